This is an optimization exercise on Yosys and OpenROAD, whose aim is small area, a short achievable clock period and few clock cycles, not a production implementation. RTL that was checked went through simulation tests only; none was proved equivalent to the original. Order is by start time. A run may have started before the one above it ended, and the first run may already hold edits. The series may have gaps, and a smaller design here may also do less where the tests do not look. The RTL of runs 2 to 6 and 8 was laid out without a check of its function.

<file path="flow/design.v">
module INV_IP #(parameter IP_WIDTH = 6) (
    IN_1, IN_2,
    OUT_INV
);
input  [IP_WIDTH-1:0] IN_1, IN_2;
output [IP_WIDTH-1:0] OUT_INV;
parameter LOOP_IDX = 8;
genvar i;
reg [IP_WIDTH-1:0] old_r [0:LOOP_IDX-1];
reg [IP_WIDTH-1:0] r [0:LOOP_IDX-1];
reg [IP_WIDTH-1:0] q [0:LOOP_IDX-1];
reg signed [IP_WIDTH-1:0] old_t [0:LOOP_IDX-1];
reg [3:0] index [1:LOOP_IDX-1];
reg signed [IP_WIDTH-1:0] t [0:LOOP_IDX-1];
generate
for(i=0;i<LOOP_IDX;i=i+1) begin: loop_old_r
    always@(*) begin
        if(i==0) begin
            old_r[0] = (IN_1 > IN_2)? IN_1:IN_2;
        end
        else begin
            old_r[i] = r[i-1];        
        end
    end
end
endgenerate
generate
for(i=0;i<LOOP_IDX;i=i+1) begin: loop_r
    always@(*) begin
        if(i==0) begin
            r[0] = (IN_1 > IN_2)? IN_2:IN_1;
        end
        else begin
            if(r[i-1]!=0)
                r[i] = old_r[i-1] - q[i-1] * r[i-1];
            else
                r[i] = 0;
        end
    end
end
endgenerate
generate
for(i=0;i<LOOP_IDX;i=i+1) begin: loop_q
    always@(*) begin
        if(r[i]!=0)
            q[i] = old_r[i] / r[i];
        else
            q[i] = 0;
    end
end
endgenerate
generate
for(i=0;i<LOOP_IDX;i=i+1) begin: loop_old_t
    always@(*) begin
        if(i==0) begin
            old_t[0] = 0;    
        end
        else begin
            if(r[i-1]!=0) begin
                old_t[i] = t[i-1];
            end
            else
                old_t[i] = 0;
        end
    end
end
endgenerate
generate
for(i=1;i<LOOP_IDX;i=i+1) begin: loop_index
    always@(*) begin
            if(r[i-1]!=0) begin
                index[i] = i;
            end
            else
                index[i] = index[i-1];
    end
end
endgenerate
generate
for(i=0;i<LOOP_IDX;i=i+1) begin: loop_t
    always@(*) begin
        if(i==0) begin
            t[0] = 1;    
        end
        else begin
            if(r[i-1]!=0)
                t[i] = old_t[i-1] - q[i-1] * t[i-1];
            else
                t[i] = 0;
        end
    end
end
endgenerate
assign OUT_INV = (old_t[index[LOOP_IDX-1]][IP_WIDTH-1]==1)? old_t[index[LOOP_IDX-1]]+old_r[0]:old_t[index[LOOP_IDX-1]];
endmodule
module EC_TOP(
    clk, rst_n, in_valid,
    in_Px, in_Py, in_Qx, in_Qy, in_prime, in_a,
    out_valid, out_Rx, out_Ry
);
input clk, rst_n, in_valid;
input [6-1:0] in_Px, in_Py, in_Qx, in_Qy, in_prime, in_a;
output reg out_valid;
output reg [6-1:0] out_Rx, out_Ry;
localparam S_IDLE = 0;
localparam S_IN_DATA = 1;
localparam S_P_ADD = 2;
localparam S_P_DOU = 3;
localparam S_XR_YR = 4;
localparam S_OUT = 5;
parameter IP_WIDTH = 6;
reg [2:0] current_state, next_state;
reg [3:0] cnt_s_p;
reg [2:0] cnt_xr_yr;
reg [5:0] px_reg;
reg [5:0] py_reg;
reg [5:0] qx_reg;
reg [5:0] qy_reg;
reg [5:0] a_reg;
reg [5:0] prime_reg;
wire [5:0] p_sub_xp;
wire [5:0] p_sub_yp;
wire [5:0] p_sub_xq;
wire [5:0] p_sub_xr;
wire [6:0] xq_xp1;
wire [6:0] yq_yp1;
wire [7:0] xr_w;
wire [6:0] xp2_3_a;
reg [5:0] xr_reg ;
reg [5:0] s_reg;
reg [11:0] mod_in;
wire [5:0] mod_out;
reg [IP_WIDTH-1:0]  IN_2;
wire [IP_WIDTH-1:0] OUT_INV;
reg [5:0] yp2_ip;
wire [6:0] xp_xr1;
wire [11:0]mul_out;
reg [5:0] mul_in1, mul_in2;
wire [6:0] s_xp_xr1_yp1;
always@(posedge clk or negedge rst_n) begin
    if(!rst_n)
        current_state <= S_IDLE;
    else
        current_state <= next_state;
end
always@(*) begin
    case (current_state)
        S_IDLE:    next_state = in_valid? S_IN_DATA:S_IDLE;
        S_IN_DATA: next_state = (px_reg==qx_reg && py_reg==qy_reg)? S_P_DOU:S_P_ADD;
        S_P_ADD:   next_state = (cnt_s_p==4)? S_XR_YR:S_P_ADD;
        S_P_DOU:   next_state = (cnt_s_p==8)? S_XR_YR:S_P_DOU;
        S_XR_YR:   next_state = (cnt_xr_yr==6)? S_OUT:S_XR_YR;
        S_OUT:     next_state = S_IDLE;
        default: next_state = S_IDLE;
    endcase
end
always @(posedge clk or negedge rst_n) begin
    if (!rst_n) 
        cnt_s_p <= 0;    
    else begin
        if(current_state==S_P_ADD && cnt_s_p<=3)
            cnt_s_p <= cnt_s_p + 1;
        else if(current_state==S_P_DOU && cnt_s_p<=7)
            cnt_s_p <= cnt_s_p + 1;
        else
            cnt_s_p <= 0;
    end  
end
always @(posedge clk or negedge rst_n) begin
    if (!rst_n) 
        cnt_xr_yr <= 0;    
    else begin
        if(current_state==S_XR_YR && cnt_xr_yr<=5)
            cnt_xr_yr <= cnt_xr_yr + 1;
        else
            cnt_xr_yr <= 0;
    end  
end
always@(posedge clk or negedge rst_n) begin
    if(!rst_n) 
        px_reg <= 0;
    else begin
        if(in_valid)
            px_reg <= in_Px;
    end
end
always@(posedge clk or negedge rst_n) begin
    if(!rst_n) 
        py_reg <= 0;
    else begin
        if(in_valid)
            py_reg <= in_Py;
    end
end
always@(posedge clk or negedge rst_n) begin
    if(!rst_n) 
        qx_reg <= 0;
    else begin
        if(in_valid)
            qx_reg <= in_Qx;
    end
end
always@(posedge clk or negedge rst_n) begin
    if(!rst_n) 
        qy_reg <= 0;
    else begin
        if(in_valid)
            qy_reg <= in_Qy;
    end
end
always@(posedge clk or negedge rst_n) begin
    if(!rst_n) 
        a_reg <= 0;
    else begin
        if(in_valid)
            a_reg <= in_a;
    end
end
always@(posedge clk or negedge rst_n) begin
    if(!rst_n) 
        prime_reg <= 2;
    else begin
        if(in_valid)
            prime_reg <= in_prime;
    end
end
assign p_sub_xp = prime_reg - px_reg;
assign p_sub_yp = prime_reg - py_reg;
assign p_sub_xq = prime_reg - qx_reg;
assign p_sub_xr = prime_reg - mod_out;
assign xq_xp1 = qx_reg + p_sub_xp;    
assign yq_yp1 = qy_reg + p_sub_yp;    
assign xr_w = mod_out + p_sub_xp + p_sub_xq;  
assign xp_xr1 = px_reg + p_sub_xr;
assign s_xp_xr1_yp1 = mod_out + p_sub_yp;
assign xp2_3_a = mod_out + a_reg;
always@(posedge clk or negedge rst_n) begin
    if(!rst_n)
        s_reg <= 0;
    else begin
        if(current_state==S_P_ADD && cnt_s_p==4 || current_state==S_P_DOU && cnt_s_p==8)
            s_reg <= mod_out;
    end
end
always @(posedge clk or negedge rst_n) begin
    if (!rst_n) begin
       xr_reg <= 0;
    end
    else begin
        if(cnt_xr_yr==2) 
            xr_reg <= mod_out;
    end
end
always @(posedge clk or negedge rst_n) begin
    if(!rst_n)
        mod_in <= 0;
    else begin
        if(current_state==S_P_ADD) begin
            case(cnt_s_p)
                'd0: mod_in <= xq_xp1;
                'd1: mod_in <= yq_yp1;
                'd3: mod_in <= mul_out;
            endcase
        end
        else if(current_state==S_P_DOU) begin
            case(cnt_s_p)
                'd0: mod_in <= {py_reg, 1'b0};
                'd2: mod_in <= mul_out;
                'd4: mod_in <= mul_out;
                'd5: mod_in <= xp2_3_a;
                'd7: mod_in <= mul_out;
            endcase
        end
        else if(current_state==S_XR_YR) begin
             case(cnt_xr_yr)
                'd0: mod_in <= mul_out;
                'd1: mod_in <= xr_w;
                'd2: mod_in <= xp_xr1;
                'd4: mod_in <= mul_out;
                'd5: mod_in <= s_xp_xr1_yp1;
            endcase
        end
    end
end
assign mod_out = mod_in % prime_reg;
always@(posedge clk or negedge rst_n) begin
    if(!rst_n)
        IN_2 <= 0;
    else begin
        if((current_state==S_P_ADD || current_state==S_P_DOU) && cnt_s_p==1) begin
            IN_2 <= mod_out;
        end
    end
end
INV_IP #(.IP_WIDTH(IP_WIDTH)) I_INV_IP ( .IN_1(prime_reg), .IN_2(IN_2), . OUT_INV(OUT_INV));
always@(posedge clk or negedge rst_n) begin
    if(!rst_n) 
        yp2_ip <= 0;
    else begin
        if(current_state==S_P_DOU && cnt_s_p==2)
            yp2_ip <= OUT_INV;
    end
end
always @(posedge clk or negedge rst_n) begin
    if(!rst_n)
        mul_in1 <= 0;
    else begin
         if(current_state==S_P_ADD) begin
            case(cnt_s_p)
                'd2: mul_in1 <= mod_out;
                'd4: mul_in1 <= mod_out;
            endcase
        end
        else if(current_state==S_P_DOU) begin
            case(cnt_s_p)
                'd1: mul_in1 <= px_reg;
                'd3: mul_in1 <= 3;
                'd6: mul_in1 <= mod_out;
                'd8: mul_in1 <= mod_out;
            endcase
        end
        else if(current_state==S_XR_YR) begin
            case(cnt_xr_yr)
                'd3: mul_in1 <= s_reg;
            endcase
        end
    end
end
always @(posedge clk or negedge rst_n) begin
    if(!rst_n)
        mul_in2 <= 0;
    else begin
         if(current_state==S_P_ADD) begin
            case(cnt_s_p)
                'd2: mul_in2 <= OUT_INV;
                'd4: mul_in2 <= mod_out;
            endcase
        end
        else if(current_state==S_P_DOU) begin
            case(cnt_s_p)
                'd1: mul_in2 <= px_reg;
                'd3: mul_in2 <= mod_out;
                'd6: mul_in2 <= yp2_ip;
                'd8: mul_in2 <= mod_out;
            endcase
        end
        else if(current_state==S_XR_YR) begin
            case(cnt_xr_yr)
                'd3: mul_in2 <= mod_out;
            endcase
        end
    end
end
assign mul_out = mul_in1 * mul_in2;
always @(posedge clk or negedge rst_n) begin
    if(!rst_n)
        out_valid <= 0;
    else begin
        if(cnt_xr_yr==6)
            out_valid <= 1;
        else
            out_valid <= 0;
    end
end
always @(posedge clk or negedge rst_n) begin
    if(!rst_n)
        out_Rx <= 0;
    else begin
        if(cnt_xr_yr==6)
            out_Rx <= xr_reg;
        else
            out_Rx <= 0;
    end
end
always @(posedge clk or negedge rst_n) begin
    if(!rst_n)
        out_Ry <= 0;
    else begin
        if(cnt_xr_yr==6)
            out_Ry <= mod_out;
        else
            out_Ry <= 0;
    end
end
endmodule
</file>
<file path="flow/run.sh">
#!/bin/bash
# synth_recipe.tcl (not shown) runs the flow's synth.tcl, then flattens the netlist and writes it again
# the make line also repeats each setting of config.mk as NAME=value (left out here)
make -C /OpenROAD-flow-scripts/flow DESIGN_CONFIG=/design/flow/config.mk WORK_HOME=/design/flow/orfs CLKGATE_MAP_FILE= SYNTH_SCRIPT=/design/flow/synth_recipe.tcl finish
</file>
<file path="flow/config.mk">
export PLATFORM = sky130hd
export DESIGN_NAME = EC_TOP
export DESIGN_NICKNAME = EC_TOP
export VERILOG_FILES = /design/flow/design.v
export SDC_FILE = /design/flow/constraint.sdc
export NUM_CORES = 4
export LEC_CHECK = 0
export CAP_MARGIN = 20
export CORE_MARGIN = 2
export CORE_UTILIZATION = 40
export SLEW_MARGIN = 20
</file>
<file path="flow/constraint.sdc">
create_clock -name core_clock -period 77.0 [get_ports {clk}]
set_input_delay 15.4000 -clock core_clock [delete_from_list [all_inputs] [get_ports {clk}]]
set_output_delay 15.4000 -clock core_clock [all_outputs]
set_load 0.01 [all_outputs]
</file>
==> summary.md, run 1 <==
| Metric | Value |
|---|---|
| Total CTS buffers | 9 |
| Post-synth top area share | 20.9% |
| Final setup fails | 0 |
| Top cells by area in the synthesized netlist | ha_1 (21%), dfrtp_1 (11%), fa_1 (8.7%) |
| Post-CTS resize count | 0 |
| R2R setup slack | 6.68 ns |
| Most used cell, CP | ha_1 |
| Most used flip-flop cell after synthesis | dfrtp_1 |
| Port Buf Inserts | 51 |
| Critical path startpoint | prime_reg[0] |
| Vias in the first global route | 21400 |
| Crit Path Class | reg2reg |
| CTS tree | built |
| H-tree levels | 3 |
| Total Wirelength | 74.2 mm |
| Design area | 26700 um^2 |
| Count leader, synth | ha_1 |
| Setup_tns | 0 ns |
| Measured slew at the worst slew-check pin | 1.05 ns |
| Crit path DAT | 70.52 ns |
| DRC Markers | 0 |
| Max-Cap Viols | 0 |
| Required @ worst endpoint | 77.20 ns |
| WL met3 | 3.40 mm |
| # hold bufs at CTS | 0 |
| Synth Register Bits | 107 |
| GRT overflow | 0 |
| Ys async rst share | 100% |
| Post-DR wirelength/cell | 18.6 um |
| Via/cell ratio | 5.60 |
| Syn_area_per_cell | 7.93 um^2 |
| Fmax | 0.0142 GHz |
| Crit path capture type | flip-flop |
| ANT nets after route | 0 |
| Final Hold Fails | 0 |
| Max clock buf depth | 2 |
| Tcrit/Tclk final | 91.3% |
| Synthesized cell area | 25000 um^2 |
| Post-synth top area cell | ha_1 |
| Met2 WL | 34.8 mm |
| Max Used Layer | met4 |
| Largest stage delay, worst path | 0.68 ns |
| DP HPWL | 60.5 mm |
| Vias | 22400 |
| Synth warnings | 8 |
| Root Driver | clkbuf_16 |
| Die X | 254 um |
| I/O pin cnt | 52 |
| Starting Density | 40.5% |
| EDFF count, synth | 0 |
| Commonest cells in the netlist | ha_1 (417), nor2_1 (296), inv_1 (293) |
| GRT Total Usage | 23.0% |
| First-pass GRT wire length | 118 mm |
| # clock sinks | 107 |
| Worst Path Max Fanout | 35 |
| Drt initial violations | 1776 |
| Rel. slew slack | 29.7% |
| RSZ-0062 raised after global routing | no |
| Tmin final | 70.32 ns |
| Crit Reg-Reg Startpoint | prime_reg[0] |
| Final net count | 3717 |
| Outcome | finished clean |
| Layout cells sized above 1 | 6.49% |
| Initial DRT Pass Iterations | 6 |
| R2R cell count | 311 |
| Core Rows | 91 |
| Met1 WL | 34.1 mm |
| Setup Skew | 0.0208 ns |
| Initial antenna violation count | 1 |
| Post-Synthesis Cells | 3150 |
| Area Growth Syn to Fin | 6.93% |
| Die height | 254 um |
| Crit Reg-Reg Endpoint | mul_in2[5] |
| Count of different cell masters after synthesis | 100 |
| Post-CTS Setup Inserts | 0 |
| Largest net degree at the start of global routing | 59 |
| DP Area | 26400 um^2 |
| Final slew viol count | 0 |
| Startpoint Class | flip-flop |
| Seq/Total Area, Yosys | 10.7% |
| Critical path destination | mul_in2[5] |
| CP max-delay cell | dfrtp_1 |
| Syn nets | 3714 |
| Floorplan core area | 61700 um^2 |
| Hold Path Class | reg2reg |
| Worst-Skew Late Latency | 0.37 ns |
| CTS clk-pin slew, worst paths | 0.09 ns |
| Placer's final routability congestion estimate | 0.949 |
| Max FFs per register | 12 |
| ANT cells | 0 |
| Biggest register | mod_in |
| Core Util, Final | 43.3% |
| Die area | 64500 um^2 |
## metrics by stage
step	cells	worst slack [ns]	hold WS (ns)
4_1_cts	3995	6.89	0.487
2_1_floorplan	3150	13.72	0.443
3_5_place_dp	3979	7.04	0.466
5_1_grt	3995	0.140	0.513
6_report	3995	6.68	0.486
3_3_place_gp	3979	9.08	0.457
## cell type report
cell class,count,area [um^2]
Clock buffer,9,225
Clock inverter,7,80.1
Fill cell,6333,35000
Tap cell,837,1050
Timing Repair Buffer,87,773
Inverter,298,1120
Sequential cell,107,2680
Multi-Input combinational cell,2650,20800
## critical path, delay by kind of cell, from the launching register on
kind	cells	cell delay [ns]
AOI/OAI and AO/OA	123	24.77
xor gates and xnor gates	14	2.91
adders and majority gates	62	21.29
buffers and inverters	23	2.52
DFF	1	0.68
muxes	19	5.69
and+or+nand+nor	70	12.14
## per-layer routing
layer / track usage [%] / up-vias
met5: 0 / -
met4: 5.92 / 0
met3: 1.96 / 106
met2: 39.0 / 621
met1: 31.2 / 10600
li1: - / 11100
## worst min path at each step
stage / slack (ns) / end / start / cells past startpoint
6_report: 0.49 / s_reg[0] / s_reg[0] / 2
5_1_grt: 0.51 / s_reg[2] / s_reg[2] / 2
4_1_cts: 0.49 / s_reg[5] / s_reg[5] / 2
3_5_place_dp: 0.47 / s_reg[5] / s_reg[5] / 2
3_3_place_gp: 0.46 / s_reg[0] / s_reg[0] / 2
2_1_floorplan: 0.44 / xr_reg[0] / xr_reg[0] / 2
## cells in the final DEF, fill, tap and decap left out, types with 17 or more instances in the layout
cell,count
xor2_1,90
o21a_1,91
nand3_1,46
and2_1,39
clkdlybuf4s50_1,49
or3_1,22
nand2b_1,55
fa_1,108
o31ai_1,31
a21oi_1,173
nor2b_1,42
nand2_1,252
buf_4,37
mux2_2,65
o21ai_0,188
a21o_1,84
nor3_1,108
or2_2,29
dfrtp_1,106
mux2i_1,49
o21bai_1,18
nor2_1,296
inv_1,293
ha_1,417
xnor2_1,152
o211ai_1,17
nor4_1,24
## kinds of logic after synthesis
group / Yosys count / share of synthesized area (%)
AO/OA/AOI/OAI: 754 / 19.5
flip-flops: 107 / 10.7
AND/OR/NAND/NOR: 991 / 19.1
XOR/XNOR: 258 / 9.74
multiplexers: 122 / 5.31
adder cells (fa/ha/maj): 525 / 29.5
buffers and inverters: 393 / 6.08
Testbench counts, summed over its fixed seeds: cycles 38,496.
Power of run 1 is not shown: default switching activity piles up to over one toggle a cycle in this logic, so the estimate is an artifact.
==> run 2: changes to the inputs <==
==> flow/design.v (replaced) <==
module INV_IP (IN_P, IN_K, OUT_INV);
input  [5:0] IN_P;
input  [4:0] IN_K;
output reg [5:0] OUT_INV;
reg [4:0] idx;
always @(*) begin
    case (IN_P)
        6'd3: idx = 5'd0;
        6'd5: idx = 5'd1;
        6'd7: idx = 5'd2;
        6'd11: idx = 5'd3;
        6'd13: idx = 5'd4;
        6'd17: idx = 5'd5;
        6'd19: idx = 5'd6;
        6'd23: idx = 5'd7;
        6'd29: idx = 5'd8;
        6'd31: idx = 5'd9;
        6'd37: idx = 5'd10;
        6'd41: idx = 5'd11;
        6'd43: idx = 5'd12;
        6'd47: idx = 5'd13;
        6'd53: idx = 5'd14;
        6'd59: idx = 5'd15;
        6'd61: idx = 5'd16;
        default: idx = 5'd0;
    endcase
end
always @(*) begin
    case ({idx, IN_K})
        10'd0: OUT_INV = 6'd1;
        10'd32: OUT_INV = 6'd1;
        10'd33: OUT_INV = 6'd2;
        10'd64: OUT_INV = 6'd1;
        10'd65: OUT_INV = 6'd5;
        10'd66: OUT_INV = 6'd3;
        10'd96: OUT_INV = 6'd1;
        10'd97: OUT_INV = 6'd4;
        10'd98: OUT_INV = 6'd9;
        10'd99: OUT_INV = 6'd8;
        10'd100: OUT_INV = 6'd5;
        10'd128: OUT_INV = 6'd1;
        10'd129: OUT_INV = 6'd9;
        10'd130: OUT_INV = 6'd8;
        10'd131: OUT_INV = 6'd2;
        10'd132: OUT_INV = 6'd3;
        10'd133: OUT_INV = 6'd6;
        10'd160: OUT_INV = 6'd1;
        10'd161: OUT_INV = 6'd6;
        10'd162: OUT_INV = 6'd7;
        10'd163: OUT_INV = 6'd5;
        10'd164: OUT_INV = 6'd2;
        10'd165: OUT_INV = 6'd14;
        10'd166: OUT_INV = 6'd4;
        10'd167: OUT_INV = 6'd8;
        10'd192: OUT_INV = 6'd1;
        10'd193: OUT_INV = 6'd13;
        10'd194: OUT_INV = 6'd4;
        10'd195: OUT_INV = 6'd11;
        10'd196: OUT_INV = 6'd17;
        10'd197: OUT_INV = 6'd7;
        10'd198: OUT_INV = 6'd3;
        10'd199: OUT_INV = 6'd14;
        10'd200: OUT_INV = 6'd9;
        10'd224: OUT_INV = 6'd1;
        10'd225: OUT_INV = 6'd8;
        10'd226: OUT_INV = 6'd14;
        10'd227: OUT_INV = 6'd10;
        10'd228: OUT_INV = 6'd18;
        10'd229: OUT_INV = 6'd21;
        10'd230: OUT_INV = 6'd16;
        10'd231: OUT_INV = 6'd20;
        10'd232: OUT_INV = 6'd19;
        10'd233: OUT_INV = 6'd17;
        10'd234: OUT_INV = 6'd11;
        10'd256: OUT_INV = 6'd1;
        10'd257: OUT_INV = 6'd10;
        10'd258: OUT_INV = 6'd6;
        10'd259: OUT_INV = 6'd25;
        10'd260: OUT_INV = 6'd13;
        10'd261: OUT_INV = 6'd8;
        10'd262: OUT_INV = 6'd9;
        10'd263: OUT_INV = 6'd2;
        10'd264: OUT_INV = 6'd12;
        10'd265: OUT_INV = 6'd26;
        10'd266: OUT_INV = 6'd18;
        10'd267: OUT_INV = 6'd24;
        10'd268: OUT_INV = 6'd7;
        10'd269: OUT_INV = 6'd14;
        10'd288: OUT_INV = 6'd1;
        10'd289: OUT_INV = 6'd21;
        10'd290: OUT_INV = 6'd25;
        10'd291: OUT_INV = 6'd9;
        10'd292: OUT_INV = 6'd7;
        10'd293: OUT_INV = 6'd17;
        10'd294: OUT_INV = 6'd12;
        10'd295: OUT_INV = 6'd29;
        10'd296: OUT_INV = 6'd11;
        10'd297: OUT_INV = 6'd18;
        10'd298: OUT_INV = 6'd3;
        10'd299: OUT_INV = 6'd27;
        10'd300: OUT_INV = 6'd5;
        10'd301: OUT_INV = 6'd23;
        10'd302: OUT_INV = 6'd15;
        10'd320: OUT_INV = 6'd1;
        10'd321: OUT_INV = 6'd25;
        10'd322: OUT_INV = 6'd15;
        10'd323: OUT_INV = 6'd16;
        10'd324: OUT_INV = 6'd33;
        10'd325: OUT_INV = 6'd27;
        10'd326: OUT_INV = 6'd20;
        10'd327: OUT_INV = 6'd5;
        10'd328: OUT_INV = 6'd24;
        10'd329: OUT_INV = 6'd2;
        10'd330: OUT_INV = 6'd30;
        10'd331: OUT_INV = 6'd29;
        10'd332: OUT_INV = 6'd3;
        10'd333: OUT_INV = 6'd11;
        10'd334: OUT_INV = 6'd23;
        10'd335: OUT_INV = 6'd6;
        10'd336: OUT_INV = 6'd9;
        10'd337: OUT_INV = 6'd18;
        10'd352: OUT_INV = 6'd1;
        10'd353: OUT_INV = 6'd14;
        10'd354: OUT_INV = 6'd33;
        10'd355: OUT_INV = 6'd6;
        10'd356: OUT_INV = 6'd32;
        10'd357: OUT_INV = 6'd15;
        10'd358: OUT_INV = 6'd19;
        10'd359: OUT_INV = 6'd11;
        10'd360: OUT_INV = 6'd29;
        10'd361: OUT_INV = 6'd13;
        10'd362: OUT_INV = 6'd2;
        10'd363: OUT_INV = 6'd25;
        10'd364: OUT_INV = 6'd23;
        10'd365: OUT_INV = 6'd38;
        10'd366: OUT_INV = 6'd17;
        10'd367: OUT_INV = 6'd4;
        10'd368: OUT_INV = 6'd5;
        10'd369: OUT_INV = 6'd34;
        10'd370: OUT_INV = 6'd10;
        10'd371: OUT_INV = 6'd20;
        10'd384: OUT_INV = 6'd1;
        10'd385: OUT_INV = 6'd29;
        10'd386: OUT_INV = 6'd26;
        10'd387: OUT_INV = 6'd37;
        10'd388: OUT_INV = 6'd24;
        10'd389: OUT_INV = 6'd4;
        10'd390: OUT_INV = 6'd10;
        10'd391: OUT_INV = 6'd23;
        10'd392: OUT_INV = 6'd38;
        10'd393: OUT_INV = 6'd34;
        10'd394: OUT_INV = 6'd41;
        10'd395: OUT_INV = 6'd15;
        10'd396: OUT_INV = 6'd31;
        10'd397: OUT_INV = 6'd8;
        10'd398: OUT_INV = 6'd3;
        10'd399: OUT_INV = 6'd25;
        10'd400: OUT_INV = 6'd30;
        10'd401: OUT_INV = 6'd16;
        10'd402: OUT_INV = 6'd7;
        10'd403: OUT_INV = 6'd32;
        10'd404: OUT_INV = 6'd21;
        10'd416: OUT_INV = 6'd1;
        10'd417: OUT_INV = 6'd16;
        10'd418: OUT_INV = 6'd19;
        10'd419: OUT_INV = 6'd27;
        10'd420: OUT_INV = 6'd21;
        10'd421: OUT_INV = 6'd30;
        10'd422: OUT_INV = 6'd29;
        10'd423: OUT_INV = 6'd22;
        10'd424: OUT_INV = 6'd36;
        10'd425: OUT_INV = 6'd5;
        10'd426: OUT_INV = 6'd9;
        10'd427: OUT_INV = 6'd45;
        10'd428: OUT_INV = 6'd32;
        10'd429: OUT_INV = 6'd7;
        10'd430: OUT_INV = 6'd13;
        10'd431: OUT_INV = 6'd44;
        10'd432: OUT_INV = 6'd10;
        10'd433: OUT_INV = 6'd43;
        10'd434: OUT_INV = 6'd14;
        10'd435: OUT_INV = 6'd41;
        10'd436: OUT_INV = 6'd39;
        10'd437: OUT_INV = 6'd35;
        10'd438: OUT_INV = 6'd23;
        10'd448: OUT_INV = 6'd1;
        10'd449: OUT_INV = 6'd18;
        10'd450: OUT_INV = 6'd32;
        10'd451: OUT_INV = 6'd38;
        10'd452: OUT_INV = 6'd6;
        10'd453: OUT_INV = 6'd29;
        10'd454: OUT_INV = 6'd49;
        10'd455: OUT_INV = 6'd46;
        10'd456: OUT_INV = 6'd25;
        10'd457: OUT_INV = 6'd14;
        10'd458: OUT_INV = 6'd48;
        10'd459: OUT_INV = 6'd30;
        10'd460: OUT_INV = 6'd17;
        10'd461: OUT_INV = 6'd2;
        10'd462: OUT_INV = 6'd11;
        10'd463: OUT_INV = 6'd12;
        10'd464: OUT_INV = 6'd45;
        10'd465: OUT_INV = 6'd50;
        10'd466: OUT_INV = 6'd43;
        10'd467: OUT_INV = 6'd34;
        10'd468: OUT_INV = 6'd22;
        10'd469: OUT_INV = 6'd37;
        10'd470: OUT_INV = 6'd33;
        10'd471: OUT_INV = 6'd44;
        10'd472: OUT_INV = 6'd13;
        10'd473: OUT_INV = 6'd26;
        10'd480: OUT_INV = 6'd1;
        10'd481: OUT_INV = 6'd20;
        10'd482: OUT_INV = 6'd12;
        10'd483: OUT_INV = 6'd17;
        10'd484: OUT_INV = 6'd46;
        10'd485: OUT_INV = 6'd43;
        10'd486: OUT_INV = 6'd50;
        10'd487: OUT_INV = 6'd4;
        10'd488: OUT_INV = 6'd7;
        10'd489: OUT_INV = 6'd28;
        10'd490: OUT_INV = 6'd45;
        10'd491: OUT_INV = 6'd18;
        10'd492: OUT_INV = 6'd26;
        10'd493: OUT_INV = 6'd35;
        10'd494: OUT_INV = 6'd57;
        10'd495: OUT_INV = 6'd40;
        10'd496: OUT_INV = 6'd34;
        10'd497: OUT_INV = 6'd27;
        10'd498: OUT_INV = 6'd8;
        10'd499: OUT_INV = 6'd56;
        10'd500: OUT_INV = 6'd36;
        10'd501: OUT_INV = 6'd11;
        10'd502: OUT_INV = 6'd21;
        10'd503: OUT_INV = 6'd54;
        10'd504: OUT_INV = 6'd53;
        10'd505: OUT_INV = 6'd22;
        10'd506: OUT_INV = 6'd49;
        10'd507: OUT_INV = 6'd44;
        10'd508: OUT_INV = 6'd29;
        10'd512: OUT_INV = 6'd1;
        10'd513: OUT_INV = 6'd41;
        10'd514: OUT_INV = 6'd49;
        10'd515: OUT_INV = 6'd35;
        10'd516: OUT_INV = 6'd34;
        10'd517: OUT_INV = 6'd50;
        10'd518: OUT_INV = 6'd47;
        10'd519: OUT_INV = 6'd57;
        10'd520: OUT_INV = 6'd18;
        10'd521: OUT_INV = 6'd45;
        10'd522: OUT_INV = 6'd32;
        10'd523: OUT_INV = 6'd8;
        10'd524: OUT_INV = 6'd22;
        10'd525: OUT_INV = 6'd52;
        10'd526: OUT_INV = 6'd40;
        10'd527: OUT_INV = 6'd2;
        10'd528: OUT_INV = 6'd37;
        10'd529: OUT_INV = 6'd7;
        10'd530: OUT_INV = 6'd33;
        10'd531: OUT_INV = 6'd36;
        10'd532: OUT_INV = 6'd3;
        10'd533: OUT_INV = 6'd44;
        10'd534: OUT_INV = 6'd19;
        10'd535: OUT_INV = 6'd13;
        10'd536: OUT_INV = 6'd5;
        10'd537: OUT_INV = 6'd6;
        10'd538: OUT_INV = 6'd38;
        10'd539: OUT_INV = 6'd10;
        10'd540: OUT_INV = 6'd15;
        10'd541: OUT_INV = 6'd30;
        default: OUT_INV = 6'd0;
    endcase
end
endmodule
module EC_TOP(
    clk, rst_n, in_valid,
    in_Px, in_Py, in_Qx, in_Qy, in_prime, in_a,
    out_valid, out_Rx, out_Ry
);
input clk, rst_n, in_valid;
input [6-1:0] in_Px, in_Py, in_Qx, in_Qy, in_prime, in_a;
output reg out_valid;
output reg [6-1:0] out_Rx, out_Ry;
reg v1, v2, v3, v4;
always @(posedge clk or negedge rst_n) begin
    if (!rst_n) begin
        v1 <= 1'b0; v2 <= 1'b0; v3 <= 1'b0; v4 <= 1'b0;
    end else begin
        v1 <= in_valid; v2 <= v1; v3 <= v2; v4 <= v3;
    end
end
reg [5:0] px, py, qx, qy, pr, aa;
always @(posedge clk) begin
    if (in_valid) begin
        px <= in_Px; py <= in_Py; qx <= in_Qx; qy <= in_Qy; pr <= in_prime; aa <= in_a;
    end
end
reg  [5:0] mm_a, mm_b;
reg  [6:0] mm_c;
reg  [11:0] mm_x;
reg  [7:0] mm_d;
integer k;
always @(*) begin
    mm_x = mm_a * mm_b + mm_c;
    for (k = 5; k >= 0; k = k - 1) begin
        mm_d = {1'b0, mm_x[k +: 7]} - {2'b00, pr};
        if (!mm_d[7]) mm_x[k +: 7] = mm_d[6:0];
    end
end
wire [5:0] mm_out = mm_x[5:0];
wire dbl = (px == qx) && (py == qy);
wire [7:0] px3  = {2'b00, px} + {1'b0, px, 1'b0};
wire [7:0] px3a = px3 - {1'b0, pr, 1'b0};
wire [7:0] px3b = px3 - {2'b00, pr};
wire [5:0] tx   = !px3a[7] ? px3a[5:0] : (!px3b[7] ? px3b[5:0] : px3[5:0]);    
wire [6:0] py2  = {py, 1'b0};
wire [7:0] py2s = {1'b0, py2} - {2'b00, pr};
wire [6:0] dsub = {1'b0, qx} - {1'b0, px};
wire [5:0] den  = dbl ? (py2s[7] ? py2[5:0] : py2s[5:0])
                      : (dsub[6] ? dsub[5:0] + pr : dsub[5:0]);
wire [5:0] dodd = den[0] ? den : pr - den;       
wire [5:0] rinv;
INV_IP I_INV_IP (.IN_P(pr), .IN_K(dodd[5:1]), .OUT_INV(rinv));
wire [5:0] inv  = den[0] ? rinv : pr - rinv;
reg [5:0] r_num, r_inv, r_s, r_rx, r_t;
wire [6:0] tsub = {1'b0, px} - {1'b0, mm_out};
wire [5:0] tval = tsub[6] ? tsub[5:0] + pr : tsub[5:0];
always @(*) begin
    mm_a = r_s; mm_b = r_s; mm_c = 7'd0;
    if (v1) begin
        mm_a = px;
        mm_b = dbl ? tx : 6'd0;
        mm_c = dbl ? {1'b0, aa} : ({1'b0, qy} + {1'b0, pr} - {1'b0, py});
    end else if (v2) begin
        mm_a = r_num; mm_b = r_inv; mm_c = 7'd0;
    end else if (v3) begin
        mm_a = r_s; mm_b = r_s; mm_c = {pr, 1'b0} - {1'b0, px} - {1'b0, qx};
    end else begin
        mm_a = r_s; mm_b = r_t; mm_c = {1'b0, pr} - {1'b0, py};
    end
end
always @(posedge clk) begin
    if (v1) begin r_num <= mm_out; r_inv <= inv; end
    if (v2) r_s <= mm_out;
    if (v3) begin r_rx <= mm_out; r_t <= tval; end
end
always @(posedge clk or negedge rst_n) begin
    if (!rst_n) begin
        out_valid <= 1'b0; out_Rx <= 6'd0; out_Ry <= 6'd0;
    end else begin
        out_valid <= v4;
        out_Rx <= v4 ? r_rx : 6'd0;
        out_Ry <= v4 ? mm_out : 6'd0;
    end
end
endmodule
--- a/flow/config.mk
+++ b/flow/config.mk
@@ -5,6 +5,7 @@
 export SDC_FILE = /design/flow/constraint.sdc
 export NUM_CORES = 4
 export LEC_CHECK = 0
+export ABC_CLOCK_PERIOD_IN_PS = 12000
 export CAP_MARGIN = 20
 export CORE_MARGIN = 2
 export CORE_UTILIZATION = 40
==> summary.md, run 2 <==
| Metric | Value |
|---|---|
| Outcome | stopped before the end |
| Failing step | synthesis |
| Stop err | ERROR: TCL interpreter returned an error: Source files actually used in the design: |
| Synth warnings | 2 (-6) |
==> run 3: changes to the inputs <==
--- a/flow/config.mk
+++ b/flow/config.mk
@@ -5,7 +5,6 @@
 export SDC_FILE = /design/flow/constraint.sdc
 export NUM_CORES = 4
 export LEC_CHECK = 0
-export ABC_CLOCK_PERIOD_IN_PS = 12000
 export CAP_MARGIN = 20
 export CORE_MARGIN = 2
 export CORE_UTILIZATION = 40
==> summary.md, run 3 <==
| Metric | Value |
|---|---|
| Stop err | ERROR: TCL interpreter returned an error: Source files actually used in the design: |
| Outcome | stopped before the end |
| Synth warnings | 2 (unchanged) |
| Failing step | synthesis |
==> run 4: changes to the inputs <==
==> flow/design.v (replaced) <==
module INV_IP (IN_P, IN_K, OUT_INV);
input  [5:0] IN_P;
input  [4:0] IN_K;
output [5:0] OUT_INV;
reg [4:0] idx;
always @(*) begin
    case (IN_P)
        6'd3: idx = 5'd0;
        6'd5: idx = 5'd1;
        6'd7: idx = 5'd2;
        6'd11: idx = 5'd3;
        6'd13: idx = 5'd4;
        6'd17: idx = 5'd5;
        6'd19: idx = 5'd6;
        6'd23: idx = 5'd7;
        6'd29: idx = 5'd8;
        6'd31: idx = 5'd9;
        6'd37: idx = 5'd10;
        6'd41: idx = 5'd11;
        6'd43: idx = 5'd12;
        6'd47: idx = 5'd13;
        6'd53: idx = 5'd14;
        6'd59: idx = 5'd15;
        6'd61: idx = 5'd16;
        default: idx = 5'd0;
    endcase
end
localparam [1023:0] T0 = 1024'h00000000000000000000000000000000000000000000000000000000000000000000000000000000000000000000000000000000000000000000000011d702cf1562652901655161007a6e5d0014dc8b00015be5000178b700007dbf00001059000007210000017b0000000d0000001300000015000000070000000100000001;
localparam [1023:0] T1 = 1024'h0000000000000000000000000000000000000000000000000000000000000000000000000000000000000000000000000000000000000000000000003e52917802a33970021e6a9a007720ac00055bc4000634ea0002f62400006f10000036860000051c000000e8000000360000003800000000000000040000000200000000;
localparam [1023:0] T2 = 1024'h00000000000000000000000000000000000000000000000000000000000000000000000000000000000000000000000000000000000000000000000037ab32401bd0079601b18ab80054ebf0001519aa0009b32a0000ccc4000070d200003114000000a4000000a60000006e0000002000000012000000020000000000000000;
localparam [1023:0] T3 = 1024'h00000000000000000000000000000000000000000000000000000000000000000000000000000000000000000000000000000000000000000000000038a04ac2182ed6340385cba0000fcc680001bc5600040ba200012d26000049cc00002b7a0000040e0000018a000000a0000000060000000c000000000000000000000000;
localparam [1023:0] T4 = 1024'h000000000000000000000000000000000000000000000000000000000000000000000000000000000000000000000000000000000000000000000000204031a417ca5a4a02121d62004000fe001390960008594000024d6a00002aa600000e08000003f000000010000000000000000000000000000000000000000000000000;
localparam [1023:0] T5 = 1024'h000000000000000000000000000000000000000000000000000000000000000000000000000000000000000000000000000000000000000000000000042d66fe0d99e47000ef04cc003a990000080708000220140000001000000000000000000000000000000000000000000000000000000000000000000000000000000000;
wire [9:0] sel = {idx, IN_K};
assign OUT_INV[0] = T0[sel];
assign OUT_INV[1] = T1[sel];
assign OUT_INV[2] = T2[sel];
assign OUT_INV[3] = T3[sel];
assign OUT_INV[4] = T4[sel];
assign OUT_INV[5] = T5[sel];
endmodule
module EC_TOP(
    clk, rst_n, in_valid,
    in_Px, in_Py, in_Qx, in_Qy, in_prime, in_a,
    out_valid, out_Rx, out_Ry
);
input clk, rst_n, in_valid;
input [6-1:0] in_Px, in_Py, in_Qx, in_Qy, in_prime, in_a;
output reg out_valid;
output reg [6-1:0] out_Rx, out_Ry;
reg v1, v2, v3, v4;
always @(posedge clk or negedge rst_n) begin
    if (!rst_n) begin
        v1 <= 1'b0; v2 <= 1'b0; v3 <= 1'b0; v4 <= 1'b0;
    end else begin
        v1 <= in_valid; v2 <= v1; v3 <= v2; v4 <= v3;
    end
end
reg [5:0] px, py, qx, qy, pr, aa;
always @(posedge clk) begin
    if (in_valid) begin
        px <= in_Px; py <= in_Py; qx <= in_Qx; qy <= in_Qy; pr <= in_prime; aa <= in_a;
    end
end
reg  [5:0] mm_a, mm_b;
reg  [6:0] mm_c;
reg  [11:0] mm_x;
reg  [7:0] mm_d;
integer k;
always @(*) begin
    mm_x = mm_a * mm_b + mm_c;
    for (k = 5; k >= 0; k = k - 1) begin
        mm_d = {1'b0, mm_x[k +: 7]} - {2'b00, pr};
        if (!mm_d[7]) mm_x[k +: 7] = mm_d[6:0];
    end
end
wire [5:0] mm_out = mm_x[5:0];
wire dbl = (px == qx) && (py == qy);
wire [7:0] px3  = {2'b00, px} + {1'b0, px, 1'b0};
wire [7:0] px3a = px3 - {1'b0, pr, 1'b0};
wire [7:0] px3b = px3 - {2'b00, pr};
wire [5:0] tx   = !px3a[7] ? px3a[5:0] : (!px3b[7] ? px3b[5:0] : px3[5:0]);    
wire [6:0] py2  = {py, 1'b0};
wire [7:0] py2s = {1'b0, py2} - {2'b00, pr};
wire [6:0] dsub = {1'b0, qx} - {1'b0, px};
wire [5:0] den  = dbl ? (py2s[7] ? py2[5:0] : py2s[5:0])
                      : (dsub[6] ? dsub[5:0] + pr : dsub[5:0]);
wire [5:0] dodd = den[0] ? den : pr - den;       
wire [5:0] rinv;
INV_IP I_INV_IP (.IN_P(pr), .IN_K(dodd[5:1]), .OUT_INV(rinv));
wire [5:0] inv  = den[0] ? rinv : pr - rinv;
reg [5:0] r_num, r_inv, r_s, r_rx, r_t;
wire [6:0] tsub = {1'b0, px} - {1'b0, mm_out};
wire [5:0] tval = tsub[6] ? tsub[5:0] + pr : tsub[5:0];
always @(*) begin
    mm_a = r_s; mm_b = r_s; mm_c = 7'd0;
    if (v1) begin
        mm_a = px;
        mm_b = dbl ? tx : 6'd0;
        mm_c = dbl ? {1'b0, aa} : ({1'b0, qy} + {1'b0, pr} - {1'b0, py});
    end else if (v2) begin
        mm_a = r_num; mm_b = r_inv; mm_c = 7'd0;
    end else if (v3) begin
        mm_a = r_s; mm_b = r_s; mm_c = {pr, 1'b0} - {1'b0, px} - {1'b0, qx};
    end else begin
        mm_a = r_s; mm_b = r_t; mm_c = {1'b0, pr} - {1'b0, py};
    end
end
always @(posedge clk) begin
    if (v1) begin r_num <= mm_out; r_inv <= inv; end
    if (v2) r_s <= mm_out;
    if (v3) begin r_rx <= mm_out; r_t <= tval; end
end
always @(posedge clk or negedge rst_n) begin
    if (!rst_n) begin
        out_valid <= 1'b0; out_Rx <= 6'd0; out_Ry <= 6'd0;
    end else begin
        out_valid <= v4;
        out_Rx <= v4 ? r_rx : 6'd0;
        out_Ry <= v4 ? mm_out : 6'd0;
    end
end
endmodule
--- a/flow/config.mk
+++ b/flow/config.mk
@@ -5,6 +5,7 @@
 export SDC_FILE = /design/flow/constraint.sdc
 export NUM_CORES = 4
 export LEC_CHECK = 0
+export ABC_CLOCK_PERIOD_IN_PS = 12000
 export CAP_MARGIN = 20
 export CORE_MARGIN = 2
 export CORE_UTILIZATION = 40
==> summary.md, run 4 <==
| Metric | Value |
|---|---|
| Outcome | finished clean |
| Max clock buf depth | 2 |
| Worst Path Max Fanout | 11 |
| Fmax | 0.0421 GHz |
| Final net count | 1840 |
| Die X | 185 um |
| RSZ-0062 raised after global routing | no |
| Count leader, synth | nor2_1 |
| Most common cell after layout, fill and taps aside | nor2_1 |
| Post-synth top area cell | edfxtp_1 |
| CTS clk-pin slew, worst paths | 0.07 ns |
| Root Driver | clkbuf_16 |
| Commonest cells in the netlist | nor2_1 (156), ha_1 (155), a21oi_1 (137) |
| Seq/Total Area, Yosys | 19.2% |
| Most used cell, CP | ha_1 |
| Most used flip-flop cell after synthesis | edfxtp_1 |
| Crit Path Class | reg2reg |
| Post-CTS Setup Inserts | 0 |
| Drt initial violations | 1331 |
| Post-DR wirelength/cell | 20.1 um |
| Crit path capture type | flip-flop |
| CP top delay family | compound AO/OA/AOI/OAI gates |
| DRC Markers | 0 |
| Final Hold Fails | 0 |
| Rel. slew slack | 33.0% |
| Measured slew at the worst slew-check pin | 0.978 ns |
| Post-Synthesis Cells | 1586 |
| Floorplan core area | 32400 um^2 |
| # hold bufs at CTS | 0 |
| Area occupied by multi-input gates | 9760 um^2 |
| Core Rows | 66 |
| Total Wirelength | 41.1 mm |
| Required @ worst endpoint | 77.09 ns |
| CP max-delay cell | edfxtp_1 |
| Die area | 34100 um^2 |
| Worst-Skew Late Latency | 0.35 ns |
| ANT cells | 0 |
| Tcrit/Tclk final | 30.8% |
| I/O pin cnt | 52 |
| Synthesized cell area | 13100 um^2 |
| Crit path buf inv count | 10 |
| Largest net degree at the start of global routing | 51 |
| Syn nets | 1828 |
| Count of different cell masters after synthesis | 98 |
| Max-Cap Viols | 0 |
| GRT overflow | 0 |
| Ys async rst share | 19.3% |
| Post-synth top area share | 15.2% |
| GRT Total Usage | 24.4% |
| Final slew viol count | 0 |
| Vias in the first global route | 11800 |
| Initial DRT Pass Iterations | 5 |
| Most frequent cells in the layout | nor2_1 (156), ha_1 (155), a21oi_1 (136) |
| EDFF count, synth | 66 |
| Die height | 185 um |
| Crit path DAT | 23.83 ns |
| Starting Density | 40.3% |
| Tmin final | 23.74 ns |
| Initial antenna violation count | 0 |
| Final setup fails | 0 |
| Area Growth Syn to Fin | 9.93% |
| Reg area | 2510 um^2 |
| Vias | 12300 |
| Synth Register Bits | 88 |
| Core Util, Final | 44.3% |
| Fillers | 3283 |
| Post-CTS resize count | 0 |
| Top cells by area in the synthesized netlist | edfxtp_1 (15%), ha_1 (15%), fa_1 (7.4%) |
| Largest stage delay, worst path | 0.57 ns |
| # clock sinks | 88 |
| Setup_tns | 0 ns |
| Via/cell ratio | 6.04 |
| Placer's final routability congestion estimate | 0.966 |
| Port Buf Inserts | 51 |
| Synth warnings | 2 (unchanged) |
| ANT nets after route | 0 |
| Hold Path Class | reg2reg |
| Layout cells sized above 1 | 6.86% |
| CTS tree | built |
| H-tree levels | 3 |
| First-pass GRT wire length | 64.7 mm |
| Startpoint Class | flip-flop |
| DP HPWL | 30.4 mm |
| Setup Skew | 0.00869 ns |
| Total CTS buffers | 9 |
| Syn_area_per_cell | 8.23 um^2 |
[run 4: logic make-up (layout without fill, tap and decap cells)]
logic type	after synthesis	after routing	synth area share (%)
compound gates	517	517	27.0
fa+ha+maj	205	205	22.4
mux	52	52	4.40
xor+xnor	79	79	5.30
buf+inv	211	228	6.25
simple gates	434	434	15.4
flops	88	88	19.2
[run 4: worst register-to-register path, delay by kind of cell, from the launching register on]
| family | cells | cell delay (ns) |
|---|---|---|
| buf+inv | 10 | 0.60 |
| fa+ha+maj | 18 | 6.25 |
| mux | 6 | 2.43 |
| flops | 1 | 0.57 |
| xor+xnor | 3 | 0.88 |
| simple gates | 14 | 2.64 |
| compound gates | 46 | 10.08 |
[run 4: metal layers]
layer  share of wire (%)  global-route usage [%]  vias up
met3                 8.3                    4.23       93
li1                    -                       -     5804
met1                  45                    33.9     5845
met5                   0                       0        -
met4                 2.4                    7.68        0
met2                  45                    38.4      602
[run 4: worst paths after layout]
kind | slack [ns] | end | start | depth (start not counted)
max | 53.26 | r_t[5] | px[1] | 97
min | 0.46 | out_Rx[5] | r_rx[5] | 1
max reg2reg | 53.26 | r_t[5] | px[1] | 97
min reg2reg | 0.46 | out_Rx[5] | r_rx[5] | 1
max in group asynchronous | 61.05 | out_Ry[4] | rst_n | 1
min in group asynchronous | 15.48 | out_Rx[2] | rst_n | 1
[run 4: cell type report]
type,instances,share of cell area [%]
clock buffers,12,1.97
clock inverters,4,0.262
inverters,134,3.51
multi-input cells,1287,68.0
flip-flops and latches,88,17.5
well taps,442,3.85
repair buffers,78,4.94
[run 4: stage by stage]
| stage | cells | instance area [um^2] | hold WS (ns) | setup WS (ns) |
|---|---|---|---|---|
| floorplan | 1586 | 13100 | 0.378 | 55.85 |
| global placement | 2029 | 14000 | 0.442 | 54.08 |
| detailed placement | 2029 | 14000 | 0.447 | 53.51 |
| CTS | 2045 | 14300 | 0.463 | 53.40 |
| global route | 2045 | 14300 | 0.468 | 51.43 |
| finish | 2045 | 14300 | 0.457 | 53.26 |
Power of run 4 is left out for the same reason.
==> run 5: changes to the inputs <==
--- a/flow/config.mk
+++ b/flow/config.mk
@@ -5,7 +5,6 @@
 export SDC_FILE = /design/flow/constraint.sdc
 export NUM_CORES = 4
 export LEC_CHECK = 0
-export ABC_CLOCK_PERIOD_IN_PS = 12000
 export CAP_MARGIN = 20
 export CORE_MARGIN = 2
 export CORE_UTILIZATION = 40
==> summary.md, run 5 <==
| Metric | Value |
|---|---|
| Die area | 34100 um^2 (unchanged) |
| Synth warnings | 2 (unchanged) |
| Vias in the first global route | 11800 (unchanged) |
| Startpoint Class | flip-flop |
| Crit Path Class | reg2reg |
| Tmin final | 23.74 ns (unchanged) |
| Setup Skew | 0.00869 ns (unchanged) |
| Final slew viol count | 0 (unchanged) |
| DRC Markers | 0 (unchanged) |
| R2R cell count | 97 (unchanged) |
| Total CTS buffers | 9 (unchanged) |
| Crit Reg-Reg Startpoint | px[1] |
| Root Driver | clkbuf_16 |
| Worst Path Max Fanout | 11 (unchanged) |
| Vias | 12300 (unchanged) |
| Largest stage delay, worst path | 0.57 ns (about the same) |
| Final net count | 1840 (unchanged) |
| Max clock buf depth | 2 (unchanged) |
| DP HPWL | 30.4 mm (unchanged) |
| Largest net degree at the start of global routing | 51 (unchanged) |
| Syn nets | 1828 (unchanged) |
| Crit Reg-Reg Endpoint | r_t[5] |
| Floorplan core area | 32400 um^2 (unchanged) |
| Design area | 14300 um^2 (unchanged) |
| Port Buf Inserts | 51 (unchanged) |
| Count leader, synth | nor2_1 |
| Setup_tns | 0 ns (unchanged) |
| Die X | 185 um (unchanged) |
| Fmax | 0.0421 GHz (unchanged) |
| Hold_sp | r_rx[5] |
| Max-Cap Viols | 0 (unchanged) |
| Post-CTS resize count | 0 (unchanged) |
| Measured slew at the worst slew-check pin | 0.978 ns (unchanged) |
| Die height | 185 um (unchanged) |
| Post-CTS Setup Inserts | 0 (unchanged) |
| DP Area | 14000 um^2 (unchanged) |
| Crit path DAT | 23.83 ns (about the same) |
| Hold Path End | out_Rx[5] |
| Layout cells sized above 1 | 6.86% (unchanged) |
| Top cells by area in the synthesized netlist | edfxtp_1 (15%), ha_1 (15%), fa_1 (7.4%) |
| Seq/Total Area, Yosys | 19.2% (unchanged) |
| Syn_area_per_cell | 8.23 um^2 (unchanged) |
| EDFF count, synth | 66 (unchanged) |
| CTS tree | built |
| Placed cells | 2029 (unchanged) |
| Initial antenna violation count | 0 (unchanged) |
| Starting Density | 40.3% (unchanged) |
| # hold bufs at CTS | 0 (unchanged) |
| Hold Worst Slack | 0.457 ns (unchanged) |
| Count of different cell masters after synthesis | 98 (unchanged) |
| R2R setup slack | 53.26 ns (about the same) |
| First-pass GRT wire length | 64.7 mm (unchanged) |
| CTS clk-pin slew, worst paths | 0.07 ns (about the same) |
| Finished Layout Cells | 2045 (unchanged) |
| Outcome | finished clean |
| Tcrit/Tclk final | 30.8% (unchanged) |
| Most used cell, CP | ha_1 |
| H-tree levels | 3 (unchanged) |
| Core Rows | 66 (unchanged) |
| Most frequent cells in the layout | nor2_1 (156), ha_1 (155), a21oi_1 (136) |
| ANT nets after route | 0 (unchanged) |
| Rel. slew slack | 33.0% (unchanged) |
| ANT cells | 0 (unchanged) |
| Ys async rst share | 19.3% (unchanged) |
| Initial DRT Pass Iterations | 5 (unchanged) |
| Post-synth top area share | 15.2% (unchanged) |
| Total Wirelength | 41.1 mm (unchanged) |
| Worst-Skew Late Latency | 0.35 ns (about the same) |
| Post-Synthesis Cells | 1586 (unchanged) |
| Crit path capture type | flip-flop |
| # clock sinks | 88 (unchanged) |
| Commonest cells in the netlist | nor2_1 (156), ha_1 (155), a21oi_1 (137) |
| Final setup fails | 0 (unchanged) |
| GRT overflow | 0 (unchanged) |
| Most used flip-flop cell after synthesis | edfxtp_1 |
| Placer's final routability congestion estimate | 0.966 (unchanged) |
| Drt initial violations | 1331 (unchanged) |
| Final Hold Fails | 0 (unchanged) |
| Post-DR wirelength/cell | 20.1 um (unchanged) |
| I/O pin cnt | 52 (unchanged) |
| Most common cell after layout, fill and taps aside | nor2_1 |
| GRT Total Usage | 24.4% (unchanged) |
| Via/cell ratio | 6.04 (unchanged) |
| CP max-delay cell | edfxtp_1 |
| Area Growth Syn to Fin | 9.93% (unchanged) |
| Synth Register Bits | 88 (unchanged) |
| Hold Crit Depth | 1 (unchanged) |
| Hold Path Class | reg2reg |
| Synthesized cell area | 13100 um^2 (unchanged) |
| RSZ-0062 raised after global routing | no |
| Required @ worst endpoint | 77.09 ns (about the same) |
| Post-synth top area cell | edfxtp_1 |
[run 5: cell counts after synthesis]
Identical to the previous run, type by type.
[run 5: cells by family after synthesis]
group	share of synthesized area (%)
AOI/OAI and AO/OA	27.0
DFF	19.2
muxes	4.40
and+or+nand+nor	15.4
buffers and inverters	6.25
xor gates and xnor gates	5.30
adders and majority gates	22.4
[run 5: layer usage]
layer | track usage (%) | routed length [um] | share of wire (%)
met1 | 33.9 | 18300 | 45
met2 | 38.4 | 18400 | 45
met3 | 4.23 | 3430 | 8.3
met4 | 7.68 | 990 | 2.4
met5 | 0 | 0 | 0
[run 5: worst max-delay path: cells and delay by family (launching register included)]
family,cells,cell delay [ns]
muxes,6,2.43
buffers and inverters,10,0.60
xor gates and xnor gates,3,0.88
adders and majority gates,18,6.25
DFF,1,0.57
AOI/OAI and AO/OA,46,10.08
and+or+nand+nor,14,2.64
[run 5: how the worst max path moves through the flow]
stage / from / to / slack [ns] / cells past startpoint
floorplan: pr[1] / r_t[5] / 55.85 / 97
global placement: px[1] / r_t[5] / 54.08 / 97
detailed placement: px[1] / r_t[5] / 53.51 / 97
CTS: px[1] / r_t[5] / 53.40 / 97
global route: px[1] / r_t[5] / 51.43 / 97
finish: px[1] / r_t[5] / 53.26 / 97
[run 5: final cells by class]
cell class | count | area, um^2
Fill cell | 3283 | 18000
Multi-Input combinational cell | 1287 | 9760
Sequential cell | 88 | 2510
Timing Repair Buffer | 78 | 708
Tap cell | 442 | 553
Inverter | 134 | 503
Clock buffer | 12 | 283
Clock inverter | 4 | 37.5
[run 5: through the flow]
stage                     setup slack [ns]  util [%]
final                                53.26      44.3
after global routing                 51.43      44.3
after CTS                            53.40      44.3
after detailed placement             53.51      43.3
after global placement               54.08      43.3
after floorplan                      55.85         -
Power of run 5 is left out for the same reason.
==> run 6: changes to the inputs <==
--- a/flow/design.v
+++ b/flow/design.v
@@ -48,76 +48,114 @@
 input [6-1:0] in_Px, in_Py, in_Qx, in_Qy, in_prime, in_a;
 output reg out_valid;
 output reg [6-1:0] out_Rx, out_Ry;
-reg v1, v2, v3, v4;
+reg v1, vd, v2, v3, v4;
+wire dbl;
 always @(posedge clk or negedge rst_n) begin
     if (!rst_n) begin
-        v1 <= 1'b0; v2 <= 1'b0; v3 <= 1'b0; v4 <= 1'b0;
+        v1 <= 1'b0; vd <= 1'b0; v2 <= 1'b0; v3 <= 1'b0; v4 <= 1'b0;
     end else begin
-        v1 <= in_valid; v2 <= v1; v3 <= v2; v4 <= v3;
+        v1 <= in_valid;
+        vd <= v1 & dbl;
+        v2 <= (v1 & ~dbl) | vd;
+        v3 <= v2;
+        v4 <= v3;
     end
 end
 reg [5:0] px, py, qx, qy, pr, aa;
 always @(posedge clk) begin
     if (in_valid) begin
-        px <= in_Px; py <= in_Py; qx <= in_Qx; qy <= in_Qy; pr <= in_prime; aa <= in_a;
+        px <= in_Px; py <= in_Py; qx <= in_Qx; pr <= in_prime; aa <= in_a;
     end
+    qy <= in_Qy;
 end
+assign dbl = (px == qx) && (py == qy);
 reg  [5:0] mm_a, mm_b;
-reg  [6:0] mm_c;
+reg  [7:0] mm_c;
 reg  [11:0] mm_x;
-reg  [7:0] mm_d;
+reg  [8:0] mm_d1, mm_d2, mm_d3;
+wire [7:0] p3 = {2'b00, pr} + {1'b0, pr, 1'b0};
 integer k;
 always @(*) begin
     mm_x = mm_a * mm_b + mm_c;
-    for (k = 5; k >= 0; k = k - 1) begin
-        mm_d = {1'b0, mm_x[k +: 7]} - {2'b00, pr};
-        if (!mm_d[7]) mm_x[k +: 7] = mm_d[6:0];
+    for (k = 4; k >= 0; k = k - 2) begin
+        mm_d1 = {1'b0, mm_x[k +: 8]} - {3'b000, pr};
+        mm_d2 = {1'b0, mm_x[k +: 8]} - {2'b00, pr, 1'b0};
+        mm_d3 = {1'b0, mm_x[k +: 8]} - {1'b0, p3};
+        if (!mm_d3[8])      mm_x[k +: 8] = mm_d3[7:0];
+        else if (!mm_d2[8]) mm_x[k +: 8] = mm_d2[7:0];
+        else if (!mm_d1[8]) mm_x[k +: 8] = mm_d1[7:0];
     end
 end
 wire [5:0] mm_out = mm_x[5:0];
-wire dbl = (px == qx) && (py == qy);
-wire [7:0] px3  = {2'b00, px} + {1'b0, px, 1'b0};
-wire [7:0] px3a = px3 - {1'b0, pr, 1'b0};
-wire [7:0] px3b = px3 - {2'b00, pr};
-wire [5:0] tx   = !px3a[7] ? px3a[5:0] : (!px3b[7] ? px3b[5:0] : px3[5:0]);    
-wire [6:0] py2  = {py, 1'b0};
-wire [7:0] py2s = {1'b0, py2} - {2'b00, pr};
-wire [6:0] dsub = {1'b0, qx} - {1'b0, px};
-wire [5:0] den  = dbl ? (py2s[7] ? py2[5:0] : py2s[5:0])
-                      : (dsub[6] ? dsub[5:0] + pr : dsub[5:0]);
-wire [5:0] dodd = den[0] ? den : pr - den;       
+wire [6:0] ex   = dbl ? {py, 1'b0} : {1'b0, qx};
+wire [6:0] ey   = dbl ? {1'b0, pr} : {1'b0, px};
+wire [7:0] e;
+wire [5:0] eneg_v, dflip;
+RIPPLE #(8) u_e  (.a({1'b0, ex}), .b(~{1'b0, ey}), .ci(1'b1), .s(e));
+RIPPLE #(6) u_en (.a(ey[5:0]), .b(~ex[5:0]), .ci(1'b1), .s(eneg_v));
+wire       eneg = e[7];
+wire [5:0] eabs = eneg ? eneg_v : e[5:0];
+RIPPLE #(6) u_df (.a(pr), .b(~eabs), .ci(1'b1), .s(dflip));
+wire [5:0] dodd = e[0] ? eabs : dflip;
+wire       sg   = eneg ^ ~e[0];
 wire [5:0] rinv;
 INV_IP I_INV_IP (.IN_P(pr), .IN_K(dodd[5:1]), .OUT_INV(rinv));
-wire [5:0] inv  = den[0] ? rinv : pr - rinv;
-reg [5:0] r_num, r_inv, r_s, r_rx, r_t;
-wire [6:0] tsub = {1'b0, px} - {1'b0, mm_out};
-wire [5:0] tval = tsub[6] ? tsub[5:0] + pr : tsub[5:0];
+reg [5:0] ra, rb;
+reg       r_sg;
+wire [5:0] mneg;                     
+RIPPLE #(6) u_mn (.a(pr), .b(~mm_out), .ci(1'b1), .s(mneg));
+wire [6:0] nsub;
+wire [5:0] nadd;
+RIPPLE #(7) u_ns (.a({1'b0, qy}), .b(~{1'b0, py}), .ci(1'b1), .s(nsub));
+RIPPLE #(6) u_na (.a(nsub[5:0]), .b(nsub[6] ? pr : 6'd0), .ci(1'b0), .s(nadd));    
+wire [7:0] c3, c4;
+RIPPLE #(8) u_c3 (.a({1'b0, px, 1'b0}), .b({2'b00, qx}), .ci(1'b0), .s(c3));     
+RIPPLE #(8) u_c4 (.a({2'b00, pr}), .b(~{2'b00, py}), .ci(1'b1), .s(c4));          
 always @(*) begin
-    mm_a = r_s; mm_b = r_s; mm_c = 7'd0;
+    mm_a = ra; mm_b = rb; mm_c = 8'd0;
     if (v1) begin
-        mm_a = px;
-        mm_b = dbl ? tx : 6'd0;
-        mm_c = dbl ? {1'b0, aa} : ({1'b0, qy} + {1'b0, pr} - {1'b0, py});
-    end else if (v2) begin
-        mm_a = r_num; mm_b = r_inv; mm_c = 7'd0;
-    end else if (v3) begin
-        mm_a = r_s; mm_b = r_s; mm_c = {pr, 1'b0} - {1'b0, px} - {1'b0, qx};
-    end else begin
-        mm_a = r_s; mm_b = r_t; mm_c = {1'b0, pr} - {1'b0, py};
+        mm_a = px; mm_b = px;
     end
+    if (vd) begin
+        mm_b = 6'd3; mm_c = {2'b00, aa};
+    end
+    if (v3) mm_c = c3;
+    if (v4) mm_c = c4;
 end
 always @(posedge clk) begin
-    if (v1) begin r_num <= mm_out; r_inv <= inv; end
-    if (v2) r_s <= mm_out;
-    if (v3) begin r_rx <= mm_out; r_t <= tval; end
+    if (v1) r_sg <= sg;
+    if (v1) ra <= dbl ? mm_out : nadd;
+    else if (vd) ra <= mm_out;
+    else if (v2) ra <= r_sg ? mneg : mm_out;
+    if (v1) rb <= rinv;
+    else if (v2) rb <= r_sg ? mm_out : mneg;
+    else if (v3) rb <= mm_out;
 end
+wire [6:0] rxs;
+wire [5:0] rxv;
+RIPPLE #(7) u_rs (.a({1'b0, px}), .b(~{1'b0, rb}), .ci(1'b1), .s(rxs));
+RIPPLE #(6) u_rv (.a(rxs[5:0]), .b(rxs[6] ? pr : 6'd0), .ci(1'b0), .s(rxv));   
 always @(posedge clk or negedge rst_n) begin
     if (!rst_n) begin
         out_valid <= 1'b0; out_Rx <= 6'd0; out_Ry <= 6'd0;
     end else begin
         out_valid <= v4;
-        out_Rx <= v4 ? r_rx : 6'd0;
+        out_Rx <= v4 ? rxv : 6'd0;
         out_Ry <= v4 ? mm_out : 6'd0;
     end
 end
 endmodule
+module RIPPLE #(parameter N = 6) (a, b, ci, s);
+input  [N-1:0] a, b;
+input          ci;
+output [N-1:0] s;
+wire   [N:0]   c;
+assign c[0] = ci;
+genvar i;
+generate
+    for (i = 0; i < N; i = i + 1) begin : g
+        assign s[i]   = a[i] ^ b[i] ^ c[i];
+        assign c[i+1] = (a[i] & b[i]) | (c[i] & (a[i] ^ b[i]));
+    end
+endgenerate
+endmodule
==> summary.md, run 6 <==
| Metric | Value |
|---|---|
| Ys async rst share | 25.0% (+5.7 points) |
| Via/cell ratio | 5.95 (-1.4%) |
| R2R cell count | 61 (-37%) |
| Seq/Total Area, Yosys | 16.9% (-2.3 points) |
| Largest net degree at the start of global routing | 72 (+41%) |
| Drt initial violations | 1344 (+0.98%) |
| CTS tree | built |
| Most used flip-flop cell after synthesis | edfxtp_1 |
| Worst Path Max Fanout | 45 (+34) |
| CP Cell Sequence | buf_2, buf_4, o21ai_1, and3_1, o21bai_1, a222oi_1, nor2_1 |
| Commonest cells in the netlist | nor2_1 (141), inv_1 (128), a21oi_1 (121) |
| Most frequent cells in the layout | nor2_1 (141), inv_1 (128), a21oi_1 (121) |
| Tcrit/Tclk final | 22.1% (-8.7 points) |
| Crit path buf inv count | 2 (-8) |
| Final Hold Fails | 0 (unchanged) |
| CTS clk-pin slew, worst paths | 0.06 ns (about the same) |
| # clock sinks | 72 (-18%) |
| Max clock buf depth | 2 (unchanged) |
| Crit Reg-Reg Endpoint | ra[5] |
| Port Buf Inserts | 51 (unchanged) |
| First-pass GRT wire length | 58.8 mm (-9.0%) |
| I/O pin cnt | 52 (unchanged) |
| Die height | 174 um (-5.7%) |
| Post-synth top area cell | fa_1 |
| Hold Path End | v3 |
| Rel. slew slack | 38.3% (+5.3 points) |
| Count of different cell masters after synthesis | 100 (+2.0%) |
| Synth Area in Simple Gates | 17.7% (+2.2 points) |
| Top cells by area in the synthesized netlist | fa_1 (13%), ha_1 (13%), edfxtp_1 (11%) |
| Post-Synthesis Cells | 1434 (-9.6%) |
| Fmax | 0.0588 GHz (+40%) |
| Total Wirelength | 36.9 mm (-10%) |
| Multiplexer share of the synthesized area | 2.87% (-1.5 points) |
| Post-DR wirelength/cell | 20.2 um (+0.31%) |
| Starting Density | 40.5% (+0.14 points) |
| Post-CTS resize count | 0 (unchanged) |
| Vias in the first global route | 10500 (-11%) |
| Crit Path Class | in2reg |
| Syn_area_per_cell | 8.08 um^2 (-1.8%) |
| DRC Markers | 0 (unchanged) |
| R2R setup slack | 61.36 ns (+8.10 ns) |
| Post-synth top area share | 13.1% (-2.0 points) |
| Setup Skew | 0.0154 ns (+0.00671 ns) |
| Syn nets | 1667 (-8.8%) |
| Synth warnings | 2 (unchanged) |
| Hold Path Class | reg2reg |
| # hold bufs at CTS | 0 (unchanged) |
| Synthesized cell area | 11600 um^2 (-11%) |
| Final net count | 1671 (-9.2%) |
| Area Growth Syn to Fin | 10.1% |
| Crit path DAT | 17.23 ns (-6.60 ns) |
| CP top delay family | compound AO/OA/AOI/OAI gates |
| Core Rows | 62 (-6.1%) |
| Floorplan core area | 28600 um^2 (-12%) |
| Startpoint Class | input pin |
| Placer's final routability congestion estimate | 0.933 (-3.4%) |
| DP HPWL | 28.0 mm (-7.9%) |
| Worst-Skew Late Latency | 0.37 ns (+0.02 ns) |
| Complex-gate fraction of the synthesized area | 25.0% (-2.0 points) |
| Total CTS buffers | 9 (unchanged) |
| Vias | 10900 (-12%) |
| EDFF count, synth | 43 (-35%) |
| Die X | 174 um (-5.7%) |
| GRT overflow | 0 (unchanged) |
| ANT nets after route | 0 (unchanged) |
| Setup_tns | 0 ns (unchanged) |
| Required @ worst endpoint | 77.22 ns (+0.13 ns) |
| Outcome | finished clean |
| Initial antenna violation count | 0 (unchanged) |
| Adder-cell share of the synthesized area | 25.9% (+3.5 points) |
| RSZ-0062 raised after global routing | no |
| GRT Total Usage | 24.6% (+0.21 points) |
| ANT cells | 0 (unchanged) |
| Largest family of logic cells by synthesized area | adder cells |
| Initial DRT Pass Iterations | 6 (+1) |
| Count leader, synth | nor2_1 |
| Root Driver | clkbuf_16 |
| H-tree levels | 3 (unchanged) |
| Largest stage delay, worst path | 0.48 ns (-0.09 ns) |
| Measured slew at the worst slew-check pin | 0.923 ns (-0.0550 ns) |
| Crit path capture type | flip-flop |
| Post-CTS Setup Inserts | 0 (unchanged) |
| Tmin final | 17.01 ns (-6.74 ns) |
| Max-Cap Viols | 0 (unchanged) |
| CP max-delay cell | buf_4 |
| Final setup fails | 0 (unchanged) |
| Die area | 30300 um^2 (-11%) |
| Hold Crit Depth | 0 (-1) |
| Synth Register Bits | 72 (-18%) |
| Most common cell after layout, fill and taps aside | nor2_1 |
| Hold_sp | v2 |
| Final slew viol count | 0 (unchanged) |
| Crit Reg-Reg Startpoint | v1 |
| Post-Synth XOR/XNOR Area | 4.61% (-0.69 points) |
| Layout cells sized above 1 | 6.44% (-0.42 points) |
[run 6: cell types whose count changed after synthesis, sizes merged, moves of 10 or more]
cell / previous run / this run
mux2i: 37 / 25
o21ai: 95 / 114
nor2: 156 / 143
xnor2: 50 / 29
nand2b: 13 / 30
o211ai: 25 / 15
a21o: 49 / 34
edfxtp: 66 / 43
ha: 155 / 118
fa: 48 / 76
nor3: 19 / 30
a21oi: 139 / 123
[run 6: metrics by stage]
stage          util, %  area, um^2  hold WS (ns)  worst slack [ns]  cells
5_1_grt           44.5       12700         0.485             59.93   1827
4_1_cts           44.5       12700         0.471             60.06   1827
6_report          44.5       12700         0.471             59.99   1827
2_1_floorplan        -       11600         0.373             60.31   1434
3_5_place_dp      43.4       12400         0.457             59.68   1811
3_3_place_gp      43.4       12400         0.447             59.76   1811
[run 6: worst max path at each step]
stage | to | slack (ns) | from | depth (start not counted)
4_1_cts | I_INV_IP.idx[0] | 60.06 | in_valid | 7
3_3_place_gp | I_INV_IP.idx[0] | 59.76 | in_valid | 7
3_5_place_dp | I_INV_IP.idx[0] | 59.68 | in_valid | 7
2_1_floorplan | I_INV_IP.idx[0] | 60.31 | in_valid | 6
6_report | I_INV_IP.idx[0] | 59.99 | in_valid | 7
5_1_grt | I_INV_IP.idx[0] | 59.93 | in_valid | 7
[run 6: area by class of cell]
cell class	instances	area, um^2
flip-flops and latches	72	1960
well taps	384	480
clock buffers	10	239
inverters	133	500
repair buffers	68	633
clock inverters	6	95.1
fillers	2829	15900
multi-input cells	1154	8840
[run 6: logic make-up (layout without fill, tap and decap cells)]
| logic type | after synthesis | after routing |
|---|---|---|
| muxes | 31 | 31 |
| DFF | 72 | 72 |
| and+or+nand+nor | 429 | 429 |
| xor gates and xnor gates | 61 | 61 |
| AOI/OAI and AO/OA | 439 | 439 |
| buffers and inverters | 208 | 217 |
| adders and majority gates | 194 | 194 |
[run 6: worst reg2reg max path: cells and delay by family, from the launching register on]
kind                       cells  cell delay, ns
xor gates and xnor gates       2            0.48
muxes                          2            1.13
and+or+nand+nor               18            3.26
buffers and inverters         10            1.47
AOI/OAI and AO/OA             17            3.89
DFF                            1            0.36
adders and majority gates     12            4.89
[run 6: routing by layer]
metal	global-route usage [%]	part of all wire, %
met1	35.4	46
met2	36.7	43
met3	4.66	7.9
met4	8.61	2.7
met5	0	0
Power of run 6 is left out for the same reason.
==> run 7: changes to the inputs <==
--- a/flow/design.v
+++ b/flow/design.v
@@ -2,36 +2,15 @@
 input  [5:0] IN_P;
 input  [4:0] IN_K;
 output [5:0] OUT_INV;
-reg [4:0] idx;
-always @(*) begin
-    case (IN_P)
-        6'd3: idx = 5'd0;
-        6'd5: idx = 5'd1;
-        6'd7: idx = 5'd2;
-        6'd11: idx = 5'd3;
-        6'd13: idx = 5'd4;
-        6'd17: idx = 5'd5;
-        6'd19: idx = 5'd6;
-        6'd23: idx = 5'd7;
-        6'd29: idx = 5'd8;
-        6'd31: idx = 5'd9;
-        6'd37: idx = 5'd10;
-        6'd41: idx = 5'd11;
-        6'd43: idx = 5'd12;
-        6'd47: idx = 5'd13;
-        6'd53: idx = 5'd14;
-        6'd59: idx = 5'd15;
-        6'd61: idx = 5'd16;
-        default: idx = 5'd0;
-    endcase
-end
-localparam [1023:0] T0 = 1024'h00000000000000000000000000000000000000000000000000000000000000000000000000000000000000000000000000000000000000000000000011d702cf1562652901655161007a6e5d0014dc8b00015be5000178b700007dbf00001059000007210000017b0000000d0000001300000015000000070000000100000001;
-localparam [1023:0] T1 = 1024'h0000000000000000000000000000000000000000000000000000000000000000000000000000000000000000000000000000000000000000000000003e52917802a33970021e6a9a007720ac00055bc4000634ea0002f62400006f10000036860000051c000000e8000000360000003800000000000000040000000200000000;
-localparam [1023:0] T2 = 1024'h00000000000000000000000000000000000000000000000000000000000000000000000000000000000000000000000000000000000000000000000037ab32401bd0079601b18ab80054ebf0001519aa0009b32a0000ccc4000070d200003114000000a4000000a60000006e0000002000000012000000020000000000000000;
-localparam [1023:0] T3 = 1024'h00000000000000000000000000000000000000000000000000000000000000000000000000000000000000000000000000000000000000000000000038a04ac2182ed6340385cba0000fcc680001bc5600040ba200012d26000049cc00002b7a0000040e0000018a000000a0000000060000000c000000000000000000000000;
-localparam [1023:0] T4 = 1024'h000000000000000000000000000000000000000000000000000000000000000000000000000000000000000000000000000000000000000000000000204031a417ca5a4a02121d62004000fe001390960008594000024d6a00002aa600000e08000003f000000010000000000000000000000000000000000000000000000000;
-localparam [1023:0] T5 = 1024'h000000000000000000000000000000000000000000000000000000000000000000000000000000000000000000000000000000000000000000000000042d66fe0d99e47000ef04cc003a990000080708000220140000001000000000000000000000000000000000000000000000000000000000000000000000000000000000;
+localparam [319:0] PIDX = 320'h0020078000001c00000068000601600014000000481000000038000300a000080180001002000000;
+wire [4:0] idx = PIDX[IN_P*5 +: 5];
 wire [9:0] sel = {idx, IN_K};
+localparam [1023:0] T0 = 1024'h75626529516551616e7a6e5ddc94dc8b5be15be578b578b7fdbffdbf50595059272127217b7b7b7b0d0d0d0d1313131355555555ffffffff5555555511d702cf75626529516551616e7a6e5ddc94dc8b5be15be578b578b7fdbffdbf50595059272127217b7b7b7b0d0d0d0d1313131355555555ffffffff55555555ffffffff;
+localparam [1023:0] T1 = 1024'h22a339706a1e6a9a20f720ac5bc55bc434e634eaf626f6246f106f10b686b6861d1c1d1ce8e8e8e836363636b8b8b8b80000000044444444aaaaaaaabe52917822a339706a1e6a9a20f720ac5bc55bc434e634eaf626f6246f106f10b686b6861d1c1d1ce8e8e8e836363636b8b8b8b80000000044444444aaaaaaaa00000000;
+localparam [1023:0] T2 = 1024'h1bd0079689b18ab8ebd4ebf019b519aab329b32accc4ccc4f0d2f0d231143114a0a4a0a4a6a6a6a66e6e6e6e2020202032323232aaaaaaaa0000000037ab32401bd0079689b18ab8ebd4ebf019b519aab329b32accc4ccc4f0d2f0d231143114a0a4a0a4a6a6a6a66e6e6e6e2020202032323232aaaaaaaa0000000000000000;
+localparam [1023:0] T3 = 1024'hd82ed634cb85cba0cc0fcc68bc41bc560ba40ba22d252d26c9ccc9cc6b7a6b7a0c0e0c0e8b8a8b8aa0a0a0a046464646cccccccc000000000000000078a04ac2d82ed634cb85cba0cc0fcc68bc41bc560ba40ba22d252d26c9ccc9cc6b7a6b7a0c0e0c0e8b8a8b8aa0a0a0a046464646cccccccc000000000000000000000000;
+localparam [1023:0] T4 = 1024'h57ca5a4a1e121d6200c000fe90939096594859404d6a4d6aaaa6aaa60e080e08f3f0f3f0101010100000000000000000000000000000000000000000204031a457ca5a4a1e121d6200c000fe90939096594859404d6a4d6aaaa6aaa60e080e08f3f0f3f010101010000000000000000000000000000000000000000000000000;
+localparam [1023:0] T5 = 1024'hed99e47004ef04cc993a9900070807082012201400100010000000000000000000000000000000000000000000000000000000000000000000000000442d66feed99e47004ef04cc993a990007080708201220140010001000000000000000000000000000000000000000000000000000000000000000000000000000000000;
 assign OUT_INV[0] = T0[sel];
 assign OUT_INV[1] = T1[sel];
 assign OUT_INV[2] = T2[sel];
@@ -62,8 +41,9 @@
     end
 end
 reg [5:0] px, py, qx, qy, pr, aa;
+wire busy = v1 | vd | v2 | v3 | v4;
 always @(posedge clk) begin
-    if (in_valid) begin
+    if (!busy) begin
         px <= in_Px; py <= in_Py; qx <= in_Qx; pr <= in_prime; aa <= in_a;
     end
     qy <= in_Qy;
==> summary.md, run 7 <==
| Metric | Value |
|---|---|
| Post-synth top area cell | fa_1 |
| GR peak layer | met2 |
| Area Growth Syn to Fin | 10.9% |
| Syn nets | 1623 (-2.6%) |
| Hold_sp | v2 |
| Most common cell after layout, fill and taps aside | nor2_1 |
| ANT cells | 0 (unchanged) |
| DP HPWL | 26.5 mm (-5.5%) |
| RSZ-0062 raised after global routing | no |
| DRC Markers | 0 (unchanged) |
| Worst-Skew Late Latency | 0.35 ns (-0.02 ns) |
| Fillers | 2784 (-1.6%) |
| Grt met2 use | 37.5% (+0.85 points) |
| Most used flip-flop cell after synthesis | edfxtp_1 |
| Placer's final routability congestion estimate | 0.921 (-1.3%) |
| Synth Register Bits | 67 (-6.9%) |
| Synth warnings | 1 (-1) |
| Largest net degree at the start of global routing | 58 (-19%) |
| Die X | 173 um (-0.76%) |
| EDFF count, synth | 43 (unchanged) |
| Crit path buf inv count | 1 (-1) |
| Drt initial violations | 1306 (-2.8%) |
| Final setup fails | 0 (unchanged) |
| Rel. slew slack | 28.9% (-9.4 points) |
| CP top delay family | buffers and inverters |
| Post-synth top area share | 13.3% (+0.21 points) |
| Required @ worst endpoint | 61.60 ns (-15.62 ns) |
| Fmax | 0.0602 GHz (+2.5%) |
| Critical path startpoint | out_Ry[5] |
| Via/cell ratio | 5.91 (-0.66%) |
| Final net count | 1630 (-2.5%) |
| Crit Reg-Reg Startpoint | v1 |
| Initial antenna violation count | 0 (unchanged) |
| H-tree levels | 3 (unchanged) |
| Met3 usage | 3.19% (-1.5 points) |
| Outcome | finished clean |
| Vias in the first global route | 9896 (-5.7%) |
| Met1 usage | 32.9% (-2.5 points) |
| Post-Synthesis Cells | 1387 (-3.3%) |
| CP max-delay cell | clkdlybuf4s50_1 |
| Commonest cells in the netlist | nor2_1 (140), inv_1 (123), ha_1 (121) |
| Hold Path Class | reg2reg |
| Vias | 10500 (-3.4%) |
| I/O pin cnt | 52 (unchanged) |
| Top cells by area in the synthesized netlist | fa_1 (13%), ha_1 (13%), edfxtp_1 (11%) |
| CP Cell Sequence | clkdlybuf4s50_1 |
| Crit Path Class | reg2out |
| # hold bufs at CTS | 0 (unchanged) |
| GRT Total Usage | 23.3% (-1.2 points) |
| Crit path DAT | 1.20 ns (-16.03 ns) |
| Tcrit/Tclk final | 21.6% (-0.53 points) |
| Count of different cell masters after synthesis | 92 (-8.0%) |
| Tmin final | 16.60 ns (-0.407 ns) |
| Die area | 29900 um^2 (-1.5%) |
| Synthesized cell area | 11400 um^2 (-1.5%) |
| Root Driver | clkbuf_16 |
| Setup_tns | 0 ns (unchanged) |
| Max clock buf depth | 2 (unchanged) |
| Worst Path Max Fanout | 1 (-98%) |
| Ys async rst share | 26.9% (+1.9 points) |
| Max-Cap Viols | 0 (unchanged) |
| Setup Skew | 0.0151 ns (-0.000269 ns) |
| Count leader, synth | nor2_1 |
| ANT nets after route | 0 (unchanged) |
| GRT overflow | 0 (unchanged) |
| Post-CTS resize count | 0 (unchanged) |
| Largest stage delay, worst path | 0.53 ns (+0.05 ns) |
| Final slew viol count | 0 (unchanged) |
| Starting Density | 40.8% (+0.36 points) |
| Core Rows | 61 (-1.6%) |
| Total Wirelength | 35.3 mm (-4.3%) |
| Startpoint Class | flip-flop |
| Final Hold Fails | 0 (unchanged) |
| CTS tree | built |
| Syn_area_per_cell | 8.22 um^2 (+1.8%) |
| Port Buf Inserts | 51 (unchanged) |
| Seq/Total Area, Yosys | 16.3% (-0.61 points) |
| Most frequent cells in the layout | nor2_1 (140), inv_1 (123), ha_1 (121) |
| Layout cells sized above 1 | 5.50% (-0.94 points) |
| Post-CTS Setup Inserts | 0 (unchanged) |
| Post-DR wirelength/cell | 19.8 um (-1.6%) |
| First-pass GRT wire length | 56.2 mm (-4.5%) |
| CTS clk-pin slew, worst paths | 0.07 ns (about the same) |
| Crit path capture type | output pin |
| Floorplan core area | 27900 um^2 (-2.4%) |
| Die height | 173 um (-0.76%) |
| Total CTS buffers | 9 (unchanged) |
| Measured slew at the worst slew-check pin | 1.07 ns (+0.144 ns) |
| # clock sinks | 67 (-6.9%) |
| Initial DRT Pass Iterations | 6 (unchanged) |
run 7: cells by family (layout without fill, tap and decap cells):
| kind of cell | Yosys count | count (layout) | synth area share (%) |
|---|---|---|---|
| AOI/OAI and AO/OA | 401 | 401 | 24.9 |
| xor gates and xnor gates | 60 | 60 | 4.77 |
| adders and majority gates | 197 | 197 | 26.6 |
| buffers and inverters | 204 | 216 | 6.85 |
| DFF | 67 | 67 | 16.3 |
| muxes | 23 | 23 | 2.15 |
| and+or+nand+nor | 435 | 435 | 18.4 |
run 7: metrics by stage:
stage / worst slack (ns) / hold slack [ns] / cells / cell area (um^2) / utilization [%]
6_report: 60.40 / 0.488 / 1777 / 12600 / 45.3
5_1_grt: 60.21 / 0.500 / 1777 / 12600 / 45.3
4_1_cts: 60.39 / 0.479 / 1777 / 12600 / 45.3
3_5_place_dp: 60.41 / 0.458 / 1761 / 12300 / 43.9
3_3_place_gp: 60.42 / 0.444 / 1761 / 12300 / 43.9
2_1_floorplan: 61.22 / 0.352 / 1387 / 11400 / -
run 7: final cells by class:
type,count,area [um^2],area share (%)
Timing Repair Buffer,72,668,5.28
Multi-Input combinational cell,1116,8790,69.5
Clock buffer,9,225,1.78
Sequential cell,67,1860,14.7
Clock inverter,7,146,1.16
Inverter,128,480,3.80
Tap cell,378,473,3.74
run 7: worst paths after layout:
kind | slack [ns] | end | cells after the start
worst max register to register | 61.24 | rb[5] | 60
worst min register to register | 0.49 | v3 | 0
min in group asynchronous | 15.59 | out_Ry[5] | 1
worst max-delay path | 60.40 | out_Ry[5] | 1
max in group asynchronous | 60.81 | out_Rx[0] | 1
worst min-delay path | 0.49 | v3 | 0
run 7: worst register-to-register path: cells and delay by family (launching register included):
family	cells	cell delay (ns)
XOR/XNOR	3	0.76
AND/OR/NAND/NOR	16	3.02
multiplexers	2	0.87
adder cells (fa/ha/maj)	12	4.85
buffers and inverters	9	1.27
flip-flops	1	0.35
AO/OA/AOI/OAI	18	4.42
run 7: metal layers:
layer	up-vias	wire length, um
li1	4972	-
met5	-	0
met2	471	16100
met1	4984	15600
met3	81	2640
met4	0	945
Testbench counts for the RTL of run 7, summed over its fixed seeds: cycles 15,024.
Power of run 7 is left out for the same reason.
==> run 8: changes to the inputs <==
--- a/flow/design.v
+++ b/flow/design.v
@@ -51,12 +51,19 @@
 assign dbl = (px == qx) && (py == qy);
 reg  [5:0] mm_a, mm_b;
 reg  [7:0] mm_c;
-reg  [11:0] mm_x;
+reg  [11:0] mm_x, mm_s, mm_cy, mm_pp, mm_ns;
 reg  [8:0] mm_d1, mm_d2, mm_d3;
 wire [7:0] p3 = {2'b00, pr} + {1'b0, pr, 1'b0};
 integer k;
 always @(*) begin
-    mm_x = mm_a * mm_b + mm_c;
+    mm_s = {4'd0, mm_c}; mm_cy = 12'd0;
+    for (k = 0; k < 6; k = k + 1) begin
+        mm_pp = mm_b[k] ? ({6'd0, mm_a} << k) : 12'd0;
+        mm_ns = mm_s ^ mm_cy ^ mm_pp;
+        mm_cy = ((mm_s & mm_cy) | (mm_s & mm_pp) | (mm_cy & mm_pp)) << 1;
+        mm_s  = mm_ns;
+    end
+    mm_x = mm_s + mm_cy;
     for (k = 4; k >= 0; k = k - 2) begin
         mm_d1 = {1'b0, mm_x[k +: 8]} - {3'b000, pr};
         mm_d2 = {1'b0, mm_x[k +: 8]} - {2'b00, pr, 1'b0};
@@ -69,17 +76,14 @@
 wire [5:0] mm_out = mm_x[5:0];
 wire [6:0] ex   = dbl ? {py, 1'b0} : {1'b0, qx};
 wire [6:0] ey   = dbl ? {1'b0, pr} : {1'b0, px};
-wire [7:0] e;
-wire [5:0] eneg_v, dflip;
+wire [7:0] e, eo;
 RIPPLE #(8) u_e  (.a({1'b0, ex}), .b(~{1'b0, ey}), .ci(1'b1), .s(e));
-RIPPLE #(6) u_en (.a(ey[5:0]), .b(~ex[5:0]), .ci(1'b1), .s(eneg_v));
-wire       eneg = e[7];
-wire [5:0] eabs = eneg ? eneg_v : e[5:0];
-RIPPLE #(6) u_df (.a(pr), .b(~eabs), .ci(1'b1), .s(dflip));
-wire [5:0] dodd = e[0] ? eabs : dflip;
-wire       sg   = eneg ^ ~e[0];
+wire [7:0] emv  = e[0] ? 8'd0 : (e[7] ? {2'b00, pr} : ~{2'b00, pr});
+RIPPLE #(8) u_eo (.a(e), .b(emv), .ci(~e[0] & ~e[7]), .s(eo));
+wire       sg   = eo[7];
+wire [4:0] kidx = sg ? ~eo[5:1] : eo[5:1];    
 wire [5:0] rinv;
-INV_IP I_INV_IP (.IN_P(pr), .IN_K(dodd[5:1]), .OUT_INV(rinv));
+INV_IP I_INV_IP (.IN_P(pr), .IN_K(kidx), .OUT_INV(rinv));
 reg [5:0] ra, rb;
 reg       r_sg;
 wire [5:0] mneg;                     
==> summary.md, run 8 <==
| Metric | Value |
|---|---|
| Max-Cap Viols | 0 (unchanged) |
| Hold Worst Slack | 0.478 ns (-0.00992 ns) |
| Total CTS buffers | 9 (unchanged) |
| Total Wirelength | 35.6 mm (+0.99%) |
| Final net count | 1634 (+0.25%) |
| Starting Density | 40.5% (-0.30 points) |
| Setup_tns | 0 ns (unchanged) |
| Floorplan core area | 27800 um^2 (-0.55%) |
| Count of different cell masters after synthesis | 84 (-8.7%) |
| Count leader, synth | nor2_1 |
| Crit path buf inv count | 1 (unchanged) |
| Die X | 172 um (-0.62%) |
| Root Driver | clkbuf_16 |
| ANT nets after route | 0 (unchanged) |
| Commonest cells in the netlist | nor2_1 (146), inv_1 (132), nand2_1 (118) |
| CTS tree | built |
| H-tree levels | 3 (unchanged) |
| Crit path DAT | 1.22 ns (+0.02 ns) |
| Most frequent cells in the layout | nor2_1 (146), inv_1 (132), nand2_1 (118) |
| Synth Register Bits | 67 (unchanged) |
| Core Rows | 61 (unchanged) |
| Crit path capture type | output pin |
| Synthesized cell area | 11300 um^2 (-1.3%) |
| Seq/Total Area, Yosys | 16.5% (+0.21 points) |
| RSZ-0062 raised after global routing | no |
| # hold bufs at CTS | 0 (unchanged) |
| Final slew viol count | 0 (unchanged) |
| I/O pin cnt | 52 (unchanged) |
| GRT overflow | 0 (unchanged) |
| Die area | 29500 um^2 (-1.2%) |
| CP top delay family | buffers and inverters |
| Synth warnings | 1 (unchanged) |
| Core Util, Final | 45.0% (-0.26 points) |
| DP Area | 12200 um^2 (-0.84%) |
| Most common cell after layout, fill and taps aside | nor2_1 |
| Top cells by area in the synthesized netlist | fa_1 (14%), ha_1 (12%), edfxtp_1 (11%) |
| CP Cell Sequence | clkdlybuf4s50_1 |
| ANT cells | 0 (unchanged) |
| Final Hold Fails | 0 (unchanged) |
| First-pass GRT wire length | 56.2 mm (about the same) |
| Initial antenna violation count | 0 (unchanged) |
| Most used flip-flop cell after synthesis | edfxtp_1 |
| Outcome | finished clean |
| Startpoint Class | flip-flop |
| Ys async rst share | 26.9% (unchanged) |
| Post-CTS Setup Inserts | 0 (unchanged) |
| Final setup fails | 0 (unchanged) |
| Post-CTS resize count | 0 (unchanged) |
| Post-synth top area share | 14.0% (+0.71 points) |
| Post-Synthesis Cells | 1394 (+0.50%) |
| Tmin final | 16.62 ns (+0.0245 ns) |
| Placer's final routability congestion estimate | 0.949 (+3.0%) |
| # clock sinks | 67 (unchanged) |
| Drt initial violations | 1189 (-9.0%) |
| Worst Path Max Fanout | 1 (unchanged) |
| Syn_area_per_cell | 8.08 um^2 (-1.8%) |
| Setup Skew | 0.0113 ns (-0.00379 ns) |
| CP max-delay cell | clkdlybuf4s50_1 |
| GRT Total Usage | 24.4% (+1.0 points) |
| Largest net degree at the start of global routing | 55 (-5.2%) |
| Largest stage delay, worst path | 0.54 ns (about the same) |
| Via/cell ratio | 5.96 (+0.77%) |
| Tcrit/Tclk final | 21.6% (+0.032 points) |
| Vias in the first global route | 10300 (+3.9%) |
| Design area | 12500 um^2 (-1.1%) |
| Layout cells sized above 1 | 5.16% (-0.34 points) |
| CTS clk-pin slew, worst paths | 0.07 ns (about the same) |
| Max clock buf depth | 2 (unchanged) |
| Area Growth Syn to Fin | 11.1% |
| Hold Path Class | reg2reg |
| Port Buf Inserts | 51 (unchanged) |
| EDFF count, synth | 43 (unchanged) |
| Syn nets | 1618 (-0.31%) |
| Vias | 10700 (+1.7%) |
| Measured slew at the worst slew-check pin | 0.947 ns (-0.119 ns) |
| Die height | 172 um (-0.62%) |
| Initial DRT Pass Iterations | 8 (+2) |
| Worst-Skew Late Latency | 0.34 ns (about the same) |
| DRC Markers | 0 (unchanged) |
| Post-synth top area cell | fa_1 |
| Rel. slew slack | 36.8% (+8.0 points) |
| DP HPWL | 26.5 mm (+0.23%) |
| Required @ worst endpoint | 61.60 ns (about the same) |
| Fmax | 0.0602 GHz (-0.15%) |
| Post-DR wirelength/cell | 19.9 um (about the same) |
| Crit Path Class | reg2out |
==> run 8: cell count changes in the layout (fill, tap and decap cells not counted), moves of 9 or more <==
cell     previous run  this run
o21ai_0            70        90
ha_1              121       106
a21oi_1            87       108
a21o_1             45        28
xor2_1             27        15
inv_1             123       132
==> run 8: through the flow <==
step	setup WS, ns	cells
finish	60.38	1793
global route	59.85	1793
CTS	60.37	1793
global placement	60.44	1777
detailed placement	60.43	1777
floorplan	61.22	1394
==> run 8: cells by family (layout without fill, tap and decap cells) <==
| logic type | Yosys count | after routing | share of synthesized area [%] |
|---|---|---|---|
| and+or+nand+nor | 426 | 426 | 17.7 |
| xor gates and xnor gates | 51 | 51 | 4.70 |
| DFF | 67 | 67 | 16.5 |
| muxes | 24 | 24 | 2.44 |
| buffers and inverters | 208 | 229 | 7.03 |
| AOI/OAI and AO/OA | 433 | 433 | 25.8 |
| adders and majority gates | 185 | 185 | 25.8 |
==> run 8: final timing paths <==
kind	start	endpoint	slack [ns]	cells past startpoint
worst max-delay path	out_Ry[3]	out_Ry[3]	60.38	1
worst min-delay path	v2	v3	0.48	0
worst max register to register	pr[0]	ra[5]	61.04	62
worst min register to register	v2	v3	0.48	0
max in group asynchronous	rst_n	out_Rx[5]	60.85	1
min in group asynchronous	rst_n	vd	15.58	1
==> run 8: routing by layer <==
layer / vias to the layer above / share of wire, % / global-route usage [%]
met5: - / 0 / 0
met1: 5091 / 44 / 34.4
met2: 484 / 45 / 39.3
li1: 5017 / - / -
met4: 0 / 3.3 / 7.82
met3: 92 / 7.1 / 2.16
==> run 8: layout make-up <==
class | instances | area [um^2]
clock buffer | 9 | 225
inverter | 134 | 503
timing repair buffer | 79 | 721
multi-input combinational | 1119 | 8610
clock inverter | 7 | 106
fill | 2798 | 15300
tap | 378 | 473
sequential | 67 | 1860
Power of run 8 is left out for the same reason.
==> run 9: changes to the inputs <==
==> flow/design.v (replaced) <==
module INV_IP (IN_P, IN_K, OUT_INV);
input  [5:0] IN_P;
input  [4:0] IN_K;
output [5:0] OUT_INV;
wire [10:0] sel = {IN_P, IN_K};
assign OUT_INV[0] =
    (~sel[4] & ~sel[3] & ~sel[2] & ~sel[1] & ~sel[0])
  | (~sel[9] & ~sel[7] & sel[3] & sel[2] & ~sel[0])
  | (sel[9] & sel[8] & ~sel[7] & sel[2] & ~sel[1] & sel[0])
  | (~sel[10] & ~sel[9] & sel[8] & sel[7] & ~sel[2] & ~sel[1])
  | (sel[10] & sel[9] & sel[8] & ~sel[6] & ~sel[3] & ~sel[2] & ~sel[1])
  | (~sel[8] & sel[3] & sel[2] & ~sel[0])
  | (~sel[9] & sel[8] & ~sel[6] & ~sel[2] & ~sel[1] & ~sel[0])
  | (~sel[10] & sel[8] & ~sel[3] & ~sel[1] & ~sel[0])
  | (~sel[8] & sel[6] & sel[3])
  | (sel[9] & ~sel[8] & ~sel[2] & ~sel[1] & ~sel[0])
  | (~sel[10] & ~sel[8] & ~sel[6] & ~sel[2] & ~sel[0])
  | (sel[10] & sel[9] & sel[8] & sel[7] & ~sel[4] & ~sel[2] & ~sel[1] & sel[0])
  | (~sel[9] & ~sel[8] & sel[2] & ~sel[1])
  | (~sel[10] & sel[9] & ~sel[7] & sel[6] & ~sel[1])
  | (sel[4] & sel[3] & ~sel[1] & ~sel[0])
  | (sel[4] & sel[2] & sel[1] & ~sel[0])
  | (sel[6] & sel[3] & sel[1] & ~sel[0])
  | (~sel[10] & sel[8] & sel[6] & sel[2] & sel[0])
  | (~sel[10] & sel[8] & sel[6] & ~sel[2] & ~sel[0])
  | (~sel[7] & ~sel[6] & sel[3] & ~sel[2] & ~sel[1])
  | (sel[10] & ~sel[9] & ~sel[6] & ~sel[3] & sel[2] & sel[0])
  | (~sel[10] & ~sel[7] & sel[6] & sel[2] & ~sel[0])
  | (~sel[9] & sel[4] & sel[2])
  | (sel[10] & sel[9] & sel[8] & ~sel[6] & ~sel[3] & sel[1] & ~sel[0])
  | (sel[9] & ~sel[7] & ~sel[4] & ~sel[3] & ~sel[2] & sel[1] & sel[0])
  | (sel[10] & ~sel[9] & ~sel[7] & sel[6] & ~sel[4] & sel[1] & sel[0])
  | (sel[10] & sel[7] & sel[6] & ~sel[4] & ~sel[3] & ~sel[0])
  | (sel[10] & sel[8] & ~sel[6] & ~sel[3] & sel[2] & sel[1])
  | (sel[7] & sel[6] & sel[4] & sel[0])
  | (~sel[9] & ~sel[7] & sel[6] & sel[4] & sel[1] & ~sel[0])
  | (sel[10] & ~sel[9] & sel[6] & ~sel[4] & ~sel[2] & sel[1] & sel[0])
  | (~sel[9] & sel[3] & ~sel[2] & sel[1] & sel[0])
  | (sel[10] & ~sel[9] & sel[7] & ~sel[6] & ~sel[4] & ~sel[3] & ~sel[1])
  | (~sel[8] & sel[7] & ~sel[3] & sel[2] & ~sel[1] & sel[0])
  | (sel[9] & sel[6] & sel[4] & ~sel[3] & ~sel[1] & sel[0])
  | (sel[8] & ~sel[6] & sel[4] & sel[2] & ~sel[0])
  | (~sel[8] & sel[4] & ~sel[2] & ~sel[0])
  | (sel[8] & ~sel[6] & ~sel[3] & sel[2] & sel[1] & ~sel[0])
  | (~sel[10] & sel[3] & sel[2] & ~sel[0])
  | (sel[10] & ~sel[9] & ~sel[7] & sel[6] & ~sel[4] & ~sel[3] & ~sel[2] & ~sel[1])
  | (~sel[10] & sel[6] & sel[3] & sel[1])
  | (~sel[10] & ~sel[9] & sel[7] & sel[6])
  | (~sel[10] & sel[8] & sel[7] & sel[6] & ~sel[3] & ~sel[2])
  | (sel[10] & ~sel[9] & ~sel[6] & ~sel[4] & ~sel[3] & ~sel[2] & ~sel[0])
  | (sel[9] & sel[8] & ~sel[4] & ~sel[3] & ~sel[2] & sel[1] & sel[0])
  | (~sel[9] & sel[8] & sel[7] & sel[3] & ~sel[1] & sel[0])
  | (sel[9] & ~sel[8] & sel[7] & ~sel[6] & sel[2] & sel[1] & ~sel[0])
  | (sel[9] & ~sel[7] & sel[3] & ~sel[2] & ~sel[0]);
assign OUT_INV[1] =
    (~sel[8] & sel[7] & sel[6] & ~sel[2] & sel[1])
  | (~sel[10] & ~sel[9] & ~sel[6] & sel[1] & sel[0])
  | (~sel[10] & sel[9] & ~sel[7] & sel[6] & sel[1] & sel[0])
  | (sel[10] & sel[8] & ~sel[6] & ~sel[4] & ~sel[3] & ~sel[2] & sel[1] & sel[0])
  | (sel[10] & sel[8] & sel[7] & ~sel[6] & ~sel[4] & ~sel[3] & sel[2] & ~sel[1])
  | (sel[9] & sel[6] & sel[4] & ~sel[1] & sel[0])
  | (sel[10] & ~sel[9] & sel[6] & ~sel[3] & ~sel[2] & sel[1] & ~sel[0])
  | (~sel[9] & sel[8] & ~sel[3] & sel[2] & sel[1] & sel[0])
  | (~sel[9] & sel[7] & sel[4] & ~sel[1] & sel[0])
  | (sel[7] & sel[4] & sel[3] & sel[0])
  | (~sel[6] & sel[4] & sel[2] & ~sel[1] & ~sel[0])
  | (~sel[10] & sel[9] & ~sel[6] & ~sel[2] & ~sel[1] & sel[0])
  | (~sel[10] & ~sel[6] & sel[3] & sel[2])
  | (~sel[8] & sel[3] & sel[2] & sel[1] & ~sel[0])
  | (~sel[8] & sel[7] & sel[6] & sel[3] & ~sel[0])
  | (sel[9] & ~sel[8] & sel[7] & ~sel[6] & ~sel[2] & sel[0])
  | (~sel[10] & ~sel[8] & ~sel[6] & ~sel[1] & sel[0])
  | (~sel[10] & sel[9] & ~sel[6] & ~sel[2] & sel[1] & ~sel[0])
  | (sel[10] & ~sel[7] & ~sel[6] & ~sel[4] & ~sel[3] & sel[0])
  | (sel[10] & sel[9] & ~sel[8] & ~sel[4] & ~sel[3] & sel[1] & sel[0])
  | (sel[10] & sel[9] & sel[8] & ~sel[4] & sel[3] & ~sel[1] & ~sel[0])
  | (~sel[9] & ~sel[8] & sel[3] & sel[2])
  | (~sel[9] & ~sel[6] & sel[3] & ~sel[2] & sel[1] & ~sel[0])
  | (sel[10] & sel[8] & ~sel[6] & ~sel[3] & sel[2] & sel[1] & ~sel[0])
  | (sel[7] & sel[6] & sel[4] & ~sel[0])
  | (sel[9] & sel[7] & sel[6] & sel[3] & sel[1])
  | (sel[9] & sel[7] & sel[6] & ~sel[3] & sel[2] & ~sel[1] & ~sel[0])
  | (sel[10] & sel[7] & sel[6] & ~sel[4] & ~sel[3] & sel[1] & sel[0])
  | (sel[6] & sel[4] & sel[2] & sel[0])
  | (sel[9] & ~sel[7] & sel[2] & ~sel[1] & sel[0])
  | (~sel[8] & ~sel[6] & sel[3] & ~sel[1] & sel[0])
  | (~sel[9] & sel[7] & sel[2] & ~sel[1] & sel[0])
  | (~sel[10] & sel[8] & sel[6] & sel[3] & ~sel[2])
  | (~sel[9] & ~sel[7] & sel[6] & sel[3] & sel[2] & ~sel[0])
  | (~sel[6] & sel[4] & ~sel[2] & ~sel[1] & sel[0])
  | (sel[9] & sel[7] & sel[6] & sel[3] & sel[2] & sel[0])
  | (~sel[9] & ~sel[7] & sel[6] & sel[3] & ~sel[2] & ~sel[1])
  | (sel[6] & sel[4] & ~sel[3] & ~sel[2] & ~sel[1] & ~sel[0])
  | (~sel[9] & sel[8] & sel[7] & ~sel[6] & sel[2])
  | (~sel[7] & sel[6] & ~sel[4] & sel[3] & ~sel[2] & sel[1] & sel[0])
  | (~sel[7] & ~sel[6] & sel[3] & sel[2] & ~sel[1])
  | (~sel[7] & ~sel[6] & sel[4] & sel[1] & ~sel[0])
  | (~sel[8] & sel[4] & ~sel[2] & sel[1])
  | (~sel[10] & sel[7] & ~sel[6] & sel[2] & sel[1] & sel[0])
  | (~sel[7] & sel[6] & ~sel[4] & ~sel[3] & sel[2] & sel[1] & ~sel[0])
  | (sel[9] & ~sel[8] & sel[7] & ~sel[3] & sel[2] & ~sel[1] & ~sel[0])
  | (~sel[9] & ~sel[8] & ~sel[2] & sel[1] & ~sel[0])
  | (sel[10] & sel[9] & sel[8] & ~sel[4] & ~sel[3] & sel[2] & ~sel[0])
  | (sel[8] & sel[7] & ~sel[6] & sel[3] & sel[2] & sel[1] & sel[0])
  | (~sel[10] & ~sel[8] & ~sel[6] & sel[2] & ~sel[1])
  | (~sel[6] & sel[4] & sel[3] & sel[1]);
assign OUT_INV[2] =
    (~sel[10] & sel[8] & sel[6] & sel[2] & ~sel[0])
  | (sel[10] & sel[9] & ~sel[8] & ~sel[4] & sel[1] & sel[0])
  | (~sel[9] & ~sel[7] & sel[4] & ~sel[1] & ~sel[0])
  | (~sel[9] & ~sel[6] & sel[4] & sel[1] & sel[0])
  | (sel[9] & ~sel[7] & ~sel[4] & ~sel[2] & sel[1] & ~sel[0])
  | (~sel[9] & ~sel[8] & sel[2] & sel[1])
  | (sel[10] & sel[8] & sel[7] & ~sel[4] & ~sel[3] & sel[2] & sel[1] & ~sel[0])
  | (sel[9] & ~sel[8] & sel[7] & ~sel[6] & ~sel[3] & sel[2] & ~sel[1])
  | (~sel[7] & sel[4] & sel[3] & sel[0])
  | (sel[10] & sel[8] & ~sel[6] & sel[3] & ~sel[1] & sel[0])
  | (sel[8] & ~sel[6] & sel[3] & sel[2] & ~sel[1])
  | (~sel[10] & sel[9] & ~sel[6] & ~sel[3] & ~sel[2] & sel[1] & ~sel[0])
  | (~sel[9] & sel[6] & sel[3] & ~sel[2] & sel[1] & sel[0])
  | (sel[9] & ~sel[7] & ~sel[6] & sel[1] & ~sel[0])
  | (~sel[9] & sel[6] & sel[4] & sel[1] & ~sel[0])
  | (sel[4] & sel[2] & sel[1] & sel[0])
  | (~sel[9] & sel[8] & ~sel[6] & sel[2] & ~sel[1] & sel[0])
  | (sel[7] & sel[4] & sel[3] & ~sel[0])
  | (sel[9] & ~sel[8] & sel[6] & ~sel[3] & ~sel[2] & sel[1] & ~sel[0])
  | (sel[9] & sel[8] & ~sel[7] & sel[3] & ~sel[2] & ~sel[1])
  | (sel[6] & sel[4] & sel[2] & ~sel[0])
  | (~sel[7] & ~sel[4] & ~sel[3] & ~sel[2] & ~sel[1] & sel[0])
  | (~sel[8] & ~sel[7] & ~sel[6] & ~sel[2] & sel[1])
  | (~sel[9] & ~sel[8] & sel[3] & sel[1])
  | (~sel[9] & ~sel[8] & ~sel[6] & sel[1] & ~sel[0])
  | (sel[10] & sel[9] & ~sel[7] & ~sel[3] & sel[2] & ~sel[1] & ~sel[0])
  | (sel[9] & ~sel[8] & ~sel[3] & sel[2] & ~sel[1] & sel[0])
  | (sel[10] & sel[9] & ~sel[8] & ~sel[4] & sel[3] & ~sel[2] & sel[0])
  | (sel[10] & ~sel[9] & ~sel[7] & sel[6] & ~sel[4] & ~sel[3] & sel[0])
  | (sel[9] & sel[8] & sel[6] & ~sel[4] & ~sel[3] & ~sel[2] & ~sel[1] & sel[0])
  | (sel[10] & sel[7] & sel[6] & sel[2] & sel[1])
  | (~sel[10] & ~sel[9] & sel[7] & sel[6] & sel[0])
  | (sel[8] & sel[7] & ~sel[6] & sel[4] & ~sel[3] & sel[0])
  | (sel[9] & sel[7] & sel[4] & ~sel[2] & ~sel[1] & ~sel[0])
  | (~sel[10] & sel[3] & sel[2])
  | (sel[8] & sel[7] & sel[6] & ~sel[3] & sel[2] & ~sel[0])
  | (sel[6] & ~sel[3] & sel[2] & sel[1] & sel[0])
  | (~sel[9] & sel[8] & sel[7] & sel[3] & ~sel[2] & ~sel[1])
  | (~sel[9] & ~sel[6] & sel[3] & sel[2] & sel[1] & sel[0])
  | (~sel[10] & ~sel[6] & sel[3] & ~sel[1] & ~sel[0])
  | (sel[10] & ~sel[9] & ~sel[7] & ~sel[4] & ~sel[3] & ~sel[2] & sel[0])
  | (~sel[10] & sel[9] & sel[7] & ~sel[6] & sel[2] & ~sel[1] & ~sel[0])
  | (~sel[9] & ~sel[7] & sel[3] & ~sel[1] & ~sel[0])
  | (~sel[9] & sel[8] & sel[7] & ~sel[4] & sel[2] & sel[0]);
assign OUT_INV[3] =
    (~sel[10] & sel[8] & sel[6] & ~sel[3] & sel[1])
  | (sel[7] & sel[6] & sel[4] & ~sel[2])
  | (~sel[9] & sel[3] & ~sel[2] & sel[1] & sel[0])
  | (~sel[8] & ~sel[7] & sel[2] & sel[1] & sel[0])
  | (~sel[7] & ~sel[6] & sel[3] & ~sel[2] & ~sel[1])
  | (~sel[10] & sel[9] & sel[8] & ~sel[6] & ~sel[3] & sel[2] & ~sel[0])
  | (~sel[10] & sel[9] & ~sel[8] & sel[7] & ~sel[2] & sel[1])
  | (sel[9] & ~sel[8] & ~sel[6] & ~sel[4] & ~sel[3] & sel[2] & sel[0])
  | (sel[10] & ~sel[9] & ~sel[7] & sel[6] & ~sel[4] & ~sel[3] & sel[2] & ~sel[0])
  | (sel[4] & sel[3] & sel[1] & sel[0])
  | (sel[10] & sel[8] & sel[7] & ~sel[6] & ~sel[4] & ~sel[3] & sel[2] & sel[1])
  | (~sel[9] & ~sel[6] & sel[4] & sel[1] & ~sel[0])
  | (sel[9] & sel[8] & ~sel[7] & ~sel[3] & sel[2] & ~sel[1] & sel[0])
  | (sel[4] & sel[3] & sel[2])
  | (~sel[9] & sel[6] & ~sel[4] & ~sel[3] & sel[2] & sel[1] & ~sel[0])
  | (sel[9] & ~sel[6] & ~sel[4] & sel[3] & ~sel[2] & sel[0])
  | (sel[9] & ~sel[8] & sel[6] & ~sel[3] & ~sel[2] & sel[0])
  | (sel[10] & ~sel[9] & ~sel[8] & ~sel[4] & ~sel[3] & ~sel[1] & sel[0])
  | (~sel[9] & sel[7] & ~sel[6] & ~sel[2] & sel[1] & ~sel[0])
  | (~sel[9] & sel[6] & sel[4] & ~sel[2] & ~sel[1] & ~sel[0])
  | (sel[9] & sel[6] & sel[4] & ~sel[3] & ~sel[2] & sel[0])
  | (sel[9] & ~sel[7] & ~sel[4] & sel[3] & ~sel[2] & ~sel[1] & sel[0])
  | (sel[9] & ~sel[7] & sel[4] & ~sel[3] & ~sel[2] & sel[1])
  | (~sel[8] & sel[4] & ~sel[2] & ~sel[0])
  | (sel[10] & sel[7] & sel[6] & sel[3] & sel[1])
  | (~sel[10] & sel[9] & sel[8] & ~sel[2] & sel[1] & sel[0])
  | (sel[9] & ~sel[7] & sel[3] & sel[2] & ~sel[0])
  | (~sel[9] & ~sel[7] & sel[6] & sel[3] & sel[2] & ~sel[1])
  | (sel[10] & sel[9] & ~sel[8] & sel[2] & sel[1] & sel[0])
  | (sel[10] & ~sel[7] & sel[6] & ~sel[4] & ~sel[2] & sel[1] & ~sel[0])
  | (sel[8] & ~sel[6] & sel[4] & sel[2] & sel[0])
  | (~sel[9] & sel[7] & sel[6] & ~sel[4] & ~sel[3] & sel[2] & ~sel[1] & sel[0])
  | (~sel[7] & ~sel[6] & ~sel[3] & sel[2] & sel[0])
  | (sel[7] & sel[6] & ~sel[2] & sel[1] & sel[0])
  | (sel[8] & ~sel[6] & ~sel[4] & ~sel[2] & ~sel[1] & sel[0])
  | (sel[9] & sel[3] & sel[2] & sel[1] & ~sel[0])
  | (~sel[8] & ~sel[7] & sel[3])
  | (sel[9] & sel[6] & sel[3] & sel[2] & sel[1])
  | (sel[10] & sel[9] & ~sel[8] & sel[3] & ~sel[2] & sel[0])
  | (sel[10] & ~sel[8] & sel[3] & ~sel[2] & ~sel[1] & ~sel[0])
  | (sel[10] & sel[9] & ~sel[7] & ~sel[4] & ~sel[3] & sel[2] & ~sel[1])
  | (~sel[9] & ~sel[8] & sel[2] & ~sel[1] & sel[0])
  | (~sel[10] & sel[9] & ~sel[6] & sel[2] & ~sel[1] & sel[0])
  | (~sel[10] & sel[8] & sel[3] & ~sel[2] & ~sel[1] & ~sel[0])
  | (sel[10] & ~sel[9] & ~sel[7] & ~sel[4] & ~sel[3] & ~sel[2] & ~sel[1] & sel[0])
  | (~sel[9] & ~sel[7] & sel[6] & sel[3] & sel[2] & sel[0]);
assign OUT_INV[4] =
    (~sel[8] & sel[6] & sel[2] & ~sel[1] & ~sel[0])
  | (~sel[9] & ~sel[6] & sel[2] & sel[1] & ~sel[0])
  | (sel[6] & sel[4] & sel[2] & sel[1])
  | (~sel[10] & sel[6] & sel[3] & sel[0])
  | (sel[10] & ~sel[9] & ~sel[7] & sel[6] & sel[2] & ~sel[1] & ~sel[0])
  | (~sel[10] & ~sel[8] & sel[7] & sel[2])
  | (sel[7] & sel[6] & ~sel[4] & ~sel[3] & sel[2] & sel[0])
  | (sel[9] & sel[8] & ~sel[7] & sel[2] & sel[1] & ~sel[0])
  | (~sel[10] & ~sel[6] & sel[3] & sel[1])
  | (~sel[8] & sel[7] & ~sel[4] & sel[3] & ~sel[2] & ~sel[1] & ~sel[0])
  | (~sel[8] & sel[4] & ~sel[2] & ~sel[1] & sel[0])
  | (~sel[9] & ~sel[8] & ~sel[2] & sel[1] & sel[0])
  | (sel[10] & sel[9] & sel[8] & ~sel[6] & ~sel[4] & ~sel[3] & sel[2] & sel[0])
  | (sel[10] & ~sel[8] & ~sel[4] & ~sel[3] & ~sel[1] & sel[0])
  | (sel[10] & sel[9] & ~sel[6] & ~sel[4] & sel[3] & ~sel[1] & ~sel[0])
  | (sel[10] & sel[7] & sel[6] & ~sel[4] & ~sel[3] & sel[2])
  | (sel[10] & sel[8] & sel[7] & ~sel[6] & sel[3] & sel[2] & ~sel[1] & sel[0])
  | (~sel[7] & sel[4] & sel[3] & ~sel[0])
  | (sel[9] & sel[8] & sel[7] & sel[6] & ~sel[3] & ~sel[2] & sel[1] & ~sel[0])
  | (sel[10] & sel[9] & sel[6] & ~sel[3] & ~sel[2] & sel[0])
  | (~sel[7] & ~sel[6] & sel[3] & sel[2] & ~sel[0])
  | (~sel[8] & ~sel[6] & sel[3] & ~sel[2] & sel[1])
  | (~sel[9] & ~sel[7] & sel[6] & sel[2] & sel[1] & sel[0])
  | (sel[10] & sel[6] & ~sel[4] & ~sel[3] & ~sel[2] & ~sel[1] & sel[0])
  | (~sel[9] & ~sel[6] & sel[3] & ~sel[2] & ~sel[1] & ~sel[0])
  | (sel[10] & sel[9] & ~sel[7] & ~sel[4] & ~sel[2] & sel[0])
  | (sel[10] & ~sel[9] & sel[6] & ~sel[4] & ~sel[3] & ~sel[2] & sel[1] & ~sel[0])
  | (sel[10] & sel[7] & sel[6] & ~sel[4] & ~sel[3] & sel[0])
  | (~sel[10] & sel[3] & ~sel[2] & sel[0])
  | (sel[10] & ~sel[8] & ~sel[4] & ~sel[3] & sel[2] & sel[1] & ~sel[0])
  | (sel[8] & sel[4] & sel[2] & sel[1] & ~sel[0])
  | (sel[10] & sel[8] & sel[7] & ~sel[4] & ~sel[3] & ~sel[2] & sel[1] & ~sel[0])
  | (~sel[8] & sel[4] & sel[2] & ~sel[1] & ~sel[0])
  | (~sel[7] & ~sel[6] & sel[3] & ~sel[2] & sel[1] & sel[0])
  | (sel[9] & ~sel[7] & sel[3] & sel[2] & ~sel[0])
  | (~sel[7] & ~sel[6] & sel[4] & sel[1] & sel[0])
  | (~sel[9] & ~sel[7] & sel[6] & sel[4] & ~sel[1])
  | (sel[9] & sel[8] & sel[6] & ~sel[2] & ~sel[1] & sel[0])
  | (~sel[10] & sel[9] & sel[7] & ~sel[6] & ~sel[2] & sel[1] & sel[0]);
assign OUT_INV[5] =
    (sel[10] & sel[9] & sel[7] & ~sel[4] & ~sel[3] & sel[1])
  | (~sel[7] & sel[4] & sel[3] & ~sel[2] & ~sel[0])
  | (sel[6] & sel[4] & sel[1] & sel[0])
  | (sel[9] & sel[4] & ~sel[3] & ~sel[2] & sel[1] & sel[0])
  | (~sel[9] & ~sel[7] & sel[6] & sel[3] & ~sel[2] & ~sel[0])
  | (sel[9] & sel[6] & sel[4] & ~sel[3] & ~sel[1] & ~sel[0])
  | (~sel[7] & ~sel[6] & sel[4] & ~sel[1] & sel[0])
  | (sel[10] & sel[9] & sel[8] & sel[3] & sel[1] & ~sel[0])
  | (sel[10] & sel[9] & ~sel[8] & ~sel[2] & sel[1] & ~sel[0])
  | (~sel[9] & ~sel[8] & ~sel[3] & sel[2] & ~sel[1] & ~sel[0])
  | (~sel[9] & ~sel[7] & sel[6] & sel[3] & ~sel[2] & ~sel[1])
  | (sel[9] & ~sel[8] & sel[4] & ~sel[3] & sel[0])
  | (sel[10] & sel[9] & sel[8] & ~sel[6] & ~sel[4] & ~sel[1] & sel[0])
  | (~sel[9] & sel[8] & sel[7] & sel[3] & ~sel[1] & ~sel[0])
  | (sel[7] & sel[6] & sel[4] & sel[0])
  | (~sel[9] & sel[7] & sel[6] & sel[3] & sel[1] & sel[0])
  | (~sel[9] & ~sel[7] & ~sel[6] & ~sel[4] & ~sel[3] & ~sel[2] & sel[1] & ~sel[0])
  | (sel[9] & ~sel[8] & sel[7] & ~sel[6] & ~sel[3] & sel[1])
  | (sel[9] & ~sel[7] & sel[3] & sel[2] & sel[0])
  | (sel[10] & sel[8] & sel[7] & ~sel[6] & ~sel[3] & sel[2] & ~sel[1] & sel[0])
  | (sel[10] & sel[9] & sel[6] & ~sel[4] & ~sel[3] & sel[2] & ~sel[0])
  | (sel[8] & ~sel[7] & ~sel[6] & ~sel[3] & sel[2] & ~sel[1] & ~sel[0])
  | (sel[7] & sel[6] & sel[4] & sel[2] & ~sel[1])
  | (sel[10] & sel[9] & sel[8] & ~sel[4] & ~sel[3] & sel[2] & ~sel[1])
  | (sel[9] & sel[4] & ~sel[3] & ~sel[2] & ~sel[1] & ~sel[0])
  | (sel[9] & ~sel[6] & sel[4] & ~sel[2] & sel[1] & ~sel[0])
  | (sel[10] & ~sel[9] & ~sel[7] & sel[6] & ~sel[3] & ~sel[2] & sel[1] & sel[0])
  | (~sel[9] & sel[8] & ~sel[6] & sel[3] & sel[2] & ~sel[1] & sel[0]);
endmodule
module EC_TOP(
    clk, rst_n, in_valid,
    in_Px, in_Py, in_Qx, in_Qy, in_prime, in_a,
    out_valid, out_Rx, out_Ry
);
input clk, rst_n, in_valid;
input [6-1:0] in_Px, in_Py, in_Qx, in_Qy, in_prime, in_a;
output reg out_valid;
output reg [6-1:0] out_Rx, out_Ry;
reg v1, vd, v2, v3, v4;
wire dbl;
always @(posedge clk or negedge rst_n) begin
    if (!rst_n) begin
        v1 <= 1'b0; vd <= 1'b0; v2 <= 1'b0; v3 <= 1'b0; v4 <= 1'b0;
    end else begin
        v1 <= in_valid;
        vd <= v1 & dbl;
        v2 <= (v1 & ~dbl) | vd;
        v3 <= v2;
        v4 <= v3;
    end
end
reg [5:0] px, py, qx, qy, pr, aa;
wire busy = v1 | vd | v2 | v3 | v4;
always @(posedge clk) begin
    if (!busy) begin
        px <= in_Px; py <= in_Py; qx <= in_Qx; pr <= in_prime; aa <= in_a;
    end
    qy <= in_Qy;
end
assign dbl = (px == qx) && (py == qy);
reg  [5:0] mm_a, mm_b;
reg  [7:0] mm_c;
reg  [11:0] mm_x;
reg  [8:0] mm_d1, mm_d2, mm_d3;
wire [7:0] p3 = {2'b00, pr} + {1'b0, pr, 1'b0};
integer k;
always @(*) begin
    mm_x = mm_a * mm_b + mm_c;
    for (k = 4; k >= 0; k = k - 2) begin
        mm_d1 = {1'b0, mm_x[k +: 8]} - {3'b000, pr};
        mm_d2 = {1'b0, mm_x[k +: 8]} - {2'b00, pr, 1'b0};
        mm_d3 = {1'b0, mm_x[k +: 8]} - {1'b0, p3};
        if (!mm_d3[8])      mm_x[k +: 8] = mm_d3[7:0];
        else if (!mm_d2[8]) mm_x[k +: 8] = mm_d2[7:0];
        else if (!mm_d1[8]) mm_x[k +: 8] = mm_d1[7:0];
    end
end
wire [5:0] mm_out = mm_x[5:0];
wire [6:0] ex   = dbl ? {py, 1'b0} : {1'b0, qx};
wire [6:0] ey   = dbl ? {1'b0, pr} : {1'b0, px};
wire [7:0] e, eo;
RIPPLE #(8) u_e  (.a({1'b0, ex}), .b(~{1'b0, ey}), .ci(1'b1), .s(e));
wire [7:0] emv  = e[0] ? 8'd0 : (e[7] ? {2'b00, pr} : ~{2'b00, pr});
RIPPLE #(8) u_eo (.a(e), .b(emv), .ci(~e[0] & ~e[7]), .s(eo));
wire       sg   = eo[7];
wire [4:0] kidx = sg ? ~eo[5:1] : eo[5:1];    
wire [5:0] rinv;
INV_IP I_INV_IP (.IN_P(pr), .IN_K(kidx), .OUT_INV(rinv));
reg [5:0] ra, rb;
reg       r_sg;
wire [5:0] mneg;                     
RIPPLE #(6) u_mn (.a(pr), .b(~mm_out), .ci(1'b1), .s(mneg));
wire [7:0] c3, c4;
RIPPLE #(8) u_c3 (.a({1'b0, px, 1'b0}), .b({2'b00, qx}), .ci(1'b0), .s(c3));     
RIPPLE #(8) u_c4 (.a({2'b00, pr}), .b(~{2'b00, py}), .ci(1'b1), .s(c4));          
always @(*) begin
    mm_a = ra; mm_b = rb; mm_c = 8'd0;
    if (v1) begin
        mm_a = dbl ? px : {pr[5:1], 1'b0};
        mm_b = dbl ? px : py;
        mm_c = dbl ? 8'd0 : {2'b00, qy};
    end
    if (vd) begin
        mm_b = 6'd3; mm_c = {2'b00, aa};
    end
    if (v3) mm_c = c3;
    if (v4) mm_c = c4;
end
always @(posedge clk) begin
    if (v1) r_sg <= sg;
    if (v1 | vd) ra <= mm_out;
    else if (v2) ra <= r_sg ? mneg : mm_out;
    if (v1) rb <= rinv;
    else if (v2) rb <= r_sg ? mm_out : mneg;
    else if (v3) rb <= mm_out;
end
wire [6:0] rxs;
wire [5:0] rxv;
RIPPLE #(7) u_rs (.a({1'b0, px}), .b(~{1'b0, rb}), .ci(1'b1), .s(rxs));
RIPPLE #(6) u_rv (.a(rxs[5:0]), .b(rxs[6] ? pr : 6'd0), .ci(1'b0), .s(rxv));   
always @(posedge clk or negedge rst_n) begin
    if (!rst_n) begin
        out_valid <= 1'b0; out_Rx <= 6'd0; out_Ry <= 6'd0;
    end else begin
        out_valid <= v4;
        out_Rx <= v4 ? rxv : 6'd0;
        out_Ry <= v4 ? mm_out : 6'd0;
    end
end
endmodule
module RIPPLE #(parameter N = 6) (a, b, ci, s);
input  [N-1:0] a, b;
input          ci;
output [N-1:0] s;
wire   [N:0]   c;
assign c[0] = ci;
genvar i;
generate
    for (i = 0; i < N; i = i + 1) begin : g
        assign s[i]   = a[i] ^ b[i] ^ c[i];
        assign c[i+1] = (a[i] & b[i]) | (c[i] & (a[i] ^ b[i]));
    end
endgenerate
endmodule
==> summary.md, run 9 <==
| Metric | Value |
|---|---|
| ANT nets after route | 0 (unchanged) |
| Fmax | 0.0602 GHz (+0.13%) |
| Measured slew at the worst slew-check pin | 1.07 ns (+0.125 ns) |
| Post-CTS resize count | 0 (unchanged) |
| First-pass GRT wire length | 53.8 mm (-4.4%) |
| CTS clk-pin slew, worst paths | 0.07 ns (about the same) |
| Most used flip-flop cell after synthesis | edfxtp_1 |
| Root Driver | clkbuf_16 |
| Placer's final routability congestion estimate | 0.954 (+0.57%) |
| Post-DR wirelength/cell | 21.4 um (+7.7%) |
| Post-Synthesis Cells | 1270 (-8.9%) |
| CTS tree | built |
| Tmin final | 16.60 ns (-0.0212 ns) |
| Final slew viol count | 0 (unchanged) |
| Syn_area_per_cell | 8.19 um^2 (+1.4%) |
| Ys async rst share | 26.9% (unchanged) |
| Hold Path Class | reg2reg |
| Worst Path Max Fanout | 1 (unchanged) |
| RSZ-0062 raised after global routing | no |
| Via/cell ratio | 6.20 (+4.1%) |
| Worst-Skew Late Latency | 0.35 ns (about the same) |
| Post-synth top area cell | ha_1 |
| Count leader, synth | nor2_1 |
| Crit path DAT | 1.20 ns (-0.02 ns) |
| GRT Total Usage | 25.4% (+1.0 points) |
| DP HPWL | 25.1 mm (-5.3%) |
| Synthesized cell area | 10400 um^2 (-7.6%) |
| Most common cell after layout, fill and taps aside | nor2_1 |
| Synth Register Bits | 67 (unchanged) |
| Largest stage delay, worst path | 0.53 ns (about the same) |
| CP top delay family | buffers and inverters |
| Seq/Total Area, Yosys | 17.9% (+1.4 points) |
| Drt initial violations | 1391 (+17%) |
| Count of different cell masters after synthesis | 78 (-7.1%) |
| Area Growth Syn to Fin | 12.3% |
| Most frequent cells in the layout | nor2_1 (114), ha_1 (112), nand2_1 (110) |
| Largest net degree at the start of global routing | 53 (-3.6%) |
| Syn nets | 1485 (-8.2%) |
| Port Buf Inserts | 51 (unchanged) |
| Required @ worst endpoint | 61.60 ns (about the same) |
| Startpoint Class | flip-flop |
| Top cells by area in the synthesized netlist | ha_1 (13%), edfxtp_1 (12%), fa_1 (12%) |
| DRC Markers | 0 (unchanged) |
| Core Rows | 59 (-3.3%) |
| Post-CTS Setup Inserts | 0 (unchanged) |
| Layout cells sized above 1 | 5.64% (+0.48 points) |
| Commonest cells in the netlist | nor2_1 (115), ha_1 (112), nand2_1 (110) |
| CP Cell Sequence | clkdlybuf4s50_1 |
| Crit path buf inv count | 1 (unchanged) |
| Max-Cap Viols | 0 (unchanged) |
| Die height | 165 um (-3.8%) |
| Crit Path Class | reg2out |
| Vias in the first global route | 9621 (-6.4%) |
| Starting Density | 40.4% (-0.16 points) |
| Synth warnings | 1 (unchanged) |
| Vias | 10100 (-5.4%) |
| # hold bufs at CTS | 0 (unchanged) |
| Final Hold Fails | 0 (unchanged) |
| GRT overflow | 0 (unchanged) |
| Setup Skew | 0.0125 ns (+0.00115 ns) |
| H-tree levels | 3 (unchanged) |
| Initial DRT Pass Iterations | 9 (+1) |
| Final setup fails | 0 (unchanged) |
| Initial antenna violation count | 0 (unchanged) |
| Die area | 27300 um^2 (-7.5%) |
| Outcome | finished clean |
| Total Wirelength | 34.9 mm (-2.1%) |
| # clock sinks | 67 (unchanged) |
| Crit path capture type | output pin |
| Rel. slew slack | 28.4% (-8.5 points) |
| I/O pin cnt | 52 (unchanged) |
| Post-synth top area share | 13.5% (-0.57 points) |
| EDFF count, synth | 43 (unchanged) |
| CP max-delay cell | clkdlybuf4s50_1 |
| Max clock buf depth | 2 (unchanged) |
| Setup_tns | 0 ns (unchanged) |
| Total CTS buffers | 9 (unchanged) |
| Tcrit/Tclk final | 21.6% (-0.028 points) |
| Final net count | 1505 (-7.9%) |
| Floorplan core area | 25800 um^2 (-7.3%) |
| ANT cells | 0 (unchanged) |
| Die X | 165 um (-3.8%) |
[run 9: cell types whose count changed in the layout (fill, tap and decap cells not counted), sizes merged, moves of 13 or more]
cell	change
nor2	-32
a211oi	-17
o21ai	-17
fa	-15
inv	-48
xor2	+14
o211ai	-13
[run 9: layer usage]
layer	GRT usage [%]	part of all wire [%]
met1	34.9	43
met2	41.4	46
met3	3.85	8.6
met4	7.43	2.8
met5	0	0
[run 9: per-stage QoR]
| stage | instance area, um^2 | hold WS (ns) | util, % | worst slack (ns) | instances |
|---|---|---|---|---|---|
| 2_1_floorplan | 10400 | 0.366 | - | 61.22 | 1270 |
| 3_3_place_gp | 11300 | 0.399 | 44.0 | 60.28 | 1614 |
| 3_5_place_dp | 11300 | 0.400 | 44.0 | 60.27 | 1614 |
| 4_1_cts | 11700 | 0.412 | 45.3 | 60.38 | 1630 |
| 5_1_grt | 11700 | 0.440 | 45.3 | 59.96 | 1630 |
| 6_report | 11700 | 0.411 | 45.3 | 60.40 | 1630 |
[run 9: path summary, 6_finish.rpt]
kind	start	endpoint	slack, ns	depth (start not counted)
worst max-delay path	out_Rx[3]	out_Rx[3]	60.40	1
worst min-delay path	v2	v3	0.41	0
worst max register to register	px[5]	rb[5]	60.93	52
worst min register to register	v2	v3	0.41	0
max in group asynchronous	rst_n	v1	61.60	1
min in group asynchronous	rst_n	out_Ry[0]	15.03	1
[run 9: area by class of cell]
cell class / instances / area (um^2)
fillers: 2531 / 14100
clock inverters: 6 / 95.1
repair buffers: 73 / 671
well taps: 335 / 419
multi-input cells: 1050 / 8050
inverters: 89 / 334
flip-flops and latches: 67 / 1860
clock buffers: 10 / 239
[run 9: cell families after synthesis]
kind of cell	share of synthesized area, %
flip-flops	17.9
multiplexers	2.17
XOR/XNOR	5.73
AND/OR/NAND/NOR	18.2
AO/OA/AOI/OAI	24.7
buffers and inverters	5.55
adder cells (fa/ha/maj)	25.8
Testbench counts for the RTL of run 9, summed over its fixed seeds: cycles 15,024.
Power of run 9 is left out for the same reason.
==> run 10: changes to the inputs <==
==> flow/flow/run.sh (new file) <==
#!/bin/bash
# The standard layout, with the port buffers made from buf_2 cells instead of the
# delay buffers buffer_ports picks by default.
export BUFFER_PORTS_ARGS="-buffer_cell sky130_fd_sc_hd__buf_2"
bash standard.sh > standard.log 2>&1
==> flow/standard.sh (new file) <==
#!/bin/bash
# synth_recipe.tcl (not shown) runs the flow's synth.tcl, then flattens the netlist and writes it again
# the make line also repeats each setting of config.mk as NAME=value (left out here)
make -C /OpenROAD-flow-scripts/flow DESIGN_CONFIG=/design/flow/config.mk WORK_HOME=/design/flow/orfs CLKGATE_MAP_FILE= SYNTH_SCRIPT=/design/flow/synth_recipe.tcl "${@:-finish}"
removed: flow/run.sh
==> summary.md, run 10 <==
| Metric | Value |
|---|---|
| Outcome | finished clean |
| Vias in the first global route | 9585 (-0.37%) |
| Drt initial violations | 1200 (-14%) |
| Commonest cells in the netlist | nor2_1 (115), ha_1 (112), nand2_1 (110) |
| Hold Path Class | reg2reg |
| Measured slew at the worst slew-check pin | 0.999 ns (-0.0730 ns) |
| Synth Register Bits | 67 (unchanged) |
| Post-Synthesis Cells | 1270 (unchanged) |
| Total CTS buffers | 9 (unchanged) |
| GRT overflow | 0 (unchanged) |
| Final Hold Fails | 0 (unchanged) |
| RSZ-0062 raised after global routing | no |
| Crit path capture type | output pin |
| Design area | 11400 um^2 (-2.1%) |
| Max-Cap Viols | 0 (unchanged) |
| Crit Reg-Reg Startpoint | px[5] |
| Largest net degree at the start of global routing | 46 (-13%) |
| # hold bufs at CTS | 0 (unchanged) |
| Tmin final | 16.25 ns (-0.358 ns) |
| Floorplan core area | 25800 um^2 (unchanged) |
| Count of different cell masters after synthesis | 78 (unchanged) |
| Core Rows | 59 (unchanged) |
| Rel. slew slack | 33.2% (+4.8 points) |
| ANT cells | 0 (unchanged) |
| GRT Total Usage | 25.6% (+0.19 points) |
| ANT nets after route | 0 (unchanged) |
| Vias | 10100 (+0.079%) |
| Post-synth top area cell | ha_1 |
| R2R cell count | 50 (-3.8%) |
| Synthesized cell area | 10400 um^2 (unchanged) |
| Hold Path End | v3 |
| EDFF count, synth | 43 (unchanged) |
| Max clock buf depth | 2 (unchanged) |
| Post-CTS Setup Inserts | 0 (unchanged) |
| Total Wirelength | 34.6 mm (-0.83%) |
| R2R setup slack | 61.56 ns (+0.63 ns) |
| Hold Crit Depth | 0 (unchanged) |
| Syn nets | 1485 (unchanged) |
| Die area | 27300 um^2 (unchanged) |
| Tcrit/Tclk final | 21.1% (-0.47 points) |
| Final net count | 1507 (+0.13%) |
| Worst-Skew Late Latency | 0.35 ns (about the same) |
| Fmax | 0.0616 GHz (+2.2%) |
| DP HPWL | 24.7 mm (-1.7%) |
| Crit Reg-Reg Endpoint | rb[5] |
| # clock sinks | 67 (unchanged) |
| Most used flip-flop cell after synthesis | edfxtp_1 |
| CP Cell Sequence | buf_2 |
| DRC Markers | 0 (unchanged) |
| Syn_area_per_cell | 8.19 um^2 (unchanged) |
| I/O pin cnt | 52 (unchanged) |
| Initial DRT Pass Iterations | 6 (-3) |
| CTS clk-pin slew, worst paths | 0.07 ns (about the same) |
| Count leader, synth | nor2_1 |
| Worst Path Max Fanout | 1 (unchanged) |
| Synth warnings | 1 (unchanged) |
| Largest stage delay, worst path | 0.36 ns (-0.17 ns) |
| Crit path buf inv count | 1 (unchanged) |
| Final setup fails | 0 (unchanged) |
| Required @ worst endpoint | 61.60 ns (about the same) |
| Hold_sp | v2 |
| Port Buf Inserts | 51 (unchanged) |
| Initial antenna violation count | 0 (unchanged) |
| Via/cell ratio | 6.20 (about the same) |
| Die height | 165 um (unchanged) |
| Startpoint Class | flip-flop |
| Root Driver | clkbuf_16 |
| Post-CTS resize count | 0 (unchanged) |
| Final slew viol count | 0 (unchanged) |
| Area Growth Syn to Fin | 9.90% |
| First-pass GRT wire length | 54.1 mm (+0.58%) |
| DP Area | 11100 um^2 (-2.2%) |
| Most common cell after layout, fill and taps aside | nor2_1 |
| Starting Density | 40.4% (unchanged) |
| Die X | 165 um (unchanged) |
| Post-synth top area share | 13.5% (unchanged) |
| Most frequent cells in the layout | nor2_1 (114), ha_1 (112), nand2_1 (110) |
| Layout cells sized above 1 | 9.64% (+4.0 points) |
| Setup_tns | 0 ns (unchanged) |
| CP max-delay cell | dfrtp_1 |
| CTS tree | built |
| Seq/Total Area, Yosys | 17.9% (unchanged) |
| Ys async rst share | 26.9% (unchanged) |
| Setup Skew | 0.0165 ns (+0.00397 ns) |
| CP top delay family | flip-flops |
| Top cells by area in the synthesized netlist | ha_1 (13%), edfxtp_1 (12%), fa_1 (12%) |
| Crit Path Class | reg2out |
| Placer's final routability congestion estimate | 0.975 (+2.2%) |
| H-tree levels | 3 (unchanged) |
| Crit path DAT | 0.85 ns (-0.35 ns) |
| Post-DR wirelength/cell | 21.2 um (-0.95%) |
-- run 10: logic make-up after synthesis --
| family | share of synthesized area [%] |
|---|---|
| adder cells (fa/ha/maj) | 25.8 |
| AND/OR/NAND/NOR | 18.2 |
| XOR/XNOR | 5.73 |
| multiplexers | 2.17 |
| AO/OA/AOI/OAI | 24.7 |
| flip-flops | 17.9 |
| buffers and inverters | 5.55 |
-- run 10: worst max path at each step --
stage	start	end	cells past startpoint
floorplan	out_Rx[0]	out_Rx[0]	0
global placement	out_Ry[2]	out_Ry[2]	1
detailed placement	out_Rx[5]	out_Rx[5]	1
CTS	out_Ry[3]	out_Ry[3]	1
global route	px[4]	rb[5]	50
finish	out_Ry[3]	out_Ry[3]	1
-- run 10: per-stage QoR --
stage / std cells / hold slack (ns) / setup slack [ns] / utilization, %
2_1_floorplan: 1270 / 0.366 / 61.22 / -
3_3_place_gp: 1615 / 0.391 / 61.13 / 43.0
3_5_place_dp: 1615 / 0.401 / 61.12 / 43.0
4_1_cts: 1631 / 0.406 / 60.74 / 44.2
5_1_grt: 1632 / 0.438 / 60.44 / 44.4
6_report: 1632 / 0.417 / 60.75 / 44.4
-- run 10: metal layers --
| metal | wire length (um) | track usage [%] | vias to the layer above |
|---|---|---|---|
| met5 | 0 | 0 | - |
| met4 | 1160 | 7.94 | 0 |
| met3 | 2680 | 3.97 | 103 |
| met2 | 16000 | 41.2 | 512 |
| met1 | 14800 | 35.3 | 4827 |
| li1 | - | - | 4677 |
-- run 10: area by class of cell --
cell class | instances | area, um^2
clock buffer | 10 | 250
fill | 2558 | 14300
tap | 335 | 419
sequential | 67 | 1860
timing repair buffer | 75 | 455
inverter | 89 | 334
clock inverter | 6 | 52.6
multi-input combinational | 1050 | 8060
Power of run 10 is left out for the same reason.
==> run 11: changes to the inputs <==
==> flow/design.v (replaced) <==
module INV_IP (IN_P, IN_K, OUT_INV);
input  [5:0] IN_P;
input  [4:0] IN_K;
output [5:0] OUT_INV;
wire [10:0] sel = {IN_P, IN_K};
assign OUT_INV[0] =
    (sel[8] & sel[7] & sel[6] & ~sel[2] & sel[1] & sel[0])
  | (~sel[9] & sel[3] & ~sel[2] & sel[1] & sel[0])
  | (sel[6] & sel[3] & sel[1] & ~sel[0])
  | (~sel[10] & sel[9] & ~sel[6] & ~sel[3] & ~sel[2] & sel[1] & sel[0])
  | (sel[9] & ~sel[7] & ~sel[4] & ~sel[3] & ~sel[2] & sel[1] & sel[0])
  | (sel[4] & sel[2] & sel[1] & ~sel[0])
  | (~sel[9] & ~sel[8] & sel[2] & ~sel[1])
  | (~sel[9] & ~sel[7] & sel[6] & sel[2] & sel[1] & sel[0])
  | (~sel[10] & sel[8] & sel[6] & ~sel[2] & ~sel[0])
  | (sel[4] & sel[3] & ~sel[1] & ~sel[0])
  | (~sel[10] & sel[8] & sel[6] & sel[2] & ~sel[1])
  | (~sel[10] & ~sel[7] & sel[6] & sel[2] & ~sel[0])
  | (sel[10] & sel[8] & ~sel[6] & ~sel[3] & sel[2] & sel[1])
  | (sel[10] & ~sel[9] & ~sel[6] & ~sel[3] & sel[2] & sel[0])
  | (sel[9] & ~sel[8] & ~sel[2] & ~sel[1] & ~sel[0])
  | (~sel[10] & sel[7] & ~sel[6] & sel[2] & ~sel[0])
  | (~sel[9] & ~sel[7] & sel[3] & sel[2] & ~sel[0])
  | (sel[10] & ~sel[9] & ~sel[7] & sel[6] & ~sel[4] & ~sel[3] & ~sel[2] & ~sel[1])
  | (~sel[8] & sel[3] & sel[2] & ~sel[0])
  | (sel[10] & sel[9] & sel[8] & sel[7] & ~sel[4] & ~sel[3] & ~sel[2])
  | (~sel[6] & ~sel[3] & ~sel[2] & ~sel[1] & ~sel[0])
  | (sel[9] & sel[6] & ~sel[4] & ~sel[2] & ~sel[1] & ~sel[0])
  | (sel[9] & sel[8] & sel[4] & ~sel[3] & ~sel[2] & ~sel[1] & sel[0])
  | (~sel[9] & ~sel[8] & sel[6])
  | (~sel[10] & ~sel[8] & sel[3])
  | (sel[9] & ~sel[8] & sel[7] & ~sel[6] & sel[2] & sel[1] & ~sel[0])
  | (sel[10] & sel[8] & sel[7] & ~sel[4] & sel[3] & ~sel[2] & ~sel[1] & sel[0])
  | (~sel[9] & sel[8] & ~sel[6] & sel[3] & ~sel[2] & ~sel[1])
  | (~sel[9] & ~sel[7] & sel[6] & sel[4] & sel[1] & ~sel[0])
  | (sel[9] & sel[6] & sel[2] & ~sel[1] & sel[0])
  | (sel[7] & ~sel[6] & sel[4] & ~sel[3] & sel[1] & ~sel[0])
  | (~sel[7] & ~sel[6] & ~sel[4] & ~sel[3] & ~sel[2] & ~sel[0])
  | (~sel[9] & sel[4] & sel[2])
  | (~sel[8] & ~sel[7] & sel[6] & ~sel[1])
  | (~sel[9] & ~sel[8] & ~sel[3] & ~sel[2] & ~sel[0])
  | (sel[8] & ~sel[6] & sel[4] & ~sel[1] & ~sel[0])
  | (sel[10] & ~sel[9] & ~sel[8] & ~sel[4] & ~sel[3] & ~sel[1])
  | (~sel[10] & sel[9] & sel[8] & sel[6] & ~sel[3] & sel[0])
  | (sel[10] & sel[7] & sel[6] & ~sel[4] & ~sel[3] & ~sel[0])
  | (sel[7] & sel[6] & sel[4] & sel[0])
  | (sel[10] & ~sel[9] & ~sel[7] & sel[6] & ~sel[4] & ~sel[3] & ~sel[2] & sel[0])
  | (~sel[10] & ~sel[9] & sel[8] & sel[7] & ~sel[2] & ~sel[1])
  | (~sel[8] & sel[7] & ~sel[3] & sel[2] & ~sel[1] & sel[0])
  | (~sel[9] & sel[8] & sel[7] & sel[3] & ~sel[1] & sel[0]);
assign OUT_INV[1] =
    (sel[7] & sel[6] & sel[4] & ~sel[1])
  | (~sel[10] & sel[6] & sel[3] & sel[1])
  | (~sel[10] & sel[9] & ~sel[6] & ~sel[2] & ~sel[1] & sel[0])
  | (~sel[9] & sel[7] & sel[2] & ~sel[1] & sel[0])
  | (~sel[6] & sel[4] & ~sel[2] & ~sel[1] & sel[0])
  | (~sel[8] & ~sel[6] & sel[3] & ~sel[1] & sel[0])
  | (sel[10] & sel[8] & sel[7] & ~sel[6] & ~sel[4] & sel[3] & ~sel[1] & ~sel[0])
  | (sel[10] & ~sel[9] & sel[6] & ~sel[3] & ~sel[2] & sel[1] & ~sel[0])
  | (sel[9] & ~sel[8] & sel[7] & ~sel[6] & ~sel[4] & ~sel[3] & sel[1] & sel[0])
  | (~sel[9] & ~sel[6] & sel[2] & ~sel[1] & sel[0])
  | (~sel[10] & sel[9] & sel[8] & sel[6] & ~sel[3] & sel[2] & ~sel[1] & ~sel[0])
  | (~sel[10] & ~sel[9] & sel[7] & sel[2])
  | (sel[9] & sel[7] & sel[6] & sel[3] & ~sel[2] & ~sel[0])
  | (~sel[9] & ~sel[7] & ~sel[3] & sel[2] & sel[1])
  | (~sel[10] & ~sel[8] & ~sel[6] & ~sel[1] & sel[0])
  | (~sel[9] & sel[7] & ~sel[6] & sel[3] & sel[2])
  | (sel[10] & sel[9] & ~sel[6] & ~sel[4] & ~sel[3] & ~sel[2] & sel[1] & sel[0])
  | (~sel[8] & sel[7] & sel[6] & ~sel[2] & sel[1])
  | (~sel[10] & ~sel[7] & sel[6] & sel[2] & sel[1])
  | (sel[8] & ~sel[6] & sel[3] & sel[2] & ~sel[1] & ~sel[0])
  | (sel[10] & sel[9] & ~sel[7] & ~sel[4] & ~sel[3] & sel[2] & ~sel[0])
  | (~sel[7] & sel[4] & sel[2] & sel[0])
  | (sel[9] & ~sel[8] & ~sel[6] & ~sel[3] & sel[2] & ~sel[1] & ~sel[0])
  | (~sel[6] & sel[4] & sel[3] & sel[1])
  | (~sel[9] & ~sel[7] & ~sel[6] & ~sel[4] & ~sel[3] & sel[0])
  | (~sel[10] & sel[9] & ~sel[6] & ~sel[2] & sel[1] & ~sel[0])
  | (~sel[9] & sel[4] & sel[1] & ~sel[0])
  | (~sel[10] & ~sel[8] & sel[7] & sel[2] & ~sel[1] & ~sel[0])
  | (sel[9] & ~sel[7] & sel[2] & ~sel[1] & sel[0])
  | (~sel[9] & ~sel[8] & ~sel[2] & sel[1] & ~sel[0])
  | (sel[10] & sel[8] & sel[7] & ~sel[6] & ~sel[3] & sel[2] & ~sel[0])
  | (sel[9] & sel[6] & sel[4] & ~sel[1] & sel[0])
  | (sel[10] & sel[8] & sel[7] & ~sel[4] & ~sel[3] & sel[2] & ~sel[1] & sel[0])
  | (sel[9] & ~sel[8] & sel[7] & ~sel[6] & ~sel[2] & sel[0])
  | (~sel[8] & sel[4] & ~sel[2] & sel[1])
  | (~sel[10] & ~sel[6] & sel[3] & sel[2])
  | (~sel[8] & sel[3] & sel[2] & sel[1] & ~sel[0])
  | (~sel[7] & sel[6] & ~sel[4] & sel[3] & ~sel[2] & sel[1] & sel[0])
  | (sel[6] & sel[4] & ~sel[3] & ~sel[2] & ~sel[1] & ~sel[0])
  | (~sel[10] & sel[8] & sel[6] & sel[3] & sel[0])
  | (sel[9] & sel[8] & ~sel[7] & ~sel[4] & sel[3] & ~sel[1] & ~sel[0])
  | (~sel[9] & ~sel[7] & sel[6] & sel[3] & sel[2] & ~sel[0])
  | (~sel[7] & ~sel[6] & sel[3] & ~sel[2] & sel[1] & ~sel[0])
  | (~sel[8] & ~sel[7] & sel[6] & sel[1] & sel[0])
  | (sel[9] & sel[8] & ~sel[6] & sel[3] & sel[2] & sel[1] & sel[0])
  | (~sel[10] & sel[8] & ~sel[6] & sel[2] & sel[1] & sel[0])
  | (~sel[9] & sel[8] & sel[7] & ~sel[4] & ~sel[3] & sel[1] & sel[0])
  | (~sel[6] & sel[4] & sel[3] & sel[0])
  | (~sel[9] & ~sel[7] & sel[6] & sel[3] & ~sel[2] & ~sel[1]);
assign OUT_INV[2] =
    (sel[10] & sel[8] & sel[7] & sel[3] & ~sel[1] & sel[0])
  | (sel[6] & sel[4] & sel[3] & sel[0])
  | (sel[9] & ~sel[7] & ~sel[4] & ~sel[2] & sel[1] & ~sel[0])
  | (sel[9] & sel[8] & sel[6] & ~sel[4] & ~sel[3] & ~sel[2] & ~sel[1] & sel[0])
  | (~sel[9] & ~sel[7] & sel[3] & ~sel[1] & ~sel[0])
  | (~sel[9] & sel[8] & ~sel[6] & sel[2] & ~sel[1] & sel[0])
  | (sel[8] & sel[7] & sel[6] & sel[2] & sel[1])
  | (~sel[7] & sel[4] & sel[2] & ~sel[0])
  | (sel[10] & sel[9] & ~sel[4] & sel[3] & ~sel[2] & ~sel[1] & sel[0])
  | (sel[9] & sel[7] & sel[4] & ~sel[2] & ~sel[1] & ~sel[0])
  | (sel[10] & sel[9] & ~sel[8] & ~sel[3] & sel[2] & ~sel[1])
  | (~sel[7] & ~sel[6] & ~sel[3] & ~sel[2] & sel[1] & sel[0])
  | (~sel[10] & sel[9] & sel[8] & sel[2] & ~sel[1] & ~sel[0])
  | (~sel[10] & ~sel[6] & sel[3] & ~sel[1] & ~sel[0])
  | (sel[6] & ~sel[3] & sel[2] & sel[1] & sel[0])
  | (sel[10] & sel[9] & ~sel[7] & ~sel[3] & sel[2] & ~sel[1] & ~sel[0])
  | (sel[8] & sel[7] & sel[6] & ~sel[3] & sel[2] & ~sel[0])
  | (~sel[10] & sel[8] & ~sel[7] & sel[2])
  | (sel[10] & sel[8] & sel[7] & ~sel[4] & ~sel[3] & sel[2] & sel[1] & ~sel[0])
  | (~sel[7] & ~sel[6] & ~sel[4] & ~sel[1] & sel[0])
  | (~sel[9] & sel[7] & ~sel[6] & sel[3] & sel[1])
  | (~sel[9] & ~sel[7] & sel[6] & sel[4] & ~sel[0])
  | (sel[10] & ~sel[8] & sel[2] & sel[1] & sel[0])
  | (sel[10] & ~sel[9] & ~sel[7] & ~sel[4] & ~sel[3] & ~sel[2] & sel[0])
  | (sel[10] & sel[6] & sel[3] & ~sel[2] & ~sel[1] & ~sel[0])
  | (~sel[9] & sel[7] & sel[4] & sel[1] & ~sel[0])
  | (~sel[6] & sel[4] & sel[3] & ~sel[0])
  | (~sel[10] & ~sel[7] & ~sel[1] & sel[0])
  | (sel[9] & sel[8] & sel[7] & sel[3] & sel[2] & ~sel[1])
  | (sel[10] & sel[9] & ~sel[8] & ~sel[4] & sel[1] & sel[0])
  | (sel[9] & sel[8] & ~sel[6] & sel[4] & ~sel[3] & sel[0])
  | (~sel[9] & sel[7] & sel[6] & ~sel[4] & sel[2] & sel[0])
  | (~sel[9] & sel[6] & sel[3] & ~sel[2] & sel[1] & sel[0])
  | (sel[10] & ~sel[9] & ~sel[8] & sel[1] & ~sel[0])
  | (~sel[10] & sel[9] & ~sel[8] & ~sel[3] & ~sel[2] & sel[1] & ~sel[0])
  | (~sel[8] & ~sel[7] & ~sel[6] & sel[1] & ~sel[0])
  | (~sel[10] & sel[9] & ~sel[6] & ~sel[3] & ~sel[2] & sel[1] & ~sel[0])
  | (~sel[10] & ~sel[8] & sel[2] & ~sel[1] & sel[0])
  | (~sel[9] & sel[8] & ~sel[6] & sel[3] & sel[2] & sel[0])
  | (~sel[7] & ~sel[6] & sel[4] & ~sel[1] & ~sel[0])
  | (~sel[10] & ~sel[9] & sel[7] & sel[6] & sel[0])
  | (~sel[9] & ~sel[7] & ~sel[3] & sel[2] & ~sel[1] & sel[0]);
assign OUT_INV[3] =
    (~sel[9] & sel[8] & sel[7] & sel[3] & sel[1])
  | (sel[10] & ~sel[7] & sel[6] & ~sel[4] & ~sel[2] & sel[1] & ~sel[0])
  | (sel[10] & ~sel[9] & ~sel[7] & ~sel[4] & ~sel[3] & ~sel[2] & ~sel[1] & sel[0])
  | (sel[9] & sel[3] & sel[2] & sel[1] & ~sel[0])
  | (~sel[7] & ~sel[6] & sel[3] & ~sel[2] & ~sel[1])
  | (sel[9] & ~sel[8] & ~sel[6] & sel[2] & sel[1] & sel[0])
  | (sel[9] & sel[8] & ~sel[7] & ~sel[3] & sel[2] & ~sel[1] & sel[0])
  | (sel[7] & sel[6] & ~sel[2] & sel[1] & sel[0])
  | (~sel[10] & sel[9] & sel[7] & ~sel[6] & ~sel[3] & sel[2] & ~sel[0])
  | (~sel[9] & sel[6] & ~sel[4] & ~sel[3] & sel[2] & sel[1] & ~sel[0])
  | (~sel[7] & ~sel[6] & ~sel[3] & sel[2] & sel[0])
  | (sel[4] & sel[3] & sel[2])
  | (~sel[10] & sel[8] & ~sel[7] & sel[1])
  | (sel[8] & ~sel[6] & sel[4] & sel[2] & sel[0])
  | (sel[9] & ~sel[8] & sel[7] & sel[6] & ~sel[2] & sel[1])
  | (~sel[10] & sel[9] & sel[7] & ~sel[6] & ~sel[2] & sel[0])
  | (~sel[10] & ~sel[7] & sel[3])
  | (sel[7] & sel[6] & sel[4] & ~sel[2])
  | (~sel[8] & ~sel[6] & sel[3] & ~sel[2] & ~sel[1] & ~sel[0])
  | (~sel[7] & ~sel[6] & sel[4] & sel[1] & ~sel[0])
  | (~sel[8] & sel[4] & ~sel[2] & ~sel[0])
  | (sel[9] & ~sel[8] & sel[6] & ~sel[3] & ~sel[2] & sel[0])
  | (sel[8] & ~sel[6] & ~sel[4] & ~sel[2] & ~sel[1] & sel[0])
  | (~sel[9] & ~sel[7] & sel[6] & sel[3] & sel[2] & sel[0])
  | (~sel[10] & sel[9] & ~sel[6] & sel[2] & ~sel[1] & sel[0])
  | (sel[10] & ~sel[9] & sel[7] & ~sel[6] & sel[2] & ~sel[1] & sel[0])
  | (sel[9] & sel[6] & sel[4] & ~sel[3] & ~sel[2] & sel[0])
  | (~sel[10] & sel[8] & sel[3] & ~sel[2] & ~sel[1] & ~sel[0])
  | (~sel[9] & sel[3] & ~sel[2] & sel[1] & sel[0])
  | (~sel[9] & sel[7] & ~sel[6] & ~sel[2] & sel[1] & ~sel[0])
  | (sel[10] & sel[9] & sel[8] & sel[7] & ~sel[4] & ~sel[3] & sel[2] & sel[1])
  | (sel[9] & sel[8] & sel[7] & sel[6] & ~sel[3] & sel[1])
  | (sel[10] & ~sel[9] & sel[7] & ~sel[4] & ~sel[3] & sel[2] & ~sel[1] & sel[0])
  | (sel[10] & sel[9] & ~sel[4] & sel[3] & ~sel[2] & ~sel[1] & sel[0])
  | (~sel[9] & sel[6] & sel[4] & ~sel[2] & ~sel[1] & ~sel[0])
  | (sel[10] & sel[9] & ~sel[8] & ~sel[4] & ~sel[3] & sel[2] & sel[0])
  | (sel[9] & sel[8] & sel[6] & ~sel[3] & ~sel[2] & sel[1] & ~sel[0])
  | (sel[9] & ~sel[7] & sel[3] & sel[2] & sel[1])
  | (sel[4] & sel[3] & sel[1] & sel[0])
  | (sel[10] & sel[9] & ~sel[8] & sel[3] & ~sel[2] & sel[0])
  | (sel[9] & ~sel[6] & ~sel[4] & sel[3] & ~sel[2] & sel[0])
  | (~sel[10] & ~sel[7] & sel[2] & sel[1] & sel[0])
  | (sel[10] & ~sel[7] & sel[6] & ~sel[4] & sel[2] & ~sel[1] & ~sel[0])
  | (sel[10] & ~sel[9] & ~sel[8] & ~sel[4] & ~sel[3] & ~sel[1] & sel[0]);
assign OUT_INV[4] =
    (~sel[10] & sel[3] & ~sel[2] & sel[0])
  | (sel[8] & sel[7] & sel[6] & ~sel[4] & ~sel[3] & ~sel[2] & sel[1] & ~sel[0])
  | (~sel[7] & ~sel[6] & sel[4] & sel[1] & sel[0])
  | (sel[10] & ~sel[8] & ~sel[4] & ~sel[3] & ~sel[1] & sel[0])
  | (sel[9] & sel[7] & sel[6] & sel[2] & sel[0])
  | (~sel[8] & sel[3] & ~sel[2] & sel[1] & sel[0])
  | (sel[10] & sel[8] & ~sel[6] & ~sel[4] & sel[3] & ~sel[1] & ~sel[0])
  | (sel[10] & sel[9] & ~sel[4] & sel[3] & sel[2] & ~sel[1] & ~sel[0])
  | (~sel[8] & sel[4] & sel[2] & ~sel[1] & ~sel[0])
  | (~sel[10] & sel[9] & sel[7] & ~sel[6] & ~sel[2] & sel[1] & sel[0])
  | (sel[10] & ~sel[9] & ~sel[7] & sel[6] & sel[2] & ~sel[1] & ~sel[0])
  | (~sel[8] & ~sel[6] & ~sel[4] & sel[3] & ~sel[2] & ~sel[0])
  | (sel[10] & sel[8] & sel[7] & ~sel[4] & ~sel[3] & ~sel[2] & sel[1] & ~sel[0])
  | (sel[10] & ~sel[9] & sel[6] & ~sel[4] & ~sel[3] & ~sel[2] & sel[1] & ~sel[0])
  | (sel[10] & sel[9] & sel[6] & ~sel[4] & ~sel[2] & sel[0])
  | (sel[9] & sel[8] & sel[6] & ~sel[2] & ~sel[1] & sel[0])
  | (sel[6] & sel[4] & sel[3] & ~sel[0])
  | (~sel[9] & ~sel[6] & sel[2] & sel[1] & ~sel[0])
  | (~sel[8] & sel[7] & sel[6] & sel[3] & ~sel[1])
  | (sel[8] & sel[4] & sel[2] & sel[1] & ~sel[0])
  | (sel[10] & ~sel[9] & ~sel[8] & ~sel[3] & ~sel[2] & sel[0])
  | (sel[9] & sel[8] & ~sel[7] & sel[2] & sel[1] & ~sel[0])
  | (sel[10] & sel[7] & sel[6] & ~sel[4] & ~sel[3] & sel[2])
  | (sel[10] & sel[9] & sel[8] & ~sel[6] & ~sel[4] & ~sel[3] & sel[2] & sel[0])
  | (~sel[8] & sel[4] & ~sel[2] & ~sel[1] & sel[0])
  | (~sel[9] & ~sel[7] & sel[6] & sel[4] & ~sel[1])
  | (~sel[10] & ~sel[6] & sel[3] & sel[1])
  | (sel[9] & ~sel[7] & sel[4] & ~sel[3] & sel[1] & sel[0])
  | (sel[10] & sel[9] & sel[8] & sel[7] & sel[3] & sel[2] & ~sel[1] & sel[0])
  | (~sel[9] & sel[8] & sel[7] & sel[6] & ~sel[4] & ~sel[3] & sel[0])
  | (~sel[9] & ~sel[7] & sel[6] & sel[2] & sel[1] & sel[0])
  | (sel[10] & sel[6] & ~sel[4] & ~sel[3] & ~sel[2] & ~sel[1] & sel[0])
  | (~sel[8] & sel[7] & ~sel[4] & ~sel[3] & sel[2] & sel[1] & ~sel[0])
  | (~sel[8] & sel[6] & sel[2] & ~sel[1] & ~sel[0])
  | (~sel[7] & ~sel[6] & sel[3] & ~sel[2] & sel[1] & sel[0]);
assign OUT_INV[5] =
    (sel[10] & sel[9] & ~sel[6] & ~sel[4] & ~sel[3] & sel[1])
  | (sel[9] & sel[8] & ~sel[7] & ~sel[4] & sel[2] & ~sel[1] & sel[0])
  | (sel[7] & sel[6] & sel[4] & sel[0])
  | (sel[9] & ~sel[7] & sel[3] & sel[2] & sel[0])
  | (sel[8] & ~sel[7] & ~sel[6] & ~sel[4] & ~sel[3] & ~sel[2] & sel[1] & ~sel[0])
  | (sel[10] & sel[9] & sel[8] & sel[3] & sel[1] & ~sel[0])
  | (sel[9] & ~sel[7] & sel[4] & ~sel[3] & ~sel[1] & ~sel[0])
  | (sel[10] & sel[9] & ~sel[6] & ~sel[3] & ~sel[2] & sel[1])
  | (sel[10] & sel[9] & sel[8] & sel[7] & ~sel[4] & ~sel[1] & sel[0])
  | (~sel[9] & sel[7] & sel[4] & sel[2] & ~sel[1])
  | (sel[10] & sel[9] & sel[8] & ~sel[4] & ~sel[3] & sel[2] & ~sel[0])
  | (sel[6] & sel[4] & sel[1] & sel[0])
  | (sel[10] & sel[7] & sel[6] & sel[3] & sel[1] & sel[0])
  | (~sel[9] & sel[8] & sel[7] & sel[3] & ~sel[1] & ~sel[0])
  | (sel[10] & sel[9] & ~sel[8] & ~sel[2] & sel[1] & ~sel[0])
  | (~sel[7] & ~sel[6] & sel[4] & ~sel[1] & sel[0])
  | (sel[9] & sel[7] & sel[4] & ~sel[3] & ~sel[2] & ~sel[0])
  | (~sel[9] & ~sel[7] & sel[6] & sel[3] & ~sel[2] & ~sel[1])
  | (~sel[9] & sel[8] & ~sel[6] & sel[3] & sel[2] & ~sel[1] & sel[0])
  | (sel[9] & sel[6] & sel[4] & ~sel[2] & ~sel[1] & ~sel[0])
  | (sel[9] & ~sel[8] & sel[7] & ~sel[6] & ~sel[3] & sel[1])
  | (sel[9] & ~sel[8] & sel[4] & ~sel[3] & sel[0])
  | (sel[7] & sel[4] & ~sel[3] & sel[2] & ~sel[1] & sel[0])
  | (sel[10] & ~sel[9] & ~sel[7] & sel[6] & ~sel[3] & ~sel[2] & sel[1] & sel[0])
  | (sel[10] & ~sel[9] & ~sel[6] & ~sel[3] & sel[2] & ~sel[1] & ~sel[0])
  | (~sel[9] & ~sel[7] & sel[6] & sel[3] & ~sel[2] & ~sel[0]);
endmodule
module EC_TOP(
    clk, rst_n, in_valid,
    in_Px, in_Py, in_Qx, in_Qy, in_prime, in_a,
    out_valid, out_Rx, out_Ry
);
input clk, rst_n, in_valid;
input [6-1:0] in_Px, in_Py, in_Qx, in_Qy, in_prime, in_a;
output reg out_valid;
output reg [6-1:0] out_Rx, out_Ry;
reg v1, vd, v2, v3, v4;
wire dbl;
always @(posedge clk or negedge rst_n) begin
    if (!rst_n) begin
        v1 <= 1'b0; vd <= 1'b0; v2 <= 1'b0; v3 <= 1'b0; v4 <= 1'b0;
    end else begin
        v1 <= in_valid;
        vd <= v1 & dbl;
        v2 <= (v1 & ~dbl) | vd;
        v3 <= v2;
        v4 <= v3;
    end
end
reg [5:0] px, py, qx, qy, pr, aa;
wire busy = v1 | vd | v2 | v3 | v4;
always @(posedge clk) begin
    if (!busy) begin
        px <= in_Px; py <= in_Py; qx <= in_Qx; pr <= in_prime; aa <= in_a;
    end
    qy <= in_Qy;
end
assign dbl = (px == qx) && (py == qy);
reg  [5:0] mm_a, mm_b;
reg  [7:0] mm_c;
reg  [11:0] mm_x;
reg  [8:0] mm_d1, mm_d2, mm_d3;
wire [7:0] p3 = {2'b00, pr} + {1'b0, pr, 1'b0};
integer k;
always @(*) begin
    mm_x = mm_a * mm_b + mm_c;
    for (k = 4; k >= 0; k = k - 2) begin
        mm_d1 = {1'b0, mm_x[k +: 8]} - {3'b000, pr};
        mm_d2 = {1'b0, mm_x[k +: 8]} - {2'b00, pr, 1'b0};
        mm_d3 = {1'b0, mm_x[k +: 8]} - {1'b0, p3};
        if (!mm_d3[8])      mm_x[k +: 8] = mm_d3[7:0];
        else if (!mm_d2[8]) mm_x[k +: 8] = mm_d2[7:0];
        else if (!mm_d1[8]) mm_x[k +: 8] = mm_d1[7:0];
    end
end
wire [5:0] mm_out = mm_x[5:0];
wire [6:0] ex   = dbl ? {py, 1'b0} : {1'b0, qx};
wire [6:0] ey   = dbl ? {1'b0, pr} : {1'b0, px};
wire [7:0] e, eo;
RIPPLE #(8) u_e  (.a({1'b0, ex}), .b(~{1'b0, ey}), .ci(1'b1), .s(e));
wire [7:0] emv  = e[0] ? 8'd0 : (e[7] ? {2'b00, pr} : ~{2'b00, pr});
RIPPLE #(8) u_eo (.a(e), .b(emv), .ci(~e[0] & ~e[7]), .s(eo));
wire       sg   = eo[7];
wire [4:0] kidx = sg ? ~eo[5:1] : eo[5:1];    
wire [5:0] rinv;
INV_IP I_INV_IP (.IN_P(pr), .IN_K(kidx), .OUT_INV(rinv));
reg [5:0] ra, rb;
reg       r_sg;
wire [5:0] mneg;                     
RIPPLE #(6) u_mn (.a(pr), .b(~mm_out), .ci(1'b1), .s(mneg));
wire [7:0] c3, c4;
RIPPLE #(8) u_c3 (.a({1'b0, px, 1'b0}), .b({2'b00, qx}), .ci(1'b0), .s(c3));     
RIPPLE #(8) u_c4 (.a({2'b00, pr}), .b(~{2'b00, py}), .ci(1'b1), .s(c4));          
always @(*) begin
    mm_a = ra; mm_b = rb; mm_c = 8'd0;
    if (v1) begin
        mm_a = dbl ? px : {pr[5:1], 1'b0};
        mm_b = dbl ? px : py;
        mm_c = dbl ? 8'd0 : {2'b00, qy};
    end
    if (vd) begin
        mm_b = 6'd3; mm_c = {2'b00, aa};
    end
    if (v3) mm_c = c3;
    if (v4) mm_c = c4;
end
always @(posedge clk) begin
    if (v1) r_sg <= sg;
    if (v1 | vd) ra <= mm_out;
    else if (v2) ra <= r_sg ? mneg : mm_out;
    if (v1) rb <= rinv;
    else if (v2) rb <= r_sg ? mm_out : mneg;
    else if (v3) rb <= mm_out;
end
wire [6:0] rxs;
wire [5:0] rxv;
RIPPLE #(7) u_rs (.a({1'b0, px}), .b(~{1'b0, rb}), .ci(1'b1), .s(rxs));
RIPPLE #(6) u_rv (.a(rxs[5:0]), .b(rxs[6] ? pr : 6'd0), .ci(1'b0), .s(rxv));   
always @(posedge clk or negedge rst_n) begin
    if (!rst_n) begin
        out_valid <= 1'b0; out_Rx <= 6'd0; out_Ry <= 6'd0;
    end else begin
        out_valid <= v4;
        out_Rx <= v4 ? rxv : 6'd0;
        out_Ry <= v4 ? mm_out : 6'd0;
    end
end
endmodule
module RIPPLE #(parameter N = 6) (a, b, ci, s);
input  [N-1:0] a, b;
input          ci;
output [N-1:0] s;
wire   [N:0]   c;
assign c[0] = ci;
genvar i;
generate
    for (i = 0; i < N; i = i + 1) begin : g
        assign s[i]   = a[i] ^ b[i] ^ c[i];
        assign c[i+1] = (a[i] & b[i]) | (c[i] & (a[i] ^ b[i]));
    end
endgenerate
endmodule
--- a/flow/config.mk
+++ b/flow/config.mk
@@ -8,4 +8,6 @@
 export CAP_MARGIN = 20
 export CORE_MARGIN = 2
 export CORE_UTILIZATION = 40
+export CTS_BUF_LIST = sky130_fd_sc_hd__clkbuf_8 sky130_fd_sc_hd__clkbuf_16
+export CTS_CLUSTER_SIZE = 40
 export SLEW_MARGIN = 20
==> summary.md, run 11 <==
| Metric | Value |
|---|---|
| Post-Synthesis Cells | 1231 (-3.1%) |
| I/O pin cnt | 52 (unchanged) |
| RSZ-0062 raised after global routing | no |
| Crit path capture type | output pin |
| Tmin final | 16.25 ns (+0.00500 ns) |
| Multiplexer share of the synthesized area | 2.88% (+0.71 points) |
| Post-DR wirelength/cell | 20.4 um (-3.7%) |
| CTS clk-pin slew, worst paths | 0.09 ns (+0.02 ns) |
| Setup Skew | 0.0311 ns (+0.0146 ns) |
| Most used flip-flop cell after synthesis | edfxtp_1 |
| Port Buf Inserts | 51 (unchanged) |
| Crit Reg-Reg Endpoint | rb[5] |
| Commonest cells in the netlist | ha_1 (113), nor2_1 (112), a21oi_1 (105) |
| Seq/Total Area, Yosys | 18.1% (+0.16 points) |
| Setup_tns | 0 ns (unchanged) |
| Final net count | 1472 (-2.3%) |
| Adder-cell share of the synthesized area | 26.1% (+0.35 points) |
| CTS tree | built |
| Syn nets | 1447 (-2.6%) |
| Count of different cell masters after synthesis | 84 (+7.7%) |
| Largest family of logic cells by synthesized area | adder cells |
| Initial DRT Pass Iterations | 6 (unchanged) |
| DP HPWL | 23.5 mm (-4.9%) |
| Post-CTS Setup Inserts | 0 (unchanged) |
| R2R setup slack | 61.06 ns (-0.50 ns) |
| GRT overflow | 0 (unchanged) |
| ANT cells | 0 (unchanged) |
| Vias in the first global route | 9171 (-4.3%) |
| Most frequent cells in the layout | ha_1 (113), nor2_1 (111), a21oi_1 (105) |
| Largest net degree at the start of global routing | 56 (+22%) |
| Final Hold Fails | 0 (unchanged) |
| Placer's final routability congestion estimate | 0.981 (+0.63%) |
| Starting Density | 40.8% (+0.45 points) |
| Post-synth top area share | 13.7% (+0.24 points) |
| DRC Markers | 0 (unchanged) |
| Core Rows | 58 (-1.7%) |
| Synthesized cell area | 10300 um^2 (-0.88%) |
| ANT nets after route | 0 (unchanged) |
| Initial antenna violation count | 0 (unchanged) |
| Crit Reg-Reg Startpoint | px[2] |
| Top cells by area in the synthesized netlist | ha_1 (14%), edfxtp_1 (13%), fa_1 (12%) |
| CP top delay family | flip-flops |
| Most common cell after layout, fill and taps aside | ha_1 |
| GRT Total Usage | 24.4% (-1.2 points) |
| Root Driver | clkbuf_16 |
| Rel. slew slack | 35.0% (+1.8 points) |
| Ys async rst share | 26.9% (unchanged) |
| Drt initial violations | 1007 (-16%) |
| Synth Register Bits | 67 (unchanged) |
| Count leader, synth | ha_1 |
| EDFF count, synth | 43 (unchanged) |
| Complex-gate fraction of the synthesized area | 25.1% (+0.36 points) |
| Layout cells sized above 1 | 10.4% (+0.75 points) |
| Syn_area_per_cell | 8.37 um^2 (+2.3%) |
| Worst-Skew Late Latency | 0.36 ns (about the same) |
| Max-Cap Viols | 0 (unchanged) |
| Max clock buf depth | 2 (unchanged) |
| Vias | 9652 (-4.6%) |
| Tcrit/Tclk final | 21.1% (about the same) |
| Hold Path Class | reg2reg |
| Crit path buf inv count | 1 (unchanged) |
| Floorplan core area | 25300 um^2 (-2.0%) |
| Post-synth top area cell | ha_1 |
| Die area | 27100 um^2 (-0.86%) |
| Outcome | finished clean |
| Fmax | 0.0615 GHz (about the same) |
| CP Cell Sequence | buf_2 |
| R2R cell count | 52 (+4.0%) |
| Final slew viol count | 0 (unchanged) |
| Via/cell ratio | 6.07 (-2.2%) |
| Largest stage delay, worst path | 0.36 ns (about the same) |
| Synth Area in Simple Gates | 16.4% (-1.8 points) |
| Synth warnings | 1 (unchanged) |
| Worst Path Max Fanout | 1 (unchanged) |
| Hold Path End | v3 |
| CP max-delay cell | dfrtp_1 |
| Final setup fails | 0 (unchanged) |
| Measured slew at the worst slew-check pin | 0.951 ns (-0.0483 ns) |
| Total Wirelength | 32.5 mm (-6.1%) |
| Hold Crit Depth | 0 (unchanged) |
| Area Growth Syn to Fin | 9.81% (about the same) |
| # hold bufs at CTS | 0 (unchanged) |
| # clock sinks | 67 (unchanged) |
| H-tree levels | 3 (unchanged) |
| Crit Path Class | reg2out |
| Post-Synth XOR/XNOR Area | 5.86% (+0.14 points) |
| Die height | 165 um (-0.43%) |
| Die X | 165 um (-0.43%) |
| Total CTS buffers | 9 (unchanged) |
| Startpoint Class | flip-flop |
| Required @ worst endpoint | 61.60 ns (about the same) |
| Crit path DAT | 0.85 ns (about the same) |
| Post-CTS resize count | 0 (unchanged) |
| First-pass GRT wire length | 51.3 mm (-5.2%) |
| Hold_sp | v2 |
[run 11: final cells by class]
type	instances	area, um^2
Clock inverter	7	82.6
Fill cell	2529	13900
Sequential cell	67	1860
Clock buffer	9	225
Timing Repair Buffer	76	443
Tap cell	330	413
Inverter	92	345
Multi-Input combinational cell	1010	7950
[run 11: per-layer routing]
layer | share of wire, % | routed length [um] | vias to the layer above | global-route usage, %
met5 | 0 | 0 | - | 0
met4 | 3.2 | 1030 | 0 | 8.10
met3 | 8.2 | 2670 | 86 | 4.47
met2 | 44 | 14200 | 435 | 37.1
met1 | 45 | 14500 | 4602 | 34.8
li1 | - | - | 4529 | -
[run 11: how the worst max path moves through the flow]
stage	startpoint	endpoint	cells past startpoint
after floorplan	out_Rx[0]	out_Rx[0]	0
after global routing	px[2]	rb[5]	52
after global placement	out_Rx[1]	out_Rx[1]	1
after CTS	out_Rx[0]	out_Rx[0]	1
final	out_Ry[1]	out_Ry[1]	1
after detailed placement	out_Rx[0]	out_Rx[0]	1
[run 11: cell families (layout without fill, tap and decap cells)]
| kind of cell | count (synthesis) | count (layout) |
|---|---|---|
| compound gates | 382 | 382 |
| simple gates | 355 | 355 |
| fa+ha+maj | 177 | 177 |
| buf+inv | 154 | 184 |
| xor+xnor | 69 | 69 |
| flops | 67 | 67 |
| mux | 27 | 27 |
[run 11: stage by stage]
| stage | hold slack, ns | cell area [um^2] | utilization, % | setup slack, ns | cells |
|---|---|---|---|---|---|
| finish | 0.518 | 11300 | 44.8 | 60.75 | 1591 |
| global route | 0.547 | 11300 | 44.8 | 59.79 | 1591 |
| CTS | 0.521 | 11300 | 44.8 | 60.73 | 1591 |
| detailed placement | 0.512 | 11000 | 43.6 | 61.11 | 1575 |
| global placement | 0.508 | 11000 | 43.6 | 61.13 | 1575 |
| floorplan | 0.393 | 10300 | - | 61.22 | 1231 |
Testbench counts for the RTL of run 11, summed over its fixed seeds: cycles 15,024.
Power of run 11 is left out for the same reason.
==> run 12: changes to the inputs <==
==> flow/flow/run.sh (replaced) <==
#!/bin/bash
# The standard layout, with two changes:
#  - the port buffers are buf_2 cells instead of the delay buffers buffer_ports picks;
#  - after the standard synthesis, its combinational logic is re-mapped by ABC with an
#    area script (flow/resynth.ys, flow/abc_area.script); the flip-flops are kept as the
#    standard synthesis made them.
set -uo pipefail
export BUFFER_PORTS_ARGS="-buffer_cell sky130_fd_sc_hd__buf_2"
HERE=$(pwd)
YOSYS=$FLOW_HOME/../tools/install/yosys/bin/yosys
[ -x "$YOSYS" ] || YOSYS=yosys
LIB=$FLOW_HOME/platforms/$FLOW_PLATFORM/lib/sky130_fd_sc_hd__tt_025C_1v80.lib
R=$HERE/orfs/results/$FLOW_PLATFORM/EC_TOP/base

bash standard.sh synth > standard_synth.log 2>&1 || exit 1
cp "$R/1_2_yosys.v" "$HERE/synth_std.v"

# flip-flop cell types used by the standard synthesis
FFS=$(grep -o 'sky130_fd_sc_hd__[a-z0-9_]*' "$HERE/synth_std.v" | sort -u | grep -E '__(e?s?df|dl|sdf|edf)' | sed 's/^/=/' | tr '\n' ' ')
DONTUSE=$(make -s -C "$FLOW_HOME" DESIGN_CONFIG="$HERE/config.mk" WORK_HOME="$HERE/orfs" print-DONT_USE_CELLS 2>/dev/null | sed 's/^DONT_USE_CELLS[ :=]*//' | tr ' ' '\n' | grep -v '^$' | sed 's/^/-dont_use /' | tr '\n' ' ')
sed -e "s|@LIB@|$LIB|g" -e "s|@IN@|$HERE/synth_std.v|" -e "s|@TOP@|$FLOW_TOP|g" -e "s|@FFS@|$FFS|" \
    -e "s|@DONTUSE@|$DONTUSE|" -e "s|@ABC@|$HERE/flow/abc_area.script|" -e "s|@STAT@|$HERE/resynth_stat.txt|" \
    -e "s|@OUT@|$HERE/synth_resynth.v|" flow/resynth.ys > resynth_run.ys
if "$YOSYS" -s resynth_run.ys > resynth.log 2>&1; then
  # keep the re-mapped netlist only if it has the same flip-flops (instance name and cell)
  ffs() { grep -E '^\s*sky130_fd_sc_hd__(e?s?df|dl|sdf|edf)' "$1" | awk '{print $1, $2}' | sort; }
  if [ -n "$(ffs "$HERE/synth_std.v")" ] && diff <(ffs "$HERE/synth_std.v") <(ffs "$HERE/synth_resynth.v") > resynth_ffcheck.log 2>&1; then
    cp "$HERE/synth_resynth.v" "$R/1_2_yosys.v"
    touch "$R/1_2_yosys.v"
    echo "re-mapped netlist used" >> resynth.log
  else
    echo "flip-flops differ: standard netlist kept" >> resynth.log
  fi
else
  echo "re-mapping failed: standard netlist kept" >> resynth.log
fi

bash standard.sh > standard.log 2>&1
==> flow/flow/abc_area.script (new file) <==
strash
dc2
dc2
dch -f
amap
topo
==> flow/flow/resynth.ys (new file) <==
# Re-map the combinational logic of the standard synthesis netlist for area.
# The flip-flops stay as they are (same instances, names and cells).
read_liberty -wb -ignore_miss_func -ignore_buses @LIB@
read_verilog @IN@
hierarchy -top @TOP@
blackbox @FFS@
flatten -wb -noscopeinfo
opt_clean -purge
abc -liberty @LIB@ @DONTUSE@ -script @ABC@
opt_clean -purge
hilomap -singleton -hicell sky130_fd_sc_hd__conb_1 HI -locell sky130_fd_sc_hd__conb_1 LO
splitnets
opt_clean -purge
insbuf -buf sky130_fd_sc_hd__buf_4 A X
tee -o @STAT@ stat -liberty @LIB@ @TOP@
select @TOP@
write_verilog -noattr -nohex -nodec -selected @OUT@
--- a/flow/config.mk
+++ b/flow/config.mk
@@ -8,6 +8,4 @@
 export CAP_MARGIN = 20
 export CORE_MARGIN = 2
 export CORE_UTILIZATION = 40
-export CTS_BUF_LIST = sky130_fd_sc_hd__clkbuf_8 sky130_fd_sc_hd__clkbuf_16
-export CTS_CLUSTER_SIZE = 40
 export SLEW_MARGIN = 20
==> summary.md, run 12 <==
| Metric | Value |
|---|---|
| Outcome | finished clean |
| # hold bufs at CTS | 0 (unchanged) |
| Max clock buf depth | 2 (unchanged) |
| Final worst slack | 60.28 ns (-0.466 ns) |
| Final setup fails | 0 (unchanged) |
| Syn_area_per_cell | 5.92 um^2 (-29%) |
| Drt initial violations | 1590 (+58%) |
| Initial antenna violation count | 0 (unchanged) |
| Post-Synthesis Cells | 1451 (+18%) |
| CTS clk-pin slew, worst paths | 0.06 ns (-0.03 ns) |
| Via/cell ratio | 6.29 (+3.7%) |
| Crit Path Class | reg2reg |
| Final Hold Fails | 0 (unchanged) |
| ANT cells | 0 (unchanged) |
| GRT overflow | 0 (unchanged) |
| CP max-delay cell | nor4_1 |
| GRT Total Usage | 32.2% (+7.8 points) |
| Synth warnings | 1 (unchanged) |
| Syn nets | 1490 (+3.0%) |
| Required @ worst endpoint | 77.07 ns (+15.47 ns) |
| Fillers | 2230 (-12%) |
| Core Rows | 53 (-8.6%) |
| Final net count | 1578 (+7.2%) |
| Post-CTS resize count | 0 (unchanged) |
| I/O pin cnt | 52 (unchanged) |
| Vias | 11400 (+19%) |
| Fmax | 0.0598 GHz (-2.8%) |
| Layout cells sized above 1 | 6.22% (-4.2 points) |
| Area Growth Syn to Fin | 13.3% |
| Floorplan core area | 21000 um^2 (-17%) |
| Worst-Skew Late Latency | 0.34 ns (-0.02 ns) |
| Largest net degree at the start of global routing | 39 (-30%) |
| Post-DR wirelength/cell | 20.1 um (-1.5%) |
| Tcrit/Tclk final | 21.7% (+0.60 points) |
| ANT nets after route | 0 (unchanged) |
| Root Driver | clkbuf_16 |
| Final slew viol count | 0 (unchanged) |
| Post-Place Worst Slack | 60.81 ns (-0.306 ns) |
| Crit path capture type | flip-flop |
| Rel. slew slack | 23.9% (-11 points) |
| Post-CTS Setup Inserts | 0 (unchanged) |
| Setup_tns | 0 ns (unchanged) |
| First-pass GRT wire length | 55.9 mm (+9.1%) |
| Most common cell after layout, fill and taps aside | nor2_1 |
| Die height | 150 um (-8.5%) |
| Crit path DAT | 16.78 ns (+15.93 ns) |
| Total Wirelength | 36.6 mm (+13%) |
| Setup Skew | 0.0109 ns (-0.0202 ns) |
| RSZ-0062 raised after global routing | no |
| Vias in the first global route | 10500 (+14%) |
| CTS tree | built |
| Total CTS buffers | 9 (unchanged) |
| Startpoint Class | flip-flop |
| Largest stage delay, worst path | 0.75 ns (+0.39 ns) |
| Tmin final | 16.72 ns (+0.466 ns) |
| Port Buf Inserts | 51 (unchanged) |
| Worst Path Max Fanout | 19 (+18) |
| Starting Density | 40.8% (about the same) |
| Hold Path Class | reg2reg |
| DP HPWL | 26.9 mm (+15%) |
| Max-Cap Viols | 0 (unchanged) |
| H-tree levels | 3 (unchanged) |
| # clock sinks | 67 (unchanged) |
| Die X | 150 um (-8.5%) |
| Synthesized cell area | 8580 um^2 (-17%) |
| Placer's final routability congestion estimate | 1.05 (+6.6%) |
| Initial DRT Pass Iterations | 7 (+1) |
| DRC Markers | 0 (unchanged) |
| Most frequent cells in the layout | nor2_1 (422), a21oi_1 (178), o21ai_0 (141) |
| Measured slew at the worst slew-check pin | 1.11 ns (+0.162 ns) |
| Die area | 22600 um^2 (-16%) |
run 12: layout make-up:
class / count / area, um^2 / area share [%]
multi-input combinational: 1244 / 6210 / 63.9
timing repair buffer: 77 / 450 / 4.63
clock buffer: 13 / 304 / 3.13
clock inverter: 3 / 25.0 / 0.257
inverter: 140 / 526 / 5.41
sequential: 67 / 1860 / 19.2
tap: 275 / 344 / 3.54
run 12: path summary, 6_finish.rpt:
path | startpoint | endpoint | slack [ns] | cells after the start
worst min register to register | v2 | v3 | 0.42 | 0
max in group asynchronous | rst_n | v1 | 61.57 | 1
worst max-delay path | py[4] | rb[5] | 60.28 | 81
worst max register to register | py[4] | rb[5] | 60.28 | 81
worst min-delay path | v2 | v3 | 0.42 | 0
min in group asynchronous | rst_n | out_Rx[2] | 15.05 | 1
run 12: critical path, delay by kind of cell, from the launching register on:
kind | cells | cell delay, ns
AOI/OAI and AO/OA | 37 | 7.52
buffers and inverters | 9 | 2.44
DFF | 1 | 0.45
and+or+nand+nor | 35 | 6.03
run 12: metrics by stage:
stage	instances	hold slack (ns)	utilization [%]	area, um^2
global placement	1803	0.400	44.7	9390
finish	1819	0.425	46.2	9720
detailed placement	1803	0.401	44.7	9390
global route	1819	0.419	46.2	9720
CTS	1819	0.415	46.2	9720
floorplan	1451	0.361	-	8580
run 12: layer usage:
metal  wire length [um]  global-route usage [%]  vias to the layer above
met3               4080                    6.42                      168
li1                   -                       -                     5464
met4               1870                    15.8                        0
met1              14900                    42.4                     5067
met2              15700                    50.1                      740
met5                  0                       0                        -
Power of run 12 is left out for the same reason.
==> run 13: changes to the inputs <==
==> flow/flow/abc_area.script (replaced) <==
strash
dc2
dc2
dch -f
amap
topo
upsize -c
dnsize -c
==> summary.md, run 13 <==
| Metric | Value |
|---|---|
| Initial antenna violation count | 0 (unchanged) |
| Startpoint Class | flip-flop |
| GRT Total Usage | 29.2% (-2.9 points) |
| Root Driver | clkbuf_16 |
| Outcome | finished clean |
| Setup Skew | 0.0202 ns (+0.00930 ns) |
| DP HPWL | 26.0 mm (-3.4%) |
| Final slew viol count | 0 (unchanged) |
| I/O pin cnt | 52 (unchanged) |
| Final net count | 1575 (-0.19%) |
| Hold Path Class | reg2reg |
| Post-Synthesis Cells | 1451 (unchanged) |
| # hold bufs at CTS | 0 (unchanged) |
| Starting Density | 41.0% (+0.19 points) |
| Floorplan core area | 22000 um^2 (+4.5%) |
| Final setup fails | 0 (unchanged) |
| Hold_sp | v3 |
| Post-CTS resize count | 0 (unchanged) |
| Crit path buf inv count | 1 (-8) |
| Final Hold Fails | 0 (unchanged) |
| Initial DRT Pass Iterations | 8 (+1) |
| Rel. slew slack | 26.4% (+2.5 points) |
| Post-DR wirelength/cell | 19.4 um (-3.8%) |
| DRC Markers | 0 (unchanged) |
| Syn nets | 1490 (unchanged) |
| Largest net degree at the start of global routing | 41 (+5.1%) |
| CP top delay family | flip-flops |
| Port Buf Inserts | 51 (unchanged) |
| Crit path DAT | 0.85 ns (-15.93 ns) |
| Synthesized cell area | 9010 um^2 (+4.9%) |
| Drt initial violations | 1663 (+4.6%) |
| Die height | 154 um (+2.4%) |
| Tcrit/Tclk final | 21.1% (-0.61 points) |
| Most common cell after layout, fill and taps aside | nor2_1 |
| Vias in the first global route | 10300 (-1.1%) |
| Vias | 11300 (-1.1%) |
| First-pass GRT wire length | 55.4 mm (-1.0%) |
| Fillers | 2295 (+2.9%) |
| Crit path capture type | output pin |
| GRT overflow | 0 (unchanged) |
| Worst Path Max Fanout | 1 (-18) |
| Die X | 154 um (+2.4%) |
| H-tree levels | 3 (unchanged) |
| Area Growth Syn to Fin | 12.5% |
| Via/cell ratio | 6.21 (-1.2%) |
| Post-CTS Setup Inserts | 0 (unchanged) |
| Core Rows | 54 (+1.9%) |
| Max clock buf depth | 2 (unchanged) |
| CP max-delay cell | dfrtp_1 |
| Total Wirelength | 35.2 mm (-3.6%) |
| CP Cell Sequence | buf_2 |
| CTS tree | built |
| Critical path startpoint | out_Ry[2] |
| Synth warnings | 1 (unchanged) |
| Tmin final | 16.25 ns (-0.466 ns) |
| Worst-Skew Late Latency | 0.35 ns (about the same) |
| Largest stage delay, worst path | 0.37 ns (-0.38 ns) |
| ANT cells | 0 (unchanged) |
| Crit Reg-Reg Startpoint | px[4] |
| Layout cells sized above 1 | 13.3% (+7.1 points) |
| Total CTS buffers | 9 (unchanged) |
| RSZ-0062 raised after global routing | no |
| Crit Path Class | reg2out |
| ANT nets after route | 0 (unchanged) |
| Measured slew at the worst slew-check pin | 1.10 ns (-0.00808 ns) |
| Most frequent cells in the layout | nor2_1 (407), a21oi_1 (167), nand2_1 (130) |
| Placer's final routability congestion estimate | 1.08 (+3.5%) |
| # clock sinks | 67 (unchanged) |
| Max-Cap Viols | 0 (unchanged) |
| Die area | 23700 um^2 (+4.8%) |
| Setup_tns | 0 ns (unchanged) |
| Fmax | 0.0615 GHz (+2.9%) |
| CTS clk-pin slew, worst paths | 0.07 ns (about the same) |
| Syn_area_per_cell | 6.21 um^2 (+4.9%) |
| Required @ worst endpoint | 61.60 ns (-15.47 ns) |
==> run 13: cell type report <==
| type | count | area (um^2) | share of cell area (%) |
|---|---|---|---|
| sequential | 67 | 1860 | 18.4 |
| clock inverter | 7 | 115 | 1.14 |
| inverter | 140 | 559 | 5.52 |
| multi-input combinational | 1244 | 6600 | 65.1 |
| timing repair buffer | 74 | 428 | 4.22 |
| tap | 280 | 350 | 3.46 |
| clock buffer | 9 | 225 | 2.22 |
==> run 13: final timing paths <==
kind,end,slack (ns),depth (start not counted)
setup reg to reg,rb[5],64.04,83
hold reg to reg,v4,0.43,0
hold / removal,v4,0.43,0
max in group asynchronous,vd,61.65,1
min in group asynchronous,out_Rx[2],15.01,1
setup / recovery,out_Ry[2],60.75,1
==> run 13: metal layers <==
metal | GRT usage (%) | vias to the layer above | share of wire, %
li1 | - | 5486 | -
met1 | 39.0 | 5015 | 41
met2 | 46.2 | 654 | 43
met3 | 6.23 | 161 | 11
met4 | 11.5 | 0 | 4.6
met5 | 0 | - | 0
==> run 13: stage by stage <==
step	utilization [%]	instance area, um^2	hold slack, ns	cells	setup slack [ns]
floorplan	-	9010	0.361	1451	61.22
finish	46.2	10100	0.427	1821	60.75
CTS	46.2	10100	0.424	1821	60.73
detailed placement	44.6	9800	0.416	1805	61.12
global route	46.2	10100	0.441	1821	60.73
global placement	44.6	9800	0.421	1805	61.13
Power of run 13 is left out for the same reason.
==> run 14: changes to the inputs <==
--- a/flow/flow/run.sh
+++ b/flow/flow/run.sh
@@ -16,20 +16,26 @@
 cp "$R/1_2_yosys.v" "$HERE/synth_std.v"
 
 # flip-flop cell types used by the standard synthesis
-FFS=$(grep -o 'sky130_fd_sc_hd__[a-z0-9_]*' "$HERE/synth_std.v" | sort -u | grep -E '__(e?s?df|dl|sdf|edf)' | sed 's/^/=/' | tr '\n' ' ')
+FFRE='sky130_fd_sc_hd__(e?s?df[a-z]*|dl[xr][a-z]*)_[0-9]+'
+FFS=$(grep -oE "$FFRE" "$HERE/synth_std.v" | sort -u | sed 's/^/=/' | tr '\n' ' ')
 DONTUSE=$(make -s -C "$FLOW_HOME" DESIGN_CONFIG="$HERE/config.mk" WORK_HOME="$HERE/orfs" print-DONT_USE_CELLS 2>/dev/null | sed 's/^DONT_USE_CELLS[ :=]*//' | tr ' ' '\n' | grep -v '^$' | sed 's/^/-dont_use /' | tr '\n' ' ')
 sed -e "s|@LIB@|$LIB|g" -e "s|@IN@|$HERE/synth_std.v|" -e "s|@TOP@|$FLOW_TOP|g" -e "s|@FFS@|$FFS|" \
     -e "s|@DONTUSE@|$DONTUSE|" -e "s|@ABC@|$HERE/flow/abc_area.script|" -e "s|@STAT@|$HERE/resynth_stat.txt|" \
     -e "s|@OUT@|$HERE/synth_resynth.v|" flow/resynth.ys > resynth_run.ys
 if "$YOSYS" -s resynth_run.ys > resynth.log 2>&1; then
   # keep the re-mapped netlist only if it has the same flip-flops (instance name and cell)
-  ffs() { grep -E '^\s*sky130_fd_sc_hd__(e?s?df|dl|sdf|edf)' "$1" | awk '{print $1, $2}' | sort; }
-  if [ -n "$(ffs "$HERE/synth_std.v")" ] && diff <(ffs "$HERE/synth_std.v") <(ffs "$HERE/synth_resynth.v") > resynth_ffcheck.log 2>&1; then
+  ffs() { grep -E "^\s*$FFRE " "$1" | awk '{print $1, $2}' | sort; }
+  # cells the platform marks don't-use must not appear
+  BAD=0
+  for c in $(echo "$DONTUSE" | sed 's/-dont_use//g'); do
+    if grep -q "^\s*$c " "$HERE/synth_resynth.v"; then BAD=1; fi
+  done
+  if [ $BAD -eq 0 ] && [ -n "$(ffs "$HERE/synth_std.v")" ] && diff <(ffs "$HERE/synth_std.v") <(ffs "$HERE/synth_resynth.v") > resynth_ffcheck.log 2>&1; then
     cp "$HERE/synth_resynth.v" "$R/1_2_yosys.v"
     touch "$R/1_2_yosys.v"
     echo "re-mapped netlist used" >> resynth.log
   else
-    echo "flip-flops differ: standard netlist kept" >> resynth.log
+    echo "flip-flops differ or a don't-use cell appears: standard netlist kept" >> resynth.log
   fi
 else
   echo "re-mapping failed: standard netlist kept" >> resynth.log
==> summary.md, run 14 <==
| Metric | Value |
|---|---|
| DP HPWL | 26.0 mm (unchanged) |
| Worst Path Max Fanout | 1 (unchanged) |
| Worst-Skew Late Latency | 0.35 ns (about the same) |
| DP Area | 9800 um^2 (unchanged) |
| Most common cell after layout, fill and taps aside | nor2_1 |
| Crit path buf inv count | 1 (unchanged) |
| # clock sinks | 67 (unchanged) |
| Crit path capture type | output pin |
| Tcrit/Tclk final | 21.1% (unchanged) |
| Syn_area_per_cell | 6.21 um^2 (unchanged) |
| Required @ worst endpoint | 61.60 ns (about the same) |
| Drt initial violations | 1663 (unchanged) |
| CTS tree | built |
| Crit Path Class | reg2out |
| Setup Skew | 0.0202 ns (unchanged) |
| Final setup fails | 0 (unchanged) |
| Initial antenna violation count | 0 (unchanged) |
| Largest net degree at the start of global routing | 41 (unchanged) |
| CTS clk-pin slew, worst paths | 0.07 ns (about the same) |
| Post-Synthesis Cells | 1451 (unchanged) |
| Startpoint Class | flip-flop |
| I/O pin cnt | 52 (unchanged) |
| Post-DR wirelength/cell | 19.4 um (unchanged) |
| Port Buf Inserts | 51 (unchanged) |
| Synth warnings | 1 (unchanged) |
| Die area | 23700 um^2 (unchanged) |
| Total Wirelength | 35.2 mm (unchanged) |
| Total CTS buffers | 9 (unchanged) |
| Final net count | 1575 (unchanged) |
| Vias in the first global route | 10300 (unchanged) |
| GRT Total Usage | 29.2% (unchanged) |
| RSZ-0062 raised after global routing | no |
| Placer's final routability congestion estimate | 1.08 (unchanged) |
| ANT cells | 0 (unchanged) |
| Measured slew at the worst slew-check pin | 1.10 ns (unchanged) |
| Syn nets | 1490 (unchanged) |
| Floorplan core area | 22000 um^2 (unchanged) |
| DRC Markers | 0 (unchanged) |
| Core Util, Final | 46.2% (unchanged) |
| Crit path DAT | 0.85 ns (about the same) |
| Post-CTS Setup Inserts | 0 (unchanged) |
| Starting Density | 41.0% (unchanged) |
| CP top delay family | flip-flops |
| Hold Path Class | reg2reg |
| Final Hold Fails | 0 (unchanged) |
| Via/cell ratio | 6.21 (unchanged) |
| Tmin final | 16.25 ns (unchanged) |
| Rel. slew slack | 26.4% (unchanged) |
| Initial DRT Pass Iterations | 8 (unchanged) |
| Area Growth Syn to Fin | 12.5% (unchanged) |
| Final slew viol count | 0 (unchanged) |
| Synthesized cell area | 9010 um^2 (unchanged) |
| Max-Cap Viols | 0 (unchanged) |
| Setup_tns | 0 ns (unchanged) |
| CP Cell Sequence | buf_2 |
| ANT nets after route | 0 (unchanged) |
| Max clock buf depth | 2 (unchanged) |
| Most frequent cells in the layout | nor2_1 (407), a21oi_1 (167), nand2_1 (130) |
| Post-CTS resize count | 0 (unchanged) |
| Layout cells sized above 1 | 13.3% (unchanged) |
| Core Rows | 54 (unchanged) |
| Root Driver | clkbuf_16 |
| H-tree levels | 3 (unchanged) |
| Die X | 154 um (unchanged) |
| First-pass GRT wire length | 55.4 mm (unchanged) |
| GRT overflow | 0 (unchanged) |
| # hold bufs at CTS | 0 (unchanged) |
| Fmax | 0.0615 GHz (unchanged) |
| Design area | 10100 um^2 (unchanged) |
| CP max-delay cell | dfrtp_1 |
| Outcome | finished clean |
| Vias | 11300 (unchanged) |
| Die height | 154 um (unchanged) |
| Largest stage delay, worst path | 0.37 ns (about the same) |
run 14: stage by stage:
step                hold WS [ns]  worst slack, ns  cells
finish                     0.427            60.75   1821
global route               0.441            60.73   1821
CTS                        0.424            60.73   1821
detailed placement         0.416            61.12   1805
global placement           0.421            61.13   1805
floorplan                  0.361            61.22   1451
run 14: path summary, 6_finish.rpt:
| check | cells past startpoint | startpoint | end | slack, ns |
|---|---|---|---|---|
| min reg2reg | 0 | v3 | v4 | 0.43 |
| max in group asynchronous | 1 | rst_n | vd | 61.65 |
| min | 0 | v3 | v4 | 0.43 |
| min in group asynchronous | 1 | rst_n | out_Rx[2] | 15.01 |
| max reg2reg | 83 | px[4] | rb[5] | 64.04 |
| max | 1 | out_Ry[2] | out_Ry[2] | 60.75 |
run 14: layout make-up:
cell class                      instances  area, um^2
Inverter                              140         559
Clock buffer                            9         225
Timing Repair Buffer                   74         428
Multi-Input combinational cell       1244        6600
Clock inverter                          7         115
Sequential cell                        67        1860
Tap cell                              280         350
Fill cell                            2295       11800
run 14: layer usage:
metal	part of all wire (%)	track usage, %	vias to the layer above	routed length, um
met1	41	39.0	5015	14500
met2	43	46.2	654	15300
met4	4.6	11.5	0	1630
met5	0	0	-	0
li1	-	-	5486	-
met3	11	6.23	161	3860
Power of run 14 is left out for the same reason.
==> run 15: changes to the inputs <==
==> flow/flow/abc_area.script (replaced) <==
strash
dc2
dc2
dc2
dch -f
amap
topo
upsize -c -D 12500
dnsize -c -D 12500
==> summary.md, run 15 <==
| Metric | Value |
|---|---|
| Worst-Skew Late Latency | 0.34 ns (about the same) |
| Syn_area_per_cell | 6.02 um^2 (-3.0%) |
| Vias | 11200 (-1.4%) |
| Fmax | 0.0616 GHz (about the same) |
| Core Rows | 53 (-1.9%) |
| Crit path buf inv count | 1 (unchanged) |
| Most common cell after layout, fill and taps aside | nor2_1 |
| Tmin final | 16.24 ns (-0.0104 ns) |
| Final worst slack | 60.76 ns (+0.0104 ns) |
| Vias in the first global route | 10200 (-1.3%) |
| GRT overflow | 0 (unchanged) |
| Floorplan core area | 21000 um^2 (-4.6%) |
| CTS clk-pin slew, worst paths | 0.07 ns (about the same) |
| Crit path DAT | 0.84 ns (about the same) |
| CTS tree | built |
| CP Cell Sequence | buf_2 |
| Final setup fails | 0 (unchanged) |
| Measured slew at the worst slew-check pin | 1.10 ns (-0.00463 ns) |
| Starting Density | 40.7% (-0.29 points) |
| Initial DRT Pass Iterations | 6 (-2) |
| Synth warnings | 1 (unchanged) |
| Max clock buf depth | 2 (unchanged) |
| Post-CTS Setup Inserts | 0 (unchanged) |
| Root Driver | clkbuf_16 |
| Drt initial violations | 1317 (-21%) |
| Crit Path Class | reg2out |
| Max-Cap Viols | 0 (unchanged) |
| Port Buf Inserts | 51 (unchanged) |
| Die X | 150 um (-2.6%) |
| Hold Path Class | reg2reg |
| Tcrit/Tclk final | 21.1% (about the same) |
| ANT cells | 0 (unchanged) |
| CP max-delay cell | dfrtp_1 |
| Worst Path Max Fanout | 1 (unchanged) |
| Placed cells | 1764 (-2.3%) |
| H-tree levels | 3 (unchanged) |
| Largest net degree at the start of global routing | 44 (+7.3%) |
| Total CTS buffers | 9 (unchanged) |
| Syn nets | 1456 (-2.3%) |
| Setup Skew | 0.0132 ns (-0.00691 ns) |
| Core Util, Final | 45.9% (-0.27 points) |
| Rel. slew slack | 26.7% (+0.31 points) |
| Area Growth Syn to Fin | 12.7% |
| DRC Markers | 0 (unchanged) |
| ANT nets after route | 0 (unchanged) |
| Post-Place Worst Slack | 61.12 ns (+0.00290 ns) |
| First-pass GRT wire length | 55.6 mm (+0.35%) |
| Post-DR wirelength/cell | 20.1 um (+4.1%) |
| Final slew viol count | 0 (unchanged) |
| Via/cell ratio | 6.27 (+0.87%) |
| Initial antenna violation count | 0 (unchanged) |
| GRT Total Usage | 32.1% (+2.8 points) |
| Setup_tns | 0 ns (unchanged) |
| Placer's final routability congestion estimate | 0.996 (-8.0%) |
| Post-Synthesis Cells | 1417 (-2.3%) |
| Final net count | 1539 (-2.3%) |
| I/O pin cnt | 52 (unchanged) |
| Final Hold Fails | 0 (unchanged) |
| Startpoint Class | flip-flop |
| RSZ-0062 raised after global routing | no |
| Outcome | finished clean |
| # hold bufs at CTS | 0 (unchanged) |
| Synthesized cell area | 8530 um^2 (-5.3%) |
| # clock sinks | 67 (unchanged) |
| Layout cells sized above 1 | 7.51% (-5.8 points) |
| Total Wirelength | 35.8 mm (+1.7%) |
| DP HPWL | 26.1 mm (+0.30%) |
| Die area | 22500 um^2 (-5.1%) |
| Crit path capture type | output pin |
| Required @ worst endpoint | 61.60 ns (about the same) |
| Post-CTS resize count | 0 (unchanged) |
| Most frequent cells in the layout | nor2_1 (410), a21oi_1 (168), nand2_1 (131), o21ai_0 (131), clkinv_1 (114) |
| Largest stage delay, worst path | 0.37 ns (about the same) |
| Die height | 150 um (-2.6%) |
| Finished Layout Cells | 1780 (-2.3%) |
| CP top delay family | flip-flops |
run 15: routing by layer:
metal  share of wire (%)  global-route usage [%]  vias up
li1                    -                       -     5390
met1                  40                    42.3     4904
met2                  43                    49.6      713
met3                  11                    6.83      150
met4                 5.1                    15.8        0
met5                   0                       0        -
run 15: through the flow:
| step | hold slack (ns) | area [um^2] |
|---|---|---|
| CTS | 0.407 | 9620 |
| global placement | 0.368 | 9300 |
| finish | 0.405 | 9620 |
| floorplan | 0.361 | 8530 |
| detailed placement | 0.393 | 9300 |
| global route | 0.411 | 9620 |
run 15: layout make-up:
type,instances,area [um^2]
Timing Repair Buffer,72,413
Tap cell,275,344
Sequential cell,67,1860
Multi-Input combinational cell,1222,6200
Clock buffer,10,229
Inverter,128,482
Fill cell,2286,11300
Clock inverter,6,88.8
run 15: path summary, 6_finish.rpt:
check	from	to	slack, ns	depth (start not counted)
worst max-delay path	out_Rx[3]	out_Rx[3]	60.76	1
worst min-delay path	v2	v3	0.40	0
worst max register to register	py[4]	rb[5]	60.85	77
worst min register to register	v2	v3	0.40	0
max in group asynchronous	rst_n	v2	61.62	1
min in group asynchronous	rst_n	out_valid	15.02	1
Power of run 15 is left out for the same reason.
==> run 16: changes to the inputs <==
==> flow/flow/abc_area.script (replaced) <==
strash
dc2
dc2
dc2
dch -f
amap
topo
upsize -c
dnsize -c
==> summary.md, run 16 <==
| Metric | Value |
|---|---|
| Rel. slew slack | 33.4% (+6.7 points) |
| Final slew viol count | 0 (unchanged) |
| Drt initial violations | 1493 (+13%) |
| CTS tree | built |
| Die X | 151 um (+0.84%) |
| Worst Path Max Fanout | 1 (unchanged) |
| ANT cells | 0 (unchanged) |
| Tmin final | 16.30 ns (+0.0557 ns) |
| Crit Reg-Reg Startpoint | py[4] |
| Vias | 11200 (+0.018%) |
| Via/cell ratio | 6.27 (about the same) |
| Die area | 22900 um^2 (+1.7%) |
| Hold Path Class | reg2reg |
| Layout cells sized above 1 | 10.3% (+2.8 points) |
| Most common cell after layout, fill and taps aside | nor2_1 |
| RSZ-0062 raised after global routing | no |
| Floorplan core area | 21200 um^2 (+0.95%) |
| Largest stage delay, worst path | 0.40 ns (+0.03 ns) |
| Core Rows | 53 (unchanged) |
| Final Hold Fails | 0 (unchanged) |
| Max-Cap Viols | 0 (unchanged) |
| Placer's final routability congestion estimate | 0.992 (-0.42%) |
| CP top delay family | flip-flops |
| Crit Reg-Reg Endpoint | rb[5] |
| Vias in the first global route | 10100 (-1.3%) |
| Crit path capture type | output pin |
| Hold Crit Depth | 0 (unchanged) |
| # clock sinks | 67 (unchanged) |
| Critical path destination | out_Ry[2] |
| Total CTS buffers | 9 (unchanged) |
| Initial DRT Pass Iterations | 7 (+1) |
| Post-Synthesis Cells | 1417 (unchanged) |
| Tcrit/Tclk final | 21.2% (+0.072 points) |
| Max clock buf depth | 2 (unchanged) |
| Met1 usage | 41.4% (-0.98 points) |
| Post-DR wirelength/cell | 19.8 um (-1.9%) |
| Initial antenna violation count | 0 (unchanged) |
| Setup_tns | 0 ns (unchanged) |
| Startpoint Class | flip-flop |
| Largest net degree at the start of global routing | 45 (+2.3%) |
| # hold bufs at CTS | 0 (unchanged) |
| Crit path buf inv count | 1 (unchanged) |
| H-tree levels | 3 (unchanged) |
| Crit Path Class | reg2out |
| Syn nets | 1456 (unchanged) |
| Synthesized cell area | 8680 um^2 (+1.7%) |
| Die height | 151 um (+0.84%) |
| CP Cell Sequence | buf_2 |
| GRT Total Usage | 30.8% (-1.3 points) |
| Worst-Skew Late Latency | 0.35 ns (about the same) |
| Critical path startpoint | out_Ry[2] |
| I/O pin cnt | 52 (unchanged) |
| Crit path DAT | 0.90 ns (+0.06 ns) |
| Area Growth Syn to Fin | 12.3% |
| Syn_area_per_cell | 6.13 um^2 (+1.7%) |
| Post-CTS resize count | 0 (unchanged) |
| Port Buf Inserts | 51 (unchanged) |
| Fmax | 0.0614 GHz (-0.34%) |
| Outcome | finished clean |
| DP HPWL | 25.8 mm (-1.4%) |
| ANT nets after route | 0 (unchanged) |
| R2R setup slack | 62.40 ns (+1.55 ns) |
| DRC Markers | 0 (unchanged) |
| R2R cell count | 80 (+3.9%) |
| Final setup fails | 0 (unchanged) |
| Setup Skew | 0.00765 ns (-0.00560 ns) |
| Root Driver | clkbuf_16 |
| GR peak layer | met2 |
| Required @ worst endpoint | 61.60 ns (about the same) |
| First-pass GRT wire length | 54.2 mm (-2.5%) |
| Most frequent cells in the layout | nor2_1 (404), a21oi_1 (164), nand2_1 (131) |
| Final net count | 1538 (-0.065%) |
| Critical Path Stages | 1 (unchanged) |
| Measured slew at the worst slew-check pin | 0.989 ns (-0.111 ns) |
| Synth warnings | 1 (unchanged) |
| Met3 usage | 6.23% (-0.59 points) |
| Post-CTS Setup Inserts | 0 (unchanged) |
| CP max-delay cell | dfrtp_1 |
| CTS clk-pin slew, worst paths | 0.06 ns (about the same) |
| Grt met2 use | 48.1% (-1.5 points) |
| GRT overflow | 0 (unchanged) |
| Starting Density | 41.0% (+0.32 points) |
| Total Wirelength | 35.1 mm (-2.0%) |
-- run 16: cell count changes in the layout (fill, tap and decap cells not counted), moves of 7 or more --
cell      before  now
o21ai_0      131  111
inv_2         12   24
and2_1         2    9
clkinv_1     114   98
o21ai_1        3   19
and2_0        17   10
-- run 16: through the flow --
stage / util, % / instance area, um^2 / instances / setup WS [ns] / hold WS [ns]
final: 46.1 / 9750 / 1779 / 60.70 / 0.418
after global routing: 46.1 / 9750 / 1779 / 60.70 / 0.416
after CTS: 46.1 / 9750 / 1779 / 60.70 / 0.404
after detailed placement: 44.6 / 9440 / 1763 / 61.07 / 0.395
after global placement: 44.6 / 9440 / 1763 / 61.07 / 0.391
after floorplan: - / 8680 / 1417 / 61.22 / 0.361
-- run 16: worst min path at each step --
stage / startpoint / end / slack (ns)
after floorplan: v2 / v3 / 0.36
after global placement: v2 / v3 / 0.39
after detailed placement: v2 / v3 / 0.40
after CTS: v2 / v3 / 0.40
after global routing: v2 / v3 / 0.42
final: v2 / v3 / 0.42
-- run 16: cell type report --
| type | instances | area, um^2 |
|---|---|---|
| Tap cell | 275 | 344 |
| Timing Repair Buffer | 71 | 405 |
| Clock inverter | 5 | 77.6 |
| Multi-Input combinational cell | 1222 | 6340 |
| Sequential cell | 67 | 1860 |
| Inverter | 128 | 492 |
| Fill cell | 2216 | 11400 |
| Clock buffer | 11 | 233 |
-- run 16: layer usage --
layer,part of all wire (%),up-vias
li1,-,5388
met1,42,4951
met2,43,661
met3,11,159
met4,4.5,0
met5,0,-
Power of run 16 is left out for the same reason.
==> run 17: changes to the inputs <==
--- a/flow/config.mk
+++ b/flow/config.mk
@@ -8,4 +8,5 @@
 export CAP_MARGIN = 20
 export CORE_MARGIN = 2
 export CORE_UTILIZATION = 40
+export CTS_BUF_LIST = sky130_fd_sc_hd__clkbuf_4
 export SLEW_MARGIN = 20
==> summary.md, run 17 <==
| Metric | Value |
|---|---|
| Startpoint Class | flip-flop |
| Synth warnings | 1 (unchanged) |
| Hold Path Class | reg2reg |
| Starting Density | 41.0% (unchanged) |
| Fmax | 0.0609 GHz (-0.79%) |
| # hold bufs at CTS | 0 (unchanged) |
| Most common cell after layout, fill and taps aside | nor2_1 |
| Syn_area_per_cell | 6.13 um^2 (unchanged) |
| Tmin final | 16.43 ns (+0.130 ns) |
| Post-CTS Setup Inserts | 0 (unchanged) |
| GRT overflow | 0 (unchanged) |
| Rel. slew slack | 30.9% (-2.5 points) |
| Placed cells | 1763 (unchanged) |
| Total Wirelength | 35.0 mm (-0.29%) |
| Crit path DAT | 1.03 ns (+0.13 ns) |
| Final net count | 1538 (unchanged) |
| # clock sinks | 67 (unchanged) |
| Max-Cap Viols | 0 (unchanged) |
| Fillers | 2237 (+0.95%) |
| Crit Path Class | reg2out |
| Syn nets | 1456 (unchanged) |
| RSZ-0062 raised after global routing | no |
| Worst Path Max Fanout | 1 (unchanged) |
| First-pass GRT wire length | 54.1 mm (-0.24%) |
| Setup_tns | 0 ns (unchanged) |
| Initial DRT Pass Iterations | 8 (+1) |
| Root Driver | clkbuf_4 |
| H-tree levels | 3 (unchanged) |
| Crit path capture type | output pin |
| Crit path buf inv count | 1 (unchanged) |
| Area Growth Syn to Fin | 10.6% |
| Synthesized cell area | 8680 um^2 (unchanged) |
| Die height | 151 um (unchanged) |
| Tcrit/Tclk final | 21.3% (+0.17 points) |
| CP max-delay cell | dfrtp_1 |
| Final Hold Fails | 0 (unchanged) |
| Core Rows | 53 (unchanged) |
| DRC Markers | 0 (unchanged) |
| Vias in the first global route | 10000 (-0.32%) |
| Floorplan core area | 21200 um^2 (unchanged) |
| CP Cell Sequence | buf_2 |
| Finished Layout Cells | 1779 (unchanged) |
| Final slew viol count | 0 (unchanged) |
| ANT cells | 0 (unchanged) |
| Layout cells sized above 1 | 10.4% (+0.13 points) |
| Largest net degree at the start of global routing | 45 (unchanged) |
| Setup Skew | 0.0156 ns (+0.00798 ns) |
| Post-CTS resize count | 0 (unchanged) |
| Port Buf Inserts | 51 (unchanged) |
| Worst-Skew Late Latency | 0.46 ns (+0.11 ns) |
| CP top delay family | flip-flops |
| Max clock buf depth | 2 (unchanged) |
| GRT Total Usage | 30.7% (-0.070 points) |
| Largest stage delay, worst path | 0.42 ns (+0.02 ns) |
| Vias | 11100 (-0.51%) |
| DP HPWL | 25.8 mm (unchanged) |
| Via/cell ratio | 6.24 (-0.51%) |
| Total CTS buffers | 9 (unchanged) |
| Measured slew at the worst slew-check pin | 1.04 ns (+0.0476 ns) |
| Outcome | finished clean |
| Die area | 22900 um^2 (unchanged) |
| CTS tree | built |
| CTS clk-pin slew, worst paths | 0.13 ns (+0.07 ns) |
| Die X | 151 um (unchanged) |
| Required @ worst endpoint | 61.60 ns (about the same) |
| Post-DR wirelength/cell | 19.7 um (-0.29%) |
| ANT nets after route | 0 (unchanged) |
| Initial antenna violation count | 0 (unchanged) |
| Placer's final routability congestion estimate | 0.992 (unchanged) |
| Post-Synthesis Cells | 1417 (unchanged) |
| Most frequent cells in the layout | nor2_1 (404), a21oi_1 (164), nand2_1 (131) |
| Drt initial violations | 1494 (+0.067%) |
| I/O pin cnt | 52 (unchanged) |
| Final setup fails | 0 (unchanged) |
## run 17: final cells by class
type / instances / area (um^2) / area share [%]
multi-input combinational: 1222 / 6340 / 66.0
sequential: 67 / 1860 / 19.4
inverter: 128 / 492 / 5.12
timing repair buffer: 71 / 405 / 4.22
tap: 275 / 344 / 3.58
clock buffer: 11 / 82.6 / 0.860
clock inverter: 5 / 77.6 / 0.808
## run 17: metrics by stage
| stage | area (um^2) | setup WS, ns | util [%] | hold WS (ns) |
|---|---|---|---|---|
| detailed placement | 9440 | 61.07 | 44.6 | 0.395 |
| finish | 9600 | 60.57 | 45.4 | 0.417 |
| global placement | 9440 | 61.07 | 44.6 | 0.391 |
| CTS | 9600 | 60.56 | 45.4 | 0.409 |
| floorplan | 8680 | 61.22 | - | 0.361 |
| global route | 9600 | 60.56 | 45.4 | 0.422 |
## run 17: routing by layer
metal | wire (um) | global-route usage (%)
met2 | 14900 | 47.9
met1 | 14800 | 41.6
met3 | 3760 | 6.14
met5 | 0 | 0
met4 | 1600 | 12.4
## run 17: path summary, 6_finish.rpt
check,from,endpoint,slack [ns],depth (start not counted)
setup / recovery,out_Ry[2],out_Ry[2],60.57,1
hold / removal,v2,v3,0.42,0
setup reg to reg,py[4],rb[5],62.38,80
hold reg to reg,v2,v3,0.42,0
max in group asynchronous,rst_n,out_Ry[3],61.74,1
min in group asynchronous,rst_n,vd,14.89,1
Power of run 17 is left out for the same reason.
==> run 18: changes to the inputs <==
--- a/flow/config.mk
+++ b/flow/config.mk
@@ -8,5 +8,5 @@
 export CAP_MARGIN = 20
 export CORE_MARGIN = 2
 export CORE_UTILIZATION = 40
-export CTS_BUF_LIST = sky130_fd_sc_hd__clkbuf_4
+export CTS_BUF_LIST = sky130_fd_sc_hd__clkbuf_8
 export SLEW_MARGIN = 20
==> summary.md, run 18 <==
| Metric | Value |
|---|---|
| Max Used Layer | met4 |
| Root Driver | clkbuf_8 |
| Required @ worst endpoint | 61.60 ns (about the same) |
| Core Rows | 53 (unchanged) |
| Startpoint Class | flip-flop |
| Met2 WL | 14.9 mm (about the same) |
| WL met3 | 3.83 mm (+1.7%) |
| Crit path capture type | output pin |
| Tcrit/Tclk final | 21.2% (-0.14 points) |
| Synth warnings | 1 (unchanged) |
| Fmax | 0.0613 GHz (+0.64%) |
| GRT overflow | 0 (unchanged) |
| Total CTS buffers | 9 (unchanged) |
| Synthesized cell area | 8680 um^2 (unchanged) |
| Via/cell ratio | 6.27 (+0.41%) |
| Final setup fails | 0 (unchanged) |
| Post-Synthesis Cells | 1417 (unchanged) |
| Met1 WL | 14.8 mm (+0.33%) |
| Measured slew at the worst slew-check pin | 1.08 ns (+0.0417 ns) |
| CTS clk-pin slew, worst paths | 0.08 ns (-0.05 ns) |
| Area Growth Syn to Fin | 11.1% |
| H-tree levels | 3 (unchanged) |
| DRC Markers | 0 (unchanged) |
| Setup_tns | 0 ns (unchanged) |
| Most common cell after layout, fill and taps aside | nor2_1 |
| I/O pin cnt | 52 (unchanged) |
| CP max-delay cell | dfrtp_1 |
| Tmin final | 16.32 ns (-0.105 ns) |
| Post-CTS resize count | 0 (unchanged) |
| Starting Density | 41.0% (unchanged) |
| # hold bufs at CTS | 0 (unchanged) |
| Port Buf Inserts | 51 (unchanged) |
| CTS tree | built |
| Die X | 151 um (unchanged) |
| ANT nets after route | 0 (unchanged) |
| Final slew viol count | 0 (unchanged) |
| Die height | 151 um (unchanged) |
| Vias | 11100 (+0.41%) |
| CP top delay family | flip-flops |
| Placed cells | 1763 (unchanged) |
| Crit path DAT | 0.92 ns (-0.11 ns) |
| R2R setup slack | 62.41 ns (+0.03 ns) |
| GRT Total Usage | 30.7% (-0.064 points) |
| RSZ-0062 raised after global routing | no |
| Outcome | finished clean |
| Hold Crit Depth | 0 (unchanged) |
| Crit Path Class | reg2out |
| CP Cell Sequence | buf_2 |
| Placer's final routability congestion estimate | 0.992 (unchanged) |
| Final Hold Fails | 0 (unchanged) |
| Worst-Skew Late Latency | 0.37 ns (-0.09 ns) |
| Vias in the first global route | 10100 (+0.14%) |
| First-pass GRT wire length | 54.0 mm (about the same) |
| Crit path buf inv count | 1 (unchanged) |
| Final net count | 1538 (unchanged) |
| Critical Path Stages | 1 (unchanged) |
| Hold Path Class | reg2reg |
| Max-Cap Viols | 0 (unchanged) |
| Largest net degree at the start of global routing | 45 (unchanged) |
| Drt initial violations | 1381 (-7.6%) |
| Setup Skew | 0.0100 ns (-0.00563 ns) |
| Finished Layout Cells | 1779 (unchanged) |
| Floorplan core area | 21200 um^2 (unchanged) |
| Syn nets | 1456 (unchanged) |
| Largest stage delay, worst path | 0.41 ns (about the same) |
| R2R cell count | 80 (unchanged) |
| Die area | 22900 um^2 (unchanged) |
| Most frequent cells in the layout | nor2_1 (404), a21oi_1 (164), nand2_1 (131) |
| Post-DR wirelength/cell | 19.8 um (+0.46%) |
| Initial DRT Pass Iterations | 6 (-2) |
| Total Wirelength | 35.2 mm (+0.46%) |
| Max clock buf depth | 2 (unchanged) |
| Initial antenna violation count | 0 (unchanged) |
| Syn_area_per_cell | 6.13 um^2 (unchanged) |
| Layout cells sized above 1 | 10.3% (-0.13 points) |
| Rel. slew slack | 28.1% (-2.8 points) |
| Worst Path Max Fanout | 1 (unchanged) |
| Post-CTS Setup Inserts | 0 (unchanged) |
| DP HPWL | 25.8 mm (unchanged) |
| ANT cells | 0 (unchanged) |
| # clock sinks | 67 (unchanged) |
-- run 18: routing by layer --
layer	GRT usage (%)	vias up
met5	0	-
met4	12.1	0
met3	6.23	161
met2	47.9	659
met1	41.4	4941
li1	-	5386
-- run 18: stage by stage --
stage	area, um^2	hold slack [ns]	utilization [%]	setup slack, ns
6_report	9650	0.416	45.6	60.68
5_1_grt	9650	0.418	45.6	60.67
4_1_cts	9650	0.406	45.6	60.67
3_5_place_dp	9440	0.395	44.6	61.07
3_3_place_gp	9440	0.391	44.6	61.07
2_1_floorplan	8680	0.361	-	61.22
-- run 18: area by class of cell --
cell class	count	area, um^2
Clock inverter	7	85.1
Tap cell	275	344
Fill cell	2227	11500
Timing Repair Buffer	71	405
Clock buffer	9	124
Sequential cell	67	1860
Multi-Input combinational cell	1222	6340
Inverter	128	492
-- run 18: path summary, 6_finish.rpt --
path                                 from   endpoint
worst min register to register         v2         v3
worst max register to register      py[4]      rb[5]
min in group asynchronous           rst_n         vd
worst max-delay path            out_Ry[2]  out_Ry[2]
worst min-delay path                   v2         v3
max in group asynchronous           rst_n  out_Ry[1]
Power of run 18 is left out for the same reason.
==> run 19: changes to the inputs <==
==> flow/flow/abc_area.script (replaced) <==
strash
dc2
dc2
dc2
dch -f
amap
topo
upsize -c -D 12000
dnsize -c -D 12000
==> summary.md, run 19 <==
| Metric | Value |
|---|---|
| Die height | 151 um (-0.46%) |
| Synthesized cell area | 8600 um^2 (-0.95%) |
| Fmax | 0.0613 GHz (about the same) |
| Final net count | 1537 (-0.065%) |
| Hold Path End | v3 |
| Core Util, Final | 45.4% (-0.24 points) |
| Rel. slew slack | 36.8% (+8.6 points) |
| GRT overflow | 0 (unchanged) |
| Max clock buf depth | 2 (unchanged) |
| Syn_area_per_cell | 6.07 um^2 (-0.95%) |
| Port Buf Inserts | 51 (unchanged) |
| GR peak layer | met2 |
| Fillers | 2250 (+1.0%) |
| Final setup fails | 0 (unchanged) |
| Root Driver | clkbuf_8 |
| Synth warnings | 1 (unchanged) |
| Drt initial violations | 1605 (+16%) |
| Met3 usage | 6.70% (+0.46 points) |
| DRC Markers | 0 (unchanged) |
| Crit Reg-Reg Endpoint | rb[5] |
| RSZ-0062 raised after global routing | no |
| Tcrit/Tclk final | 21.2% (about the same) |
| # hold bufs at CTS | 0 (unchanged) |
| Hold Path Class | reg2reg |
| Crit Reg-Reg Startpoint | py[4] |
| Worst-Skew Late Latency | 0.37 ns (about the same) |
| ANT cells | 0 (unchanged) |
| Area occupied by multi-input gates | 6260 um^2 (-1.1%) |
| CP Cell Sequence | buf_2 |
| Outcome | finished clean |
| Final Hold Fails | 0 (unchanged) |
| CTS tree | built |
| Post-DR wirelength/cell | 19.5 um (-1.7%) |
| Crit path capture type | output pin |
| Vias in the first global route | 9890 (-1.6%) |
| DP Area | 9350 um^2 (-0.95%) |
| Die X | 151 um (-0.46%) |
| Area Growth Syn to Fin | 11.3% |
| Crit path buf inv count | 1 (unchanged) |
| CTS clk-pin slew, worst paths | 0.08 ns (about the same) |
| Total CTS buffers | 9 (unchanged) |
| Initial antenna violation count | 0 (unchanged) |
| Setup_tns | 0 ns (unchanged) |
| Total Wirelength | 34.6 mm (-1.7%) |
| Post-Synthesis Cells | 1417 (unchanged) |
| CP max-delay cell | dfrtp_1 |
| I/O pin cnt | 52 (unchanged) |
| Setup Skew | 0.0230 ns (+0.0130 ns) |
| Measured slew at the worst slew-check pin | 0.938 ns (-0.140 ns) |
| R2R setup slack | 61.74 ns (-0.67 ns) |
| Met1 usage | 41.0% (-0.43 points) |
| CP top delay family | flip-flops |
| Required @ worst endpoint | 61.60 ns (about the same) |
| Largest net degree at the start of global routing | 45 (unchanged) |
| Layout cells sized above 1 | 8.52% (-1.8 points) |
| Post-Place Worst Slack | 61.08 ns (+0.00380 ns) |
| Final slew viol count | 0 (unchanged) |
| Grt met2 use | 46.3% (-1.6 points) |
| Crit path DAT | 0.92 ns (about the same) |
| Startpoint Class | flip-flop |
| Reg area | 1860 um^2 (unchanged) |
| Placer's final routability congestion estimate | 1.08 (+9.1%) |
| # clock sinks | 67 (unchanged) |
| Post-CTS Setup Inserts | 0 (unchanged) |
| Worst Path Max Fanout | 1 (unchanged) |
| R2R cell count | 73 (-8.8%) |
| Max-Cap Viols | 0 (unchanged) |
| Post-CTS resize count | 0 (unchanged) |
| Hold Crit Depth | 0 (unchanged) |
| Most frequent cells in the layout | nor2_1 (408), a21oi_1 (167), nand2_1 (131) |
| Core Rows | 53 (unchanged) |
| DP HPWL | 25.0 mm (-3.0%) |
| First-pass GRT wire length | 53.0 mm (-1.9%) |
| Final worst slack | 60.68 ns (+0.00210 ns) |
| Design area | 9570 um^2 (-0.83%) |
| Die area | 22700 um^2 (-0.92%) |
| Initial DRT Pass Iterations | 9 (+3) |
| Vias | 11200 (+0.25%) |
| Via/cell ratio | 6.29 (+0.31%) |
| H-tree levels | 3 (unchanged) |
| Syn nets | 1456 (unchanged) |
| Most common cell after layout, fill and taps aside | nor2_1 |
| Starting Density | 40.8% (-0.26 points) |
| Crit Path Class | reg2out |
| GRT Total Usage | 30.2% (-0.45 points) |
| Tmin final | 16.32 ns (-0.00210 ns) |
| ANT nets after route | 0 (unchanged) |
| Floorplan core area | 21100 um^2 (-0.31%) |
| Largest stage delay, worst path | 0.41 ns (about the same) |
| Hold_sp | v2 |
run 19: layer usage:
metal	wire length (um)	up-vias
li1	-	5380
met1	14200	4922
met3	4250	167
met2	14600	706
met4	1540	0
met5	0	-
run 19: area by class of cell:
| type | count | share of cell area (%) |
|---|---|---|
| Multi-Input combinational cell | 1222 | 65.5 |
| Sequential cell | 67 | 19.5 |
| Inverter | 128 | 5.03 |
| Timing Repair Buffer | 70 | 4.16 |
| Tap cell | 275 | 3.60 |
| Clock buffer | 10 | 1.44 |
| Clock inverter | 6 | 0.850 |
run 19: how the worst max path moves through the flow:
stage	from	to	slack, ns	depth (start not counted)
global route	py[4]	rb[5]	60.01	72
finish	out_Ry[1]	out_Ry[1]	60.68	1
global placement	out_Ry[1]	out_Ry[1]	61.07	1
detailed placement	out_Ry[1]	out_Ry[1]	61.08	1
floorplan	out_Rx[0]	out_Rx[0]	61.22	0
CTS	out_Ry[1]	out_Ry[1]	60.67	1
run 19: metrics by stage:
| step | hold slack (ns) | std cells |
|---|---|---|
| 6_report | 0.448 | 1778 |
| 2_1_floorplan | 0.361 | 1417 |
| 3_5_place_dp | 0.424 | 1762 |
| 4_1_cts | 0.440 | 1778 |
| 3_3_place_gp | 0.415 | 1762 |
| 5_1_grt | 0.437 | 1778 |
Power of run 19 is left out for the same reason.

-- static timing again, ports no longer ideal --
The flow's constraints put no driver on any port. The routed layouts listed below were extracted and timed again, unchanged, in two steps. Step 1 (the two cells are an assumption about what drives the block):
set clk [get_ports {clk}]
set_driving_cell -lib_cell sky130_fd_sc_hd__clkbuf_16 $clk
set_driving_cell -lib_cell sky130_fd_sc_hd__buf_2 [delete_from_list [all_inputs] $clk]
Step 2, shift: input delay + t, output delay - t, t = (earliest + latest rising clock arrival at the registers) / 2. This alone moves slack from input paths to output paths. Three values: no drivers, after step 1, after step 2; two values: the first two.
run | t, ns | slack for setup (ns) | worst setup path at the end | worst slew at a driven data input, ns
run 1 | 0.408 | 6.680 / 6.680 / 6.680 | register to register | 0.04
run 4 | 0.401 | 53.257 / 53.257 / 53.257 | register to register | 0.05
run 5 | 0.401 | 53.257 / 53.257 / 53.257 | register to register | 0.05
run 6 | 0.404 | 59.993 / 60.005 / 59.601 | input to register | 0.05
run 7 | 0.379 | 60.400 / 60.364 / 60.439 | input, reset recovery | 0.04
run 8 | 0.377 | 60.375 / 60.336 / 60.492 | input, reset recovery | 0.04
run 9 | 0.390 | 60.397 / 60.347 / 60.736 | register to output | 0.05
run 10 | 0.391 | 60.755 / 60.706 / 61.096 | register to output | 0.04
run 11 | 0.394 | 60.750 / 60.697 / 61.055 | register to register | 0.05
run 12 | 0.381 | 60.284 / 60.284 / 60.284 | register to register | 0.06
run 13 | 0.381 | 60.750 / 60.711 / 61.092 | register to output | 0.04
run 14 | 0.381 | 60.750 / 60.711 / 61.092 | register to output | 0.04
run 15 | 0.379 | 60.761 / 60.715 / 60.853 | register to register | 0.04
run 16 | 0.385 | 60.705 / 60.665 / 61.050 | register to output | 0.03
run 17 | 0.491 | 60.575 / 60.540 / 61.031 | register to output | 0.04
run 18 | 0.402 | 60.680 / 60.644 / 61.046 | register to output | 0.03
run 19 | 0.400 | 60.682 / 60.644 / 61.044 | register to output | 0.04
After both steps every run listed still meets setup and hold. For run 6, which loses most, drivers alone change the setup slack by +0.012 ns; drivers and shift together by -0.392 ns. The worst setup slack also covers recovery checks on asynchronous resets.
